Source: an optimization exercise on an open RTL-to-GDS flow (aim: small area). Production flows keep margins and buffers that such runs may drop. At most, simulation tests tie the RTL to the original design; equivalence was not proved. The runs stand in the order in which they began. Some may have run side by side, so a run need not build on the results above it, and the first need not be the original design. Not every run is shown, and edits may drop behaviour that the tests do not exercise. No functional check of the RTL was part of run 11. Power and IR drop assume default switching activity. The clock port is modelled as an ideal driver; clocking choices that lean on that would not hold on a real chip.

==> flow/design.v <==
module ha_fa (input wire a, input wire b, input wire c, output wire s, output wire co);
  assign s = a ^ b ^ c;
  assign co = (a & b) | (a & c) | (b & c);
endmodule
module ha_ha (input wire a, input wire b, output wire s, output wire co);
  assign s = a ^ b;
  assign co = a & b;
endmodule
module ha_add #(parameter W = 16) (
  input wire [W-1:0] a,
  input wire [W-1:0] b,
  input wire ci,
  output wire [W-1:0] y,
  output wire co
);
  wire [W:0] c;
  assign c[0] = ci;
  genvar i;
  generate
    for (i = 0; i < W; i = i + 1) begin : g
      ha_fa u (.a(a[i]), .b(b[i]), .c(c[i]), .s(y[i]), .co(c[i+1]));
    end
  endgenerate
  assign co = c[W];
endmodule
module ha_inc #(parameter W = 8) (
  input wire [W-1:0] a,
  input wire ci,
  output wire [W-1:0] y,
  output wire co
);
  wire [W:0] c;
  assign c[0] = ci;
  genvar i;
  generate
    for (i = 0; i < W; i = i + 1) begin : g
      ha_ha u (.a(a[i]), .b(c[i]), .s(y[i]), .co(c[i+1]));
    end
  endgenerate
  assign co = c[W];
endmodule
module lms_mac (
  input wire [15:0] a,
  input wire [15:0] b,
  input wire [34:0] x,
  output wire [34:0] y
);
  wire m_pp0_0 = a[0] & b[0];
  wire m_pp0_1 = a[0] & b[1];
  wire m_pp0_2 = a[0] & b[2];
  wire m_pp0_3 = a[0] & b[3];
  wire m_pp0_4 = a[0] & b[4];
  wire m_pp0_5 = a[0] & b[5];
  wire m_pp0_6 = a[0] & b[6];
  wire m_pp0_7 = a[0] & b[7];
  wire m_pp0_8 = a[0] & b[8];
  wire m_pp0_9 = a[0] & b[9];
  wire m_pp0_10 = a[0] & b[10];
  wire m_pp0_11 = a[0] & b[11];
  wire m_pp0_12 = a[0] & b[12];
  wire m_pp0_13 = a[0] & b[13];
  wire m_pp0_14 = a[0] & b[14];
  wire m_pp0_15 = ~(a[0] & b[15]);
  wire m_pp1_0 = a[1] & b[0];
  wire m_pp1_1 = a[1] & b[1];
  wire m_pp1_2 = a[1] & b[2];
  wire m_pp1_3 = a[1] & b[3];
  wire m_pp1_4 = a[1] & b[4];
  wire m_pp1_5 = a[1] & b[5];
  wire m_pp1_6 = a[1] & b[6];
  wire m_pp1_7 = a[1] & b[7];
  wire m_pp1_8 = a[1] & b[8];
  wire m_pp1_9 = a[1] & b[9];
  wire m_pp1_10 = a[1] & b[10];
  wire m_pp1_11 = a[1] & b[11];
  wire m_pp1_12 = a[1] & b[12];
  wire m_pp1_13 = a[1] & b[13];
  wire m_pp1_14 = a[1] & b[14];
  wire m_pp1_15 = ~(a[1] & b[15]);
  wire m_pp2_0 = a[2] & b[0];
  wire m_pp2_1 = a[2] & b[1];
  wire m_pp2_2 = a[2] & b[2];
  wire m_pp2_3 = a[2] & b[3];
  wire m_pp2_4 = a[2] & b[4];
  wire m_pp2_5 = a[2] & b[5];
  wire m_pp2_6 = a[2] & b[6];
  wire m_pp2_7 = a[2] & b[7];
  wire m_pp2_8 = a[2] & b[8];
  wire m_pp2_9 = a[2] & b[9];
  wire m_pp2_10 = a[2] & b[10];
  wire m_pp2_11 = a[2] & b[11];
  wire m_pp2_12 = a[2] & b[12];
  wire m_pp2_13 = a[2] & b[13];
  wire m_pp2_14 = a[2] & b[14];
  wire m_pp2_15 = ~(a[2] & b[15]);
  wire m_pp3_0 = a[3] & b[0];
  wire m_pp3_1 = a[3] & b[1];
  wire m_pp3_2 = a[3] & b[2];
  wire m_pp3_3 = a[3] & b[3];
  wire m_pp3_4 = a[3] & b[4];
  wire m_pp3_5 = a[3] & b[5];
  wire m_pp3_6 = a[3] & b[6];
  wire m_pp3_7 = a[3] & b[7];
  wire m_pp3_8 = a[3] & b[8];
  wire m_pp3_9 = a[3] & b[9];
  wire m_pp3_10 = a[3] & b[10];
  wire m_pp3_11 = a[3] & b[11];
  wire m_pp3_12 = a[3] & b[12];
  wire m_pp3_13 = a[3] & b[13];
  wire m_pp3_14 = a[3] & b[14];
  wire m_pp3_15 = ~(a[3] & b[15]);
  wire m_pp4_0 = a[4] & b[0];
  wire m_pp4_1 = a[4] & b[1];
  wire m_pp4_2 = a[4] & b[2];
  wire m_pp4_3 = a[4] & b[3];
  wire m_pp4_4 = a[4] & b[4];
  wire m_pp4_5 = a[4] & b[5];
  wire m_pp4_6 = a[4] & b[6];
  wire m_pp4_7 = a[4] & b[7];
  wire m_pp4_8 = a[4] & b[8];
  wire m_pp4_9 = a[4] & b[9];
  wire m_pp4_10 = a[4] & b[10];
  wire m_pp4_11 = a[4] & b[11];
  wire m_pp4_12 = a[4] & b[12];
  wire m_pp4_13 = a[4] & b[13];
  wire m_pp4_14 = a[4] & b[14];
  wire m_pp4_15 = ~(a[4] & b[15]);
  wire m_pp5_0 = a[5] & b[0];
  wire m_pp5_1 = a[5] & b[1];
  wire m_pp5_2 = a[5] & b[2];
  wire m_pp5_3 = a[5] & b[3];
  wire m_pp5_4 = a[5] & b[4];
  wire m_pp5_5 = a[5] & b[5];
  wire m_pp5_6 = a[5] & b[6];
  wire m_pp5_7 = a[5] & b[7];
  wire m_pp5_8 = a[5] & b[8];
  wire m_pp5_9 = a[5] & b[9];
  wire m_pp5_10 = a[5] & b[10];
  wire m_pp5_11 = a[5] & b[11];
  wire m_pp5_12 = a[5] & b[12];
  wire m_pp5_13 = a[5] & b[13];
  wire m_pp5_14 = a[5] & b[14];
  wire m_pp5_15 = ~(a[5] & b[15]);
  wire m_pp6_0 = a[6] & b[0];
  wire m_pp6_1 = a[6] & b[1];
  wire m_pp6_2 = a[6] & b[2];
  wire m_pp6_3 = a[6] & b[3];
  wire m_pp6_4 = a[6] & b[4];
  wire m_pp6_5 = a[6] & b[5];
  wire m_pp6_6 = a[6] & b[6];
  wire m_pp6_7 = a[6] & b[7];
  wire m_pp6_8 = a[6] & b[8];
  wire m_pp6_9 = a[6] & b[9];
  wire m_pp6_10 = a[6] & b[10];
  wire m_pp6_11 = a[6] & b[11];
  wire m_pp6_12 = a[6] & b[12];
  wire m_pp6_13 = a[6] & b[13];
  wire m_pp6_14 = a[6] & b[14];
  wire m_pp6_15 = ~(a[6] & b[15]);
  wire m_pp7_0 = a[7] & b[0];
  wire m_pp7_1 = a[7] & b[1];
  wire m_pp7_2 = a[7] & b[2];
  wire m_pp7_3 = a[7] & b[3];
  wire m_pp7_4 = a[7] & b[4];
  wire m_pp7_5 = a[7] & b[5];
  wire m_pp7_6 = a[7] & b[6];
  wire m_pp7_7 = a[7] & b[7];
  wire m_pp7_8 = a[7] & b[8];
  wire m_pp7_9 = a[7] & b[9];
  wire m_pp7_10 = a[7] & b[10];
  wire m_pp7_11 = a[7] & b[11];
  wire m_pp7_12 = a[7] & b[12];
  wire m_pp7_13 = a[7] & b[13];
  wire m_pp7_14 = a[7] & b[14];
  wire m_pp7_15 = ~(a[7] & b[15]);
  wire m_pp8_0 = a[8] & b[0];
  wire m_pp8_1 = a[8] & b[1];
  wire m_pp8_2 = a[8] & b[2];
  wire m_pp8_3 = a[8] & b[3];
  wire m_pp8_4 = a[8] & b[4];
  wire m_pp8_5 = a[8] & b[5];
  wire m_pp8_6 = a[8] & b[6];
  wire m_pp8_7 = a[8] & b[7];
  wire m_pp8_8 = a[8] & b[8];
  wire m_pp8_9 = a[8] & b[9];
  wire m_pp8_10 = a[8] & b[10];
  wire m_pp8_11 = a[8] & b[11];
  wire m_pp8_12 = a[8] & b[12];
  wire m_pp8_13 = a[8] & b[13];
  wire m_pp8_14 = a[8] & b[14];
  wire m_pp8_15 = ~(a[8] & b[15]);
  wire m_pp9_0 = a[9] & b[0];
  wire m_pp9_1 = a[9] & b[1];
  wire m_pp9_2 = a[9] & b[2];
  wire m_pp9_3 = a[9] & b[3];
  wire m_pp9_4 = a[9] & b[4];
  wire m_pp9_5 = a[9] & b[5];
  wire m_pp9_6 = a[9] & b[6];
  wire m_pp9_7 = a[9] & b[7];
  wire m_pp9_8 = a[9] & b[8];
  wire m_pp9_9 = a[9] & b[9];
  wire m_pp9_10 = a[9] & b[10];
  wire m_pp9_11 = a[9] & b[11];
  wire m_pp9_12 = a[9] & b[12];
  wire m_pp9_13 = a[9] & b[13];
  wire m_pp9_14 = a[9] & b[14];
  wire m_pp9_15 = ~(a[9] & b[15]);
  wire m_pp10_0 = a[10] & b[0];
  wire m_pp10_1 = a[10] & b[1];
  wire m_pp10_2 = a[10] & b[2];
  wire m_pp10_3 = a[10] & b[3];
  wire m_pp10_4 = a[10] & b[4];
  wire m_pp10_5 = a[10] & b[5];
  wire m_pp10_6 = a[10] & b[6];
  wire m_pp10_7 = a[10] & b[7];
  wire m_pp10_8 = a[10] & b[8];
  wire m_pp10_9 = a[10] & b[9];
  wire m_pp10_10 = a[10] & b[10];
  wire m_pp10_11 = a[10] & b[11];
  wire m_pp10_12 = a[10] & b[12];
  wire m_pp10_13 = a[10] & b[13];
  wire m_pp10_14 = a[10] & b[14];
  wire m_pp10_15 = ~(a[10] & b[15]);
  wire m_pp11_0 = a[11] & b[0];
  wire m_pp11_1 = a[11] & b[1];
  wire m_pp11_2 = a[11] & b[2];
  wire m_pp11_3 = a[11] & b[3];
  wire m_pp11_4 = a[11] & b[4];
  wire m_pp11_5 = a[11] & b[5];
  wire m_pp11_6 = a[11] & b[6];
  wire m_pp11_7 = a[11] & b[7];
  wire m_pp11_8 = a[11] & b[8];
  wire m_pp11_9 = a[11] & b[9];
  wire m_pp11_10 = a[11] & b[10];
  wire m_pp11_11 = a[11] & b[11];
  wire m_pp11_12 = a[11] & b[12];
  wire m_pp11_13 = a[11] & b[13];
  wire m_pp11_14 = a[11] & b[14];
  wire m_pp11_15 = ~(a[11] & b[15]);
  wire m_pp12_0 = a[12] & b[0];
  wire m_pp12_1 = a[12] & b[1];
  wire m_pp12_2 = a[12] & b[2];
  wire m_pp12_3 = a[12] & b[3];
  wire m_pp12_4 = a[12] & b[4];
  wire m_pp12_5 = a[12] & b[5];
  wire m_pp12_6 = a[12] & b[6];
  wire m_pp12_7 = a[12] & b[7];
  wire m_pp12_8 = a[12] & b[8];
  wire m_pp12_9 = a[12] & b[9];
  wire m_pp12_10 = a[12] & b[10];
  wire m_pp12_11 = a[12] & b[11];
  wire m_pp12_12 = a[12] & b[12];
  wire m_pp12_13 = a[12] & b[13];
  wire m_pp12_14 = a[12] & b[14];
  wire m_pp12_15 = ~(a[12] & b[15]);
  wire m_pp13_0 = a[13] & b[0];
  wire m_pp13_1 = a[13] & b[1];
  wire m_pp13_2 = a[13] & b[2];
  wire m_pp13_3 = a[13] & b[3];
  wire m_pp13_4 = a[13] & b[4];
  wire m_pp13_5 = a[13] & b[5];
  wire m_pp13_6 = a[13] & b[6];
  wire m_pp13_7 = a[13] & b[7];
  wire m_pp13_8 = a[13] & b[8];
  wire m_pp13_9 = a[13] & b[9];
  wire m_pp13_10 = a[13] & b[10];
  wire m_pp13_11 = a[13] & b[11];
  wire m_pp13_12 = a[13] & b[12];
  wire m_pp13_13 = a[13] & b[13];
  wire m_pp13_14 = a[13] & b[14];
  wire m_pp13_15 = ~(a[13] & b[15]);
  wire m_pp14_0 = a[14] & b[0];
  wire m_pp14_1 = a[14] & b[1];
  wire m_pp14_2 = a[14] & b[2];
  wire m_pp14_3 = a[14] & b[3];
  wire m_pp14_4 = a[14] & b[4];
  wire m_pp14_5 = a[14] & b[5];
  wire m_pp14_6 = a[14] & b[6];
  wire m_pp14_7 = a[14] & b[7];
  wire m_pp14_8 = a[14] & b[8];
  wire m_pp14_9 = a[14] & b[9];
  wire m_pp14_10 = a[14] & b[10];
  wire m_pp14_11 = a[14] & b[11];
  wire m_pp14_12 = a[14] & b[12];
  wire m_pp14_13 = a[14] & b[13];
  wire m_pp14_14 = a[14] & b[14];
  wire m_pp14_15 = ~(a[14] & b[15]);
  wire m_pp15_0 = ~(a[15] & b[0]);
  wire m_pp15_1 = ~(a[15] & b[1]);
  wire m_pp15_2 = ~(a[15] & b[2]);
  wire m_pp15_3 = ~(a[15] & b[3]);
  wire m_pp15_4 = ~(a[15] & b[4]);
  wire m_pp15_5 = ~(a[15] & b[5]);
  wire m_pp15_6 = ~(a[15] & b[6]);
  wire m_pp15_7 = ~(a[15] & b[7]);
  wire m_pp15_8 = ~(a[15] & b[8]);
  wire m_pp15_9 = ~(a[15] & b[9]);
  wire m_pp15_10 = ~(a[15] & b[10]);
  wire m_pp15_11 = ~(a[15] & b[11]);
  wire m_pp15_12 = ~(a[15] & b[12]);
  wire m_pp15_13 = ~(a[15] & b[13]);
  wire m_pp15_14 = ~(a[15] & b[14]);
  wire m_pp15_15 = a[15] & b[15];
  wire m_ns_x = ~x[34];
  wire m_1, m_2;
  ha_ha u_m_1 (.a(m_pp0_12), .b(m_pp1_11), .s(m_1), .co(m_2));
  wire m_3, m_4;
  ha_fa u_m_3 (.a(m_pp0_13), .b(m_pp1_12), .c(m_pp2_11), .s(m_3), .co(m_4));
  wire m_5, m_6;
  ha_ha u_m_5 (.a(m_pp3_10), .b(m_pp4_9), .s(m_5), .co(m_6));
  wire m_7, m_8;
  ha_fa u_m_7 (.a(m_pp0_14), .b(m_pp1_13), .c(m_pp2_12), .s(m_7), .co(m_8));
  wire m_9, m_10;
  ha_fa u_m_9 (.a(m_pp3_11), .b(m_pp4_10), .c(m_pp5_9), .s(m_9), .co(m_10));
  wire m_11, m_12;
  ha_ha u_m_11 (.a(m_pp6_8), .b(m_pp7_7), .s(m_11), .co(m_12));
  wire m_13, m_14;
  ha_fa u_m_13 (.a(m_pp0_15), .b(m_pp1_14), .c(m_pp2_13), .s(m_13), .co(m_14));
  wire m_15, m_16;
  ha_fa u_m_15 (.a(m_pp3_12), .b(m_pp4_11), .c(m_pp5_10), .s(m_15), .co(m_16));
  wire m_17, m_18;
  ha_fa u_m_17 (.a(m_pp6_9), .b(m_pp7_8), .c(m_pp8_7), .s(m_17), .co(m_18));
  wire m_19, m_20;
  ha_ha u_m_19 (.a(m_pp9_6), .b(m_pp10_5), .s(m_19), .co(m_20));
  wire m_21, m_22;
  ha_fa u_m_21 (.a(m_pp1_15), .b(m_pp2_14), .c(m_pp3_13), .s(m_21), .co(m_22));
  wire m_23, m_24;
  ha_fa u_m_23 (.a(m_pp4_12), .b(m_pp5_11), .c(m_pp6_10), .s(m_23), .co(m_24));
  wire m_25, m_26;
  ha_fa u_m_25 (.a(m_pp7_9), .b(m_pp8_8), .c(m_pp9_7), .s(m_25), .co(m_26));
  wire m_27, m_28;
  ha_fa u_m_27 (.a(m_pp10_6), .b(m_pp11_5), .c(m_pp12_4), .s(m_27), .co(m_28));
  wire m_29, m_30;
  ha_fa u_m_29 (.a(m_pp2_15), .b(m_pp3_14), .c(m_pp4_13), .s(m_29), .co(m_30));
  wire m_31, m_32;
  ha_fa u_m_31 (.a(m_pp5_12), .b(m_pp6_11), .c(m_pp7_10), .s(m_31), .co(m_32));
  wire m_33, m_34;
  ha_fa u_m_33 (.a(m_pp8_9), .b(m_pp9_8), .c(m_pp10_7), .s(m_33), .co(m_34));
  wire m_35, m_36;
  ha_fa u_m_35 (.a(m_pp3_15), .b(m_pp4_14), .c(m_pp5_13), .s(m_35), .co(m_36));
  wire m_37, m_38;
  ha_fa u_m_37 (.a(m_pp6_12), .b(m_pp7_11), .c(m_pp8_10), .s(m_37), .co(m_38));
  wire m_39, m_40;
  ha_fa u_m_39 (.a(m_pp4_15), .b(m_pp5_14), .c(m_pp6_13), .s(m_39), .co(m_40));
  wire m_41, m_42;
  ha_ha u_m_41 (.a(m_pp0_8), .b(m_pp1_7), .s(m_41), .co(m_42));
  wire m_43, m_44;
  ha_fa u_m_43 (.a(m_pp0_9), .b(m_pp1_8), .c(m_pp2_7), .s(m_43), .co(m_44));
  wire m_45, m_46;
  ha_ha u_m_45 (.a(m_pp3_6), .b(m_pp4_5), .s(m_45), .co(m_46));
  wire m_47, m_48;
  ha_fa u_m_47 (.a(m_pp0_10), .b(m_pp1_9), .c(m_pp2_8), .s(m_47), .co(m_48));
  wire m_49, m_50;
  ha_fa u_m_49 (.a(m_pp3_7), .b(m_pp4_6), .c(m_pp5_5), .s(m_49), .co(m_50));
  wire m_51, m_52;
  ha_ha u_m_51 (.a(m_pp6_4), .b(m_pp7_3), .s(m_51), .co(m_52));
  wire m_53, m_54;
  ha_fa u_m_53 (.a(m_pp0_11), .b(m_pp1_10), .c(m_pp2_9), .s(m_53), .co(m_54));
  wire m_55, m_56;
  ha_fa u_m_55 (.a(m_pp3_8), .b(m_pp4_7), .c(m_pp5_6), .s(m_55), .co(m_56));
  wire m_57, m_58;
  ha_fa u_m_57 (.a(m_pp6_5), .b(m_pp7_4), .c(m_pp8_3), .s(m_57), .co(m_58));
  wire m_59, m_60;
  ha_ha u_m_59 (.a(m_pp9_2), .b(m_pp10_1), .s(m_59), .co(m_60));
  wire m_61, m_62;
  ha_fa u_m_61 (.a(m_1), .b(m_pp2_10), .c(m_pp3_9), .s(m_61), .co(m_62));
  wire m_63, m_64;
  ha_fa u_m_63 (.a(m_pp4_8), .b(m_pp5_7), .c(m_pp6_6), .s(m_63), .co(m_64));
  wire m_65, m_66;
  ha_fa u_m_65 (.a(m_pp7_5), .b(m_pp8_4), .c(m_pp9_3), .s(m_65), .co(m_66));
  wire m_67, m_68;
  ha_fa u_m_67 (.a(m_pp10_2), .b(m_pp11_1), .c(m_pp12_0), .s(m_67), .co(m_68));
  wire m_69, m_70;
  ha_fa u_m_69 (.a(m_2), .b(m_3), .c(m_5), .s(m_69), .co(m_70));
  wire m_71, m_72;
  ha_fa u_m_71 (.a(m_pp5_8), .b(m_pp6_7), .c(m_pp7_6), .s(m_71), .co(m_72));
  wire m_73, m_74;
  ha_fa u_m_73 (.a(m_pp8_5), .b(m_pp9_4), .c(m_pp10_3), .s(m_73), .co(m_74));
  wire m_75, m_76;
  ha_fa u_m_75 (.a(m_pp11_2), .b(m_pp12_1), .c(m_pp13_0), .s(m_75), .co(m_76));
  wire m_77, m_78;
  ha_fa u_m_77 (.a(m_4), .b(m_6), .c(m_7), .s(m_77), .co(m_78));
  wire m_79, m_80;
  ha_fa u_m_79 (.a(m_9), .b(m_11), .c(m_pp8_6), .s(m_79), .co(m_80));
  wire m_81, m_82;
  ha_fa u_m_81 (.a(m_pp9_5), .b(m_pp10_4), .c(m_pp11_3), .s(m_81), .co(m_82));
  wire m_83, m_84;
  ha_fa u_m_83 (.a(m_pp12_2), .b(m_pp13_1), .c(m_pp14_0), .s(m_83), .co(m_84));
  wire m_85, m_86;
  ha_fa u_m_85 (.a(m_8), .b(m_10), .c(m_12), .s(m_85), .co(m_86));
  wire m_87, m_88;
  ha_fa u_m_87 (.a(m_13), .b(m_15), .c(m_17), .s(m_87), .co(m_88));
  wire m_89, m_90;
  ha_fa u_m_89 (.a(m_19), .b(m_pp11_4), .c(m_pp12_3), .s(m_89), .co(m_90));
  wire m_91, m_92;
  ha_fa u_m_91 (.a(m_pp13_2), .b(m_pp14_1), .c(m_pp15_0), .s(m_91), .co(m_92));
  wire m_93, m_94;
  ha_fa u_m_93 (.a(m_14), .b(m_16), .c(m_18), .s(m_93), .co(m_94));
  wire m_95, m_96;
  ha_fa u_m_95 (.a(m_20), .b(m_21), .c(m_23), .s(m_95), .co(m_96));
  wire m_97, m_98;
  ha_fa u_m_97 (.a(m_25), .b(m_27), .c(m_pp13_3), .s(m_97), .co(m_98));
  wire m_99, m_100;
  ha_fa u_m_99 (.a(m_pp14_2), .b(m_pp15_1), .c(x[16]), .s(m_99), .co(m_100));
  wire m_101, m_102;
  ha_fa u_m_101 (.a(m_22), .b(m_24), .c(m_26), .s(m_101), .co(m_102));
  wire m_103, m_104;
  ha_fa u_m_103 (.a(m_28), .b(m_29), .c(m_31), .s(m_103), .co(m_104));
  wire m_105, m_106;
  ha_fa u_m_105 (.a(m_33), .b(m_pp11_6), .c(m_pp12_5), .s(m_105), .co(m_106));
  wire m_107, m_108;
  ha_fa u_m_107 (.a(m_pp13_4), .b(m_pp14_3), .c(m_pp15_2), .s(m_107), .co(m_108));
  wire m_109, m_110;
  ha_fa u_m_109 (.a(m_30), .b(m_32), .c(m_34), .s(m_109), .co(m_110));
  wire m_111, m_112;
  ha_fa u_m_111 (.a(m_35), .b(m_37), .c(m_pp9_9), .s(m_111), .co(m_112));
  wire m_113, m_114;
  ha_fa u_m_113 (.a(m_pp10_8), .b(m_pp11_7), .c(m_pp12_6), .s(m_113), .co(m_114));
  wire m_115, m_116;
  ha_fa u_m_115 (.a(m_pp13_5), .b(m_pp14_4), .c(m_pp15_3), .s(m_115), .co(m_116));
  wire m_117, m_118;
  ha_fa u_m_117 (.a(m_36), .b(m_38), .c(m_39), .s(m_117), .co(m_118));
  wire m_119, m_120;
  ha_fa u_m_119 (.a(m_pp7_12), .b(m_pp8_11), .c(m_pp9_10), .s(m_119), .co(m_120));
  wire m_121, m_122;
  ha_fa u_m_121 (.a(m_pp10_9), .b(m_pp11_8), .c(m_pp12_7), .s(m_121), .co(m_122));
  wire m_123, m_124;
  ha_fa u_m_123 (.a(m_pp13_6), .b(m_pp14_5), .c(m_pp15_4), .s(m_123), .co(m_124));
  wire m_125, m_126;
  ha_fa u_m_125 (.a(m_40), .b(m_pp5_15), .c(m_pp6_14), .s(m_125), .co(m_126));
  wire m_127, m_128;
  ha_fa u_m_127 (.a(m_pp7_13), .b(m_pp8_12), .c(m_pp9_11), .s(m_127), .co(m_128));
  wire m_129, m_130;
  ha_fa u_m_129 (.a(m_pp10_10), .b(m_pp11_9), .c(m_pp12_8), .s(m_129), .co(m_130));
  wire m_131, m_132;
  ha_fa u_m_131 (.a(m_pp13_7), .b(m_pp14_6), .c(m_pp15_5), .s(m_131), .co(m_132));
  wire m_133, m_134;
  ha_fa u_m_133 (.a(m_pp6_15), .b(m_pp7_14), .c(m_pp8_13), .s(m_133), .co(m_134));
  wire m_135, m_136;
  ha_fa u_m_135 (.a(m_pp9_12), .b(m_pp10_11), .c(m_pp11_10), .s(m_135), .co(m_136));
  wire m_137, m_138;
  ha_fa u_m_137 (.a(m_pp12_9), .b(m_pp13_8), .c(m_pp14_7), .s(m_137), .co(m_138));
  wire m_139, m_140;
  ha_fa u_m_139 (.a(m_pp7_15), .b(m_pp8_14), .c(m_pp9_13), .s(m_139), .co(m_140));
  wire m_141, m_142;
  ha_fa u_m_141 (.a(m_pp10_12), .b(m_pp11_11), .c(m_pp12_10), .s(m_141), .co(m_142));
  wire m_143, m_144;
  ha_fa u_m_143 (.a(m_pp8_15), .b(m_pp9_14), .c(m_pp10_13), .s(m_143), .co(m_144));
  wire m_145, m_146;
  ha_ha u_m_145 (.a(m_pp0_5), .b(m_pp1_4), .s(m_145), .co(m_146));
  wire m_147, m_148;
  ha_fa u_m_147 (.a(m_pp0_6), .b(m_pp1_5), .c(m_pp2_4), .s(m_147), .co(m_148));
  wire m_149, m_150;
  ha_ha u_m_149 (.a(m_pp3_3), .b(m_pp4_2), .s(m_149), .co(m_150));
  wire m_151, m_152;
  ha_fa u_m_151 (.a(m_pp0_7), .b(m_pp1_6), .c(m_pp2_5), .s(m_151), .co(m_152));
  wire m_153, m_154;
  ha_fa u_m_153 (.a(m_pp3_4), .b(m_pp4_3), .c(m_pp5_2), .s(m_153), .co(m_154));
  wire m_155, m_156;
  ha_ha u_m_155 (.a(m_pp6_1), .b(m_pp7_0), .s(m_155), .co(m_156));
  wire m_157, m_158;
  ha_fa u_m_157 (.a(m_41), .b(m_pp2_6), .c(m_pp3_5), .s(m_157), .co(m_158));
  wire m_159, m_160;
  ha_fa u_m_159 (.a(m_pp4_4), .b(m_pp5_3), .c(m_pp6_2), .s(m_159), .co(m_160));
  wire m_161, m_162;
  ha_fa u_m_161 (.a(m_pp7_1), .b(m_pp8_0), .c(x[8]), .s(m_161), .co(m_162));
  wire m_163, m_164;
  ha_fa u_m_163 (.a(m_42), .b(m_43), .c(m_45), .s(m_163), .co(m_164));
  wire m_165, m_166;
  ha_fa u_m_165 (.a(m_pp5_4), .b(m_pp6_3), .c(m_pp7_2), .s(m_165), .co(m_166));
  wire m_167, m_168;
  ha_fa u_m_167 (.a(m_pp8_1), .b(m_pp9_0), .c(x[9]), .s(m_167), .co(m_168));
  wire m_169, m_170;
  ha_fa u_m_169 (.a(m_44), .b(m_46), .c(m_47), .s(m_169), .co(m_170));
  wire m_171, m_172;
  ha_fa u_m_171 (.a(m_49), .b(m_51), .c(m_pp8_2), .s(m_171), .co(m_172));
  wire m_173, m_174;
  ha_fa u_m_173 (.a(m_pp9_1), .b(m_pp10_0), .c(x[10]), .s(m_173), .co(m_174));
  wire m_175, m_176;
  ha_fa u_m_175 (.a(m_48), .b(m_50), .c(m_52), .s(m_175), .co(m_176));
  wire m_177, m_178;
  ha_fa u_m_177 (.a(m_53), .b(m_55), .c(m_57), .s(m_177), .co(m_178));
  wire m_179, m_180;
  ha_fa u_m_179 (.a(m_59), .b(m_pp11_0), .c(x[11]), .s(m_179), .co(m_180));
  wire m_181, m_182;
  ha_fa u_m_181 (.a(m_54), .b(m_56), .c(m_58), .s(m_181), .co(m_182));
  wire m_183, m_184;
  ha_fa u_m_183 (.a(m_60), .b(m_61), .c(m_63), .s(m_183), .co(m_184));
  wire m_185, m_186;
  ha_fa u_m_185 (.a(m_65), .b(m_67), .c(x[12]), .s(m_185), .co(m_186));
  wire m_187, m_188;
  ha_fa u_m_187 (.a(m_62), .b(m_64), .c(m_66), .s(m_187), .co(m_188));
  wire m_189, m_190;
  ha_fa u_m_189 (.a(m_68), .b(m_69), .c(m_71), .s(m_189), .co(m_190));
  wire m_191, m_192;
  ha_fa u_m_191 (.a(m_73), .b(m_75), .c(x[13]), .s(m_191), .co(m_192));
  wire m_193, m_194;
  ha_fa u_m_193 (.a(m_70), .b(m_72), .c(m_74), .s(m_193), .co(m_194));
  wire m_195, m_196;
  ha_fa u_m_195 (.a(m_76), .b(m_77), .c(m_79), .s(m_195), .co(m_196));
  wire m_197, m_198;
  ha_fa u_m_197 (.a(m_81), .b(m_83), .c(x[14]), .s(m_197), .co(m_198));
  wire m_199, m_200;
  ha_fa u_m_199 (.a(m_78), .b(m_80), .c(m_82), .s(m_199), .co(m_200));
  wire m_201, m_202;
  ha_fa u_m_201 (.a(m_84), .b(m_85), .c(m_87), .s(m_201), .co(m_202));
  wire m_203, m_204;
  ha_fa u_m_203 (.a(m_89), .b(m_91), .c(x[15]), .s(m_203), .co(m_204));
  wire m_205, m_206;
  ha_fa u_m_205 (.a(m_86), .b(m_88), .c(m_90), .s(m_205), .co(m_206));
  wire m_207, m_208;
  ha_fa u_m_207 (.a(m_92), .b(m_93), .c(m_95), .s(m_207), .co(m_208));
  wire m_209, m_210;
  ha_fa u_m_209 (.a(m_97), .b(m_99), .c(1'b1), .s(m_209), .co(m_210));
  wire m_211, m_212;
  ha_fa u_m_211 (.a(m_94), .b(m_96), .c(m_98), .s(m_211), .co(m_212));
  wire m_213, m_214;
  ha_fa u_m_213 (.a(m_100), .b(m_101), .c(m_103), .s(m_213), .co(m_214));
  wire m_215, m_216;
  ha_fa u_m_215 (.a(m_105), .b(m_107), .c(x[17]), .s(m_215), .co(m_216));
  wire m_217, m_218;
  ha_fa u_m_217 (.a(m_102), .b(m_104), .c(m_106), .s(m_217), .co(m_218));
  wire m_219, m_220;
  ha_fa u_m_219 (.a(m_108), .b(m_109), .c(m_111), .s(m_219), .co(m_220));
  wire m_221, m_222;
  ha_fa u_m_221 (.a(m_113), .b(m_115), .c(x[18]), .s(m_221), .co(m_222));
  wire m_223, m_224;
  ha_fa u_m_223 (.a(m_110), .b(m_112), .c(m_114), .s(m_223), .co(m_224));
  wire m_225, m_226;
  ha_fa u_m_225 (.a(m_116), .b(m_117), .c(m_119), .s(m_225), .co(m_226));
  wire m_227, m_228;
  ha_fa u_m_227 (.a(m_121), .b(m_123), .c(x[19]), .s(m_227), .co(m_228));
  wire m_229, m_230;
  ha_fa u_m_229 (.a(m_118), .b(m_120), .c(m_122), .s(m_229), .co(m_230));
  wire m_231, m_232;
  ha_fa u_m_231 (.a(m_124), .b(m_125), .c(m_127), .s(m_231), .co(m_232));
  wire m_233, m_234;
  ha_fa u_m_233 (.a(m_129), .b(m_131), .c(x[20]), .s(m_233), .co(m_234));
  wire m_235, m_236;
  ha_fa u_m_235 (.a(m_126), .b(m_128), .c(m_130), .s(m_235), .co(m_236));
  wire m_237, m_238;
  ha_fa u_m_237 (.a(m_132), .b(m_133), .c(m_135), .s(m_237), .co(m_238));
  wire m_239, m_240;
  ha_fa u_m_239 (.a(m_137), .b(m_pp15_6), .c(x[21]), .s(m_239), .co(m_240));
  wire m_241, m_242;
  ha_fa u_m_241 (.a(m_134), .b(m_136), .c(m_138), .s(m_241), .co(m_242));
  wire m_243, m_244;
  ha_fa u_m_243 (.a(m_139), .b(m_141), .c(m_pp13_9), .s(m_243), .co(m_244));
  wire m_245, m_246;
  ha_fa u_m_245 (.a(m_pp14_8), .b(m_pp15_7), .c(x[22]), .s(m_245), .co(m_246));
  wire m_247, m_248;
  ha_fa u_m_247 (.a(m_140), .b(m_142), .c(m_143), .s(m_247), .co(m_248));
  wire m_249, m_250;
  ha_fa u_m_249 (.a(m_pp11_12), .b(m_pp12_11), .c(m_pp13_10), .s(m_249), .co(m_250));
  wire m_251, m_252;
  ha_fa u_m_251 (.a(m_pp14_9), .b(m_pp15_8), .c(x[23]), .s(m_251), .co(m_252));
  wire m_253, m_254;
  ha_fa u_m_253 (.a(m_144), .b(m_pp9_15), .c(m_pp10_14), .s(m_253), .co(m_254));
  wire m_255, m_256;
  ha_fa u_m_255 (.a(m_pp11_13), .b(m_pp12_12), .c(m_pp13_11), .s(m_255), .co(m_256));
  wire m_257, m_258;
  ha_fa u_m_257 (.a(m_pp14_10), .b(m_pp15_9), .c(x[24]), .s(m_257), .co(m_258));
  wire m_259, m_260;
  ha_fa u_m_259 (.a(m_pp10_15), .b(m_pp11_14), .c(m_pp12_13), .s(m_259), .co(m_260));
  wire m_261, m_262;
  ha_fa u_m_261 (.a(m_pp13_12), .b(m_pp14_11), .c(m_pp15_10), .s(m_261), .co(m_262));
  wire m_263, m_264;
  ha_fa u_m_263 (.a(m_pp11_15), .b(m_pp12_14), .c(m_pp13_13), .s(m_263), .co(m_264));
  wire m_265, m_266;
  ha_ha u_m_265 (.a(m_pp0_3), .b(m_pp1_2), .s(m_265), .co(m_266));
  wire m_267, m_268;
  ha_fa u_m_267 (.a(m_pp0_4), .b(m_pp1_3), .c(m_pp2_2), .s(m_267), .co(m_268));
  wire m_269, m_270;
  ha_ha u_m_269 (.a(m_pp3_1), .b(m_pp4_0), .s(m_269), .co(m_270));
  wire m_271, m_272;
  ha_fa u_m_271 (.a(m_145), .b(m_pp2_3), .c(m_pp3_2), .s(m_271), .co(m_272));
  wire m_273, m_274;
  ha_fa u_m_273 (.a(m_pp4_1), .b(m_pp5_0), .c(x[5]), .s(m_273), .co(m_274));
  wire m_275, m_276;
  ha_fa u_m_275 (.a(m_146), .b(m_147), .c(m_149), .s(m_275), .co(m_276));
  wire m_277, m_278;
  ha_fa u_m_277 (.a(m_pp5_1), .b(m_pp6_0), .c(x[6]), .s(m_277), .co(m_278));
  wire m_279, m_280;
  ha_fa u_m_279 (.a(m_148), .b(m_150), .c(m_151), .s(m_279), .co(m_280));
  wire m_281, m_282;
  ha_fa u_m_281 (.a(m_153), .b(m_155), .c(x[7]), .s(m_281), .co(m_282));
  wire m_283, m_284;
  ha_fa u_m_283 (.a(m_152), .b(m_154), .c(m_156), .s(m_283), .co(m_284));
  wire m_285, m_286;
  ha_fa u_m_285 (.a(m_157), .b(m_159), .c(m_161), .s(m_285), .co(m_286));
  wire m_287, m_288;
  ha_fa u_m_287 (.a(m_158), .b(m_160), .c(m_162), .s(m_287), .co(m_288));
  wire m_289, m_290;
  ha_fa u_m_289 (.a(m_163), .b(m_165), .c(m_167), .s(m_289), .co(m_290));
  wire m_291, m_292;
  ha_fa u_m_291 (.a(m_164), .b(m_166), .c(m_168), .s(m_291), .co(m_292));
  wire m_293, m_294;
  ha_fa u_m_293 (.a(m_169), .b(m_171), .c(m_173), .s(m_293), .co(m_294));
  wire m_295, m_296;
  ha_fa u_m_295 (.a(m_170), .b(m_172), .c(m_174), .s(m_295), .co(m_296));
  wire m_297, m_298;
  ha_fa u_m_297 (.a(m_175), .b(m_177), .c(m_179), .s(m_297), .co(m_298));
  wire m_299, m_300;
  ha_fa u_m_299 (.a(m_176), .b(m_178), .c(m_180), .s(m_299), .co(m_300));
  wire m_301, m_302;
  ha_fa u_m_301 (.a(m_181), .b(m_183), .c(m_185), .s(m_301), .co(m_302));
  wire m_303, m_304;
  ha_fa u_m_303 (.a(m_182), .b(m_184), .c(m_186), .s(m_303), .co(m_304));
  wire m_305, m_306;
  ha_fa u_m_305 (.a(m_187), .b(m_189), .c(m_191), .s(m_305), .co(m_306));
  wire m_307, m_308;
  ha_fa u_m_307 (.a(m_188), .b(m_190), .c(m_192), .s(m_307), .co(m_308));
  wire m_309, m_310;
  ha_fa u_m_309 (.a(m_193), .b(m_195), .c(m_197), .s(m_309), .co(m_310));
  wire m_311, m_312;
  ha_fa u_m_311 (.a(m_194), .b(m_196), .c(m_198), .s(m_311), .co(m_312));
  wire m_313, m_314;
  ha_fa u_m_313 (.a(m_199), .b(m_201), .c(m_203), .s(m_313), .co(m_314));
  wire m_315, m_316;
  ha_fa u_m_315 (.a(m_200), .b(m_202), .c(m_204), .s(m_315), .co(m_316));
  wire m_317, m_318;
  ha_fa u_m_317 (.a(m_205), .b(m_207), .c(m_209), .s(m_317), .co(m_318));
  wire m_319, m_320;
  ha_fa u_m_319 (.a(m_206), .b(m_208), .c(m_210), .s(m_319), .co(m_320));
  wire m_321, m_322;
  ha_fa u_m_321 (.a(m_211), .b(m_213), .c(m_215), .s(m_321), .co(m_322));
  wire m_323, m_324;
  ha_fa u_m_323 (.a(m_212), .b(m_214), .c(m_216), .s(m_323), .co(m_324));
  wire m_325, m_326;
  ha_fa u_m_325 (.a(m_217), .b(m_219), .c(m_221), .s(m_325), .co(m_326));
  wire m_327, m_328;
  ha_fa u_m_327 (.a(m_218), .b(m_220), .c(m_222), .s(m_327), .co(m_328));
  wire m_329, m_330;
  ha_fa u_m_329 (.a(m_223), .b(m_225), .c(m_227), .s(m_329), .co(m_330));
  wire m_331, m_332;
  ha_fa u_m_331 (.a(m_224), .b(m_226), .c(m_228), .s(m_331), .co(m_332));
  wire m_333, m_334;
  ha_fa u_m_333 (.a(m_229), .b(m_231), .c(m_233), .s(m_333), .co(m_334));
  wire m_335, m_336;
  ha_fa u_m_335 (.a(m_230), .b(m_232), .c(m_234), .s(m_335), .co(m_336));
  wire m_337, m_338;
  ha_fa u_m_337 (.a(m_235), .b(m_237), .c(m_239), .s(m_337), .co(m_338));
  wire m_339, m_340;
  ha_fa u_m_339 (.a(m_236), .b(m_238), .c(m_240), .s(m_339), .co(m_340));
  wire m_341, m_342;
  ha_fa u_m_341 (.a(m_241), .b(m_243), .c(m_245), .s(m_341), .co(m_342));
  wire m_343, m_344;
  ha_fa u_m_343 (.a(m_242), .b(m_244), .c(m_246), .s(m_343), .co(m_344));
  wire m_345, m_346;
  ha_fa u_m_345 (.a(m_247), .b(m_249), .c(m_251), .s(m_345), .co(m_346));
  wire m_347, m_348;
  ha_fa u_m_347 (.a(m_248), .b(m_250), .c(m_252), .s(m_347), .co(m_348));
  wire m_349, m_350;
  ha_fa u_m_349 (.a(m_253), .b(m_255), .c(m_257), .s(m_349), .co(m_350));
  wire m_351, m_352;
  ha_fa u_m_351 (.a(m_254), .b(m_256), .c(m_258), .s(m_351), .co(m_352));
  wire m_353, m_354;
  ha_fa u_m_353 (.a(m_259), .b(m_261), .c(x[25]), .s(m_353), .co(m_354));
  wire m_355, m_356;
  ha_fa u_m_355 (.a(m_260), .b(m_262), .c(m_263), .s(m_355), .co(m_356));
  wire m_357, m_358;
  ha_fa u_m_357 (.a(m_pp14_12), .b(m_pp15_11), .c(x[26]), .s(m_357), .co(m_358));
  wire m_359, m_360;
  ha_fa u_m_359 (.a(m_264), .b(m_pp12_15), .c(m_pp13_14), .s(m_359), .co(m_360));
  wire m_361, m_362;
  ha_fa u_m_361 (.a(m_pp14_13), .b(m_pp15_12), .c(x[27]), .s(m_361), .co(m_362));
  wire m_363, m_364;
  ha_fa u_m_363 (.a(m_pp13_15), .b(m_pp14_14), .c(m_pp15_13), .s(m_363), .co(m_364));
  wire m_365, m_366;
  ha_ha u_m_365 (.a(m_pp0_2), .b(m_pp1_1), .s(m_365), .co(m_366));
  wire m_367, m_368;
  ha_fa u_m_367 (.a(m_265), .b(m_pp2_1), .c(m_pp3_0), .s(m_367), .co(m_368));
  wire m_369, m_370;
  ha_fa u_m_369 (.a(m_266), .b(m_267), .c(m_269), .s(m_369), .co(m_370));
  wire m_371, m_372;
  ha_fa u_m_371 (.a(m_268), .b(m_270), .c(m_271), .s(m_371), .co(m_372));
  wire m_373, m_374;
  ha_fa u_m_373 (.a(m_272), .b(m_274), .c(m_275), .s(m_373), .co(m_374));
  wire m_375, m_376;
  ha_fa u_m_375 (.a(m_276), .b(m_278), .c(m_279), .s(m_375), .co(m_376));
  wire m_377, m_378;
  ha_fa u_m_377 (.a(m_280), .b(m_282), .c(m_283), .s(m_377), .co(m_378));
  wire m_379, m_380;
  ha_fa u_m_379 (.a(m_284), .b(m_286), .c(m_287), .s(m_379), .co(m_380));
  wire m_381, m_382;
  ha_fa u_m_381 (.a(m_288), .b(m_290), .c(m_291), .s(m_381), .co(m_382));
  wire m_383, m_384;
  ha_fa u_m_383 (.a(m_292), .b(m_294), .c(m_295), .s(m_383), .co(m_384));
  wire m_385, m_386;
  ha_fa u_m_385 (.a(m_296), .b(m_298), .c(m_299), .s(m_385), .co(m_386));
  wire m_387, m_388;
  ha_fa u_m_387 (.a(m_300), .b(m_302), .c(m_303), .s(m_387), .co(m_388));
  wire m_389, m_390;
  ha_fa u_m_389 (.a(m_304), .b(m_306), .c(m_307), .s(m_389), .co(m_390));
  wire m_391, m_392;
  ha_fa u_m_391 (.a(m_308), .b(m_310), .c(m_311), .s(m_391), .co(m_392));
  wire m_393, m_394;
  ha_fa u_m_393 (.a(m_312), .b(m_314), .c(m_315), .s(m_393), .co(m_394));
  wire m_395, m_396;
  ha_fa u_m_395 (.a(m_316), .b(m_318), .c(m_319), .s(m_395), .co(m_396));
  wire m_397, m_398;
  ha_fa u_m_397 (.a(m_320), .b(m_322), .c(m_323), .s(m_397), .co(m_398));
  wire m_399, m_400;
  ha_fa u_m_399 (.a(m_324), .b(m_326), .c(m_327), .s(m_399), .co(m_400));
  wire m_401, m_402;
  ha_fa u_m_401 (.a(m_328), .b(m_330), .c(m_331), .s(m_401), .co(m_402));
  wire m_403, m_404;
  ha_fa u_m_403 (.a(m_332), .b(m_334), .c(m_335), .s(m_403), .co(m_404));
  wire m_405, m_406;
  ha_fa u_m_405 (.a(m_336), .b(m_338), .c(m_339), .s(m_405), .co(m_406));
  wire m_407, m_408;
  ha_fa u_m_407 (.a(m_340), .b(m_342), .c(m_343), .s(m_407), .co(m_408));
  wire m_409, m_410;
  ha_fa u_m_409 (.a(m_344), .b(m_346), .c(m_347), .s(m_409), .co(m_410));
  wire m_411, m_412;
  ha_fa u_m_411 (.a(m_348), .b(m_350), .c(m_351), .s(m_411), .co(m_412));
  wire m_413, m_414;
  ha_fa u_m_413 (.a(m_352), .b(m_354), .c(m_355), .s(m_413), .co(m_414));
  wire m_415, m_416;
  ha_fa u_m_415 (.a(m_356), .b(m_358), .c(m_359), .s(m_415), .co(m_416));
  wire m_417, m_418;
  ha_fa u_m_417 (.a(m_360), .b(m_362), .c(m_363), .s(m_417), .co(m_418));
  wire m_419, m_420;
  ha_fa u_m_419 (.a(m_364), .b(m_pp14_15), .c(m_pp15_14), .s(m_419), .co(m_420));
  wire m_421, m_422;
  ha_ha u_m_421 (.a(m_pp0_1), .b(m_pp1_0), .s(m_421), .co(m_422));
  wire m_423, m_424;
  ha_fa u_m_423 (.a(m_365), .b(m_pp2_0), .c(x[2]), .s(m_423), .co(m_424));
  wire m_425, m_426;
  ha_fa u_m_425 (.a(m_366), .b(m_367), .c(x[3]), .s(m_425), .co(m_426));
  wire m_427, m_428;
  ha_fa u_m_427 (.a(m_368), .b(m_369), .c(x[4]), .s(m_427), .co(m_428));
  wire m_429, m_430;
  ha_fa u_m_429 (.a(m_370), .b(m_371), .c(m_273), .s(m_429), .co(m_430));
  wire m_431, m_432;
  ha_fa u_m_431 (.a(m_372), .b(m_373), .c(m_277), .s(m_431), .co(m_432));
  wire m_433, m_434;
  ha_fa u_m_433 (.a(m_374), .b(m_375), .c(m_281), .s(m_433), .co(m_434));
  wire m_435, m_436;
  ha_fa u_m_435 (.a(m_376), .b(m_377), .c(m_285), .s(m_435), .co(m_436));
  wire m_437, m_438;
  ha_fa u_m_437 (.a(m_378), .b(m_379), .c(m_289), .s(m_437), .co(m_438));
  wire m_439, m_440;
  ha_fa u_m_439 (.a(m_380), .b(m_381), .c(m_293), .s(m_439), .co(m_440));
  wire m_441, m_442;
  ha_fa u_m_441 (.a(m_382), .b(m_383), .c(m_297), .s(m_441), .co(m_442));
  wire m_443, m_444;
  ha_fa u_m_443 (.a(m_384), .b(m_385), .c(m_301), .s(m_443), .co(m_444));
  wire m_445, m_446;
  ha_fa u_m_445 (.a(m_386), .b(m_387), .c(m_305), .s(m_445), .co(m_446));
  wire m_447, m_448;
  ha_fa u_m_447 (.a(m_388), .b(m_389), .c(m_309), .s(m_447), .co(m_448));
  wire m_449, m_450;
  ha_fa u_m_449 (.a(m_390), .b(m_391), .c(m_313), .s(m_449), .co(m_450));
  wire m_451, m_452;
  ha_fa u_m_451 (.a(m_392), .b(m_393), .c(m_317), .s(m_451), .co(m_452));
  wire m_453, m_454;
  ha_fa u_m_453 (.a(m_394), .b(m_395), .c(m_321), .s(m_453), .co(m_454));
  wire m_455, m_456;
  ha_fa u_m_455 (.a(m_396), .b(m_397), .c(m_325), .s(m_455), .co(m_456));
  wire m_457, m_458;
  ha_fa u_m_457 (.a(m_398), .b(m_399), .c(m_329), .s(m_457), .co(m_458));
  wire m_459, m_460;
  ha_fa u_m_459 (.a(m_400), .b(m_401), .c(m_333), .s(m_459), .co(m_460));
  wire m_461, m_462;
  ha_fa u_m_461 (.a(m_402), .b(m_403), .c(m_337), .s(m_461), .co(m_462));
  wire m_463, m_464;
  ha_fa u_m_463 (.a(m_404), .b(m_405), .c(m_341), .s(m_463), .co(m_464));
  wire m_465, m_466;
  ha_fa u_m_465 (.a(m_406), .b(m_407), .c(m_345), .s(m_465), .co(m_466));
  wire m_467, m_468;
  ha_fa u_m_467 (.a(m_408), .b(m_409), .c(m_349), .s(m_467), .co(m_468));
  wire m_469, m_470;
  ha_fa u_m_469 (.a(m_410), .b(m_411), .c(m_353), .s(m_469), .co(m_470));
  wire m_471, m_472;
  ha_fa u_m_471 (.a(m_412), .b(m_413), .c(m_357), .s(m_471), .co(m_472));
  wire m_473, m_474;
  ha_fa u_m_473 (.a(m_414), .b(m_415), .c(m_361), .s(m_473), .co(m_474));
  wire m_475, m_476;
  ha_fa u_m_475 (.a(m_416), .b(m_417), .c(x[28]), .s(m_475), .co(m_476));
  wire m_477, m_478;
  ha_fa u_m_477 (.a(m_418), .b(m_419), .c(x[29]), .s(m_477), .co(m_478));
  wire m_479, m_480;
  ha_fa u_m_479 (.a(m_420), .b(m_pp15_15), .c(x[30]), .s(m_479), .co(m_480));
  wire m_481, m_482;
  ha_ha u_m_481 (.a(x[31]), .b(1'b1), .s(m_481), .co(m_482));
  wire m_483, m_484;
  ha_ha u_m_483 (.a(x[32]), .b(1'b1), .s(m_483), .co(m_484));
  wire m_485, m_486;
  ha_ha u_m_485 (.a(x[33]), .b(1'b1), .s(m_485), .co(m_486));
  wire m_487, m_488;
  ha_ha u_m_487 (.a(m_pp0_0), .b(x[0]), .s(m_487), .co(m_488));
  assign y[0] = m_487;
  wire m_489, m_490;
  ha_fa u_m_489 (.a(m_421), .b(x[1]), .c(m_488), .s(m_489), .co(m_490));
  assign y[1] = m_489;
  wire m_491, m_492;
  ha_fa u_m_491 (.a(m_422), .b(m_423), .c(m_490), .s(m_491), .co(m_492));
  assign y[2] = m_491;
  wire m_493, m_494;
  ha_fa u_m_493 (.a(m_424), .b(m_425), .c(m_492), .s(m_493), .co(m_494));
  assign y[3] = m_493;
  wire m_495, m_496;
  ha_fa u_m_495 (.a(m_426), .b(m_427), .c(m_494), .s(m_495), .co(m_496));
  assign y[4] = m_495;
  wire m_497, m_498;
  ha_fa u_m_497 (.a(m_428), .b(m_429), .c(m_496), .s(m_497), .co(m_498));
  assign y[5] = m_497;
  wire m_499, m_500;
  ha_fa u_m_499 (.a(m_430), .b(m_431), .c(m_498), .s(m_499), .co(m_500));
  assign y[6] = m_499;
  wire m_501, m_502;
  ha_fa u_m_501 (.a(m_432), .b(m_433), .c(m_500), .s(m_501), .co(m_502));
  assign y[7] = m_501;
  wire m_503, m_504;
  ha_fa u_m_503 (.a(m_434), .b(m_435), .c(m_502), .s(m_503), .co(m_504));
  assign y[8] = m_503;
  wire m_505, m_506;
  ha_fa u_m_505 (.a(m_436), .b(m_437), .c(m_504), .s(m_505), .co(m_506));
  assign y[9] = m_505;
  wire m_507, m_508;
  ha_fa u_m_507 (.a(m_438), .b(m_439), .c(m_506), .s(m_507), .co(m_508));
  assign y[10] = m_507;
  wire m_509, m_510;
  ha_fa u_m_509 (.a(m_440), .b(m_441), .c(m_508), .s(m_509), .co(m_510));
  assign y[11] = m_509;
  wire m_511, m_512;
  ha_fa u_m_511 (.a(m_442), .b(m_443), .c(m_510), .s(m_511), .co(m_512));
  assign y[12] = m_511;
  wire m_513, m_514;
  ha_fa u_m_513 (.a(m_444), .b(m_445), .c(m_512), .s(m_513), .co(m_514));
  assign y[13] = m_513;
  wire m_515, m_516;
  ha_fa u_m_515 (.a(m_446), .b(m_447), .c(m_514), .s(m_515), .co(m_516));
  assign y[14] = m_515;
  wire m_517, m_518;
  ha_fa u_m_517 (.a(m_448), .b(m_449), .c(m_516), .s(m_517), .co(m_518));
  assign y[15] = m_517;
  wire m_519, m_520;
  ha_fa u_m_519 (.a(m_450), .b(m_451), .c(m_518), .s(m_519), .co(m_520));
  assign y[16] = m_519;
  wire m_521, m_522;
  ha_fa u_m_521 (.a(m_452), .b(m_453), .c(m_520), .s(m_521), .co(m_522));
  assign y[17] = m_521;
  wire m_523, m_524;
  ha_fa u_m_523 (.a(m_454), .b(m_455), .c(m_522), .s(m_523), .co(m_524));
  assign y[18] = m_523;
  wire m_525, m_526;
  ha_fa u_m_525 (.a(m_456), .b(m_457), .c(m_524), .s(m_525), .co(m_526));
  assign y[19] = m_525;
  wire m_527, m_528;
  ha_fa u_m_527 (.a(m_458), .b(m_459), .c(m_526), .s(m_527), .co(m_528));
  assign y[20] = m_527;
  wire m_529, m_530;
  ha_fa u_m_529 (.a(m_460), .b(m_461), .c(m_528), .s(m_529), .co(m_530));
  assign y[21] = m_529;
  wire m_531, m_532;
  ha_fa u_m_531 (.a(m_462), .b(m_463), .c(m_530), .s(m_531), .co(m_532));
  assign y[22] = m_531;
  wire m_533, m_534;
  ha_fa u_m_533 (.a(m_464), .b(m_465), .c(m_532), .s(m_533), .co(m_534));
  assign y[23] = m_533;
  wire m_535, m_536;
  ha_fa u_m_535 (.a(m_466), .b(m_467), .c(m_534), .s(m_535), .co(m_536));
  assign y[24] = m_535;
  wire m_537, m_538;
  ha_fa u_m_537 (.a(m_468), .b(m_469), .c(m_536), .s(m_537), .co(m_538));
  assign y[25] = m_537;
  wire m_539, m_540;
  ha_fa u_m_539 (.a(m_470), .b(m_471), .c(m_538), .s(m_539), .co(m_540));
  assign y[26] = m_539;
  wire m_541, m_542;
  ha_fa u_m_541 (.a(m_472), .b(m_473), .c(m_540), .s(m_541), .co(m_542));
  assign y[27] = m_541;
  wire m_543, m_544;
  ha_fa u_m_543 (.a(m_474), .b(m_475), .c(m_542), .s(m_543), .co(m_544));
  assign y[28] = m_543;
  wire m_545, m_546;
  ha_fa u_m_545 (.a(m_476), .b(m_477), .c(m_544), .s(m_545), .co(m_546));
  assign y[29] = m_545;
  wire m_547, m_548;
  ha_fa u_m_547 (.a(m_478), .b(m_479), .c(m_546), .s(m_547), .co(m_548));
  assign y[30] = m_547;
  wire m_549, m_550;
  ha_fa u_m_549 (.a(m_480), .b(m_481), .c(m_548), .s(m_549), .co(m_550));
  assign y[31] = m_549;
  wire m_551, m_552;
  ha_fa u_m_551 (.a(m_482), .b(m_483), .c(m_550), .s(m_551), .co(m_552));
  assign y[32] = m_551;
  wire m_553, m_554;
  ha_fa u_m_553 (.a(m_484), .b(m_485), .c(m_552), .s(m_553), .co(m_554));
  assign y[33] = m_553;
  assign y[34] = m_486 ^ m_ns_x ^ m_554;
endmodule
module hearing_aid_processor (
    input  wire                 clk,
    input  wire                 rst_n,
    input  wire signed [15:0]   audio_in,
    input  wire                 audio_valid,
    output wire signed [15:0]   audio_out,
    output wire                 audio_ready
);
    reg  [3:0]  ph;           
    reg         nready;       
    reg  [7:0]  cnt;          
    reg  [22:0] nsum;         
    reg         pend;         
    reg         upd;          
    reg         mac;          
    reg         took;         
    reg         ready_q;
    reg  [255:0] wring;       
    reg  [255:0] dring;       
    reg  [34:0]  acc;         
    reg  [15:0]  s_q;         
    reg  [15:0]  e_q;         
    wire        take   = audio_valid & nready;    
    wire        ph15   = &ph;
    wire        ph0    = ~|ph;
    wire [14:0] noise = nsum[22:8];               
    wire        nz    = |noise;
    wire [15:0] x     = audio_in;
    wire        xneg  = x[15];
    wire [15:0] xabs1 = x ^ {16{xneg}};
    wire [22:0] nsum_nx;
    wire        nsum_c16;
    ha_add #(.W(16)) u_nadd (.a(nsum[15:0]), .b(xabs1), .ci(xneg), .y(nsum_nx[15:0]), .co(nsum_c16));
    ha_inc #(.W(7))  u_ninc (.a(nsum[22:16]), .ci(nsum_c16), .y(nsum_nx[22:16]), .co());
    wire [15:0] nop = {1'b0, noise} ^ {16{~xneg}};
    wire [15:0] t;
    ha_add #(.W(16)) u_tadd (.a(x), .b(nop), .ci(~xneg), .y(t), .co());
    wire        keep = xneg ? (t[15] & nz) : ~t[15];
    wire [15:0] s    = t & {16{keep}};
    wire        ovf = ~((&acc[34:30]) | ~(|acc[34:30]));
    wire [15:0] y   = ovf ? {acc[34], {15{~acc[34]}}} : acc[30:15];
    wire [15:0] e;
    ha_add #(.W(16)) u_esub (.a(s), .b(~y), .ci(1'b1), .y(e), .co());
    assign audio_out   = y;
    assign audio_ready = ready_q;
    wire [15:0] w0 = wring[15:0];
    wire [15:0] d0 = dring[15:0];
    wire [15:0] ma = ({16{upd}} & e_q) | ({16{mac}} & w0);
    wire        keep_acc = nready & ~upd & ~(mac & ph0);
    wire [34:0] mx = acc & {35{keep_acc}};
    wire [34:0] mt;
    lms_mac u_mac (.a(ma), .b(d0), .x(mx), .y(mt));
    wire [9:0]  dw = mt[31:22] & {10{upd}};
    wire [15:0] wsum;
    ha_add #(.W(16)) u_wadd (.a(w0), .b({{6{dw[9]}}, dw}), .ci(1'b0), .y(wsum), .co());
    wire        wovf = (w0[15] == dw[9]) & (wsum[15] != w0[15]);
    wire [15:0] wnew = wovf ? {w0[15], {15{~w0[15]}}} : wsum;
    wire start = ph15 & pend;
    wire [3:0] ph_nx;
    wire [7:0] cnt_nx;
    ha_inc #(.W(4)) u_phinc (.a(ph), .ci(1'b1), .y(ph_nx), .co());
    ha_inc #(.W(8)) u_cntinc (.a(cnt), .ci(1'b1), .y(cnt_nx), .co());
    always @(posedge clk or negedge rst_n) begin
        if (!rst_n) begin
            ph      <= 4'd0;
            nready  <= 1'b0;
            cnt     <= 8'd0;
            nsum    <= 23'd0;
            pend    <= 1'b0;
            upd     <= 1'b0;
            mac     <= 1'b0;
            took    <= 1'b0;
            ready_q <= 1'b0;
        end else begin
            ph      <= ph_nx;
            took    <= take;
            ready_q <= took;
            if (audio_valid & ~nready) begin
                cnt <= cnt_nx;
                if (&cnt)
                    nready <= 1'b1;
                else
                    nsum <= nsum_nx;
            end
            pend <= (pend | take) & ~start;
            if (ph15) begin
                upd <= pend;
                mac <= upd;
            end
        end
    end
    always @(posedge clk) begin
        if (take) begin
            s_q <= s;
            e_q <= e;
        end
        acc <= mt;
        wring <= {wnew & {16{nready}}, wring[255:16]};
        if (upd & ~ph0)
            dring[239:224] <= d0;
        else
            dring[239:224] <= dring[255:240];
        dring[223:0] <= dring[239:16];
        dring[255:240] <= (upd & ph15) ? s_q : (d0 & {16{nready}});
    end
endmodule
==> flow/run.sh <==
#!/bin/bash
# synth_recipe.tcl (not shown) runs the flow's synth.tcl, then flattens the netlist and writes it again
# the make line also repeats each setting of config.mk as NAME=value (left out here)
make -C /OpenROAD-flow-scripts/flow DESIGN_CONFIG=/design/flow/config.mk WORK_HOME=/design/flow/orfs CLKGATE_MAP_FILE= SYNTH_SCRIPT=/design/flow/synth_recipe.tcl finish
==> flow/config.mk <==
export PLATFORM = sky130hd
export DESIGN_NAME = hearing_aid_processor
export DESIGN_NICKNAME = hearing_aid_processor
export VERILOG_FILES = /design/flow/design.v
export SDC_FILE = /design/flow/constraint.sdc
export NUM_CORES = 8
export LEC_CHECK = 0
export CAP_MARGIN = 20
export CORE_MARGIN = 2
export CORE_UTILIZATION = 40
export SLEW_MARGIN = 20
==> flow/constraint.sdc <==
create_clock -name core_clock -period 40.0 [get_ports {clk}]
set_input_delay 8.0000 -clock core_clock [delete_from_list [all_inputs] [get_ports {clk}]]
set_output_delay 8.0000 -clock core_clock [all_outputs]
set_load 0.01 [all_outputs]
==> flow_summary.ini, run 1 <==
[worst_setup_path]
cp_common_cell = fa_1
worstPathMaxFanout = 32
cp.arrival_ps = 21540
r2r_start = nready$_DFFE_PN0P_
required_ps = 40390
r2r-end = wring[243]$_DFF_P_
end_kind = flop
critPathMaxStageDelay_ps = 480
path_class = input pin to flop
r2r_slack_ps = 21890
critPathLaunchType = input pin
critPathSlowestCell = mux2_2
rr_worst_depth = 51

[cts]
clock_latency_ps = 650
h-tree-depth = 2
clockRootBuffer = clkbuf_16
cts_setup_buffers = 0
clk_pin_slew_ps = 70
cts.sinks = 620
cts_tree = yes
cts_buffers = 59
clockBufferDepth = 3
postCtsHoldBufs = 0
post_cts_resize_count = 0

[synthesis]
synthCells = 1894
yosysTopAreaCell = dfxtp_1
syn-cell-area_um2 = 24500
yosys-top-cells-area = dfxtp_1 (45%), fa_1 (26%), inv_1 (4.6%)
synth_seq_area_share_pct = 52.8
syn_area_per_cell_um2 = 12.9
synth.top_cell.area_share_pct = 44.7
synth_nets = 2261
yosysUniqueCellTypes = 37
ys_ff_latch = 620
yosys_warnings = 1

[layout]
drive_gt1_share_pct = 8.34
register_area_um2 = 12900
stdcell_count = 2786
area_growth_pct = 13.5
final_nets = 2323
nFillCells = 5458
multi_input_area_um2 = 10100

[timing]
whs_ps = 303
skew_ps = 58.0
finalSetupTns_ps = 0
clock.fmax_ghz = 0.0473
finalSetupViolCount = 0
tightest_slew_ps = 1170
fin_crit_ps = 21150
min_period_over_period_pct = 52.9
slew_headroom_pct = 22.2
rsz0062_at_grt = false
hold_viol = 0
timing.final.max_slew_violations = 0

[place]
portBuffers = 35
place_inst = 2677
dp_hpwl_um = 32200
place.gp.congestion = 0.864

[power_and_ir_drop]
max-vdd-ir-drop_mv = 0.0398
leakage_uw = 0.0121
pwr-share-seq_pct = 52.2
p_switching_uw = 265
combPwrFrac_pct = 2.5
p_sw_share_pct = 21.4
p_int_uw = 977
powerDensity_nw_per_um2 = 44.7
finalPower_uw = 1240
clock_power_share_pct = 45.4

[floorplan]
io_pins = 36
fp.dieH_um = 251
coreArea_um2 = 60500
chipWidth_um = 251
rows = 90
die-area_um2 = 63200
start_util_pct = 40.5

[global_routing]
gr-total-overflow = 0
grt_use_total_pct = 15.9
grt_max_degree = 42
first_global_vias = 13800
grt_pass1_wl_um = 76900
antenna_found_initial = 4

[routing]
drt_first_pass_iters = 5
drcViolationCount = 0
post_drt_wl_per_cell_um = 17.0
ant_nets = 0
drtIter0Drc = 562
routed_wirelength_um = 47400
vias_per_cell = 4.47
vias = 12500

[hold_path]
hold_path_depth = 0
hold_class = flop to flop
min-delay-start = dring[146]$_DFF_P_
holdPathEnd = dring[130]$_DFF_P_

[status]
status = no timing/DRC/antenna violations

[flow_run]
maxCapViolCount = 0
## state kept, by name, indices dropped and copies added, names as in the netlist
signal	cells
nready	1
dring	256
took	1
wring	256
upd	1
mac	1
ph	4
s_q	16
e_q	16
cnt	8
acc	35
pend	1
nsum	23
ready_q	1
## routing by layer
metal | part of all wire (%) | vias up | routed length (um) | track usage (%)
met5 | 0 | - | 0 | 0
met4 | 3.2 | 0 | 1500 | 5.44
met3 | 5.6 | 83 | 2630 | 3.60
met2 | 47 | 255 | 22300 | 25.9
met1 | 44 | 6381 | 21000 | 21.1
li1 | - | 5744 | - | -
## worst max path at each step
stage | from | end | slack (ps) | cells after the start
3_5_place_dp | audio_in[15] | e_q[15]$_DFFE_PP_ | 18170 | 38
6_report | audio_in[15] | e_q[15]$_DFFE_PP_ | 18850 | 38
5_1_grt | audio_in[15] | e_q[15]$_DFFE_PP_ | 18280 | 38
2_1_floorplan | audio_in[15] | e_q[15]$_DFFE_PP_ | 19010 | 39
3_3_place_gp | audio_in[15] | e_q[15]$_DFFE_PP_ | 18490 | 38
4_1_cts | audio_in[15] | e_q[15]$_DFFE_PP_ | 18850 | 38
## placed cells by master (no fill, tap or decap), types with 3 or more instances in the layout
master and n:
nor4_1 3, xnor2_1 30, o21ai_0 30, nor2b_1 105, dfxtp_1 547, buf_4 29
dfrtp_1 41, clkdlybuf4s50_1 34, clkinv_16 3, and2_1 128, clkbuf_1 11, clkbuf_8 9
ha_1 35, clkinv_2 9, edfxtp_1 32, a22o_1 9, a21o_1 14, xor2_1 8
inv_8 3, fa_1 313, mux2_2 34, bufinv_16 3, nand2_1 139, nor2_1 6
clkinvlp_4 3, a21oi_1 21, and2b_1 5, a22oi_1 7, clkbuf_16 62, nand2b_1 7
inv_1 303
## layout make-up
cell class,count,share of cell area [%]
flip-flops and latches,620,46.5
well taps,782,3.52
repair buffers,64,2.03
clock buffers,82,6.18
diodes,2,0.0180
clock inverters,25,1.13
inverters,303,4.09
multi-input cells,908,36.5
## cell usage after synthesis, drive strengths merged
master  number
a21o        14
a21oi       21
a22o         9
a22oi        7
a311oi       1
a41oi        1
and2       128
and2b        5
buf         15
clkbuf      48
dfrtp       41
dfxtp      547
edfxtp      32
fa         313
ha          35
inv        303
mux2        34
mux2i        1
nand2      139
nand2b       7
nand3        2
nand4        2
nor2         8
nor2b      105
nor3         1
nor4         3
o21ai       31
o31ai        1
or2          1
or4          1
xnor2       30
xor2         8
## power groups by stage
| stage | Clock, uW | Combinational, uW | Sequential, uW |
|---|---|---|---|
| final | 564 | 30.6 | 648 |
| after global routing | 605 | 32.9 | 650 |
| after CTS | 580 | 30.4 | 649 |
| after detailed placement | 0 | 30.3 | 662 |
| after global placement | 0 | 29.5 | 662 |
| after floorplan | 0 | 15.8 | 660 |
## stage by stage
| stage | utilization (%) | worst slack (ps) | instance area (um2) |
|---|---|---|---|
| 4_1_cts | 46.0 | 18850 | 27800 |
| 3_5_place_dp | 42.6 | 18170 | 25800 |
| 6_report | 46.0 | 18850 | 27800 |
| 2_1_floorplan | - | 19010 | 24500 |
| 3_3_place_gp | 42.6 | 18490 | 25800 |
| 5_1_grt | 46.0 | 18280 | 27800 |
## cells by family after synthesis
family / share of synthesized area (%)
DFF: 52.8
and+or+nand+nor: 8.81
buffers and inverters: 5.79
adders and majority gates: 27.4
AOI/OAI and AO/OA: 2.17
xor gates and xnor gates: 1.36
muxes: 1.66
## critical path, delay by kind of cell
family / cells / cell delay (ps)
compound gates: 2 / 400
buf+inv: 3 / 950
xor+xnor: 2 / 270
simple gates: 1 / 110
mux: 1 / 480
fa+ha+maj: 29 / 11290
==> run 2: changes to the inputs <==
--- a/flow/config.mk
+++ b/flow/config.mk
@@ -8,4 +8,5 @@
 export CAP_MARGIN = 20
 export CORE_MARGIN = 2
 export CORE_UTILIZATION = 40
+export CTS_BUF_LIST = sky130_fd_sc_hd__clkbuf_8
 export SLEW_MARGIN = 20
==> run 2 against run 1 <==
  * Still clean
  * Register-to-register slack worse by 40 ps
  * Global-route usage is 0.14 points higher
  * Critical path type unchanged
  * Fmax is 0.30% higher
  * Clock skew is 12 ps higher
  * Sequential power hardly changed
  * Worst hold slack worse by 20 ps
  * Count of clock-buffer cells in the layout is 26 higher
  * Flip-flop and latch count stayed put
  * Combinational power hardly changed
  * Power is 2.9% lower
  * Final cell count is 2.0% higher
  * Largest cell class unchanged
  * Highest routed layer unchanged
  * Clock power is 6.6% lower
==> flow_summary.ini, run 2 <==
[layout]
area_growth_pct = 13.3
layout.cells.most_common_list = dfxtp_1 (547), inv_1 (333), fa_1 (313)
multi_input_area_um2 = 10100
reg.largest.list = dring (256), wring (256), acc (35)
nFillCells = 5489
drive_gt1_share_pct = 9.91
final_common_cell = dfxtp_1
stdcell_count = 2841
register_area_um2 = 12900
final_nets = 2358

[global_routing]
gr-total-overflow = 0
use_met3_pct = 3.71
grt_pass1_wl_um = 77600
grt_max_degree = 42
grt_use_total_pct = 16.1
busiest_layer = met2
grtUsageMet1_pct = 21.2
use_met2_pct = 26.1
antenna_found_initial = 3
first_global_vias = 14100

[power_and_ir_drop]
p_switching_uw = 268
pwr-share-seq_pct = 53.8
clock_power_share_pct = 43.7
p_sw_share_pct = 22.2
leakage_uw = 0.0122
combPwrFrac_pct = 2.5
powerDensity_nw_per_um2 = 43.5
max-vdd-ir-drop_mv = 0.0315
p_int_uw = 939

[synthesis]
synthArstFlopShare_pct = 6.61
synthCells = 1894
netlist_top_cells_count = dfxtp_1 (547), fa_1 (313), inv_1 (303)
synth_seq_area_share_pct = 52.8
yosysTopAreaCell = dfxtp_1
ys_ff_latch = 620
synth-edff-count = 32
dominantRegCellSynth = dfxtp_1
synth_nets = 2261
yosysUniqueCellTypes = 37
synth.top_cell.area_share_pct = 44.7
synth_most_common_cell = dfxtp_1
syn-cell-area_um2 = 24500
yosys_warnings = 1
syn_area_per_cell_um2 = 12.9
yosys-top-cells-area = dfxtp_1 (45%), fa_1 (26%), inv_1 (4.6%)

[floorplan]
chipWidth_um = 251
rows = 90
fp.dieH_um = 251
start_util_pct = 40.5
die-area_um2 = 63200
coreArea_um2 = 60500
io_pins = 36

[timing]
timing.final.max_slew_violations = 0
skew_ps = 70.3
finalSetupTns_ps = 0
finalSetupViolCount = 0
hold_viol = 0
fin_crit_ps = 21090
rsz0062_at_grt = false
clock.fmax_ghz = 0.0474
min_period_over_period_pct = 52.7
slew_headroom_pct = 19.5
whs_ps = 282
tightest_slew_ps = 1210

[cts]
clockBufferDepth = 3
post_cts_resize_count = 0
cts_buffers = 94
h-tree-depth = 3
clk_pin_slew_ps = 70
clockRootBuffer = clkbuf_8
clock_latency_ps = 700
cts_setup_buffers = 0
postCtsHoldBufs = 0
cts.sinks = 620
cts_tree = yes

[place]
place.gp.congestion = 0.864
dp_hpwl_um = 32200
portBuffers = 35
place_inst = 2677

[routing]
ant_nets = 0
vias = 12700
drtIter0Drc = 664
vias_per_cell = 4.46
post_drt_wl_per_cell_um = 16.7
drcViolationCount = 0
drt_first_pass_iters = 5
routed_wirelength_um = 47600

[worst_setup_path]
worstPathMaxFanout = 32
critPathMaxStageDelay_ps = 480
critPathLaunchType = input pin
cp_common_cell = fa_1
path_class = input pin to flop
required_ps = 40450
critPathSlowestCell = mux2_2
end_kind = flop
cp.arrival_ps = 21540

[flow_run]
maxCapViolCount = 0

[hold_path]
hold_class = flop to flop

[status]
status = no timing/DRC/antenna violations
run 2: cell counts after synthesis:
No cell type changed its count.
run 2: cell families after synthesis:
group,after synthesis,synth area share [%]
AOI/OAI and AO/OA,85,2.17
xor gates and xnor gates,38,1.36
adders and majority gates,348,27.4
buffers and inverters,366,5.79
DFF,620,52.8
muxes,35,1.66
and+or+nand+nor,402,8.81
run 2: area by class of cell:
class	count	share of cell area (%)
inverter	303	4.10
clock inverter	55	1.79
multi-input combinational	908	36.6
sequential	620	46.6
timing repair buffer	64	2.03
clock buffer	108	5.36
antenna	1	0.00902
tap	782	3.53
run 2: metal layers:
| metal | wire length (um) | vias to the layer above | part of all wire, % |
|---|---|---|---|
| met5 | 0 | - | 0 |
| met2 | 22700 | 254 | 48 |
| li1 | - | 5824 | - |
| met4 | 1450 | 0 | 3.1 |
| met3 | 2340 | 90 | 4.9 |
| met1 | 21100 | 6491 | 44 |
run 2: worst paths after layout:
kind,endpoint,depth (start not counted),slack [ps],startpoint
setup / recovery,e_q[15]$_DFFE_PP_,38,18910,audio_in[15]
hold / removal,dring[160]$_DFF_P_,0,280,dring[176]$_DFF_P_
setup reg to reg,wring[243]$_DFF_P_,51,21850,nready$_DFFE_PN0P_
hold reg to reg,dring[160]$_DFF_P_,0,280,dring[176]$_DFF_P_
max in group asynchronous,mac$_DFFE_PN0P_,1,31940,rst_n
min in group asynchronous,nsum[13]$_DFFE_PN0P_,1,7440,rst_n
run 2: power groups by stage:
| stage | Combinational (uW) | Clock [uW] | Sequential (uW) |
|---|---|---|---|
| floorplan | 15.8 | 0 | 660 |
| global placement | 29.5 | 0 | 662 |
| detailed placement | 30.3 | 0 | 662 |
| CTS | 30.4 | 547 | 649 |
| global route | 33.0 | 574 | 650 |
| finish | 30.6 | 527 | 649 |
run 2: critical path, delay by kind of cell:
kind,cells,cell delay [ps]
AO/OA/AOI/OAI,2,400
XOR/XNOR,2,270
adder cells (fa/ha/maj),29,11290
buffers and inverters,3,950
multiplexers,1,480
AND/OR/NAND/NOR,1,110
run 2: through the flow:
step                      setup slack [ps]  utilization (%)  power, uW  cell area, um2
final                                18910             45.9       1210           27700
after global routing                 18350             45.9       1260           27700
after CTS                            18930             45.9       1230           27700
after detailed placement             18170             42.6        692           25800
after global placement               18490             42.6        691           25800
after floorplan                      19010                -        676           24500
==> run 3: changes to the inputs <==
--- a/flow/config.mk
+++ b/flow/config.mk
@@ -8,5 +8,5 @@
 export CAP_MARGIN = 20
 export CORE_MARGIN = 2
 export CORE_UTILIZATION = 40
-export CTS_BUF_LIST = sky130_fd_sc_hd__clkbuf_8
+export CTS_BUF_LIST = sky130_fd_sc_hd__clkbuf_4
 export SLEW_MARGIN = 20
==> run 3 against run 2 <==
  * Still clean on timing, DRC and antenna
  * Clock power is 2% lower
  * Area after synthesis stayed put
  * Cell area hardly changed
  * Sequential power hardly changed
  * Via count is 3.7% higher
  * Power is 1.2% lower
  * Largest power group unchanged
==> flow_summary.ini, run 3 <==
[hold_path]
hold_class = flop to flop

[timing]
timing.final.max_slew_violations = 0
rsz0062_at_grt = false
finalSetupViolCount = 0
hold_viol = 0
finalSetupTns_ps = 0
min_period_over_period_pct = 52.1
fin_crit_ps = 20850
clock.fmax_ghz = 0.0480
tightest_slew_ps = 1190
slew_headroom_pct = 20.8
skew_ps = 81.4

[synthesis]
ys_ff_latch = 620
synthCells = 1894
synth-xor-area-share_pct = 1.36
syn_area_per_cell_um2 = 12.9
synth_nets = 2261
yosys-top-cells-area = dfxtp_1 (45%), fa_1 (26%), inv_1 (4.6%)
synth_most_common_cell = dfxtp_1
synth-edff-count = 32
dominantRegCellSynth = dfxtp_1
synthMuxAreaShare_pct = 1.66
yosysTopAreaCell = dfxtp_1
yosysUniqueCellTypes = 37
syn-cell-area_um2 = 24500
synth.top_cell.area_share_pct = 44.7
netlist_top_cells_count = dfxtp_1 (547), fa_1 (313), inv_1 (303)
synth_simple_gate_area_share_pct = 8.81
synth-compound-area-share_pct = 2.17
synth_seq_area_share_pct = 52.8
yosys_warnings = 1
synth_top_family_by_area = adder cells
synthArstFlopShare_pct = 6.61
synth-adder-area-share_pct = 27.4

[routing]
drcViolationCount = 0
met2_length_um = 22800
post_drt_wl_per_cell_um = 16.4
routed.top_layer = met4
drt_first_pass_iters = 5
routed_wirelength_um = 48400
ant_nets = 0
drtIter0Drc = 654
route.met3.wl_um = 3050
vias_per_cell = 4.45
vias = 13100
drt-met1-wl_um = 21000

[status]
status = no timing/DRC/antenna violations

[layout]
final_core_util_pct = 45.9
final_nets = 2416
layout.cells.most_common_list = dfxtp_1 (547), fa_1 (313), inv_1 (303)
final_common_cell = dfxtp_1
drive_gt1_share_pct = 14.1
reg.largest.list = dring (256), wring (256), acc (35)
area_growth_pct = 13.3
nFillCells = 5532

[worst_setup_path]
end_kind = flop
critPathLaunchType = input pin
critPathMaxStageDelay_ps = 480
path_class = input pin to flop
rr_worst_depth = 51
cp-endpoint = e_q[15]$_DFFE_PP_
worstPathMaxFanout = 32
r2r_start = nready$_DFFE_PN0P_
cp_common_cell = fa_1
r2r_slack_ps = 21850
cp.arrival_ps = 21540
crit_start = audio_in[15]
r2r-end = wring[243]$_DFF_P_
critPathSlowestCell = mux2_2
required_ps = 40680

[cts]
h-tree-depth = 4
clockRootBuffer = clkbuf_4
cts_tree = yes
postCtsHoldBufs = 0
clk_pin_slew_ps = 70
post_cts_resize_count = 0
cts.sinks = 620
cts_setup_buffers = 0
clock_latency_ps = 970
clockBufferDepth = 3
cts_buffers = 152

[global_routing]
antenna_found_initial = 6
first_global_vias = 14700
gr-total-overflow = 0
grt_max_degree = 42
grt_use_total_pct = 16.5
grt_pass1_wl_um = 79000

[floorplan]
fp.dieH_um = 251
start_util_pct = 40.5
rows = 90
io_pins = 36
coreArea_um2 = 60500
chipWidth_um = 251
die-area_um2 = 63200

[place]
place.gp.congestion = 0.864
portBuffers = 35
dp_hpwl_um = 32200

[power_and_ir_drop]
max-vdd-ir-drop_mv = 0.0328
leakage_uw = 0.0123
powerDensity_nw_per_um2 = 43.0

[flow_run]
maxCapViolCount = 0
-- run 3: cell counts after synthesis --
Identical to the previous run, type by type.
-- run 3: worst min-delay path by stage --
| stage | endpoint | from | cells past startpoint | slack (ps) |
|---|---|---|---|---|
| final | wring[30]$_DFF_P_ | wring[46]$_DFF_P_ | 0 | 300 |
| after global routing | wring[25]$_DFF_P_ | wring[41]$_DFF_P_ | 0 | 300 |
| after CTS | wring[25]$_DFF_P_ | wring[41]$_DFF_P_ | 0 | 290 |
| after detailed placement | dring[131]$_DFF_P_ | dring[147]$_DFF_P_ | 0 | 310 |
| after floorplan | dring[0]$_DFF_P_ | dring[16]$_DFF_P_ | 0 | 310 |
| after global placement | dring[17]$_DFF_P_ | dring[33]$_DFF_P_ | 0 | 310 |
-- run 3: power by group --
| part | leakage (uW) | switching, uW | internal [uW] | total (uW) |
|---|---|---|---|---|
| Clock | 0.00115 | 250 | 263 | 514 |
| Combinational | 0.00582 | 20.3 | 10.2 | 30.5 |
| Sequential | 0.00530 | 5.07 | 643 | 649 |
| Total | 0.0123 | 276 | 917 | 1190 |
-- run 3: cell families after synthesis --
family	after synthesis
fa+ha+maj	348
buf+inv	366
compound gates	85
xor+xnor	38
mux	35
flops	620
simple gates	402
-- run 3: worst max-delay path: cells and delay by family --
kind	cells	cell delay (ps)
compound gates	2	400
xor+xnor	2	270
fa+ha+maj	29	11290
buf+inv	3	950
mux	1	480
simple gates	1	110
-- run 3: area by class of cell --
class                   instances  area [um2]  area share, %
flip-flops and latches        620       12900           46.6
multi-input cells             908       10100           36.6
clock buffers                 212        1590           5.74
inverters                     303        1140           4.10
well taps                     782         978           3.53
repair buffers                 64         563           2.03
clock inverters                54         369           1.33
diodes                          5        12.5         0.0451
-- run 3: metal layers --
layer  up-vias  global-route usage [%]
met5         -                       0
met3        96                    4.79
met2       331                    26.1
met4         0                    7.72
li1       6036                       -
met1      6659                    21.0
-- run 3: through the flow --
| stage | hold WS, ps | cell area [um2] | worst slack [ps] | power (uW) | instances |
|---|---|---|---|---|---|
| 2_1_floorplan | 310 | 24500 | 19010 | 676 | 1894 |
| 3_3_place_gp | 310 | 25800 | 18490 | 691 | 2677 |
| 3_5_place_dp | 312 | 25800 | 18170 | 692 | 2677 |
| 4_1_cts | 287 | 27700 | 19230 | 1220 | 2943 |
| 5_1_grt | 298 | 27700 | 18650 | 1260 | 2948 |
| 6_report | 296 | 27700 | 19150 | 1190 | 2948 |
==> run 4: changes to the inputs <==
==> flow/design.v (replaced) <==
module ha_fa (input wire a, input wire b, input wire c, output wire s, output wire co);
  assign s = a ^ b ^ c;
  assign co = (a & b) | (a & c) | (b & c);
endmodule
module ha_ha (input wire a, input wire b, output wire s, output wire co);
  assign s = a ^ b;
  assign co = a & b;
endmodule
module ha_add #(parameter W = 16) (
  input wire [W-1:0] a,
  input wire [W-1:0] b,
  input wire ci,
  output wire [W-1:0] y,
  output wire co
);
  wire [W:0] c;
  assign c[0] = ci;
  genvar i;
  generate
    for (i = 0; i < W; i = i + 1) begin : g
      ha_fa u (.a(a[i]), .b(b[i]), .c(c[i]), .s(y[i]), .co(c[i+1]));
    end
  endgenerate
  assign co = c[W];
endmodule
module ha_inc #(parameter W = 8) (
  input wire [W-1:0] a,
  input wire ci,
  output wire [W-1:0] y,
  output wire co
);
  wire [W:0] c;
  assign c[0] = ci;
  genvar i;
  generate
    for (i = 0; i < W; i = i + 1) begin : g
      ha_ha u (.a(a[i]), .b(c[i]), .s(y[i]), .co(c[i+1]));
    end
  endgenerate
  assign co = c[W];
endmodule
module lms_mac (
  input wire [15:0] a,
  input wire [8:0] b,
  input wire [34:0] x,
  output wire [34:0] y
);
  wire m_pp0_0 = a[0] & b[0];
  wire m_pp0_1 = a[0] & b[1];
  wire m_pp0_2 = a[0] & b[2];
  wire m_pp0_3 = a[0] & b[3];
  wire m_pp0_4 = a[0] & b[4];
  wire m_pp0_5 = a[0] & b[5];
  wire m_pp0_6 = a[0] & b[6];
  wire m_pp0_7 = a[0] & b[7];
  wire m_pp0_8 = ~(a[0] & b[8]);
  wire m_pp1_0 = a[1] & b[0];
  wire m_pp1_1 = a[1] & b[1];
  wire m_pp1_2 = a[1] & b[2];
  wire m_pp1_3 = a[1] & b[3];
  wire m_pp1_4 = a[1] & b[4];
  wire m_pp1_5 = a[1] & b[5];
  wire m_pp1_6 = a[1] & b[6];
  wire m_pp1_7 = a[1] & b[7];
  wire m_pp1_8 = ~(a[1] & b[8]);
  wire m_pp2_0 = a[2] & b[0];
  wire m_pp2_1 = a[2] & b[1];
  wire m_pp2_2 = a[2] & b[2];
  wire m_pp2_3 = a[2] & b[3];
  wire m_pp2_4 = a[2] & b[4];
  wire m_pp2_5 = a[2] & b[5];
  wire m_pp2_6 = a[2] & b[6];
  wire m_pp2_7 = a[2] & b[7];
  wire m_pp2_8 = ~(a[2] & b[8]);
  wire m_pp3_0 = a[3] & b[0];
  wire m_pp3_1 = a[3] & b[1];
  wire m_pp3_2 = a[3] & b[2];
  wire m_pp3_3 = a[3] & b[3];
  wire m_pp3_4 = a[3] & b[4];
  wire m_pp3_5 = a[3] & b[5];
  wire m_pp3_6 = a[3] & b[6];
  wire m_pp3_7 = a[3] & b[7];
  wire m_pp3_8 = ~(a[3] & b[8]);
  wire m_pp4_0 = a[4] & b[0];
  wire m_pp4_1 = a[4] & b[1];
  wire m_pp4_2 = a[4] & b[2];
  wire m_pp4_3 = a[4] & b[3];
  wire m_pp4_4 = a[4] & b[4];
  wire m_pp4_5 = a[4] & b[5];
  wire m_pp4_6 = a[4] & b[6];
  wire m_pp4_7 = a[4] & b[7];
  wire m_pp4_8 = ~(a[4] & b[8]);
  wire m_pp5_0 = a[5] & b[0];
  wire m_pp5_1 = a[5] & b[1];
  wire m_pp5_2 = a[5] & b[2];
  wire m_pp5_3 = a[5] & b[3];
  wire m_pp5_4 = a[5] & b[4];
  wire m_pp5_5 = a[5] & b[5];
  wire m_pp5_6 = a[5] & b[6];
  wire m_pp5_7 = a[5] & b[7];
  wire m_pp5_8 = ~(a[5] & b[8]);
  wire m_pp6_0 = a[6] & b[0];
  wire m_pp6_1 = a[6] & b[1];
  wire m_pp6_2 = a[6] & b[2];
  wire m_pp6_3 = a[6] & b[3];
  wire m_pp6_4 = a[6] & b[4];
  wire m_pp6_5 = a[6] & b[5];
  wire m_pp6_6 = a[6] & b[6];
  wire m_pp6_7 = a[6] & b[7];
  wire m_pp6_8 = ~(a[6] & b[8]);
  wire m_pp7_0 = a[7] & b[0];
  wire m_pp7_1 = a[7] & b[1];
  wire m_pp7_2 = a[7] & b[2];
  wire m_pp7_3 = a[7] & b[3];
  wire m_pp7_4 = a[7] & b[4];
  wire m_pp7_5 = a[7] & b[5];
  wire m_pp7_6 = a[7] & b[6];
  wire m_pp7_7 = a[7] & b[7];
  wire m_pp7_8 = ~(a[7] & b[8]);
  wire m_pp8_0 = a[8] & b[0];
  wire m_pp8_1 = a[8] & b[1];
  wire m_pp8_2 = a[8] & b[2];
  wire m_pp8_3 = a[8] & b[3];
  wire m_pp8_4 = a[8] & b[4];
  wire m_pp8_5 = a[8] & b[5];
  wire m_pp8_6 = a[8] & b[6];
  wire m_pp8_7 = a[8] & b[7];
  wire m_pp8_8 = ~(a[8] & b[8]);
  wire m_pp9_0 = a[9] & b[0];
  wire m_pp9_1 = a[9] & b[1];
  wire m_pp9_2 = a[9] & b[2];
  wire m_pp9_3 = a[9] & b[3];
  wire m_pp9_4 = a[9] & b[4];
  wire m_pp9_5 = a[9] & b[5];
  wire m_pp9_6 = a[9] & b[6];
  wire m_pp9_7 = a[9] & b[7];
  wire m_pp9_8 = ~(a[9] & b[8]);
  wire m_pp10_0 = a[10] & b[0];
  wire m_pp10_1 = a[10] & b[1];
  wire m_pp10_2 = a[10] & b[2];
  wire m_pp10_3 = a[10] & b[3];
  wire m_pp10_4 = a[10] & b[4];
  wire m_pp10_5 = a[10] & b[5];
  wire m_pp10_6 = a[10] & b[6];
  wire m_pp10_7 = a[10] & b[7];
  wire m_pp10_8 = ~(a[10] & b[8]);
  wire m_pp11_0 = a[11] & b[0];
  wire m_pp11_1 = a[11] & b[1];
  wire m_pp11_2 = a[11] & b[2];
  wire m_pp11_3 = a[11] & b[3];
  wire m_pp11_4 = a[11] & b[4];
  wire m_pp11_5 = a[11] & b[5];
  wire m_pp11_6 = a[11] & b[6];
  wire m_pp11_7 = a[11] & b[7];
  wire m_pp11_8 = ~(a[11] & b[8]);
  wire m_pp12_0 = a[12] & b[0];
  wire m_pp12_1 = a[12] & b[1];
  wire m_pp12_2 = a[12] & b[2];
  wire m_pp12_3 = a[12] & b[3];
  wire m_pp12_4 = a[12] & b[4];
  wire m_pp12_5 = a[12] & b[5];
  wire m_pp12_6 = a[12] & b[6];
  wire m_pp12_7 = a[12] & b[7];
  wire m_pp12_8 = ~(a[12] & b[8]);
  wire m_pp13_0 = a[13] & b[0];
  wire m_pp13_1 = a[13] & b[1];
  wire m_pp13_2 = a[13] & b[2];
  wire m_pp13_3 = a[13] & b[3];
  wire m_pp13_4 = a[13] & b[4];
  wire m_pp13_5 = a[13] & b[5];
  wire m_pp13_6 = a[13] & b[6];
  wire m_pp13_7 = a[13] & b[7];
  wire m_pp13_8 = ~(a[13] & b[8]);
  wire m_pp14_0 = a[14] & b[0];
  wire m_pp14_1 = a[14] & b[1];
  wire m_pp14_2 = a[14] & b[2];
  wire m_pp14_3 = a[14] & b[3];
  wire m_pp14_4 = a[14] & b[4];
  wire m_pp14_5 = a[14] & b[5];
  wire m_pp14_6 = a[14] & b[6];
  wire m_pp14_7 = a[14] & b[7];
  wire m_pp14_8 = ~(a[14] & b[8]);
  wire m_pp15_0 = ~(a[15] & b[0]);
  wire m_pp15_1 = ~(a[15] & b[1]);
  wire m_pp15_2 = ~(a[15] & b[2]);
  wire m_pp15_3 = ~(a[15] & b[3]);
  wire m_pp15_4 = ~(a[15] & b[4]);
  wire m_pp15_5 = ~(a[15] & b[5]);
  wire m_pp15_6 = ~(a[15] & b[6]);
  wire m_pp15_7 = ~(a[15] & b[7]);
  wire m_pp15_8 = a[15] & b[8];
  wire m_ns_x = ~x[34];
  wire m_1, m_2;
  ha_fa u_m_1 (.a(m_pp0_8), .b(m_pp1_7), .c(m_pp2_6), .s(m_1), .co(m_2));
  wire m_3, m_4;
  ha_fa u_m_3 (.a(m_pp1_8), .b(m_pp2_7), .c(m_pp3_6), .s(m_3), .co(m_4));
  wire m_5, m_6;
  ha_fa u_m_5 (.a(m_pp2_8), .b(m_pp3_7), .c(m_pp4_6), .s(m_5), .co(m_6));
  wire m_7, m_8;
  ha_fa u_m_7 (.a(m_pp3_8), .b(m_pp4_7), .c(m_pp5_6), .s(m_7), .co(m_8));
  wire m_9, m_10;
  ha_fa u_m_9 (.a(m_pp4_8), .b(m_pp5_7), .c(m_pp6_6), .s(m_9), .co(m_10));
  wire m_11, m_12;
  ha_fa u_m_11 (.a(m_pp5_8), .b(m_pp6_7), .c(m_pp7_6), .s(m_11), .co(m_12));
  wire m_13, m_14;
  ha_fa u_m_13 (.a(m_pp6_8), .b(m_pp7_7), .c(m_pp8_6), .s(m_13), .co(m_14));
  wire m_15, m_16;
  ha_fa u_m_15 (.a(m_pp7_8), .b(m_pp8_7), .c(m_pp9_6), .s(m_15), .co(m_16));
  wire m_17, m_18;
  ha_ha u_m_17 (.a(m_pp10_5), .b(m_pp11_4), .s(m_17), .co(m_18));
  wire m_19, m_20;
  ha_fa u_m_19 (.a(m_pp8_8), .b(m_pp9_7), .c(m_pp10_6), .s(m_19), .co(m_20));
  wire m_21, m_22;
  ha_ha u_m_21 (.a(m_pp0_5), .b(m_pp1_4), .s(m_21), .co(m_22));
  wire m_23, m_24;
  ha_fa u_m_23 (.a(m_pp0_6), .b(m_pp1_5), .c(m_pp2_4), .s(m_23), .co(m_24));
  wire m_25, m_26;
  ha_ha u_m_25 (.a(m_pp3_3), .b(m_pp4_2), .s(m_25), .co(m_26));
  wire m_27, m_28;
  ha_fa u_m_27 (.a(m_pp0_7), .b(m_pp1_6), .c(m_pp2_5), .s(m_27), .co(m_28));
  wire m_29, m_30;
  ha_fa u_m_29 (.a(m_pp3_4), .b(m_pp4_3), .c(m_pp5_2), .s(m_29), .co(m_30));
  wire m_31, m_32;
  ha_ha u_m_31 (.a(m_pp6_1), .b(m_pp7_0), .s(m_31), .co(m_32));
  wire m_33, m_34;
  ha_fa u_m_33 (.a(m_1), .b(m_pp3_5), .c(m_pp4_4), .s(m_33), .co(m_34));
  wire m_35, m_36;
  ha_fa u_m_35 (.a(m_pp5_3), .b(m_pp6_2), .c(m_pp7_1), .s(m_35), .co(m_36));
  wire m_37, m_38;
  ha_fa u_m_37 (.a(m_pp8_0), .b(x[8]), .c(1'b1), .s(m_37), .co(m_38));
  wire m_39, m_40;
  ha_fa u_m_39 (.a(m_2), .b(m_3), .c(m_pp4_5), .s(m_39), .co(m_40));
  wire m_41, m_42;
  ha_fa u_m_41 (.a(m_pp5_4), .b(m_pp6_3), .c(m_pp7_2), .s(m_41), .co(m_42));
  wire m_43, m_44;
  ha_fa u_m_43 (.a(m_pp8_1), .b(m_pp9_0), .c(x[9]), .s(m_43), .co(m_44));
  wire m_45, m_46;
  ha_fa u_m_45 (.a(m_4), .b(m_5), .c(m_pp5_5), .s(m_45), .co(m_46));
  wire m_47, m_48;
  ha_fa u_m_47 (.a(m_pp6_4), .b(m_pp7_3), .c(m_pp8_2), .s(m_47), .co(m_48));
  wire m_49, m_50;
  ha_fa u_m_49 (.a(m_pp9_1), .b(m_pp10_0), .c(x[10]), .s(m_49), .co(m_50));
  wire m_51, m_52;
  ha_fa u_m_51 (.a(m_6), .b(m_7), .c(m_pp6_5), .s(m_51), .co(m_52));
  wire m_53, m_54;
  ha_fa u_m_53 (.a(m_pp7_4), .b(m_pp8_3), .c(m_pp9_2), .s(m_53), .co(m_54));
  wire m_55, m_56;
  ha_fa u_m_55 (.a(m_pp10_1), .b(m_pp11_0), .c(x[11]), .s(m_55), .co(m_56));
  wire m_57, m_58;
  ha_fa u_m_57 (.a(m_8), .b(m_9), .c(m_pp7_5), .s(m_57), .co(m_58));
  wire m_59, m_60;
  ha_fa u_m_59 (.a(m_pp8_4), .b(m_pp9_3), .c(m_pp10_2), .s(m_59), .co(m_60));
  wire m_61, m_62;
  ha_fa u_m_61 (.a(m_pp11_1), .b(m_pp12_0), .c(x[12]), .s(m_61), .co(m_62));
  wire m_63, m_64;
  ha_fa u_m_63 (.a(m_10), .b(m_11), .c(m_pp8_5), .s(m_63), .co(m_64));
  wire m_65, m_66;
  ha_fa u_m_65 (.a(m_pp9_4), .b(m_pp10_3), .c(m_pp11_2), .s(m_65), .co(m_66));
  wire m_67, m_68;
  ha_fa u_m_67 (.a(m_pp12_1), .b(m_pp13_0), .c(x[13]), .s(m_67), .co(m_68));
  wire m_69, m_70;
  ha_fa u_m_69 (.a(m_12), .b(m_13), .c(m_pp9_5), .s(m_69), .co(m_70));
  wire m_71, m_72;
  ha_fa u_m_71 (.a(m_pp10_4), .b(m_pp11_3), .c(m_pp12_2), .s(m_71), .co(m_72));
  wire m_73, m_74;
  ha_fa u_m_73 (.a(m_pp13_1), .b(m_pp14_0), .c(x[14]), .s(m_73), .co(m_74));
  wire m_75, m_76;
  ha_fa u_m_75 (.a(m_14), .b(m_15), .c(m_17), .s(m_75), .co(m_76));
  wire m_77, m_78;
  ha_fa u_m_77 (.a(m_pp12_3), .b(m_pp13_2), .c(m_pp14_1), .s(m_77), .co(m_78));
  wire m_79, m_80;
  ha_fa u_m_79 (.a(m_pp15_0), .b(x[15]), .c(1'b1), .s(m_79), .co(m_80));
  wire m_81, m_82;
  ha_fa u_m_81 (.a(m_16), .b(m_18), .c(m_19), .s(m_81), .co(m_82));
  wire m_83, m_84;
  ha_fa u_m_83 (.a(m_pp11_5), .b(m_pp12_4), .c(m_pp13_3), .s(m_83), .co(m_84));
  wire m_85, m_86;
  ha_fa u_m_85 (.a(m_pp14_2), .b(m_pp15_1), .c(x[16]), .s(m_85), .co(m_86));
  wire m_87, m_88;
  ha_fa u_m_87 (.a(m_20), .b(m_pp9_8), .c(m_pp10_7), .s(m_87), .co(m_88));
  wire m_89, m_90;
  ha_fa u_m_89 (.a(m_pp11_6), .b(m_pp12_5), .c(m_pp13_4), .s(m_89), .co(m_90));
  wire m_91, m_92;
  ha_fa u_m_91 (.a(m_pp14_3), .b(m_pp15_2), .c(x[17]), .s(m_91), .co(m_92));
  wire m_93, m_94;
  ha_fa u_m_93 (.a(m_pp10_8), .b(m_pp11_7), .c(m_pp12_6), .s(m_93), .co(m_94));
  wire m_95, m_96;
  ha_fa u_m_95 (.a(m_pp13_5), .b(m_pp14_4), .c(m_pp15_3), .s(m_95), .co(m_96));
  wire m_97, m_98;
  ha_fa u_m_97 (.a(m_pp11_8), .b(m_pp12_7), .c(m_pp13_6), .s(m_97), .co(m_98));
  wire m_99, m_100;
  ha_ha u_m_99 (.a(m_pp0_3), .b(m_pp1_2), .s(m_99), .co(m_100));
  wire m_101, m_102;
  ha_fa u_m_101 (.a(m_pp0_4), .b(m_pp1_3), .c(m_pp2_2), .s(m_101), .co(m_102));
  wire m_103, m_104;
  ha_ha u_m_103 (.a(m_pp3_1), .b(m_pp4_0), .s(m_103), .co(m_104));
  wire m_105, m_106;
  ha_fa u_m_105 (.a(m_21), .b(m_pp2_3), .c(m_pp3_2), .s(m_105), .co(m_106));
  wire m_107, m_108;
  ha_fa u_m_107 (.a(m_pp4_1), .b(m_pp5_0), .c(x[5]), .s(m_107), .co(m_108));
  wire m_109, m_110;
  ha_fa u_m_109 (.a(m_22), .b(m_23), .c(m_25), .s(m_109), .co(m_110));
  wire m_111, m_112;
  ha_fa u_m_111 (.a(m_pp5_1), .b(m_pp6_0), .c(x[6]), .s(m_111), .co(m_112));
  wire m_113, m_114;
  ha_fa u_m_113 (.a(m_24), .b(m_26), .c(m_27), .s(m_113), .co(m_114));
  wire m_115, m_116;
  ha_fa u_m_115 (.a(m_29), .b(m_31), .c(x[7]), .s(m_115), .co(m_116));
  wire m_117, m_118;
  ha_fa u_m_117 (.a(m_28), .b(m_30), .c(m_32), .s(m_117), .co(m_118));
  wire m_119, m_120;
  ha_fa u_m_119 (.a(m_33), .b(m_35), .c(m_37), .s(m_119), .co(m_120));
  wire m_121, m_122;
  ha_fa u_m_121 (.a(m_34), .b(m_36), .c(m_38), .s(m_121), .co(m_122));
  wire m_123, m_124;
  ha_fa u_m_123 (.a(m_39), .b(m_41), .c(m_43), .s(m_123), .co(m_124));
  wire m_125, m_126;
  ha_fa u_m_125 (.a(m_40), .b(m_42), .c(m_44), .s(m_125), .co(m_126));
  wire m_127, m_128;
  ha_fa u_m_127 (.a(m_45), .b(m_47), .c(m_49), .s(m_127), .co(m_128));
  wire m_129, m_130;
  ha_fa u_m_129 (.a(m_46), .b(m_48), .c(m_50), .s(m_129), .co(m_130));
  wire m_131, m_132;
  ha_fa u_m_131 (.a(m_51), .b(m_53), .c(m_55), .s(m_131), .co(m_132));
  wire m_133, m_134;
  ha_fa u_m_133 (.a(m_52), .b(m_54), .c(m_56), .s(m_133), .co(m_134));
  wire m_135, m_136;
  ha_fa u_m_135 (.a(m_57), .b(m_59), .c(m_61), .s(m_135), .co(m_136));
  wire m_137, m_138;
  ha_fa u_m_137 (.a(m_58), .b(m_60), .c(m_62), .s(m_137), .co(m_138));
  wire m_139, m_140;
  ha_fa u_m_139 (.a(m_63), .b(m_65), .c(m_67), .s(m_139), .co(m_140));
  wire m_141, m_142;
  ha_fa u_m_141 (.a(m_64), .b(m_66), .c(m_68), .s(m_141), .co(m_142));
  wire m_143, m_144;
  ha_fa u_m_143 (.a(m_69), .b(m_71), .c(m_73), .s(m_143), .co(m_144));
  wire m_145, m_146;
  ha_fa u_m_145 (.a(m_70), .b(m_72), .c(m_74), .s(m_145), .co(m_146));
  wire m_147, m_148;
  ha_fa u_m_147 (.a(m_75), .b(m_77), .c(m_79), .s(m_147), .co(m_148));
  wire m_149, m_150;
  ha_fa u_m_149 (.a(m_76), .b(m_78), .c(m_80), .s(m_149), .co(m_150));
  wire m_151, m_152;
  ha_fa u_m_151 (.a(m_81), .b(m_83), .c(m_85), .s(m_151), .co(m_152));
  wire m_153, m_154;
  ha_fa u_m_153 (.a(m_82), .b(m_84), .c(m_86), .s(m_153), .co(m_154));
  wire m_155, m_156;
  ha_fa u_m_155 (.a(m_87), .b(m_89), .c(m_91), .s(m_155), .co(m_156));
  wire m_157, m_158;
  ha_fa u_m_157 (.a(m_88), .b(m_90), .c(m_92), .s(m_157), .co(m_158));
  wire m_159, m_160;
  ha_fa u_m_159 (.a(m_93), .b(m_95), .c(x[18]), .s(m_159), .co(m_160));
  wire m_161, m_162;
  ha_fa u_m_161 (.a(m_94), .b(m_96), .c(m_97), .s(m_161), .co(m_162));
  wire m_163, m_164;
  ha_fa u_m_163 (.a(m_pp14_5), .b(m_pp15_4), .c(x[19]), .s(m_163), .co(m_164));
  wire m_165, m_166;
  ha_fa u_m_165 (.a(m_98), .b(m_pp12_8), .c(m_pp13_7), .s(m_165), .co(m_166));
  wire m_167, m_168;
  ha_fa u_m_167 (.a(m_pp14_6), .b(m_pp15_5), .c(x[20]), .s(m_167), .co(m_168));
  wire m_169, m_170;
  ha_fa u_m_169 (.a(m_pp13_8), .b(m_pp14_7), .c(m_pp15_6), .s(m_169), .co(m_170));
  wire m_171, m_172;
  ha_ha u_m_171 (.a(m_pp0_2), .b(m_pp1_1), .s(m_171), .co(m_172));
  wire m_173, m_174;
  ha_fa u_m_173 (.a(m_99), .b(m_pp2_1), .c(m_pp3_0), .s(m_173), .co(m_174));
  wire m_175, m_176;
  ha_fa u_m_175 (.a(m_100), .b(m_101), .c(m_103), .s(m_175), .co(m_176));
  wire m_177, m_178;
  ha_fa u_m_177 (.a(m_102), .b(m_104), .c(m_105), .s(m_177), .co(m_178));
  wire m_179, m_180;
  ha_fa u_m_179 (.a(m_106), .b(m_108), .c(m_109), .s(m_179), .co(m_180));
  wire m_181, m_182;
  ha_fa u_m_181 (.a(m_110), .b(m_112), .c(m_113), .s(m_181), .co(m_182));
  wire m_183, m_184;
  ha_fa u_m_183 (.a(m_114), .b(m_116), .c(m_117), .s(m_183), .co(m_184));
  wire m_185, m_186;
  ha_fa u_m_185 (.a(m_118), .b(m_120), .c(m_121), .s(m_185), .co(m_186));
  wire m_187, m_188;
  ha_fa u_m_187 (.a(m_122), .b(m_124), .c(m_125), .s(m_187), .co(m_188));
  wire m_189, m_190;
  ha_fa u_m_189 (.a(m_126), .b(m_128), .c(m_129), .s(m_189), .co(m_190));
  wire m_191, m_192;
  ha_fa u_m_191 (.a(m_130), .b(m_132), .c(m_133), .s(m_191), .co(m_192));
  wire m_193, m_194;
  ha_fa u_m_193 (.a(m_134), .b(m_136), .c(m_137), .s(m_193), .co(m_194));
  wire m_195, m_196;
  ha_fa u_m_195 (.a(m_138), .b(m_140), .c(m_141), .s(m_195), .co(m_196));
  wire m_197, m_198;
  ha_fa u_m_197 (.a(m_142), .b(m_144), .c(m_145), .s(m_197), .co(m_198));
  wire m_199, m_200;
  ha_fa u_m_199 (.a(m_146), .b(m_148), .c(m_149), .s(m_199), .co(m_200));
  wire m_201, m_202;
  ha_fa u_m_201 (.a(m_150), .b(m_152), .c(m_153), .s(m_201), .co(m_202));
  wire m_203, m_204;
  ha_fa u_m_203 (.a(m_154), .b(m_156), .c(m_157), .s(m_203), .co(m_204));
  wire m_205, m_206;
  ha_fa u_m_205 (.a(m_158), .b(m_160), .c(m_161), .s(m_205), .co(m_206));
  wire m_207, m_208;
  ha_fa u_m_207 (.a(m_162), .b(m_164), .c(m_165), .s(m_207), .co(m_208));
  wire m_209, m_210;
  ha_fa u_m_209 (.a(m_166), .b(m_168), .c(m_169), .s(m_209), .co(m_210));
  wire m_211, m_212;
  ha_fa u_m_211 (.a(m_170), .b(m_pp14_8), .c(m_pp15_7), .s(m_211), .co(m_212));
  wire m_213, m_214;
  ha_ha u_m_213 (.a(m_pp0_1), .b(m_pp1_0), .s(m_213), .co(m_214));
  wire m_215, m_216;
  ha_fa u_m_215 (.a(m_171), .b(m_pp2_0), .c(x[2]), .s(m_215), .co(m_216));
  wire m_217, m_218;
  ha_fa u_m_217 (.a(m_172), .b(m_173), .c(x[3]), .s(m_217), .co(m_218));
  wire m_219, m_220;
  ha_fa u_m_219 (.a(m_174), .b(m_175), .c(x[4]), .s(m_219), .co(m_220));
  wire m_221, m_222;
  ha_fa u_m_221 (.a(m_176), .b(m_177), .c(m_107), .s(m_221), .co(m_222));
  wire m_223, m_224;
  ha_fa u_m_223 (.a(m_178), .b(m_179), .c(m_111), .s(m_223), .co(m_224));
  wire m_225, m_226;
  ha_fa u_m_225 (.a(m_180), .b(m_181), .c(m_115), .s(m_225), .co(m_226));
  wire m_227, m_228;
  ha_fa u_m_227 (.a(m_182), .b(m_183), .c(m_119), .s(m_227), .co(m_228));
  wire m_229, m_230;
  ha_fa u_m_229 (.a(m_184), .b(m_185), .c(m_123), .s(m_229), .co(m_230));
  wire m_231, m_232;
  ha_fa u_m_231 (.a(m_186), .b(m_187), .c(m_127), .s(m_231), .co(m_232));
  wire m_233, m_234;
  ha_fa u_m_233 (.a(m_188), .b(m_189), .c(m_131), .s(m_233), .co(m_234));
  wire m_235, m_236;
  ha_fa u_m_235 (.a(m_190), .b(m_191), .c(m_135), .s(m_235), .co(m_236));
  wire m_237, m_238;
  ha_fa u_m_237 (.a(m_192), .b(m_193), .c(m_139), .s(m_237), .co(m_238));
  wire m_239, m_240;
  ha_fa u_m_239 (.a(m_194), .b(m_195), .c(m_143), .s(m_239), .co(m_240));
  wire m_241, m_242;
  ha_fa u_m_241 (.a(m_196), .b(m_197), .c(m_147), .s(m_241), .co(m_242));
  wire m_243, m_244;
  ha_fa u_m_243 (.a(m_198), .b(m_199), .c(m_151), .s(m_243), .co(m_244));
  wire m_245, m_246;
  ha_fa u_m_245 (.a(m_200), .b(m_201), .c(m_155), .s(m_245), .co(m_246));
  wire m_247, m_248;
  ha_fa u_m_247 (.a(m_202), .b(m_203), .c(m_159), .s(m_247), .co(m_248));
  wire m_249, m_250;
  ha_fa u_m_249 (.a(m_204), .b(m_205), .c(m_163), .s(m_249), .co(m_250));
  wire m_251, m_252;
  ha_fa u_m_251 (.a(m_206), .b(m_207), .c(m_167), .s(m_251), .co(m_252));
  wire m_253, m_254;
  ha_fa u_m_253 (.a(m_208), .b(m_209), .c(x[21]), .s(m_253), .co(m_254));
  wire m_255, m_256;
  ha_fa u_m_255 (.a(m_210), .b(m_211), .c(x[22]), .s(m_255), .co(m_256));
  wire m_257, m_258;
  ha_fa u_m_257 (.a(m_212), .b(m_pp15_8), .c(x[23]), .s(m_257), .co(m_258));
  wire m_259, m_260;
  ha_ha u_m_259 (.a(x[24]), .b(1'b1), .s(m_259), .co(m_260));
  wire m_261, m_262;
  ha_ha u_m_261 (.a(x[25]), .b(1'b1), .s(m_261), .co(m_262));
  wire m_263, m_264;
  ha_ha u_m_263 (.a(x[26]), .b(1'b1), .s(m_263), .co(m_264));
  wire m_265, m_266;
  ha_ha u_m_265 (.a(x[27]), .b(1'b1), .s(m_265), .co(m_266));
  wire m_267, m_268;
  ha_ha u_m_267 (.a(x[28]), .b(1'b1), .s(m_267), .co(m_268));
  wire m_269, m_270;
  ha_ha u_m_269 (.a(x[29]), .b(1'b1), .s(m_269), .co(m_270));
  wire m_271, m_272;
  ha_ha u_m_271 (.a(x[30]), .b(1'b1), .s(m_271), .co(m_272));
  wire m_273, m_274;
  ha_ha u_m_273 (.a(x[31]), .b(1'b1), .s(m_273), .co(m_274));
  wire m_275, m_276;
  ha_ha u_m_275 (.a(x[32]), .b(1'b1), .s(m_275), .co(m_276));
  wire m_277, m_278;
  ha_ha u_m_277 (.a(x[33]), .b(1'b1), .s(m_277), .co(m_278));
  wire m_279, m_280;
  ha_ha u_m_279 (.a(m_pp0_0), .b(x[0]), .s(m_279), .co(m_280));
  assign y[0] = m_279;
  wire m_281, m_282;
  ha_fa u_m_281 (.a(m_213), .b(x[1]), .c(m_280), .s(m_281), .co(m_282));
  assign y[1] = m_281;
  wire m_283, m_284;
  ha_fa u_m_283 (.a(m_214), .b(m_215), .c(m_282), .s(m_283), .co(m_284));
  assign y[2] = m_283;
  wire m_285, m_286;
  ha_fa u_m_285 (.a(m_216), .b(m_217), .c(m_284), .s(m_285), .co(m_286));
  assign y[3] = m_285;
  wire m_287, m_288;
  ha_fa u_m_287 (.a(m_218), .b(m_219), .c(m_286), .s(m_287), .co(m_288));
  assign y[4] = m_287;
  wire m_289, m_290;
  ha_fa u_m_289 (.a(m_220), .b(m_221), .c(m_288), .s(m_289), .co(m_290));
  assign y[5] = m_289;
  wire m_291, m_292;
  ha_fa u_m_291 (.a(m_222), .b(m_223), .c(m_290), .s(m_291), .co(m_292));
  assign y[6] = m_291;
  wire m_293, m_294;
  ha_fa u_m_293 (.a(m_224), .b(m_225), .c(m_292), .s(m_293), .co(m_294));
  assign y[7] = m_293;
  wire m_295, m_296;
  ha_fa u_m_295 (.a(m_226), .b(m_227), .c(m_294), .s(m_295), .co(m_296));
  assign y[8] = m_295;
  wire m_297, m_298;
  ha_fa u_m_297 (.a(m_228), .b(m_229), .c(m_296), .s(m_297), .co(m_298));
  assign y[9] = m_297;
  wire m_299, m_300;
  ha_fa u_m_299 (.a(m_230), .b(m_231), .c(m_298), .s(m_299), .co(m_300));
  assign y[10] = m_299;
  wire m_301, m_302;
  ha_fa u_m_301 (.a(m_232), .b(m_233), .c(m_300), .s(m_301), .co(m_302));
  assign y[11] = m_301;
  wire m_303, m_304;
  ha_fa u_m_303 (.a(m_234), .b(m_235), .c(m_302), .s(m_303), .co(m_304));
  assign y[12] = m_303;
  wire m_305, m_306;
  ha_fa u_m_305 (.a(m_236), .b(m_237), .c(m_304), .s(m_305), .co(m_306));
  assign y[13] = m_305;
  wire m_307, m_308;
  ha_fa u_m_307 (.a(m_238), .b(m_239), .c(m_306), .s(m_307), .co(m_308));
  assign y[14] = m_307;
  wire m_309, m_310;
  ha_fa u_m_309 (.a(m_240), .b(m_241), .c(m_308), .s(m_309), .co(m_310));
  assign y[15] = m_309;
  wire m_311, m_312;
  ha_fa u_m_311 (.a(m_242), .b(m_243), .c(m_310), .s(m_311), .co(m_312));
  assign y[16] = m_311;
  wire m_313, m_314;
  ha_fa u_m_313 (.a(m_244), .b(m_245), .c(m_312), .s(m_313), .co(m_314));
  assign y[17] = m_313;
  wire m_315, m_316;
  ha_fa u_m_315 (.a(m_246), .b(m_247), .c(m_314), .s(m_315), .co(m_316));
  assign y[18] = m_315;
  wire m_317, m_318;
  ha_fa u_m_317 (.a(m_248), .b(m_249), .c(m_316), .s(m_317), .co(m_318));
  assign y[19] = m_317;
  wire m_319, m_320;
  ha_fa u_m_319 (.a(m_250), .b(m_251), .c(m_318), .s(m_319), .co(m_320));
  assign y[20] = m_319;
  wire m_321, m_322;
  ha_fa u_m_321 (.a(m_252), .b(m_253), .c(m_320), .s(m_321), .co(m_322));
  assign y[21] = m_321;
  wire m_323, m_324;
  ha_fa u_m_323 (.a(m_254), .b(m_255), .c(m_322), .s(m_323), .co(m_324));
  assign y[22] = m_323;
  wire m_325, m_326;
  ha_fa u_m_325 (.a(m_256), .b(m_257), .c(m_324), .s(m_325), .co(m_326));
  assign y[23] = m_325;
  wire m_327, m_328;
  ha_fa u_m_327 (.a(m_258), .b(m_259), .c(m_326), .s(m_327), .co(m_328));
  assign y[24] = m_327;
  wire m_329, m_330;
  ha_fa u_m_329 (.a(m_260), .b(m_261), .c(m_328), .s(m_329), .co(m_330));
  assign y[25] = m_329;
  wire m_331, m_332;
  ha_fa u_m_331 (.a(m_262), .b(m_263), .c(m_330), .s(m_331), .co(m_332));
  assign y[26] = m_331;
  wire m_333, m_334;
  ha_fa u_m_333 (.a(m_264), .b(m_265), .c(m_332), .s(m_333), .co(m_334));
  assign y[27] = m_333;
  wire m_335, m_336;
  ha_fa u_m_335 (.a(m_266), .b(m_267), .c(m_334), .s(m_335), .co(m_336));
  assign y[28] = m_335;
  wire m_337, m_338;
  ha_fa u_m_337 (.a(m_268), .b(m_269), .c(m_336), .s(m_337), .co(m_338));
  assign y[29] = m_337;
  wire m_339, m_340;
  ha_fa u_m_339 (.a(m_270), .b(m_271), .c(m_338), .s(m_339), .co(m_340));
  assign y[30] = m_339;
  wire m_341, m_342;
  ha_fa u_m_341 (.a(m_272), .b(m_273), .c(m_340), .s(m_341), .co(m_342));
  assign y[31] = m_341;
  wire m_343, m_344;
  ha_fa u_m_343 (.a(m_274), .b(m_275), .c(m_342), .s(m_343), .co(m_344));
  assign y[32] = m_343;
  wire m_345, m_346;
  ha_fa u_m_345 (.a(m_276), .b(m_277), .c(m_344), .s(m_345), .co(m_346));
  assign y[33] = m_345;
  assign y[34] = m_278 ^ m_ns_x ^ m_346;
endmodule
module hearing_aid_processor (
    input  wire                 clk,
    input  wire                 rst_n,
    input  wire signed [15:0]   audio_in,
    input  wire                 audio_valid,
    output wire signed [15:0]   audio_out,
    output wire                 audio_ready
);
    reg  [4:0]  ph;           
    reg         nready;       
    reg  [7:0]  cnt;          
    reg  [22:0] nsum;         
    reg         pend;         
    reg         upd;          
    reg         mac;          
    reg         ready_q;
    reg  [255:0] wring;       
    reg  [255:0] dring;       
    reg  [34:0]  acc;         
    reg  [15:0]  s_q;         
    reg  [15:0]  e_q;         
    wire        take  = audio_valid & nready;     
    wire        ph31  = &ph;
    wire        ph0   = ~|ph;
    wire        hi    = ph[0];                    
    wire        start = ph31 & pend & ~upd;
    wire [14:0] noise = nsum[22:8];               
    wire        nz    = |noise;
    wire [15:0] x     = audio_in;
    wire        xneg  = x[15];
    wire [15:0] xabs1 = x ^ {16{xneg}};
    wire [22:0] nsum_nx;
    wire        nsum_c16;
    ha_add #(.W(16)) u_nadd (.a(nsum[15:0]), .b(xabs1), .ci(xneg), .y(nsum_nx[15:0]), .co(nsum_c16));
    ha_inc #(.W(7))  u_ninc (.a(nsum[22:16]), .ci(nsum_c16), .y(nsum_nx[22:16]), .co());
    wire [15:0] nop = {1'b0, noise} ^ {16{~xneg}};
    wire [15:0] t;
    ha_add #(.W(16)) u_tadd (.a(x), .b(nop), .ci(~xneg), .y(t), .co());
    wire        keep = xneg ? (t[15] & nz) : ~t[15];
    wire [15:0] s    = t & {16{keep}};
    wire [7:0]  w0  = wring[7:0];
    wire [7:0]  w1  = wring[15:8];
    wire [7:0]  w31 = wring[255:248];
    wire [7:0]  d0  = dring[7:0];
    wire        lo_mac = mac & ~hi;
    wire        hi_mac = mac & hi;
    wire [15:0] ma = ({16{upd}} & e_q)
                   | ({16{lo_mac}} & {w1, w0})
                   | ({16{hi_mac}} & {w0, w31});
    wire [8:0]  mb = {hi & d0[7], d0};
    wire        x_full  = lo_mac & ~ph0;
    wire        x_shift = nready & (hi | ~(upd | mac));
    wire [34:0] acc_sh  = {{8{acc[34]}}, acc[34:8]};
    wire [34:0] mx = ({35{x_full}} & acc) | ({35{x_shift}} & acc_sh);
    wire [34:0] mt;
    lms_mac u_mac (.a(ma), .b(mb), .x(mx), .y(mt));
    wire        full_wr = (upd | mac) & ~hi;      
    wire        ovf = ~((&acc[34:30]) | ~(|acc[34:30]));
    assign audio_out   = ovf ? {acc[34], {15{~acc[34]}}} : acc[30:15];
    assign audio_ready = ready_q;
    wire        yovf = ~((&mt[26:22]) | ~(|mt[26:22]));
    wire [15:0] ynx  = yovf ? {mt[26], {15{~mt[26]}}} : mt[22:7];
    wire [15:0] e;
    ha_add #(.W(16)) u_esub (.a(s_q), .b(~ynx), .ci(1'b1), .y(e), .co());
    wire [9:0]  dw = mt[23:14] & {10{upd & hi}};
    wire [15:0] wcur = {w0, w31};
    wire [15:0] wsum;
    ha_add #(.W(16)) u_wadd (.a(wcur), .b({{6{dw[9]}}, dw}), .ci(1'b0), .y(wsum), .co());
    wire        wovf = (wcur[15] == dw[9]) & (wsum[15] != wcur[15]);
    wire [15:0] wnew = wovf ? {wcur[15], {15{~wcur[15]}}} : wsum;
    wire [4:0] ph_nx;
    wire [7:0] cnt_nx;
    ha_inc #(.W(5)) u_phinc (.a(ph), .ci(1'b1), .y(ph_nx), .co());
    ha_inc #(.W(8)) u_cntinc (.a(cnt), .ci(1'b1), .y(cnt_nx), .co());
    always @(posedge clk or negedge rst_n) begin
        if (!rst_n) begin
            ph      <= 5'd0;
            nready  <= 1'b0;
            cnt     <= 8'd0;
            nsum    <= 23'd0;
            pend    <= 1'b0;
            upd     <= 1'b0;
            mac     <= 1'b0;
            ready_q <= 1'b0;
        end else begin
            ph      <= ph_nx;
            ready_q <= start;
            if (audio_valid & ~nready) begin
                cnt <= cnt_nx;
                if (&cnt)
                    nready <= 1'b1;
                else
                    nsum <= nsum_nx;
            end
            pend <= (pend | take) & ~start;
            if (ph31) begin
                upd <= start;
                mac <= upd;
            end
        end
    end
    always @(posedge clk) begin
        if (take)
            s_q <= s;
        if (start)
            e_q <= e;
        acc[34:8] <= full_wr ? mt[34:8] : mt[26:0];
        if (full_wr)
            acc[7:0] <= mt[7:0];
        wring <= {wnew[15:8] & {8{nready}}, wnew[7:0], wring[247:8]};
        dring[231:0]   <= dring[239:8];
        dring[239:232] <= (upd & (ph[4:1] != 4'd0)) ? d0 : dring[247:240];
        dring[247:240] <= dring[255:248];
        dring[255:248] <= (upd & ph[4:1] == 4'd15) ? (hi ? s_q[15:8] : s_q[7:0])
                                                  : (d0 & {8{nready}});
    end
endmodule
--- a/flow/config.mk
+++ b/flow/config.mk
@@ -8,5 +8,4 @@
 export CAP_MARGIN = 20
 export CORE_MARGIN = 2
 export CORE_UTILIZATION = 40
-export CTS_BUF_LIST = sky130_fd_sc_hd__clkbuf_4
 export SLEW_MARGIN = 20
==> run 4 against run 3 <==
  * Sequential power is 0.8% higher
  * Die area is 11% lower
  * Critical path depth is 22 higher
  * Power is 11% higher
  * Combinational power grew to 3.1 times the previous value
  * Critical endpoint unchanged
  * Sequential share of layout area is 5.6 points higher
  * Highest routed layer unchanged
  * Clock power is 11% higher
  * Flip-flop and latch count stayed put
  * Synthesized cell count is 19% lower
  * Final cell count is 21% lower
  * Area after synthesis is 11% lower
==> flow_summary.ini, run 4 <==
[floorplan]
chipWidth_um = 237
fp.dieH_um = 237
rows = 85
start_util_pct = 40.5
coreArea_um2 = 53800
die-area_um2 = 56300
io_pins = 36

[synthesis]
synth_top_family_by_area = adder cells
dominantRegCellSynth = dfxtp_1
synthCells = 1532
syn-cell-area_um2 = 21800
synth-compound-area-share_pct = 3.26
synth-edff-count = 40
syn_area_per_cell_um2 = 14.2
synthMuxAreaShare_pct = 5.82
synth_seq_area_share_pct = 59.8
synth-adder-area-share_pct = 20.9
synth.top_cell.area_share_pct = 49.5
yosysTopAreaCell = dfxtp_1
synth_most_common_cell = dfxtp_1
netlist_top_cells_count = dfxtp_1 (539), fa_1 (208), inv_1 (135)
yosysUniqueCellTypes = 53
synthArstFlopShare_pct = 6.61
ys_ff_latch = 620
synth-xor-area-share_pct = 1.53
synth_simple_gate_area_share_pct = 5.17
yosys-top-cells-area = dfxtp_1 (50%), fa_1 (19%), edfxtp_1 (5.5%)
synth_nets = 1789
yosys_warnings = 1

[timing]
hold_viol = 0
fin_crit_ps = 19750
finalSetupViolCount = 0
clock.fmax_ghz = 0.0506
skew_ps = 34.8
whs_ps = 319
slew_headroom_pct = 32.7
rsz0062_at_grt = false
min_period_over_period_pct = 49.4
tightest_slew_ps = 1010
setup_slack_ps = 20250
finalSetupTns_ps = 0
timing.final.max_slew_violations = 0

[power_and_ir_drop]
max-vdd-ir-drop_mv = 0.0395
p_int_uw = 1030
clock_power_share_pct = 43.2
powerDensity_nw_per_um2 = 52.9
pwr-share-seq_pct = 49.6
leakage_uw = 0.00997
p_sw_share_pct = 22.0
combPwrFrac_pct = 7.1
p_switching_uw = 291

[layout]
stdcell_count = 2323
diodes = 0
stdcell_area_um2 = 24900
layout.cells.most_common_list = dfxtp_1 (539), fa_1 (208), inv_1 (135)
final_common_cell = dfxtp_1
drive_gt1_share_pct = 10.9
area_growth_pct = 14.4
nFillCells = 4737
reg.largest.list = dring (256), wring (256), acc (35)
final_nets = 1836

[cts]
post_cts_resize_count = 0
cts.sinks = 620
clk_pin_slew_ps = 70
clockRootBuffer = clkbuf_16
clockBufferDepth = 3
postCtsHoldBufs = 0
cts_setup_buffers = 0
clock_latency_ps = 630
h-tree-depth = 2
cts_buffers = 58
cts_tree = yes

[worst_setup_path]
required_ps = 40380
end_kind = flop
critPathMaxStageDelay_ps = 660
cp.arrival_ps = 20130
path_class = flop to flop
critPathSlowestCell = fa_1
cp_common_cell = fa_1
worstPathMaxFanout = 54
r2r_slack_ps = 20250
critPathLaunchType = flop

[routing]
routed_wirelength_um = 40400
ant_nets = 0
vias = 10800
post_drt_wl_per_cell_um = 17.4
drt_first_pass_iters = 6
drcViolationCount = 0
vias_per_cell = 4.64
drtIter0Drc = 523

[global_routing]
grt_use_total_pct = 15.1
gr-total-overflow = 0
first_global_vias = 11500
grt_pass1_wl_um = 65300
grt_max_degree = 55
antenna_found_initial = 0

[place]
place.gp.congestion = 0.892
place_inst = 2215
dpl_cell_area_um2 = 22800
portBuffers = 35
dp_hpwl_um = 28200
dp_slack_ps = 19870

[hold_path]
hold_class = flop to flop

[status]
status = no timing/DRC/antenna violations

[flow_run]
maxCapViolCount = 0
run 4: changes by cell type in the layout (fill, tap and decap cells not counted), sizes merged, moves of 18 or more:
cell	change
a22o	+18
and2	-94
and3	+22
clkbuf	-120
clkinv	-37
fa	-105
inv	-170
mux2	+22
mux2i	+61
nand2	-20
nor2b	-104
o21ai	-20
run 4: path summary, 6_finish.rpt:
path / start / endpoint / cells past startpoint
max: ph[0]$_DFF_PN0_ / e_q[15]$_DFFE_PP_ / 60
min: dring[149]$_DFF_P_ / dring[141]$_DFF_P_ / 0
max reg2reg: ph[0]$_DFF_PN0_ / e_q[15]$_DFFE_PP_ / 60
min reg2reg: dring[149]$_DFF_P_ / dring[141]$_DFF_P_ / 0
max in group asynchronous: rst_n / ready_q$_DFF_PN0_ / 1
min in group asynchronous: rst_n / nsum[6]$_DFFE_PN0P_ / 1
run 4: per-layer routing:
| layer | global-route usage, % | share of wire [%] | up-vias |
|---|---|---|---|
| li1 | - | - | 4992 |
| met1 | 20.8 | 45 | 5466 |
| met2 | 23.5 | 46 | 257 |
| met3 | 3.05 | 5.8 | 75 |
| met4 | 5.89 | 3.1 | 0 |
| met5 | 0 | 0 | - |
run 4: cells by family (layout without fill, tap and decap cells):
logic type | after synthesis | after routing
adder cells (fa/ha/maj) | 239 | 239
flip-flops | 620 | 620
multiplexers | 118 | 118
AND/OR/NAND/NOR | 224 | 224
AO/OA/AOI/OAI | 95 | 95
XOR/XNOR | 38 | 38
buffers and inverters | 198 | 293
run 4: area by class of cell:
type / count / area (um2) / share of cell area, %
multi-input cells: 714 / 8010 / 32.1
clock buffers: 92 / 1840 / 7.37
clock inverters: 16 / 226 / 0.909
well taps: 696 / 871 / 3.49
inverters: 135 / 507 / 2.03
repair buffers: 50 / 455 / 1.83
flip-flops and latches: 620 / 13000 / 52.2
run 4: critical path, delay by kind of cell (launching register included):
family	cells	cell delay [ps]
XOR/XNOR	1	130
buffers and inverters	11	1120
AND/OR/NAND/NOR	2	800
AO/OA/AOI/OAI	1	310
multiplexers	3	1010
flip-flops	1	320
adder cells (fa/ha/maj)	42	15700
run 4: power by group through the flow:
stage / sequential (uW) / clock [uW] / combinational (uW)
finish: 654 / 570 / 93.9
global route: 656 / 611 / 112
CTS: 655 / 585 / 96.2
detailed placement: 668 / 0 / 95.0
global placement: 668 / 0 / 90.0
floorplan: 664 / 0 / 71.1
run 4: stage by stage:
| stage | power [uW] | util (%) |
|---|---|---|
| CTS | 1340 | 46.3 |
| global route | 1380 | 46.3 |
| detailed placement | 763 | 42.5 |
| floorplan | 735 | - |
| finish | 1320 | 46.3 |
| global placement | 758 | 42.5 |
==> run 5: changes to the inputs <==
--- a/flow/config.mk
+++ b/flow/config.mk
@@ -8,4 +8,6 @@
 export CAP_MARGIN = 20
 export CORE_MARGIN = 2
 export CORE_UTILIZATION = 40
+export CTS_CLUSTER_DIAMETER = 100
+export CTS_CLUSTER_SIZE = 25
 export SLEW_MARGIN = 20
==> run 5 against run 4 <==
  * Critical endpoint unchanged
  * Sequential power hardly changed
  * Global-route usage fell by 0.50 points
  * Non-clock buffer count is the same
  * Clock power decreased by 43%
  * Synthesized cell count stayed put
==> flow_summary.ini, run 5 <==
[status]
status = no timing/DRC/antenna violations

[layout]
area_growth_pct = 8.73
multi_input_area_um2 = 8010
final_common_cell = dfxtp_1
nFillCells = 4848
register_area_um2 = 13000
reg.largest.list = dring (256), wring (256), acc (35)
final_nets = 1807
layout.cells.most_common_list = dfxtp_1 (539), fa_1 (208), inv_1 (135)
drive_gt1_share_pct = 7.68
stdcell_area_um2 = 23700

[timing]
fin_crit_ps = 19700
rsz0062_at_grt = false
finalSetupViolCount = 0
skew_ps = 17.6
slew_headroom_pct = 32.7
tightest_slew_ps = 1010
hold_viol = 0
clock.fmax_ghz = 0.0508
min_period_over_period_pct = 49.3
finalSetupTns_ps = 0
timing.final.max_slew_violations = 0

[flow_run]
maxCapViolCount = 0

[cts]
cts_buffers = 29
clock_latency_ps = 610
postCtsHoldBufs = 0
h-tree-depth = 1
post_cts_resize_count = 0
cts_tree = yes
clockRootBuffer = clkbuf_16
clk_pin_slew_ps = 110
clockBufferDepth = 3
cts.sinks = 620
cts_setup_buffers = 0

[routing]
ant_nets = 0
drt_first_pass_iters = 5
drcViolationCount = 0
route.met3.wl_um = 2200
routed.top_layer = met4
post_drt_wl_per_cell_um = 17.4
drtIter0Drc = 660
drt-met1-wl_um = 18200
vias = 10600
met2_length_um = 17900
vias_per_cell = 4.69
routed_wirelength_um = 39300

[global_routing]
grt_max_degree = 55
grt_pass1_wl_um = 63700
first_global_vias = 11200
gr-total-overflow = 0
antenna_found_initial = 0
grt_use_total_pct = 14.6

[synthesis]
synth.top_cell.area_share_pct = 49.5
yosysTopAreaCell = dfxtp_1
synth_most_common_cell = dfxtp_1
yosys_warnings = 1
syn_area_per_cell_um2 = 14.2
synth_seq_area_share_pct = 59.8
syn-cell-area_um2 = 21800
netlist_top_cells_count = dfxtp_1 (539), fa_1 (208), inv_1 (135)
yosysUniqueCellTypes = 53
synthArstFlopShare_pct = 6.61
synth-edff-count = 40
yosys-top-cells-area = dfxtp_1 (50%), fa_1 (19%), edfxtp_1 (5.5%)
synth_nets = 1789
ys_ff_latch = 620
synthCells = 1532
dominantRegCellSynth = dfxtp_1

[worst_setup_path]
crit_family = adder cells
critPathSlowestCell = fa_1
cp_common_cell = fa_1
path_class = flop to flop
required_ps = 40380
r2r_start = ph[0]$_DFF_PN0_
critPathLaunchType = flop
path_buf_inv = 11
r2r_slack_ps = 20300
worstPathMaxFanout = 54
r2r-end = e_q[15]$_DFFE_PP_
end_kind = flop
critPathMaxStageDelay_ps = 670
rr_worst_depth = 60
cp.arrival_ps = 20080

[power_and_ir_drop]
powerDensity_nw_per_um2 = 45.2
finalPower_uw = 1070
max-vdd-ir-drop_mv = 0.0295
leakage_uw = 0.00937

[hold_path]
hold_class = flop to flop
hold_path_depth = 0
holdPathEnd = wring[30]$_DFF_P_
min-delay-start = wring[38]$_DFF_P_

[place]
dp_hpwl_um = 28200
dpl_cell_area_um2 = 22800
place.gp.congestion = 0.892
portBuffers = 35

[floorplan]
start_util_pct = 40.5
fp.dieH_um = 237
die-area_um2 = 56300
coreArea_um2 = 53800
chipWidth_um = 237
io_pins = 36
rows = 85
==> run 5: per-layer routing <==
| metal | global-route usage, % | up-vias |
|---|---|---|
| li1 | - | 4891 |
| met1 | 20.7 | 5387 |
| met2 | 23.1 | 252 |
| met3 | 2.43 | 57 |
| met4 | 4.04 | 0 |
| met5 | 0 | - |
==> run 5: cell type report <==
type / instances / area share (%)
clock buffers: 38 / 3.25
multi-input cells: 714 / 33.8
diodes: 1 / 0.0106
flip-flops and latches: 620 / 55.0
well taps: 696 / 3.68
repair buffers: 50 / 1.92
inverters: 135 / 2.14
clock inverters: 5 / 0.232
==> run 5: worst max path at each step <==
stage	end	slack (ps)	start	depth (start not counted)
6_report	e_q[15]$_DFFE_PP_	20300	ph[0]$_DFF_PN0_	60
5_1_grt	e_q[15]$_DFFE_PP_	19450	ph[0]$_DFF_PN0_	60
4_1_cts	e_q[15]$_DFFE_PP_	19920	ph[0]$_DFF_PN0_	60
3_5_place_dp	e_q[15]$_DFFE_PP_	19870	ph[0]$_DFF_PN0_	60
3_3_place_gp	e_q[15]$_DFFE_PP_	20190	ph[0]$_DFF_PN0_	60
2_1_floorplan	e_q[15]$_DFFE_PP_	21560	ph[0]$_DFF_PN0_	62
==> run 5: report_power, final <==
| group | internal (uW) | switching (uW) | total [uW] |
|---|---|---|---|
| Combinational | 49.2 | 44.3 | 93.4 |
| Sequential | 641 | 12.9 | 654 |
| Clock | 138 | 186 | 323 |
| Total | 828 | 243 | 1070 |
==> run 5: cells by family (layout without fill, tap and decap cells) <==
group	Yosys count	count (layout)	synth area share [%]
multiplexers	118	118	5.82
flip-flops	620	620	59.8
buffers and inverters	198	228	3.59
AO/OA/AOI/OAI	95	95	3.26
other	0	1	0
XOR/XNOR	38	38	1.53
AND/OR/NAND/NOR	224	224	5.17
adder cells (fa/ha/maj)	239	239	20.9
==> run 5: metrics by stage <==
| stage | setup slack (ps) | util (%) | cells | hold WS [ps] |
|---|---|---|---|---|
| after floorplan | 21560 | - | 1532 | 310 |
| final | 20300 | 44.0 | 2259 | 318 |
| after CTS | 19920 | 44.0 | 2258 | 317 |
| after global routing | 19450 | 44.0 | 2258 | 329 |
| after global placement | 20190 | 42.5 | 2215 | 311 |
| after detailed placement | 19870 | 42.5 | 2215 | 312 |
==> run 6: changes to the inputs <==
--- a/flow/design.v
+++ b/flow/design.v
@@ -583,7 +583,7 @@
     reg  [4:0]  ph;           
     reg         nready;       
     reg  [7:0]  cnt;          
-    reg  [22:0] nsum;         
+    reg  [14:0] noise;        
     reg         pend;         
     reg         upd;          
     reg         mac;          
@@ -598,15 +598,12 @@
     wire        ph0   = ~|ph;
     wire        hi    = ph[0];                    
     wire        start = ph31 & pend & ~upd;
-    wire [14:0] noise = nsum[22:8];               
     wire        nz    = |noise;
     wire [15:0] x     = audio_in;
     wire        xneg  = x[15];
-    wire [15:0] xabs1 = x ^ {16{xneg}};
-    wire [22:0] nsum_nx;
-    wire        nsum_c16;
-    ha_add #(.W(16)) u_nadd (.a(nsum[15:0]), .b(xabs1), .ci(xneg), .y(nsum_nx[15:0]), .co(nsum_c16));
-    ha_inc #(.W(7))  u_ninc (.a(nsum[22:16]), .ci(nsum_c16), .y(nsum_nx[22:16]), .co());
+    wire        nsamp = audio_valid & ~nready;    
+    wire        nlast = nsamp & (&cnt);           
+    wire        nacc  = nsamp & ~(&cnt);
     wire [15:0] nop = {1'b0, noise} ^ {16{~xneg}};
     wire [15:0] t;
     ha_add #(.W(16)) u_tadd (.a(x), .b(nop), .ci(~xneg), .y(t), .co());
@@ -620,15 +617,16 @@
     wire        hi_mac = mac & hi;
     wire [15:0] ma = ({16{upd}} & e_q)
                    | ({16{lo_mac}} & {w1, w0})
-                   | ({16{hi_mac}} & {w0, w31});
-    wire [8:0]  mb = {hi & d0[7], d0};
-    wire        x_full  = lo_mac & ~ph0;
-    wire        x_shift = nready & (hi | ~(upd | mac));
+                   | ({16{hi_mac}} & {w0, w31})
+                   | ({16{nacc}} & x);
+    wire [8:0]  mb = nacc ? {{8{xneg}}, 1'b1} : {hi & d0[7], d0};
+    wire        x_full  = (lo_mac & ~ph0) | (nacc & (|cnt));
+    wire        x_shift = ~nsamp & (hi | ~(upd | mac));
     wire [34:0] acc_sh  = {{8{acc[34]}}, acc[34:8]};
     wire [34:0] mx = ({35{x_full}} & acc) | ({35{x_shift}} & acc_sh);
     wire [34:0] mt;
     lms_mac u_mac (.a(ma), .b(mb), .x(mx), .y(mt));
-    wire        full_wr = (upd | mac) & ~hi;      
+    wire        full_wr = ((upd | mac) & ~hi) | nsamp;    
     wire        ovf = ~((&acc[34:30]) | ~(|acc[34:30]));
     assign audio_out   = ovf ? {acc[34], {15{~acc[34]}}} : acc[30:15];
     assign audio_ready = ready_q;
@@ -645,13 +643,12 @@
     wire [4:0] ph_nx;
     wire [7:0] cnt_nx;
     ha_inc #(.W(5)) u_phinc (.a(ph), .ci(1'b1), .y(ph_nx), .co());
-    ha_inc #(.W(8)) u_cntinc (.a(cnt), .ci(1'b1), .y(cnt_nx), .co());
+    ha_inc #(.W(8)) u_cntinc (.a(cnt), .ci(nsamp), .y(cnt_nx), .co());
     always @(posedge clk or negedge rst_n) begin
         if (!rst_n) begin
             ph      <= 5'd0;
             nready  <= 1'b0;
             cnt     <= 8'd0;
-            nsum    <= 23'd0;
             pend    <= 1'b0;
             upd     <= 1'b0;
             mac     <= 1'b0;
@@ -659,13 +656,9 @@
         end else begin
             ph      <= ph_nx;
             ready_q <= start;
-            if (audio_valid & ~nready) begin
-                cnt <= cnt_nx;
-                if (&cnt)
-                    nready <= 1'b1;
-                else
-                    nsum <= nsum_nx;
-            end
+            cnt     <= cnt_nx;
+            if (nlast)
+                nready <= 1'b1;
             pend <= (pend | take) & ~start;
             if (ph31) begin
                 upd <= start;
@@ -676,6 +669,8 @@
     always @(posedge clk) begin
         if (take)
             s_q <= s;
+        if (nlast)
+            noise <= acc[22:8];
         if (start)
             e_q <= e;
         acc[34:8] <= full_wr ? mt[34:8] : mt[26:0];
==> run 6 against run 5 <==
  * Area after synthesis fell by 5.0%
  * Count of clock-buffer cells in the layout is 2 lower
  * Non-clock buffer count is 2 lower
  * Critical endpoint unchanged
==> flow_summary.ini, run 6 <==
[status]
status = no timing/DRC/antenna violations

[timing]
min_period_over_period_pct = 67.7
timing.final.max_slew_violations = 0
clock.fmax_ghz = 0.0369
tightest_slew_ps = 918
skew_ps = 41.9
finalSetupViolCount = 0
fin_crit_ps = 27090
hold_viol = 0
finalSetupTns_ps = 0
rsz0062_at_grt = false
slew_headroom_pct = 38.8

[flow_run]
maxCapViolCount = 0

[routing]
post_drt_wl_per_cell_um = 19.4
vias_per_cell = 4.71
drt_first_pass_iters = 6
routed_wirelength_um = 43200
drcViolationCount = 0
drtIter0Drc = 848
ant_nets = 0
vias = 10500

[layout]
multi_input_area_um2 = 7140
final_nets = 1783
reg.largest.list = dring (256), wring (256), acc (35)
layout.cells.most_common_list = dfxtp_1 (539), fa_1 (194), nand2_1 (168)
diodes = 0
drive_gt1_share_pct = 4.76
final_common_cell = dfxtp_1
nFillCells = 4691
area_growth_pct = 9.13
register_area_um2 = 12900

[worst_setup_path]
crit_family = adder cells
path_class = input pin to flop
r2r_slack_ps = 19990
path_buf_inv = 11
cp_common_cell = fa_1
critPathMaxStageDelay_ps = 700
critPathLaunchType = input pin
end_kind = flop
required_ps = 40350
cp.arrival_ps = 27440
critPathSlowestCell = o21a_1
worstPathMaxFanout = 24

[cts]
clockBufferDepth = 3
post_cts_resize_count = 0
h-tree-depth = 1
clockRootBuffer = clkbuf_16
cts_buffers = 28
postCtsHoldBufs = 0
clk_pin_slew_ps = 100
cts.sinks = 612
clock_latency_ps = 600
cts_setup_buffers = 0
cts_tree = yes

[synthesis]
synth.top_cell.area_share_pct = 52.1
synthArstFlopShare_pct = 2.94
syn_area_per_cell_um2 = 13.7
yosys_warnings = 1
netlist_top_cells_count = dfxtp_1 (539), fa_1 (194), nand2_1 (168)
synth_most_common_cell = dfxtp_1
synth_nets = 1750
yosysUniqueCellTypes = 47
dominantRegCellSynth = dfxtp_1
ys_ff_latch = 612
synth-edff-count = 55
synthCells = 1513
synth_seq_area_share_pct = 62.3
yosys-top-cells-area = dfxtp_1 (52%), fa_1 (19%), edfxtp_1 (8.0%)
yosysTopAreaCell = dfxtp_1
syn-cell-area_um2 = 20700

[floorplan]
start_util_pct = 40.4
die-area_um2 = 53600
io_pins = 36
rows = 83
fp.dieH_um = 231
chipWidth_um = 231
coreArea_um2 = 51200

[place]
place.gp.congestion = 0.940
portBuffers = 35
dp_hpwl_um = 32900

[global_routing]
gr-total-overflow = 0
grt_pass1_wl_um = 67900
antenna_found_initial = 0
grt_use_total_pct = 17.0
first_global_vias = 11200
grt_max_degree = 45

[hold_path]
hold_class = flop to flop
run 6: changes by cell type after synthesis, sizes merged, moves of 15 or more:
cell,delta
nor2,+54
nand2,+49
mux2i,-41
mux2,-40
dfrtp,-23
o21ai,+19
xnor2,-19
a22o,-18
edfxtp,+15
run 6: layer usage:
metal | up-vias | part of all wire (%) | global-route usage [%]
met5 | - | 0 | 0
met4 | 0 | 5.0 | 7.82
met3 | 88 | 6.9 | 3.88
met2 | 313 | 45 | 26.4
met1 | 5271 | 43 | 22.5
li1 | 4843 | - | -
run 6: worst register-to-register path, delay by kind of cell, from the launching register on:
family                   cells  cell delay (ps)
adder cells (fa/ha/maj)     40            15270
AND/OR/NAND/NOR              6             2050
AO/OA/AOI/OAI                2              870
buffers and inverters       10              680
flip-flops                   1              600
XOR/XNOR                     2              300
run 6: cell type report:
class	instances	share of cell area [%]
repair buffers	48	1.98
clock inverters	2	0.0720
clock buffers	36	3.33
multi-input cells	728	31.6
flip-flops and latches	612	57.1
inverters	128	2.13
well taps	680	3.77
run 6: path summary, 6_finish.rpt:
check                                         from                 end  depth (start not counted)
worst min register to register  dring[137]$_DFF_P_  dring[129]$_DFF_P_                          0
worst min-delay path            dring[137]$_DFF_P_  dring[129]$_DFF_P_                          0
min in group asynchronous                    rst_n      pend$_DFF_PN0_                          1
worst max register to register  nready$_DFFE_PN0P_   e_q[15]$_DFFE_PP_                         60
max in group asynchronous                    rst_n     ph[2]$_DFF_PN0_                          1
worst max-delay path                   audio_valid   e_q[15]$_DFFE_PP_                         61
run 6: metrics by stage:
step / util, % / area [um2] / hold WS (ps) / setup slack [ps] / std cells
3_5_place_dp: 42.6 / 21800 / 312 / 12250 / 2196
2_1_floorplan: - / 20700 / 310 / 14200 / 1513
6_report: 44.1 / 22600 / 303 / 12910 / 2234
4_1_cts: 44.1 / 22600 / 309 / 12900 / 2234
3_3_place_gp: 42.6 / 21800 / 310 / 12580 / 2196
5_1_grt: 44.1 / 22600 / 322 / 11920 / 2234
run 6: cells by family (layout without fill, tap and decap cells):
kind of cell    Yosys count  after routing  share of synthesized area [%]
simple gates            317            317                           6.86
mux                      37             37                           1.89
compound gates          136            136                           4.61
buf+inv                 173            214                           3.28
flops                   612            612                           62.3
fa+ha+maj               218            218                           20.2
xor+xnor                 20             20                          0.846
Power of run 6 is not shown: the default activity estimate is doubtful for this run.
==> run 7: changes to the inputs <==
==> flow/flow/run.sh (new file) <==
#!/bin/bash
# Own layout flow: the standard flow (standard.sh, which runs ORFS from
# synthesis to the final layout and writes out/final.def), with two changes:
#  - the port buffers use the smallest buffer cell;
#  - the clock tree uses larger sink clusters and no dummy loads.
# ORFS writes each step's full log under orfs/logs; make's own output goes to
# flow.log in this folder.
set -euo pipefail
export BUFFER_PORTS_ARGS="-buffer_cell sky130_fd_sc_hd__buf_1"
export CTS_ARGS="-sink_clustering_enable -repair_clock_nets -sink_clustering_size 25 -sink_clustering_max_diameter 100 -dont_use_dummy_load"
bash standard.sh > flow.log 2>&1
==> flow/standard.sh (new file) <==
#!/bin/bash
# synth_recipe.tcl (not shown) runs the flow's synth.tcl, then flattens the netlist and writes it again
# the make line also repeats each setting of config.mk as NAME=value (left out here)
make -C /OpenROAD-flow-scripts/flow DESIGN_CONFIG=/design/flow/config.mk WORK_HOME=/design/flow/orfs CLKGATE_MAP_FILE= SYNTH_SCRIPT=/design/flow/synth_recipe.tcl "${@:-finish}"
--- a/flow/config.mk
+++ b/flow/config.mk
@@ -8,6 +8,4 @@
 export CAP_MARGIN = 20
 export CORE_MARGIN = 2
 export CORE_UTILIZATION = 40
-export CTS_CLUSTER_DIAMETER = 100
-export CTS_CLUSTER_SIZE = 25
 export SLEW_MARGIN = 20
removed: flow/run.sh
==> run 7 against run 6 <==
  * Flip-flop and latch count is the same
  * Still clean on timing, DRC and antenna
  * Wire length shrank 2.1%
  * First-iteration DRC count shrank 16%
  * Largest cell class unchanged
  * Clock skew grew 1.3 ps
  * Non-clock buffer count is the same
  * Register-to-register slack gained 170 ps
  * Worst hold slack gained 13 ps
  * Critical path type unchanged
  * Die area is the same
  * Via count shrank 0.80%
  * Critical path depth is the same
  * Highest routed layer unchanged
==> flow_summary.ini, run 7 <==
[status]
status = no timing/DRC/antenna violations

[place]
place.gp.congestion = 0.957
dp_hpwl_um = 32000
portBuffers = 35
dp_slack_ps = 12660

[floorplan]
io_pins = 36
coreArea_um2 = 51200
die-area_um2 = 53600
start_util_pct = 40.4
rows = 83
chipWidth_um = 231
fp.dieH_um = 231

[worst_setup_path]
cp_common_cell = fa_1
path_class = input pin to flop
required_ps = 40340
critPathLaunchType = input pin
end_kind = flop
critPathSlowestCell = o21a_1
cp.arrival_ps = 26910
worstPathMaxFanout = 24
critPathMaxStageDelay_ps = 690

[timing]
finalSetupTns_ps = 0
finalSetupViolCount = 0
clock.fmax_ghz = 0.0376
tightest_slew_ps = 1050
min_period_over_period_pct = 66.4
hold_viol = 0
setup_slack_ps = 13430
timing.final.max_slew_violations = 0
skew_ps = 43.1
slew_headroom_pct = 29.2
rsz0062_at_grt = false
fin_crit_ps = 26570

[cts]
post_cts_resize_count = 0
clk_pin_slew_ps = 90
clock_latency_ps = 590
postCtsHoldBufs = 0
cts.sinks = 612
cts_tree = yes
cts_setup_buffers = 0
clockRootBuffer = clkbuf_16
clockBufferDepth = 3
h-tree-depth = 1
cts_buffers = 28

[routing]
vias_per_cell = 4.69
ant_nets = 0
routed_wirelength_um = 42300
vias = 10400
post_drt_wl_per_cell_um = 19.0
drt_first_pass_iters = 5
drtIter0Drc = 713
drcViolationCount = 0

[hold_path]
hold_class = flop to flop

[layout]
final_common_cell = dfxtp_1
reg.largest.list = dring (256), wring (256), acc (35)
nFillCells = 4666
area_growth_pct = 7.70
final_core_util_pct = 43.5
layout.cells.most_common_list = dfxtp_1 (539), fa_1 (194), nand2_1 (168)
final_nets = 1783
drive_gt1_share_pct = 4.66

[synthesis]
yosysUniqueCellTypes = 47
syn-cell-area_um2 = 20700
synth-edff-count = 55
yosys_warnings = 1
ys_ff_latch = 612
synthArstFlopShare_pct = 2.94
synth.top_cell.area_share_pct = 52.1
synth_seq_area_share_pct = 62.3
syn_area_per_cell_um2 = 13.7
netlist_top_cells_count = dfxtp_1 (539), fa_1 (194), nand2_1 (168)
yosysTopAreaCell = dfxtp_1
dominantRegCellSynth = dfxtp_1
yosys-top-cells-area = dfxtp_1 (52%), fa_1 (19%), edfxtp_1 (8.0%)
synth_most_common_cell = dfxtp_1
synthCells = 1513
synth_nets = 1750

[flow_run]
maxCapViolCount = 0

[global_routing]
first_global_vias = 10800
gr-total-overflow = 0
antenna_found_initial = 0
grt_max_degree = 46
grt_pass1_wl_um = 66200
grt_use_total_pct = 16.5
[run 7: cell families after synthesis]
family	synth area share, %
and+or+nand+nor	6.86
DFF	62.3
xor gates and xnor gates	0.846
muxes	1.89
buffers and inverters	3.28
AOI/OAI and AO/OA	4.61
adders and majority gates	20.2
[run 7: layout make-up]
cell class	instances	area, um2	share of cell area (%)
Clock buffer	28	701	3.14
Sequential cell	612	12900	57.8
Tap cell	680	851	3.82
Multi-Input combinational cell	728	7130	32.0
Antenna cell	1	2.50	0.0112
Timing Repair Buffer	48	228	1.02
Inverter	128	480	2.16
[run 7: final timing paths]
check / start / endpoint / slack [ps] / depth (start not counted)
setup / recovery: audio_valid / e_q[15]$_DFFE_PP_ / 13430 / 61
hold / removal: wring[94]$_DFF_P_ / wring[86]$_DFF_P_ / 320 / 0
setup reg to reg: nready$_DFFE_PN0P_ / e_q[15]$_DFFE_PP_ / 20160 / 60
hold reg to reg: wring[94]$_DFF_P_ / wring[86]$_DFF_P_ / 320 / 0
max in group asynchronous: rst_n / ph[2]$_DFF_PN0_ / 32290 / 1
min in group asynchronous: rst_n / cnt[0]$_DFF_PN0_ / 7350 / 1
[run 7: metal layers]
metal	global-route usage, %	vias to the layer above	part of all wire [%]
met3	3.97	81	7.2
li1	-	4827	-
met1	22.3	5200	44
met5	0	-	0
met2	25.4	323	44
met4	7.02	0	4.5
[run 7: stage by stage]
stage | instances | hold WS (ps) | cell area (um2)
after global placement | 2195 | 310 | 21600
after floorplan | 1513 | 310 | 20700
final | 2225 | 317 | 22300
after detailed placement | 2195 | 312 | 21600
after CTS | 2223 | 314 | 22300
after global routing | 2224 | 327 | 22300
[run 7: critical path: cells and delay by family]
| kind | cells | cell delay, ps |
|---|---|---|
| adder cells (fa/ha/maj) | 40 | 15120 |
| AND/OR/NAND/NOR | 6 | 1830 |
| AO/OA/AOI/OAI | 2 | 860 |
| buffers and inverters | 11 | 780 |
| XOR/XNOR | 2 | 280 |
Power of run 7 is not shown: the default activity estimate is doubtful for this run.
==> run 8: changes to the inputs <==
--- a/flow/flow/run.sh
+++ b/flow/flow/run.sh
@@ -7,5 +7,5 @@
 # flow.log in this folder.
 set -euo pipefail
 export BUFFER_PORTS_ARGS="-buffer_cell sky130_fd_sc_hd__buf_1"
-export CTS_ARGS="-sink_clustering_enable -repair_clock_nets -sink_clustering_size 25 -sink_clustering_max_diameter 100 -dont_use_dummy_load"
+export CTS_ARGS="-sink_clustering_enable -repair_clock_nets -sink_clustering_size 30 -sink_clustering_max_diameter 100 -dont_use_dummy_load"
 bash standard.sh > flow.log 2>&1
==> run 8 against run 7 <==
  * Cell area down 0.46%
  * Utilization down 0.20 points
  * Sequential share of layout area up 0.27 points
  * Global-route usage about the same
  * Critical path type unchanged
  * Final cell count down 0.22%
  * Critical endpoint unchanged
  * Still clean on timing, DRC and antenna
  * Clock skew up 2.8 ps
  * Largest cell class unchanged
  * First-iteration DRC count up 8.0%
  * Worst hold slack better by 3.7 ps
  * Register-to-register slack about the same
==> flow_summary.ini, run 8 <==
[status]
status = no timing/DRC/antenna violations

[cts]
cts_tree = yes
cts_buffers = 24
cts_setup_buffers = 0
clockBufferDepth = 3
clock_latency_ps = 580
clockRootBuffer = clkbuf_16
post_cts_resize_count = 0
cts.sinks = 612
clk_pin_slew_ps = 100
h-tree-depth = 1
postCtsHoldBufs = 0

[synthesis]
dominantRegCellSynth = dfxtp_1
yosys-top-cells-area = dfxtp_1 (52%), fa_1 (19%), edfxtp_1 (8.0%)
yosys_warnings = 1
synth_most_common_cell = dfxtp_1
synthArstFlopShare_pct = 2.94
synth_nets = 1750
syn-cell-area_um2 = 20700
ys_ff_latch = 612
synth_seq_area_share_pct = 62.3
synth-edff-count = 55
yosysUniqueCellTypes = 47
synth.top_cell.area_share_pct = 52.1
yosysTopAreaCell = dfxtp_1
netlist_top_cells_count = dfxtp_1 (539), fa_1 (194), nand2_1 (168)
syn_area_per_cell_um2 = 13.7
synthCells = 1513

[routing]
ant_nets = 0
drcViolationCount = 0
drt_first_pass_iters = 5
drtIter0Drc = 770
post_drt_wl_per_cell_um = 19.0
vias_per_cell = 4.71
routed_wirelength_um = 42300
vias = 10400

[floorplan]
coreArea_um2 = 51200
io_pins = 36
chipWidth_um = 231
fp.dieH_um = 231
rows = 83
start_util_pct = 40.4
die-area_um2 = 53600

[hold_path]
hold_class = flop to flop
hold_path_depth = 0

[worst_setup_path]
cp.arrival_ps = 26900
critPathLaunchType = input pin
critPathMaxStageDelay_ps = 700
required_ps = 40330
rr_worst_depth = 60
end_kind = flop
cp_common_cell = fa_1
critPathSlowestCell = o21a_1
worstPathMaxFanout = 24
path_class = input pin to flop

[timing]
finalSetupViolCount = 0
tightest_slew_ps = 1050
hold_viol = 0
skew_ps = 46.0
finalSetupTns_ps = 0
fin_crit_ps = 26570
clock.fmax_ghz = 0.0376
timing.final.max_slew_violations = 0
rsz0062_at_grt = false
slew_headroom_pct = 29.0
min_period_over_period_pct = 66.4

[place]
portBuffers = 35
place.gp.congestion = 0.957
dp_hpwl_um = 32000

[layout]
area_growth_pct = 7.20
final_nets = 1779
diodes = 0
drive_gt1_share_pct = 4.42
reg.largest.list = dring (256), wring (256), acc (35)
final_common_cell = dfxtp_1
layout.cells.most_common_list = dfxtp_1 (539), fa_1 (194), nand2_1 (168)

[global_routing]
antenna_found_initial = 0
first_global_vias = 10800
grt_use_total_pct = 16.5
gr-total-overflow = 0
grt_pass1_wl_um = 66100
grt_max_degree = 46

[flow_run]
maxCapViolCount = 0
## run 8: layout make-up
type	instances	area (um2)
clock buffer	24	601
fill	4671	29000
inverter	128	480
multi-input combinational	728	7130
sequential	612	12900
tap	680	851
timing repair buffer	48	228
## run 8: metrics by stage
stage | hold slack [ps] | utilization (%) | setup slack, ps | instance area, um2 | instances
floorplan | 310 | - | 14200 | 20700 | 1513
global placement | 310 | 42.1 | 12820 | 21600 | 2195
detailed placement | 312 | 42.1 | 12660 | 21600 | 2195
CTS | 322 | 43.3 | 13280 | 22200 | 2219
global route | 335 | 43.3 | 12430 | 22200 | 2220
finish | 320 | 43.3 | 13430 | 22200 | 2220
## run 8: path summary, 6_finish.rpt
check / slack [ps] / start / end
max: 13430 / audio_valid / e_q[15]$_DFFE_PP_
min: 320 / wring[36]$_DFF_P_ / wring[28]$_DFF_P_
min in group asynchronous: 7370 / rst_n / cnt[3]$_DFF_PN0_
max reg2reg: 20170 / nready$_DFFE_PN0P_ / e_q[15]$_DFFE_PP_
min reg2reg: 320 / wring[36]$_DFF_P_ / wring[28]$_DFF_P_
max in group asynchronous: 32280 / rst_n / ph[3]$_DFF_PN0_
## run 8: cells by family (layout without fill, tap and decap cells)
group                      after synthesis  after routing  share of synthesized area [%]
DFF                                    612            612                           62.3
and+or+nand+nor                        317            317                           6.86
adders and majority gates              218            218                           20.2
buffers and inverters                  173            200                           3.28
AOI/OAI and AO/OA                      136            136                           4.61
muxes                                   37             37                           1.89
xor gates and xnor gates                20             20                          0.846
## run 8: routing by layer
layer / up-vias / global-route usage [%] / share of wire, %
li1: 4819 / - / -
met1: 5238 / 22.3 / 44
met2: 313 / 25.5 / 44
met3: 77 / 3.81 / 7.0
met4: 0 / 6.90 / 4.5
met5: - / 0 / 0
## run 8: critical path, delay by kind of cell
family,cells,cell delay [ps]
fa+ha+maj,40,15100
simple gates,6,1840
compound gates,2,870
buf+inv,11,780
xor+xnor,2,280
Power of run 8 is not shown: the default activity estimate is doubtful for this run.
==> run 9: changes to the inputs <==
--- a/flow/flow/run.sh
+++ b/flow/flow/run.sh
@@ -7,5 +7,5 @@
 # flow.log in this folder.
 set -euo pipefail
 export BUFFER_PORTS_ARGS="-buffer_cell sky130_fd_sc_hd__buf_1"
-export CTS_ARGS="-sink_clustering_enable -repair_clock_nets -sink_clustering_size 30 -sink_clustering_max_diameter 100 -dont_use_dummy_load"
+export CTS_ARGS="-sink_clustering_enable -repair_clock_nets -sink_clustering_size 40 -sink_clustering_max_diameter 70 -dont_use_dummy_load"
 bash standard.sh > flow.log 2>&1
==> run 9 against run 8 <==
  * Still clean on timing, DRC and antenna
  * Non-clock buffer count unchanged
  * Cell area up 0.45%
  * Worst setup slack worse by 29 ps
  * Worst hold slack worse by 65 ps
  * First-iteration DRC count down 16%
  * Clock skew up 43 ps
  * Critical path depth unchanged
  * Synthesized cell count unchanged
  * Via count up 0.24%
  * Sequential share of layout area down 0.26 points
  * Critical endpoint unchanged
  * Largest cell class unchanged
  * Highest routed layer unchanged
==> flow_summary.ini, run 9 <==
[synthesis]
synthArstFlopShare_pct = 2.94
dominantRegCellSynth = dfxtp_1
yosys_warnings = 1
yosysTopAreaCell = dfxtp_1
synth_nets = 1750
syn-cell-area_um2 = 20700
ys_ff_latch = 612
synth_seq_area_share_pct = 62.3
syn_area_per_cell_um2 = 13.7
yosys-top-cells-area = dfxtp_1 (52%), fa_1 (19%), edfxtp_1 (8.0%)
synthCells = 1513
netlist_top_cells_count = dfxtp_1 (539), fa_1 (194), nand2_1 (168)
synth.top_cell.area_share_pct = 52.1
synth-edff-count = 55
synth_most_common_cell = dfxtp_1
yosysUniqueCellTypes = 47

[routing]
routed_wirelength_um = 42400
post_drt_wl_per_cell_um = 19.1
drcViolationCount = 0
drt_first_pass_iters = 6
vias_per_cell = 4.71
drtIter0Drc = 645
ant_nets = 0
vias = 10500

[floorplan]
start_util_pct = 40.4
fp.dieH_um = 231
coreArea_um2 = 51200
io_pins = 36
chipWidth_um = 231
rows = 83
die-area_um2 = 53600

[layout]
final_nets = 1783
final_common_cell = dfxtp_1
layout.cells.most_common_list = dfxtp_1 (539), fa_1 (194), nand2_1 (168)
nFillCells = 4667
multi_input_area_um2 = 7130
drive_gt1_share_pct = 4.66
diodes = 0
reg.largest.list = dring (256), wring (256), acc (35)
register_area_um2 = 12900
area_growth_pct = 7.69

[cts]
cts_buffers = 28
post_cts_resize_count = 0
cts.sinks = 612
postCtsHoldBufs = 0
clockBufferDepth = 3
clockRootBuffer = clkbuf_16
h-tree-depth = 1
clock_latency_ps = 610
clk_pin_slew_ps = 120
cts_setup_buffers = 0
cts_tree = yes

[global_routing]
gr-total-overflow = 0
grt_use_total_pct = 16.5
grt_pass1_wl_um = 66200
first_global_vias = 10800
grt_max_degree = 46
antenna_found_initial = 0

[timing]
hold_viol = 0
min_period_over_period_pct = 66.5
skew_ps = 89.4
tightest_slew_ps = 1040
setup_slack_ps = 13400
slew_headroom_pct = 29.8
finalSetupTns_ps = 0
fin_crit_ps = 26600
rsz0062_at_grt = false
finalSetupViolCount = 0
clock.fmax_ghz = 0.0376
timing.final.max_slew_violations = 0

[worst_setup_path]
r2r_slack_ps = 20130
critPathMaxStageDelay_ps = 690
critPathSlowestCell = o21a_1
cp_common_cell = fa_1
end_kind = flop
cp.arrival_ps = 26920
critPathLaunchType = input pin
required_ps = 40320
worstPathMaxFanout = 24
path_class = input pin to flop

[status]
status = no timing/DRC/antenna violations

[place]
portBuffers = 35
place.gp.congestion = 0.957
dp_slack_ps = 12660
dp_hpwl_um = 32000

[hold_path]
hold_class = flop to flop

[flow_run]
maxCapViolCount = 0
## run 9: cell counts after synthesis
No cell type changed its count.
## run 9: through the flow
| stage | hold WS, ps | std cells | area (um2) | util, % |
|---|---|---|---|---|
| 2_1_floorplan | 310 | 1513 | 20700 | - |
| 3_3_place_gp | 310 | 2195 | 21600 | 42.1 |
| 3_5_place_dp | 312 | 2195 | 21600 | 42.1 |
| 4_1_cts | 259 | 2223 | 22300 | 43.5 |
| 5_1_grt | 261 | 2224 | 22300 | 43.5 |
| 6_report | 256 | 2224 | 22300 | 43.5 |
## run 9: final cells by class
type / count / area share, %
Clock buffer: 28 / 3.14
Inverter: 128 / 2.16
Tap cell: 680 / 3.82
Multi-Input combinational cell: 728 / 32.0
Timing Repair Buffer: 48 / 1.02
Sequential cell: 612 / 57.9
## run 9: cells by family after synthesis
group                    after synthesis  synth area share [%]
flip-flops                           612                  62.3
adder cells (fa/ha/maj)              218                  20.2
multiplexers                          37                  1.89
buffers and inverters                173                  3.28
AND/OR/NAND/NOR                      317                  6.86
AO/OA/AOI/OAI                        136                  4.61
XOR/XNOR                              20                 0.846
## run 9: routing by layer
layer  track usage (%)  up-vias  routed length [um]
met5                 0        -                   0
met4              7.24        0                2110
met2              25.3      323               18700
met3              4.13       84                3100
met1              22.2     5236               18500
li1                  -     4829                   -
## run 9: final timing paths
check | from | endpoint | cells after the start
max | audio_valid | e_q[15]$_DFFE_PP_ | 61
min | dring[251]$_DFF_P_ | dring[243]$_DFF_P_ | 0
max reg2reg | nready$_DFFE_PN0P_ | e_q[15]$_DFFE_PP_ | 60
min reg2reg | dring[251]$_DFF_P_ | dring[243]$_DFF_P_ | 0
max in group asynchronous | rst_n | ph[3]$_DFF_PN0_ | 1
min in group asynchronous | rst_n | pend$_DFF_PN0_ | 1
## run 9: critical path, delay by kind of cell
kind,cells,cell delay (ps)
AOI/OAI and AO/OA,2,860
buffers and inverters,11,780
adders and majority gates,40,15110
xor gates and xnor gates,2,280
and+or+nand+nor,6,1840
Power of run 9 is not shown: the default activity estimate is doubtful for this run.
==> run 10: changes to the inputs <==
--- a/flow/flow/run.sh
+++ b/flow/flow/run.sh
@@ -7,5 +7,5 @@
 # flow.log in this folder.
 set -euo pipefail
 export BUFFER_PORTS_ARGS="-buffer_cell sky130_fd_sc_hd__buf_1"
-export CTS_ARGS="-sink_clustering_enable -repair_clock_nets -sink_clustering_size 40 -sink_clustering_max_diameter 70 -dont_use_dummy_load"
+export CTS_ARGS="-sink_clustering_enable -repair_clock_nets -sink_clustering_size 35 -sink_clustering_max_diameter 90 -dont_use_dummy_load"
 bash standard.sh > flow.log 2>&1
==> run 10 against run 9 <==
  * Wire length fell by 0.24%
  * Register-to-register slack better by 60 ps
  * Still clean on timing, DRC and antenna
  * Synthesized cell count is the same
  * Critical path depth stayed put
  * Die area unchanged
  * Sequential share of layout area is 0.26 points higher
  * Largest cell class unchanged
  * Count of clock-buffer cells in the layout is 4 lower
  * Cell area decreased by 0.45%
  * Fmax rose by 0.16%
==> flow_summary.ini, run 10 <==
[synthesis]
synthArstFlopShare_pct = 2.94
synth_nets = 1750
yosys_warnings = 1
synth_seq_area_share_pct = 62.3
ys_ff_latch = 612
synth.top_cell.area_share_pct = 52.1
synth-edff-count = 55
syn_area_per_cell_um2 = 13.7
syn-cell-area_um2 = 20700
synth_most_common_cell = dfxtp_1
synthCells = 1513
yosysUniqueCellTypes = 47
yosys-top-cells-area = dfxtp_1 (52%), fa_1 (19%), edfxtp_1 (8.0%)
dominantRegCellSynth = dfxtp_1
yosysTopAreaCell = dfxtp_1
netlist_top_cells_count = dfxtp_1 (539), fa_1 (194), nand2_1 (168)

[worst_setup_path]
cp.arrival_ps = 26910
r2r-end = e_q[15]$_DFFE_PP_
critPathMaxStageDelay_ps = 690
worstPathMaxFanout = 24
critPathSlowestCell = o21a_1
critPathLaunchType = input pin
r2r_slack_ps = 20190
cp_common_cell = fa_1
required_ps = 40350
r2r_start = nready$_DFFE_PN0P_
path_class = input pin to flop
crit_start = audio_valid
rr_worst_depth = 60
end_kind = flop

[routing]
drt_first_pass_iters = 6
routed_wirelength_um = 42300
post_drt_wl_per_cell_um = 19.1
drcViolationCount = 0
ant_nets = 0
vias_per_cell = 4.69
vias = 10400
drtIter0Drc = 658

[timing]
tightest_slew_ps = 1050
clock.fmax_ghz = 0.0377
rsz0062_at_grt = false
finalSetupViolCount = 0
min_period_over_period_pct = 66.4
slew_headroom_pct = 29.4
finalSetupTns_ps = 0
hold_viol = 0
skew_ps = 79.9
fin_crit_ps = 26560
whs_ps = 286
timing.final.max_slew_violations = 0

[place]
dp_hpwl_um = 32000
place.gp.congestion = 0.957
portBuffers = 35

[floorplan]
die-area_um2 = 53600
start_util_pct = 40.4
fp.dieH_um = 231
rows = 83
io_pins = 36
coreArea_um2 = 51200
chipWidth_um = 231

[cts]
clock_latency_ps = 590
cts_tree = yes
postCtsHoldBufs = 0
clockRootBuffer = clkbuf_16
cts_setup_buffers = 0
cts_buffers = 24
post_cts_resize_count = 0
cts.sinks = 612
clk_pin_slew_ps = 110
h-tree-depth = 1
clockBufferDepth = 3

[global_routing]
gr-total-overflow = 0
grt_use_total_pct = 16.5
grt_pass1_wl_um = 66100
first_global_vias = 10800
grt_max_degree = 46
antenna_found_initial = 0

[layout]
reg.largest.list = dring (256), wring (256), acc (35)
layout.cells.most_common_list = dfxtp_1 (539), fa_1 (194), nand2_1 (168)
drive_gt1_share_pct = 4.42
final_nets = 1779
final_common_cell = dfxtp_1
area_growth_pct = 7.20
nFillCells = 4676
diodes = 0

[hold_path]
hold_path_depth = 0
holdPathEnd = wring[59]$_DFF_P_
min-delay-start = wring[67]$_DFF_P_
hold_class = flop to flop

[status]
status = no timing/DRC/antenna violations

[flow_run]
maxCapViolCount = 0
==> run 10: area by class of cell <==
type / count / area, um2 / area share [%]
Tap cell: 680 / 851 / 3.84
Clock buffer: 24 / 601 / 2.71
Timing Repair Buffer: 48 / 228 / 1.03
Multi-Input combinational cell: 728 / 7130 / 32.1
Sequential cell: 612 / 12900 / 58.1
Inverter: 128 / 480 / 2.17
==> run 10: per-layer routing <==
metal | vias up | share of wire (%) | routed length [um] | global-route usage (%)
met2 | 313 | 44 | 18800 | 25.5
li1 | 4817 | - | - | -
met3 | 84 | 6.8 | 2860 | 3.62
met4 | 0 | 4.5 | 1900 | 6.98
met1 | 5188 | 44 | 18700 | 22.3
met5 | - | 0 | 0 | 0
==> run 10: worst max path at each step <==
stage | cells after the start | end
final | 61 | e_q[15]$_DFFE_PP_
after global routing | 61 | e_q[15]$_DFFE_PP_
after CTS | 62 | e_q[15]$_DFFE_PP_
after detailed placement | 62 | e_q[15]$_DFFE_PP_
after global placement | 62 | e_q[15]$_DFFE_PP_
after floorplan | 60 | e_q[15]$_DFFE_PP_
==> run 10: through the flow <==
step           worst slack, ps  utilization (%)  instance area, um2  cells
2_1_floorplan            14200                -               20700   1513
3_3_place_gp             12820             42.1               21600   2195
3_5_place_dp             12660             42.1               21600   2195
4_1_cts                  13290             43.3               22200   2219
5_1_grt                  12450             43.3               22200   2220
6_report                 13440             43.3               22200   2220
==> run 10: cells by family (layout without fill, tap and decap cells) <==
family	Yosys count	after routing	share of synthesized area, %
adder cells (fa/ha/maj)	218	218	20.2
buffers and inverters	173	200	3.28
XOR/XNOR	20	20	0.846
flip-flops	612	612	62.3
AND/OR/NAND/NOR	317	317	6.86
AO/OA/AOI/OAI	136	136	4.61
multiplexers	37	37	1.89
==> run 10: critical path: cells and delay by family <==
kind | cells | cell delay, ps
AO/OA/AOI/OAI | 2 | 860
XOR/XNOR | 2 | 280
adder cells (fa/ha/maj) | 40 | 15130
buffers and inverters | 11 | 780
AND/OR/NAND/NOR | 6 | 1840
Power of run 10 is not shown: the default activity estimate is doubtful for this run.
==> run 11: changes to the inputs <==
--- a/flow/design.v
+++ b/flow/design.v
@@ -6,7 +6,7 @@
   assign s = a ^ b;
   assign co = a & b;
 endmodule
-module ha_add #(parameter W = 16) (
+module ha_add #(parameter W = 16, parameter CI = -1) (
   input wire [W-1:0] a,
   input wire [W-1:0] b,
   input wire ci,
@@ -14,35 +14,50 @@
   output wire co
 );
   wire [W:0] c;
-  assign c[0] = ci;
   genvar i;
   generate
-    for (i = 0; i < W; i = i + 1) begin : g
+    if (CI == 0) begin : c0
+      ha_ha u0 (.a(a[0]), .b(b[0]), .s(y[0]), .co(c[1]));
+    end else if (CI == 1) begin : c1
+      assign y[0] = ~(a[0] ^ b[0]);
+      assign c[1] = a[0] | b[0];
+    end else begin : cv
+      ha_fa u0 (.a(a[0]), .b(b[0]), .c(ci), .s(y[0]), .co(c[1]));
+    end
+    for (i = 1; i < W; i = i + 1) begin : g
       ha_fa u (.a(a[i]), .b(b[i]), .c(c[i]), .s(y[i]), .co(c[i+1]));
     end
   endgenerate
+  assign c[0] = 1'b0;
   assign co = c[W];
 endmodule
-module ha_inc #(parameter W = 8) (
+module ha_inc #(parameter W = 8, parameter CI = -1) (
   input wire [W-1:0] a,
   input wire ci,
   output wire [W-1:0] y,
   output wire co
 );
   wire [W:0] c;
-  assign c[0] = ci;
   genvar i;
   generate
-    for (i = 0; i < W; i = i + 1) begin : g
+    if (CI == 1) begin : c1
+      assign y[0] = ~a[0];
+      assign c[1] = a[0];
+    end else begin : cv
+      ha_ha u0 (.a(a[0]), .b(ci), .s(y[0]), .co(c[1]));
+    end
+    for (i = 1; i < W; i = i + 1) begin : g
       ha_ha u (.a(a[i]), .b(c[i]), .s(y[i]), .co(c[i+1]));
     end
   endgenerate
+  assign c[0] = 1'b0;
   assign co = c[W];
 endmodule
 module lms_mac (
   input wire [15:0] a,
   input wire [8:0] b,
   input wire [34:0] x,
+  input wire k,
   output wire [34:0] y
 );
   wire m_pp0_0 = a[0] & b[0];
@@ -226,8 +241,8 @@
   ha_fa u_m_33 (.a(m_1), .b(m_pp3_5), .c(m_pp4_4), .s(m_33), .co(m_34));
   wire m_35, m_36;
   ha_fa u_m_35 (.a(m_pp5_3), .b(m_pp6_2), .c(m_pp7_1), .s(m_35), .co(m_36));
-  wire m_37, m_38;
-  ha_fa u_m_37 (.a(m_pp8_0), .b(x[8]), .c(1'b1), .s(m_37), .co(m_38));
+  wire m_37 = ~(m_pp8_0 ^ x[8]);
+  wire m_38 = m_pp8_0 | x[8];
   wire m_39, m_40;
   ha_fa u_m_39 (.a(m_2), .b(m_3), .c(m_pp4_5), .s(m_39), .co(m_40));
   wire m_41, m_42;
@@ -268,8 +283,8 @@
   ha_fa u_m_75 (.a(m_14), .b(m_15), .c(m_17), .s(m_75), .co(m_76));
   wire m_77, m_78;
   ha_fa u_m_77 (.a(m_pp12_3), .b(m_pp13_2), .c(m_pp14_1), .s(m_77), .co(m_78));
-  wire m_79, m_80;
-  ha_fa u_m_79 (.a(m_pp15_0), .b(x[15]), .c(1'b1), .s(m_79), .co(m_80));
+  wire m_79 = ~(m_pp15_0 ^ x[15]);
+  wire m_80 = m_pp15_0 | x[15];
   wire m_81, m_82;
   ha_fa u_m_81 (.a(m_16), .b(m_18), .c(m_19), .s(m_81), .co(m_82));
   wire m_83, m_84;
@@ -403,174 +418,167 @@
   wire m_211, m_212;
   ha_fa u_m_211 (.a(m_170), .b(m_pp14_8), .c(m_pp15_7), .s(m_211), .co(m_212));
   wire m_213, m_214;
-  ha_ha u_m_213 (.a(m_pp0_1), .b(m_pp1_0), .s(m_213), .co(m_214));
+  ha_ha u_m_213 (.a(m_pp15_8), .b(x[23]), .s(m_213), .co(m_214));
   wire m_215, m_216;
-  ha_fa u_m_215 (.a(m_171), .b(m_pp2_0), .c(x[2]), .s(m_215), .co(m_216));
+  ha_ha u_m_215 (.a(m_pp0_1), .b(m_pp1_0), .s(m_215), .co(m_216));
   wire m_217, m_218;
-  ha_fa u_m_217 (.a(m_172), .b(m_173), .c(x[3]), .s(m_217), .co(m_218));
+  ha_fa u_m_217 (.a(m_171), .b(m_pp2_0), .c(x[2]), .s(m_217), .co(m_218));
   wire m_219, m_220;
-  ha_fa u_m_219 (.a(m_174), .b(m_175), .c(x[4]), .s(m_219), .co(m_220));
+  ha_fa u_m_219 (.a(m_172), .b(m_173), .c(x[3]), .s(m_219), .co(m_220));
   wire m_221, m_222;
-  ha_fa u_m_221 (.a(m_176), .b(m_177), .c(m_107), .s(m_221), .co(m_222));
+  ha_fa u_m_221 (.a(m_174), .b(m_175), .c(x[4]), .s(m_221), .co(m_222));
   wire m_223, m_224;
-  ha_fa u_m_223 (.a(m_178), .b(m_179), .c(m_111), .s(m_223), .co(m_224));
+  ha_fa u_m_223 (.a(m_176), .b(m_177), .c(m_107), .s(m_223), .co(m_224));
   wire m_225, m_226;
-  ha_fa u_m_225 (.a(m_180), .b(m_181), .c(m_115), .s(m_225), .co(m_226));
+  ha_fa u_m_225 (.a(m_178), .b(m_179), .c(m_111), .s(m_225), .co(m_226));
   wire m_227, m_228;
-  ha_fa u_m_227 (.a(m_182), .b(m_183), .c(m_119), .s(m_227), .co(m_228));
+  ha_fa u_m_227 (.a(m_180), .b(m_181), .c(m_115), .s(m_227), .co(m_228));
   wire m_229, m_230;
-  ha_fa u_m_229 (.a(m_184), .b(m_185), .c(m_123), .s(m_229), .co(m_230));
+  ha_fa u_m_229 (.a(m_182), .b(m_183), .c(m_119), .s(m_229), .co(m_230));
   wire m_231, m_232;
-  ha_fa u_m_231 (.a(m_186), .b(m_187), .c(m_127), .s(m_231), .co(m_232));
+  ha_fa u_m_231 (.a(m_184), .b(m_185), .c(m_123), .s(m_231), .co(m_232));
   wire m_233, m_234;
-  ha_fa u_m_233 (.a(m_188), .b(m_189), .c(m_131), .s(m_233), .co(m_234));
+  ha_fa u_m_233 (.a(m_186), .b(m_187), .c(m_127), .s(m_233), .co(m_234));
   wire m_235, m_236;
-  ha_fa u_m_235 (.a(m_190), .b(m_191), .c(m_135), .s(m_235), .co(m_236));
+  ha_fa u_m_235 (.a(m_188), .b(m_189), .c(m_131), .s(m_235), .co(m_236));
   wire m_237, m_238;
-  ha_fa u_m_237 (.a(m_192), .b(m_193), .c(m_139), .s(m_237), .co(m_238));
+  ha_fa u_m_237 (.a(m_190), .b(m_191), .c(m_135), .s(m_237), .co(m_238));
   wire m_239, m_240;
-  ha_fa u_m_239 (.a(m_194), .b(m_195), .c(m_143), .s(m_239), .co(m_240));
+  ha_fa u_m_239 (.a(m_192), .b(m_193), .c(m_139), .s(m_239), .co(m_240));
   wire m_241, m_242;
-  ha_fa u_m_241 (.a(m_196), .b(m_197), .c(m_147), .s(m_241), .co(m_242));
+  ha_fa u_m_241 (.a(m_194), .b(m_195), .c(m_143), .s(m_241), .co(m_242));
   wire m_243, m_244;
-  ha_fa u_m_243 (.a(m_198), .b(m_199), .c(m_151), .s(m_243), .co(m_244));
+  ha_fa u_m_243 (.a(m_196), .b(m_197), .c(m_147), .s(m_243), .co(m_244));
   wire m_245, m_246;
-  ha_fa u_m_245 (.a(m_200), .b(m_201), .c(m_155), .s(m_245), .co(m_246));
+  ha_fa u_m_245 (.a(m_198), .b(m_199), .c(m_151), .s(m_245), .co(m_246));
   wire m_247, m_248;
-  ha_fa u_m_247 (.a(m_202), .b(m_203), .c(m_159), .s(m_247), .co(m_248));
+  ha_fa u_m_247 (.a(m_200), .b(m_201), .c(m_155), .s(m_247), .co(m_248));
   wire m_249, m_250;
-  ha_fa u_m_249 (.a(m_204), .b(m_205), .c(m_163), .s(m_249), .co(m_250));
+  ha_fa u_m_249 (.a(m_202), .b(m_203), .c(m_159), .s(m_249), .co(m_250));
   wire m_251, m_252;
-  ha_fa u_m_251 (.a(m_206), .b(m_207), .c(m_167), .s(m_251), .co(m_252));
+  ha_fa u_m_251 (.a(m_204), .b(m_205), .c(m_163), .s(m_251), .co(m_252));
   wire m_253, m_254;
-  ha_fa u_m_253 (.a(m_208), .b(m_209), .c(x[21]), .s(m_253), .co(m_254));
+  ha_fa u_m_253 (.a(m_206), .b(m_207), .c(m_167), .s(m_253), .co(m_254));
   wire m_255, m_256;
-  ha_fa u_m_255 (.a(m_210), .b(m_211), .c(x[22]), .s(m_255), .co(m_256));
+  ha_fa u_m_255 (.a(m_208), .b(m_209), .c(x[21]), .s(m_255), .co(m_256));
   wire m_257, m_258;
-  ha_fa u_m_257 (.a(m_212), .b(m_pp15_8), .c(x[23]), .s(m_257), .co(m_258));
+  ha_fa u_m_257 (.a(m_210), .b(m_211), .c(x[22]), .s(m_257), .co(m_258));
   wire m_259, m_260;
-  ha_ha u_m_259 (.a(x[24]), .b(1'b1), .s(m_259), .co(m_260));
-  wire m_261, m_262;
-  ha_ha u_m_261 (.a(x[25]), .b(1'b1), .s(m_261), .co(m_262));
-  wire m_263, m_264;
-  ha_ha u_m_263 (.a(x[26]), .b(1'b1), .s(m_263), .co(m_264));
-  wire m_265, m_266;
-  ha_ha u_m_265 (.a(x[27]), .b(1'b1), .s(m_265), .co(m_266));
-  wire m_267, m_268;
-  ha_ha u_m_267 (.a(x[28]), .b(1'b1), .s(m_267), .co(m_268));
-  wire m_269, m_270;
-  ha_ha u_m_269 (.a(x[29]), .b(1'b1), .s(m_269), .co(m_270));
-  wire m_271, m_272;
-  ha_ha u_m_271 (.a(x[30]), .b(1'b1), .s(m_271), .co(m_272));
-  wire m_273, m_274;
-  ha_ha u_m_273 (.a(x[31]), .b(1'b1), .s(m_273), .co(m_274));
-  wire m_275, m_276;
-  ha_ha u_m_275 (.a(x[32]), .b(1'b1), .s(m_275), .co(m_276));
-  wire m_277, m_278;
-  ha_ha u_m_277 (.a(x[33]), .b(1'b1), .s(m_277), .co(m_278));
-  wire m_279, m_280;
-  ha_ha u_m_279 (.a(m_pp0_0), .b(x[0]), .s(m_279), .co(m_280));
-  assign y[0] = m_279;
-  wire m_281, m_282;
-  ha_fa u_m_281 (.a(m_213), .b(x[1]), .c(m_280), .s(m_281), .co(m_282));
-  assign y[1] = m_281;
-  wire m_283, m_284;
-  ha_fa u_m_283 (.a(m_214), .b(m_215), .c(m_282), .s(m_283), .co(m_284));
-  assign y[2] = m_283;
-  wire m_285, m_286;
-  ha_fa u_m_285 (.a(m_216), .b(m_217), .c(m_284), .s(m_285), .co(m_286));
-  assign y[3] = m_285;
-  wire m_287, m_288;
-  ha_fa u_m_287 (.a(m_218), .b(m_219), .c(m_286), .s(m_287), .co(m_288));
-  assign y[4] = m_287;
-  wire m_289, m_290;
-  ha_fa u_m_289 (.a(m_220), .b(m_221), .c(m_288), .s(m_289), .co(m_290));
-  assign y[5] = m_289;
-  wire m_291, m_292;
-  ha_fa u_m_291 (.a(m_222), .b(m_223), .c(m_290), .s(m_291), .co(m_292));
-  assign y[6] = m_291;
-  wire m_293, m_294;
-  ha_fa u_m_293 (.a(m_224), .b(m_225), .c(m_292), .s(m_293), .co(m_294));
-  assign y[7] = m_293;
-  wire m_295, m_296;
-  ha_fa u_m_295 (.a(m_226), .b(m_227), .c(m_294), .s(m_295), .co(m_296));
-  assign y[8] = m_295;
-  wire m_297, m_298;
-  ha_fa u_m_297 (.a(m_228), .b(m_229), .c(m_296), .s(m_297), .co(m_298));
-  assign y[9] = m_297;
-  wire m_299, m_300;
-  ha_fa u_m_299 (.a(m_230), .b(m_231), .c(m_298), .s(m_299), .co(m_300));
-  assign y[10] = m_299;
-  wire m_301, m_302;
-  ha_fa u_m_301 (.a(m_232), .b(m_233), .c(m_300), .s(m_301), .co(m_302));
-  assign y[11] = m_301;
-  wire m_303, m_304;
-  ha_fa u_m_303 (.a(m_234), .b(m_235), .c(m_302), .s(m_303), .co(m_304));
-  assign y[12] = m_303;
-  wire m_305, m_306;
-  ha_fa u_m_305 (.a(m_236), .b(m_237), .c(m_304), .s(m_305), .co(m_306));
-  assign y[13] = m_305;
-  wire m_307, m_308;
-  ha_fa u_m_307 (.a(m_238), .b(m_239), .c(m_306), .s(m_307), .co(m_308));
-  assign y[14] = m_307;
-  wire m_309, m_310;
-  ha_fa u_m_309 (.a(m_240), .b(m_241), .c(m_308), .s(m_309), .co(m_310));
-  assign y[15] = m_309;
-  wire m_311, m_312;
-  ha_fa u_m_311 (.a(m_242), .b(m_243), .c(m_310), .s(m_311), .co(m_312));
-  assign y[16] = m_311;
-  wire m_313, m_314;
-  ha_fa u_m_313 (.a(m_244), .b(m_245), .c(m_312), .s(m_313), .co(m_314));
-  assign y[17] = m_313;
-  wire m_315, m_316;
-  ha_fa u_m_315 (.a(m_246), .b(m_247), .c(m_314), .s(m_315), .co(m_316));
-  assign y[18] = m_315;
-  wire m_317, m_318;
-  ha_fa u_m_317 (.a(m_248), .b(m_249), .c(m_316), .s(m_317), .co(m_318));
-  assign y[19] = m_317;
-  wire m_319, m_320;
-  ha_fa u_m_319 (.a(m_250), .b(m_251), .c(m_318), .s(m_319), .co(m_320));
-  assign y[20] = m_319;
-  wire m_321, m_322;
-  ha_fa u_m_321 (.a(m_252), .b(m_253), .c(m_320), .s(m_321), .co(m_322));
-  assign y[21] = m_321;
-  wire m_323, m_324;
-  ha_fa u_m_323 (.a(m_254), .b(m_255), .c(m_322), .s(m_323), .co(m_324));
-  assign y[22] = m_323;
-  wire m_325, m_326;
-  ha_fa u_m_325 (.a(m_256), .b(m_257), .c(m_324), .s(m_325), .co(m_326));
-  assign y[23] = m_325;
-  wire m_327, m_328;
-  ha_fa u_m_327 (.a(m_258), .b(m_259), .c(m_326), .s(m_327), .co(m_328));
-  assign y[24] = m_327;
-  wire m_329, m_330;
-  ha_fa u_m_329 (.a(m_260), .b(m_261), .c(m_328), .s(m_329), .co(m_330));
-  assign y[25] = m_329;
-  wire m_331, m_332;
-  ha_fa u_m_331 (.a(m_262), .b(m_263), .c(m_330), .s(m_331), .co(m_332));
-  assign y[26] = m_331;
-  wire m_333, m_334;
-  ha_fa u_m_333 (.a(m_264), .b(m_265), .c(m_332), .s(m_333), .co(m_334));
-  assign y[27] = m_333;
-  wire m_335, m_336;
-  ha_fa u_m_335 (.a(m_266), .b(m_267), .c(m_334), .s(m_335), .co(m_336));
-  assign y[28] = m_335;
-  wire m_337, m_338;
-  ha_fa u_m_337 (.a(m_268), .b(m_269), .c(m_336), .s(m_337), .co(m_338));
-  assign y[29] = m_337;
-  wire m_339, m_340;
-  ha_fa u_m_339 (.a(m_270), .b(m_271), .c(m_338), .s(m_339), .co(m_340));
-  assign y[30] = m_339;
-  wire m_341, m_342;
-  ha_fa u_m_341 (.a(m_272), .b(m_273), .c(m_340), .s(m_341), .co(m_342));
-  assign y[31] = m_341;
-  wire m_343, m_344;
-  ha_fa u_m_343 (.a(m_274), .b(m_275), .c(m_342), .s(m_343), .co(m_344));
-  assign y[32] = m_343;
-  wire m_345, m_346;
-  ha_fa u_m_345 (.a(m_276), .b(m_277), .c(m_344), .s(m_345), .co(m_346));
-  assign y[33] = m_345;
-  assign y[34] = m_278 ^ m_ns_x ^ m_346;
+  ha_fa u_m_259 (.a(m_212), .b(m_213), .c(k), .s(m_259), .co(m_260));
+  wire m_261 = ~(m_214 ^ x[24]);
+  wire m_262 = m_214 | x[24];
+  wire m_263 = ~x[25];
+  wire m_264 = ~x[26];
+  wire m_265 = ~x[27];
+  wire m_266 = ~x[28];
+  wire m_267 = ~x[29];
+  wire m_268 = ~x[30];
+  wire m_269 = ~x[31];
+  wire m_270 = ~x[32];
+  wire m_271 = ~x[33];
+  wire m_272, m_273;
+  ha_ha u_m_272 (.a(m_pp0_0), .b(x[0]), .s(m_272), .co(m_273));
+  assign y[0] = m_272;
+  wire m_274, m_275;
+  ha_fa u_m_274 (.a(m_215), .b(x[1]), .c(m_273), .s(m_274), .co(m_275));
+  assign y[1] = m_274;
+  wire m_276, m_277;
+  ha_fa u_m_276 (.a(m_216), .b(m_217), .c(m_275), .s(m_276), .co(m_277));
+  assign y[2] = m_276;
+  wire m_278, m_279;
+  ha_fa u_m_278 (.a(m_218), .b(m_219), .c(m_277), .s(m_278), .co(m_279));
+  assign y[3] = m_278;
+  wire m_280, m_281;
+  ha_fa u_m_280 (.a(m_220), .b(m_221), .c(m_279), .s(m_280), .co(m_281));
+  assign y[4] = m_280;
+  wire m_282, m_283;
+  ha_fa u_m_282 (.a(m_222), .b(m_223), .c(m_281), .s(m_282), .co(m_283));
+  assign y[5] = m_282;
+  wire m_284, m_285;
+  ha_fa u_m_284 (.a(m_224), .b(m_225), .c(m_283), .s(m_284), .co(m_285));
+  assign y[6] = m_284;
+  wire m_286, m_287;
+  ha_fa u_m_286 (.a(m_226), .b(m_227), .c(m_285), .s(m_286), .co(m_287));
+  assign y[7] = m_286;
+  wire m_288, m_289;
+  ha_fa u_m_288 (.a(m_228), .b(m_229), .c(m_287), .s(m_288), .co(m_289));
+  assign y[8] = m_288;
+  wire m_290, m_291;
+  ha_fa u_m_290 (.a(m_230), .b(m_231), .c(m_289), .s(m_290), .co(m_291));
+  assign y[9] = m_290;
+  wire m_292, m_293;
+  ha_fa u_m_292 (.a(m_232), .b(m_233), .c(m_291), .s(m_292), .co(m_293));
+  assign y[10] = m_292;
+  wire m_294, m_295;
+  ha_fa u_m_294 (.a(m_234), .b(m_235), .c(m_293), .s(m_294), .co(m_295));
+  assign y[11] = m_294;
+  wire m_296, m_297;
+  ha_fa u_m_296 (.a(m_236), .b(m_237), .c(m_295), .s(m_296), .co(m_297));
+  assign y[12] = m_296;
+  wire m_298, m_299;
+  ha_fa u_m_298 (.a(m_238), .b(m_239), .c(m_297), .s(m_298), .co(m_299));
+  assign y[13] = m_298;
+  wire m_300, m_301;
+  ha_fa u_m_300 (.a(m_240), .b(m_241), .c(m_299), .s(m_300), .co(m_301));
+  assign y[14] = m_300;
+  wire m_302, m_303;
+  ha_fa u_m_302 (.a(m_242), .b(m_243), .c(m_301), .s(m_302), .co(m_303));
+  assign y[15] = m_302;
+  wire m_304, m_305;
+  ha_fa u_m_304 (.a(m_244), .b(m_245), .c(m_303), .s(m_304), .co(m_305));
+  assign y[16] = m_304;
+  wire m_306, m_307;
+  ha_fa u_m_306 (.a(m_246), .b(m_247), .c(m_305), .s(m_306), .co(m_307));
+  assign y[17] = m_306;
+  wire m_308, m_309;
+  ha_fa u_m_308 (.a(m_248), .b(m_249), .c(m_307), .s(m_308), .co(m_309));
+  assign y[18] = m_308;
+  wire m_310, m_311;
+  ha_fa u_m_310 (.a(m_250), .b(m_251), .c(m_309), .s(m_310), .co(m_311));
+  assign y[19] = m_310;
+  wire m_312, m_313;
+  ha_fa u_m_312 (.a(m_252), .b(m_253), .c(m_311), .s(m_312), .co(m_313));
+  assign y[20] = m_312;
+  wire m_314, m_315;
+  ha_fa u_m_314 (.a(m_254), .b(m_255), .c(m_313), .s(m_314), .co(m_315));
+  assign y[21] = m_314;
+  wire m_316, m_317;
+  ha_fa u_m_316 (.a(m_256), .b(m_257), .c(m_315), .s(m_316), .co(m_317));
+  assign y[22] = m_316;
+  wire m_318, m_319;
+  ha_fa u_m_318 (.a(m_258), .b(m_259), .c(m_317), .s(m_318), .co(m_319));
+  assign y[23] = m_318;
+  wire m_320, m_321;
+  ha_fa u_m_320 (.a(m_260), .b(m_261), .c(m_319), .s(m_320), .co(m_321));
+  assign y[24] = m_320;
+  wire m_322, m_323;
+  ha_fa u_m_322 (.a(m_262), .b(m_263), .c(m_321), .s(m_322), .co(m_323));
+  assign y[25] = m_322;
+  wire m_324, m_325;
+  ha_fa u_m_324 (.a(x[25]), .b(m_264), .c(m_323), .s(m_324), .co(m_325));
+  assign y[26] = m_324;
+  wire m_326, m_327;
+  ha_fa u_m_326 (.a(x[26]), .b(m_265), .c(m_325), .s(m_326), .co(m_327));
+  assign y[27] = m_326;
+  wire m_328, m_329;
+  ha_fa u_m_328 (.a(x[27]), .b(m_266), .c(m_327), .s(m_328), .co(m_329));
+  assign y[28] = m_328;
+  wire m_330, m_331;
+  ha_fa u_m_330 (.a(x[28]), .b(m_267), .c(m_329), .s(m_330), .co(m_331));
+  assign y[29] = m_330;
+  wire m_332, m_333;
+  ha_fa u_m_332 (.a(x[29]), .b(m_268), .c(m_331), .s(m_332), .co(m_333));
+  assign y[30] = m_332;
+  wire m_334, m_335;
+  ha_fa u_m_334 (.a(x[30]), .b(m_269), .c(m_333), .s(m_334), .co(m_335));
+  assign y[31] = m_334;
+  wire m_336, m_337;
+  ha_fa u_m_336 (.a(x[31]), .b(m_270), .c(m_335), .s(m_336), .co(m_337));
+  assign y[32] = m_336;
+  wire m_338, m_339;
+  ha_fa u_m_338 (.a(x[32]), .b(m_271), .c(m_337), .s(m_338), .co(m_339));
+  assign y[33] = m_338;
+  assign y[34] = x[33] ^ m_ns_x ^ m_339;
 endmodule
 module hearing_aid_processor (
     input  wire                 clk,
@@ -582,7 +590,7 @@
 );
     reg  [4:0]  ph;           
     reg         nready;       
-    reg  [7:0]  cnt;          
+    reg         nstart;       
     reg  [14:0] noise;        
     reg         pend;         
     reg         upd;          
@@ -602,8 +610,9 @@
     wire [15:0] x     = audio_in;
     wire        xneg  = x[15];
     wire        nsamp = audio_valid & ~nready;    
-    wire        nlast = nsamp & (&cnt);           
-    wire        nacc  = nsamp & ~(&cnt);
+    wire        nfull = nstart & (&acc[30:23]);   
+    wire        nlast = nsamp & nfull;            
+    wire        nacc  = nsamp & ~nfull;
     wire [15:0] nop = {1'b0, noise} ^ {16{~xneg}};
     wire [15:0] t;
     ha_add #(.W(16)) u_tadd (.a(x), .b(nop), .ci(~xneg), .y(t), .co());
@@ -620,12 +629,12 @@
                    | ({16{hi_mac}} & {w0, w31})
                    | ({16{nacc}} & x);
     wire [8:0]  mb = nacc ? {{8{xneg}}, 1'b1} : {hi & d0[7], d0};
-    wire        x_full  = (lo_mac & ~ph0) | (nacc & (|cnt));
+    wire        x_full  = (lo_mac & ~ph0) | (nacc & nstart);
     wire        x_shift = ~nsamp & (hi | ~(upd | mac));
     wire [34:0] acc_sh  = {{8{acc[34]}}, acc[34:8]};
     wire [34:0] mx = ({35{x_full}} & acc) | ({35{x_shift}} & acc_sh);
     wire [34:0] mt;
-    lms_mac u_mac (.a(ma), .b(mb), .x(mx), .y(mt));
+    lms_mac u_mac (.a(ma), .b(mb), .x(mx), .k(nacc), .y(mt));
     wire        full_wr = ((upd | mac) & ~hi) | nsamp;    
     wire        ovf = ~((&acc[34:30]) | ~(|acc[34:30]));
     assign audio_out   = ovf ? {acc[34], {15{~acc[34]}}} : acc[30:15];
@@ -633,22 +642,20 @@
     wire        yovf = ~((&mt[26:22]) | ~(|mt[26:22]));
     wire [15:0] ynx  = yovf ? {mt[26], {15{~mt[26]}}} : mt[22:7];
     wire [15:0] e;
-    ha_add #(.W(16)) u_esub (.a(s_q), .b(~ynx), .ci(1'b1), .y(e), .co());
+    ha_add #(.W(16), .CI(1)) u_esub (.a(s_q), .b(~ynx), .ci(1'b1), .y(e), .co());
     wire [9:0]  dw = mt[23:14] & {10{upd & hi}};
     wire [15:0] wcur = {w0, w31};
     wire [15:0] wsum;
-    ha_add #(.W(16)) u_wadd (.a(wcur), .b({{6{dw[9]}}, dw}), .ci(1'b0), .y(wsum), .co());
+    ha_add #(.W(16), .CI(0)) u_wadd (.a(wcur), .b({{6{dw[9]}}, dw}), .ci(1'b0), .y(wsum), .co());
     wire        wovf = (wcur[15] == dw[9]) & (wsum[15] != wcur[15]);
     wire [15:0] wnew = wovf ? {wcur[15], {15{~wcur[15]}}} : wsum;
     wire [4:0] ph_nx;
-    wire [7:0] cnt_nx;
-    ha_inc #(.W(5)) u_phinc (.a(ph), .ci(1'b1), .y(ph_nx), .co());
-    ha_inc #(.W(8)) u_cntinc (.a(cnt), .ci(nsamp), .y(cnt_nx), .co());
+    ha_inc #(.W(5), .CI(1)) u_phinc (.a(ph), .ci(1'b1), .y(ph_nx), .co());
     always @(posedge clk or negedge rst_n) begin
         if (!rst_n) begin
             ph      <= 5'd0;
             nready  <= 1'b0;
-            cnt     <= 8'd0;
+            nstart  <= 1'b0;
             pend    <= 1'b0;
             upd     <= 1'b0;
             mac     <= 1'b0;
@@ -656,7 +663,8 @@
         end else begin
             ph      <= ph_nx;
             ready_q <= start;
-            cnt     <= cnt_nx;
+            if (nsamp)
+                nstart <= 1'b1;
             if (nlast)
                 nready <= 1'b1;
             pend <= (pend | take) & ~start;
==> flow/flow/run.sh (replaced) <==
#!/bin/bash
set -euo pipefail
here=$(pwd)

# synthesis script: ORFS's synth.tcl with the adder mapping after its first
# hierarchy pass, run from a copy of synth_recipe.tcl
sed "s|^hierarchy -check -top \$::env(DESIGN_NAME)\$|&\ntechmap -map $here/flow/fa_map.v\nhierarchy -check -top \$::env(DESIGN_NAME)|" \
  "$FLOW_HOME/scripts/synth.tcl" > own_synth_body.tcl
sed "s|source \$::env(SCRIPTS_DIR)/synth.tcl|source $here/own_synth_body.tcl|" \
  synth_recipe.tcl > own_synth.tcl
grep -q "fa_map.v" own_synth_body.tcl
grep -q "own_synth_body.tcl" own_synth.tcl

# standard.sh with the synthesis script swapped
sed "s|SYNTH_SCRIPT=$here/synth_recipe.tcl|SYNTH_SCRIPT=$here/own_synth.tcl|" standard.sh > own.sh
grep -q "SYNTH_SCRIPT=$here/own_synth.tcl" own.sh

export BUFFER_PORTS_ARGS="-buffer_cell sky130_fd_sc_hd__buf_1"
export CTS_ARGS="-sink_clustering_enable -repair_clock_nets -sink_clustering_size 35 -sink_clustering_max_diameter 90 -dont_use_dummy_load"
bash own.sh > flow.log 2>&1
==> flow/flow/fa_map.v (new file) <==
// Maps the design's full and half adder cells to the library's adder cells.
module ha_fa (input wire a, input wire b, input wire c, output wire s, output wire co);
  sky130_fd_sc_hd__fa_1 _TECHMAP_REPLACE_ (.A(a), .B(b), .CIN(c), .COUT(co), .SUM(s));
endmodule
module ha_ha (input wire a, input wire b, output wire s, output wire co);
  sky130_fd_sc_hd__ha_1 _TECHMAP_REPLACE_ (.A(a), .B(b), .COUT(co), .SUM(s));
endmodule
==> run 11 against run 10 <==
  * Critical endpoint unchanged
  * Synthesized cell count down 8.3%
  * Cell area down 2.4%
  * First-iteration DRC count up 37%
  * Wire length down 9.1%
  * Area after synthesis down 2.4%
  * Still clean on timing, DRC and antenna
  * Die area down 2.3%
  * Register-to-register slack worse by 900 ps
  * Critical path depth down 7
==> flow_summary.ini, run 11 <==
[timing]
hold_viol = 0
timing.final.max_slew_violations = 0
min_period_over_period_pct = 68.6
skew_ps = 59.4
clock.fmax_ghz = 0.0365
finalSetupTns_ps = 0
fin_crit_ps = 27430
tightest_slew_ps = 992
slew_headroom_pct = 33.4
finalSetupViolCount = 0
rsz0062_at_grt = false

[cts]
clockBufferDepth = 3
h-tree-depth = 1
clk_pin_slew_ps = 120
postCtsHoldBufs = 0
cts_setup_buffers = 0
cts_buffers = 23
post_cts_resize_count = 0
clock_latency_ps = 570
cts.sinks = 605
cts_tree = yes
clockRootBuffer = clkbuf_16

[layout]
final_common_cell = dfxtp_1
area_growth_pct = 7.14
reg.largest.list = dring (256), wring (256), acc (35)
final_nets = 1649
drive_gt1_share_pct = 6.52
layout.cells.most_common_list = dfxtp_1 (539), fa_1 (198), nor2_1 (125)

[worst_setup_path]
required_ps = 40310
critPathMaxStageDelay_ps = 790
cp_common_cell = fa_1
worstPathMaxFanout = 19
critPathLaunchType = input pin
path_class = input pin to flop
end_kind = flop
critPathSlowestCell = o21ai_1
cp.arrival_ps = 27740

[floorplan]
start_util_pct = 40.4
die-area_um2 = 52300
coreArea_um2 = 50000
fp.dieH_um = 229
io_pins = 36
rows = 82
chipWidth_um = 229

[global_routing]
use_met2_pct = 23.9
antenna_found_initial = 2
first_global_vias = 10300
grt_use_total_pct = 15.1
busiest_layer = met2
use_met3_pct = 2.93
grt_max_degree = 43
grtUsageMet1_pct = 21.4
grt_pass1_wl_um = 61100
gr-total-overflow = 0

[status]
status = no timing/DRC/antenna violations

[routing]
drcViolationCount = 0
drt_first_pass_iters = 6
post_drt_wl_per_cell_um = 18.5
vias_per_cell = 4.74
ant_nets = 0
vias = 9878
drtIter0Drc = 901
routed_wirelength_um = 38500

[synthesis]
syn-cell-area_um2 = 20200
synth-edff-count = 55
synthCells = 1388
syn_area_per_cell_um2 = 14.6
synth_seq_area_share_pct = 62.9
yosys_warnings = 1
yosys-top-cells-area = dfxtp_1 (53%), fa_1 (20%), edfxtp_1 (8.2%)
yosysTopAreaCell = dfxtp_1
synthArstFlopShare_pct = 1.82
dominantRegCellSynth = dfxtp_1
synth_most_common_cell = dfxtp_1
synth.top_cell.area_share_pct = 53.4
synth_nets = 1624
yosysUniqueCellTypes = 53
netlist_top_cells_count = dfxtp_1 (539), fa_1 (198), nor2_1 (127)
ys_ff_latch = 605

[hold_path]
hold_class = flop to flop

[flow_run]
maxCapViolCount = 0

[place]
place.gp.congestion = 0.880
dp_hpwl_um = 28100
portBuffers = 35
[run 11: cell types whose count changed after synthesis, sizes merged, moves of 14 or more]
cell | before | now
nor2 | 60 | 127
o21ai | 30 | 11
nand2 | 168 | 82
inv | 128 | 18
buf | 23 | 39
a22o | 9 | 23
nand2b | 3 | 20
a22oi | 21 | 4
[run 11: area by class of cell]
cell class	instances	area (um2)
diodes	1	2.50
inverters	18	70.1
flip-flops and latches	605	12700
multi-input cells	700	7080
well taps	672	841
fillers	4528	28300
repair buffers	65	357
clock buffers	23	576
[run 11: logic make-up after synthesis]
kind of cell             after synthesis  synth area share [%]
XOR/XNOR                              16                 0.694
AND/OR/NAND/NOR                      299                  6.70
buffers and inverters                 83                  2.04
multiplexers                          36                  2.01
AO/OA/AOI/OAI                        132                  4.81
flip-flops                           605                  62.9
adder cells (fa/ha/maj)              217                  20.8
[run 11: critical path: cells and delay by family]
family	cells	cell delay [ps]
buffers and inverters	6	920
adder cells (fa/ha/maj)	43	16980
AND/OR/NAND/NOR	1	120
AO/OA/AOI/OAI	4	1650
[run 11: through the flow]
step	hold slack, ps	worst slack (ps)	utilization (%)	std cells	area (um2)
after floorplan	310	13600	-	1388	20200
after global placement	310	12190	42.2	2060	21100
after detailed placement	312	11890	42.2	2060	21100
after CTS	286	12480	43.3	2083	21600
after global routing	279	11800	43.3	2083	21600
final	279	12570	43.3	2084	21600
[run 11: path summary, 6_finish.rpt]
kind | slack, ps | end | startpoint | cells after the start
min in group asynchronous | 7440 | ready_q$_DFF_PN0_ | rst_n | 1
max reg2reg | 19290 | e_q[15]$_DFFE_PP_ | nready$_DFFE_PN0P_ | 53
min | 280 | wring[73]$_DFF_P_ | wring[81]$_DFF_P_ | 0
min reg2reg | 280 | wring[73]$_DFF_P_ | wring[81]$_DFF_P_ | 0
max in group asynchronous | 32100 | upd$_DFFE_PN0P_ | rst_n | 1
max | 12570 | e_q[15]$_DFFE_PP_ | audio_in[15] | 54
[run 11: per-layer routing]
layer	part of all wire, %	wire (um)
met2	46	17600
met1	46	17800
met3	5.6	2140
met5	0.031	12
met4	2.4	922
Power of run 11 is left out: the tool's default activity adds up to more than one toggle a clock period on the data nets, which glitch-free logic cannot reach.

==> port drivers added, routing unchanged <==
In the flow no input, the clock included, has a driving cell. The finished layouts below were timed again as built, in two steps.
Step 1 (the two cells are an assumption about what drives the block):
set clk [get_ports {clk}]
set_driving_cell -lib_cell sky130_fd_sc_hd__clkbuf_16 $clk
set_driving_cell -lib_cell sky130_fd_sc_hd__buf_2 [delete_from_list [all_inputs] $clk]
Step 2 adds t to the input delays and takes it off the output delays; t is the mean of the earliest and latest rising clock arrival at the registers after step 1. Input paths then give back, and output paths get back, about the clock's delay inside the block.
Slacks: ideal / step 1 / step 2; pairs: ideal / step 1.
| run | t, ns | setup slack, ns | hold slack, ns | clock arrival spread, ns | pins driven straight from the clock port |
|---|---|---|---|---|---|
| run 1 | 0.679 | 18.846 / 18.874 / 18.195 | 0.303 / 0.303 / 0.303 | 0.058 / 0.058 | 1 |
| run 2 | 0.724 | 18.910 / 18.937 / 18.213 | 0.282 / 0.282 / 0.282 | 0.072 / 0.072 | 1 |
| run 3 | 0.980 | 19.148 / 19.173 / 18.194 | 0.296 / 0.296 / 0.296 | 0.087 / 0.087 | 1 |
| run 4 | 0.673 | 20.255 / 20.255 / 20.255 | 0.319 / 0.319 / 0.319 | 0.035 / 0.035 | 1 |
| run 5 | 0.659 | 20.298 / 20.298 / 20.298 | 0.318 / 0.318 / 0.318 | 0.022 / 0.022 | 1 |
| run 6 | 0.629 | 12.908 / 12.877 / 12.248 | 0.303 / 0.303 / 0.303 | 0.044 / 0.044 | 1 |
| run 7 | 0.625 | 13.432 / 13.408 / 12.783 | 0.317 / 0.317 / 0.317 | 0.046 / 0.046 | 1 |
| run 8 | 0.615 | 13.430 / 13.406 / 12.791 | 0.320 / 0.320 / 0.320 | 0.048 / 0.048 | 1 |
| run 9 | 0.621 | 13.401 / 13.375 / 12.753 | 0.256 / 0.256 / 0.256 | 0.093 / 0.093 | 1 |
| run 10 | 0.609 | 13.444 / 13.418 / 12.808 | 0.286 / 0.286 / 0.286 | 0.081 / 0.081 | 1 |
| run 11 | 0.590 | 12.571 / 12.596 / 12.006 | 0.279 / 0.279 / 0.279 | 0.063 / 0.063 | 1 |
After both steps setup and hold are still met in every run listed. The setup slack of run 3, which loses most, moves by +0.025 ns with the drivers and by -0.954 ns with both steps.
